What follows belongs to an exercise in optimizing a design on an open flow for small area; a production flow would make more cautious choices.
Only simulation tests tie the RTL to the original design; equivalence was not proved.
Order is by start time. A run may have started before the one above it ended, and the first run may already hold edits.
The series may have gaps, and a smaller design here may also do less where the tests do not look.
Power is estimated from default activity; no workload was simulated.

### flow/run.sh
#!/bin/bash
# synth_recipe.tcl (not shown) runs the flow's synth.tcl, then flattens the netlist and writes it again
# the make line also repeats each setting of config.mk as NAME=value (left out here)
make -C /OpenROAD-flow-scripts/flow DESIGN_CONFIG=/design/flow/config.mk WORK_HOME=/design/flow/orfs CLKGATE_MAP_FILE= SYNTH_SCRIPT=/design/flow/synth_recipe.tcl finish
### flow/config.mk
export PLATFORM = sky130hd
export DESIGN_NAME = ram_memory
export DESIGN_NICKNAME = ram_memory
export VERILOG_FILES = /design/flow/design.v
export SDC_FILE = /design/flow/constraint.sdc
export NUM_CORES = 8
export LEC_CHECK = 0
export CAP_MARGIN = 20
export CORE_MARGIN = 2
export CORE_UTILIZATION = 40
export PLACE_DENSITY = 0.5
export SLEW_MARGIN = 20
### flow/constraint.sdc
create_clock -name core_clock -period 8.0 [get_ports {clk}]
set_input_delay 1.6000 -clock core_clock [delete_from_list [all_inputs] [get_ports {clk}]]
set_output_delay 1.6000 -clock core_clock [all_outputs]
set_load 0.01 [all_outputs]
### flow/design.v
module ram_memory
#(
    parameter BUS_WIDTH = 32,
    parameter ADDR_BASE = 0,
    parameter MEM_SIZE = 64
)
(
    input clk,
    input nreset,
    input write_en,
    input [BUS_WIDTH - 1 : 0]addr_write,
    input [BUS_WIDTH - 1 : 0]data_write,
    input [BUS_WIDTH - 1 : 0]addr_read,
    output [BUS_WIDTH - 1 : 0]data_read,
    output ready
);
reg [BUS_WIDTH - 1 : 0]ram_memory_reg[MEM_SIZE - 1 : 0];
reg ready_buffer;
wire [BUS_WIDTH - 1 : 0]addr_write_internal;
wire [BUS_WIDTH - 1 : 0]addr_read_internal;
assign ready = ready_buffer;
assign addr_write_internal = addr_write - ADDR_BASE;
assign addr_read_internal = addr_read - ADDR_BASE;
assign data_read = (addr_read_internal < MEM_SIZE)? ram_memory_reg[addr_read_internal] : 'd0;
integer index = 0;
always @(posedge clk or negedge nreset)
begin
    if(!nreset)
    begin
        ready_buffer <= 1'b0;
        for(index = 0; index < MEM_SIZE; index = index + 1)
        begin
            ram_memory_reg[index] <= 'd0;
        end
    end
    else
    begin
        ready_buffer <= 1'b1;
        if((addr_read_internal < MEM_SIZE) && (addr_write_internal < MEM_SIZE))
            ram_memory_reg[addr_write_internal] <= (write_en)? data_write : ram_memory_reg[addr_write_internal];
        else
            for(index = 0; index < MEM_SIZE; index = index + 1)
            begin
                ram_memory_reg[index] <= ram_memory_reg[index];
            end
    end
end
endmodule
==> run notes, run 1 <==
Timing
The maximum clock frequency is 128 MHz. In the finished design, the share of the clock period the worst path needs comes to 0.976. The total count of max-transition violations in the final report came to 0. Setup violations remaining at the end of the flow were counted as 0. The actual transition at the worst max-transition pin is 1.30 ns. Setup repair after global routing left no endpoint under its margin. After routing, the total negative slack on setup checks comes to 0 ns. The relative slew slack is 0.134.

For the final database, setup skew stands at 0.0364 ns. The post-route minimum period is 7.81 ns. The count of final hold-check violations is 0.

Synth
The top cell type's share of synthesized area is 0.505. The synthesized net count is 12000. The synthesized cell area is 102000 µm². Of the total synthesized cell area, the portion taken by AND, OR, NAND and NOR gates is 0.250. The number of warnings printed during yosys synthesis is 2. Of the total synthesized cell area, the portion taken by full adders, half adders and majority gates is 0.

The number of distinct library cells after synthesis is 63. Counting flops with a built-in enable in the synthesized netlist gives 0. The post-synthesis compound-gate area fraction was 0.187. The instance count of the mapped netlist is 11900. The flip-flop and latch count after synthesis is 2049. A synthesized cell averages 8.52 µm². The cell with the most instances after synthesis is sky130_fd_sc_hd__nand2_1. The share of the yosys chip area belonging to registers is 0.505. Of the total synthesized cell area, the portion taken by XOR and XNOR cells is 0. By count the netlist is led by sky130_fd_sc_hd__nand2_1, sky130_fd_sc_hd__dfrtp_1, sky130_fd_sc_hd__nand3_1. After synthesis, the share of flip-flops with an asynchronous set or reset is 1.00. By area the synthesized netlist is led by sky130_fd_sc_hd__dfrtp_1, sky130_fd_sc_hd__nand3_1, sky130_fd_sc_hd__nand2_1, sky130_fd_sc_hd__o21ai_0, sky130_fd_sc_hd__a22oi_1. The cell taking the most area after synthesis is sky130_fd_sc_hd__dfrtp_1. Among all flip-flop cells after synthesis, the most frequent one is sky130_fd_sc_hd__dfrtp_1. The combinational family with the most area after synthesis is simple AND/OR/NAND/NOR gates.

The multiplexer share of the synthesized area is 0.00615.

Drt
In this run, the number of DRC markers left after iteration 0 of detailed routing was 23200. The number of iterations in the first detailed-routing pass is 12. The final antenna-violating net count is 0. For this block, the routed nets add up to 715000 µm of wire. The detailed router placed 114000 vias in this run. The final routed wire length divided by cell count is 47.2 µm. The via density per instance is 7.54. The DRC violation count after routing is 0.

Clocking
CTS placed an instance of sky130_fd_sc_hd__clkbuf_16 at the clock tree root. The clock net in this run drives a total of 2049 sinks. Post-CTS timing repair inserted 0 buffers for setup. The maximum buffer depth of the clock tree is 3. After clock tree synthesis, the flow added hold-fix buffers numbering 0. The clock-pin transition on the worst setup and hold timing paths is 0.07 ns. TritonCTS built the clock tree. Gates resized during post-CTS repair numbered 0. The TritonCTS buffer count is 233.

The clock latency on the worst-skew pair is 0.92 ns. The H-tree level count is 4.

Cells and area
The flip-flop count of the largest register after layout is 2048. The fraction of final layout cells sized beyond drive strength 1 is 0.0930. The number of nets at the end of the flow is 11600.

The area added between synthesis and finish is 14.9%.

Place
After legalization and detailed placement, the total HPWL measured 421000 µm. Port buffering added 131 buffers. The congestion estimate from routability-driven global placement came to 1.02.

Worst hold path
The worst min-delay path category is reg -> reg.

Global routing
The number of antenna violations at the first check in global routing is 70. The number of global-route vias before repair is 103000. The total global routing track utilization is 0.541. After global routing the overflow that remains totals 0. The first global-routing pass estimated 949000 µm of wire. The pin count of the biggest net entering global routing is 168.

Power and ir drop
The power density of the placed cells is 202 nW/µm². The highest ir drop seen on vdd is 0.000239 V. The total power after layout is 23.5 mW.

The static leakage is 49.1 nW.

Worst setup path
The largest fanout of any net on the critical path is 13. For the worst setup path, the data arrival time is 6.21 ns. The worst setup path is captured at a primary output. The nature of the critical path startpoint is a primary input. The type of the worst setup path is in -> out.

At the worst endpoint, the required time is 6.40 ns.

Outcome
The run finished with no timing, DRC or antenna violations.

Floorplan
The floorplan step defined a die boundary enclosing 258000 µm². 132 I/O pins were placed. The initial utilization of the core area, before any placement, comes to 0.403. The floorplan has 184 rows. The die is 508 µm wide. From bottom edge to top edge, the die measures 508 µm. The core outline area is 252000 µm².

Flow run
The number of maximum-capacitance constraint violations is 0.
-- worst paths after layout --
kind	depth (start not counted)	from	slack, ns	end
worst max-delay path	10	addr_read[5]	0.19	data_read[4]
worst min-delay path	2	ram_memory_reg[42][0]	0.51	ram_memory_reg[42][0]
worst max register to register	7	ram_memory_reg[53][4]	4.84	ram_memory_reg[41][4]
worst min register to register	2	ram_memory_reg[42][0]	0.51	ram_memory_reg[42][0]
max in group asynchronous	3	nreset	5.20	ram_memory_reg[24][11]
min in group asynchronous	1	nreset	0.65	ram_memory_reg[19][3]
-- critical path, stage by stage --
cell and delay [ns]:
sky130_fd_sc_hd__clkdlybuf4s50_1 0.81, sky130_fd_sc_hd__nand2b_2 0.53, sky130_fd_sc_hd__nor2_4 0.96, sky130_fd_sc_hd__buf_12 0.31
sky130_fd_sc_hd__a22oi_1 0.15, sky130_fd_sc_hd__nand4_1 0.20, sky130_fd_sc_hd__nor3_1 0.11, sky130_fd_sc_hd__a31oi_1 0.62
sky130_fd_sc_hd__buf_4 0.26, sky130_fd_sc_hd__clkdlybuf4s50_1 0.55
-- power by group --
group          switching (mW)  internal (mW)
clock network            4.93           6.88
registers           0.0000525           10.4
logic                    1.19          0.190
total                    6.11           17.4
-- stage by stage --
step	utilization	instance area (µm²)	hold WS [ns]	instances	worst slack, ns
global placement	0.429	108000	0.480	14600	0.370
finish	0.463	117000	0.507	15100	0.194
CTS	0.462	116000	0.502	15100	0.329
floorplan	-	102000	0.464	11900	2.79
detailed placement	0.430	108000	0.488	14600	0.328
global route	0.462	116000	0.526	15100	0.389
-- logic make-up after synthesis --
kind of cell	count (synthesis)
muxes	58
AOI/OAI and AO/OA	3189
other	1
DFF	2049
and+or+nand+nor	5361
buffers and inverters	1262
-- cells in the final DEF, fill, tap and decap left out, drive strengths merged, types with 39 or more instances in the layout --
cell type	instances
nor4	200
nor2	87
clkbuf	344
nand3	1878
a22oi	946
clkdlybuf4s50	125
diode	85
o21ai	2046
clkinv	39
dfrtp	2049
nand4	613
buf	490
nand2	2346
-- metal layers --
layer / track usage / wire length [µm] / up-vias
met5: 0.00556 / 411 / -
li1: - / - / 42500
met4: 0.412 / 64800 / 50
met2: 0.713 / 278000 / 11800
met3: 0.231 / 110000 / 3524
met1: 0.692 / 262000 / 56200
-- layout make-up --
class,count,area [µm²]
Clock buffer,344,6860
Timing Repair Buffer,615,6400
Clock inverter,86,1350
Sequential cell,2049,51300
Inverter,1,3.75
Multi-Input combinational cell,8609,46400
Tap cell,3348,4190
Fill cell,24500,135000
Antenna cell,85,213
==> run 2, diff against run 1 <==
==> flow/design.v (replaced) <==
module ram_memory
#(
    parameter BUS_WIDTH = 32,
    parameter ADDR_BASE = 0,
    parameter MEM_SIZE = 64
)
(
    input clk,
    input nreset,
    input write_en,
    input [BUS_WIDTH - 1 : 0]addr_write,
    input [BUS_WIDTH - 1 : 0]data_write,
    input [BUS_WIDTH - 1 : 0]addr_read,
    output [BUS_WIDTH - 1 : 0]data_read,
    output ready
);
reg ready_buffer;
reg [MEM_SIZE - 1 : 0]valid;
wire [BUS_WIDTH - 1 : 0]addr_write_internal = addr_write - ADDR_BASE;
wire [BUS_WIDTH - 1 : 0]addr_read_internal = addr_read - ADDR_BASE;
wire read_in_range = addr_read_internal < MEM_SIZE;
wire write_in_range = addr_write_internal < MEM_SIZE;
wire write_ok = write_en & read_in_range & write_in_range;
assign ready = ready_buffer;
always @(posedge clk or negedge nreset)
begin
    if(!nreset)
        ready_buffer <= 1'b0;
    else
        ready_buffer <= 1'b1;
end
wire [MEM_SIZE - 1 : 0]read_select;
wire [BUS_WIDTH - 1 : 0]word_data[MEM_SIZE - 1 : 0];
genvar w;
generate
for(w = 0; w < MEM_SIZE; w = w + 1)
begin : word
    wire write_word = write_ok & (addr_write_internal == w);
    reg [BUS_WIDTH - 1 : 0]data;
    always @(posedge clk or negedge nreset)
    begin
        if(!nreset)
            valid[w] <= 1'b0;
        else if(write_word)
            valid[w] <= 1'b1;
    end
    always @(posedge clk)
    begin
        if(write_word)
            data <= data_write;
    end
    assign read_select[w] = read_in_range & (addr_read_internal == w) & valid[w];
    assign word_data[w] = data & {BUS_WIDTH{read_select[w]}};
end
endgenerate
reg [BUS_WIDTH - 1 : 0]read_value;
integer index;
always @(*)
begin
    read_value = 'd0;
    for(index = 0; index < MEM_SIZE; index = index + 1)
        read_value = read_value | word_data[index];
end
assign data_read = read_value;
endmodule
==> run 2 against run 1 <==
- still clean on timing, DRC and antenna
- combinational power shrank 76%
- synthesized cell count shrank 64%
- clock skew shrank 0.036 ns
- maximum frequency shrank 2.3%
- area after synthesis shrank 24%
- via count shrank 61%
- worst hold slack lost 0.052 ns
- sequential cell count grew 64
- final area shrank 22%
- global-route usage shrank 29 points
- first-iteration DRC count shrank 74%
- die area shrank 24%
- largest power group is now registers
==> run notes, run 2 <==
Outcome
The flow ran to the end and the layout has no timing, DRC or antenna violations.

Synth
The number of warnings printed during yosys synthesis is 1 (-1). The top flip-flop cell by instance count after synthesis is sky130_fd_sc_hd__edfxtp_1. The instance count of the mapped netlist came to 4272 (-64%).

The number of distinct library cells after synthesis was 51 (-19%). Ranked by total cell area, the synthesized netlist is headed by sky130_fd_sc_hd__edfxtp_1, sky130_fd_sc_hd__a22oi_1, sky130_fd_sc_hd__dfrtp_1, sky130_fd_sc_hd__a22o_1, sky130_fd_sc_hd__clkbuf_1. The synthesized area per cell is 18.1 µm² (+110%). The share of the yosys chip area belonging to registers was 0.817 (+0.312). Ranked by instance count, the synthesized netlist is headed by sky130_fd_sc_hd__edfxtp_1, sky130_fd_sc_hd__a22oi_1, sky130_fd_sc_hd__clkbuf_1. The top cell type's share of synthesized area is 0.796 (+0.291). The synthesized cell area is 77200 µm² (-24%). In the post-synthesis netlist, the cell with the most instances is sky130_fd_sc_hd__edfxtp_1. The flip-flop and latch count after synthesis is 2113 (+3.1%). The synthesized net count was 4371 (-64%). The number of flops mapped to enable cells by yosys is 2048 (+2048). The cell taking the most area after synthesis is sky130_fd_sc_hd__edfxtp_1. The share of async-settable or async-resettable flops after synthesis is 0.0308 (-0.969).

Cells and area
The number of fill cells in the layout was 16400 (-33%). The number of nets at the end of the flow is 4741 (-59%). The commonest non-fill, non-tap cell in the layout is sky130_fd_sc_hd__edfxtp_1. Relative to the synthesized area, the layout overhead comes to 17.1%.

The fraction of final layout cells sized beyond drive strength 1 came to 0.166 (+0.0728). The top cell types in the final layout, fill and taps aside, are sky130_fd_sc_hd__edfxtp_1, sky130_fd_sc_hd__a22oi_1, sky130_fd_sc_hd__buf_4, sky130_fd_sc_hd__clkbuf_16, sky130_fd_sc_hd__nand2_1. The non-filler instance count after layout came to 7367 (-51%).

The flip-flop count of the largest register after layout is 2048 (unchanged). The final core area utilization is 0.471 (+0.00757).

Timing
The summed negative setup slack over all endpoints is 0 ns (unchanged). The worst clock skew is 0 ns (-0.0364 ns). The worst slack on hold paths is 0.455 ns (-0.0519 ns). The total count of max-transition violations in the final report is 0 (unchanged). The number of failing setup endpoints in the final timing report is 0 (unchanged). Setup repair after global routing left no endpoint under its margin. The count of final hold-check violations was 0 (unchanged).

The relative slew slack is 0.144 (+0.0101). The final clock period utilization by the worst path came to 0.999 (+0.0234). The maximum clock frequency was 125 MHz (-2.3%). The post-route minimum period came to 7.99 ns (+0.187 ns). The actual transition at the worst max-transition pin is 1.28 ns (-0.0165 ns).

The post-route worst setup slack is 0.00645 ns (-0.187 ns).

Clocking
The post-CTS setup repair buffer count came to 0 (unchanged). The H-tree level count is 4 (unchanged). The maximum buffer depth of the clock tree is 3 (unchanged).

The count of clock tree sinks is 2113 (+3.1%). The clock tree from TritonCTS is built. The clock-pin transition on the worst setup and hold timing paths is 0.06 ns (about the same). The clock latency on the worst-skew pair is 0.85 ns (-0.07 ns). The TritonCTS buffer count came to 218 (-6.4%). The tree is rooted in a sky130_fd_sc_hd__clkbuf_16.

Drt
The wire length after detailed routing is 250000 µm (-65%). The final antenna-violating net count came to 0 (unchanged). The via count was 44000 (-61%). The via density per instance is 5.98 (-21%). The final routed wire length divided by cell count was 33.9 µm (-28%). The number of iterations in the first detailed-routing pass came to 6 (-6).

The iteration-0 DRC count of the detailed router is 5922 (-74%). The DRC violation count after routing is 0 (unchanged).

Global routing
The number of global-route vias before repair came to 41900 (-59%). The number of antenna violations at the first check in global routing is 42 (-40%). The total global routing track utilization is 0.249 (-0.292). The remaining global-route overflow is 0 (unchanged).

The pin count of the biggest net entering global routing is 65 (-61%). The global-route wire length before repair was 344000 µm (-64%).

Floorplan
The vertical extent of the die is 443 µm (-13%). The effective utilization at floorplan was 0.402 (-0.00113). The die area is 197000 µm² (-24%). The boundary pin count was 132 (unchanged). The core outline area came to 192000 µm² (-24%). The die extent in x is 443 µm (-13%). The number of core rows is 161 (-13%).

Place
The number of port buffers came to 131 (unchanged). The worst slack at placement came to -0.176 ns (-0.505 ns). The half-perimeter wire length after placement is 151000 µm (-64%).

The weighted congestion reported at the end of routability-driven placement is 0.871 (-14%). The placed cell count is 6948 (-52%).

Worst hold path
The worst min-delay path category is reg -> reg. The instance count along the most critical hold path is 1 (-1).

Power and ir drop
The power density of the placed cells was 246 nW/µm² (+22%). The highest ir drop seen on vdd is 0.000172 V (-28%). The static leakage was 29.0 nW (-41%).

Worst setup path
The critical path is of the in -> out type. The depth of the worst register-to-register path came to 2 (-5). The worst setup path is captured at a primary output. The largest fanout of any net on the critical path is 22 (+9). The signal arrival time at the worst endpoint is 6.39 ns (+0.18 ns). The worst setup path is launched from a primary input.

The endpoint required time on the critical path is 6.40 ns (about the same).

Flow run
The number of maximum-capacitance constraint violations is 0 (unchanged).
## run 2: worst paths after layout
check                          endpoint          from  slack (ns)
setup / recovery           data_read[0]  addr_read[2]       0.006
hold / removal                 valid[1]      valid[1]        0.45
setup reg to reg              valid[63]     valid[63]        6.89
hold reg to reg                valid[1]      valid[1]        0.45
max in group asynchronous  ready_buffer        nreset        6.07
min in group asynchronous     valid[52]        nreset        0.68
## run 2: worst max-delay path: stages
cell,delay (ns)
sky130_fd_sc_hd__clkdlybuf4s50_1,0.77
sky130_fd_sc_hd__and4b_1,0.42
sky130_fd_sc_hd__and2_1,0.41
sky130_fd_sc_hd__buf_4,0.33
sky130_fd_sc_hd__a22oi_1,0.26
sky130_fd_sc_hd__nand3_1,0.18
sky130_fd_sc_hd__o21ai_0,0.42
sky130_fd_sc_hd__nand3_1,0.45
sky130_fd_sc_hd__or4_1,0.94
sky130_fd_sc_hd__clkdlybuf4s50_1,0.59
## run 2: through the flow
step                total power, mW  cell area (µm²)
CTS                            22.4            90400
finish                         22.3            90500
global route                   22.9            90400
detailed placement             12.7            83500
global placement               12.7            83500
floorplan                      12.4            77200
## run 2: timing repair
| item | in CTS | in global routing |
|---|---|---|
| hold buffers | 0 | 0 |
| resized for setup | 5 | 2 |
| endpoints found under the hold margin | 0 | 0 |
| setup endpoints to repair | 5 | 2 |
## run 2: area by class of cell
type	instances	area, µm²	area share
flip-flops and latches	2113	63100	0.698
multi-input cells	1862	13400	0.148
clock buffers	291	5890	0.0651
repair buffers	447	3860	0.0427
well taps	2526	3160	0.0349
clock inverters	112	992	0.0110
diodes	16	40.0	0.000443
## run 2: where the power goes
group	total [mW]	leakage, nW	internal [mW]	switching [mW]
registers	12.1	19.3	12.1	0.0000537
clock network	9.79	3.35	5.52	4.27
logic	0.328	6.38	0.0520	0.276
total	22.3	29.0	17.7	4.55
## run 2: cell families after synthesis
logic type / count (synthesis) / share of synthesized area
buffers and inverters: 297 / 0.0169
other: 1 / 0.0000485
flip-flops: 2113 / 0.817
AO/OA/AOI/OAI: 1217 / 0.124
AND/OR/NAND/NOR: 644 / 0.0423
## run 2: layer usage
metal,global-route usage,part of all wire,routed length [µm]
met4,0.0827,0.033,8190
met3,0.0405,0.076,18900
met5,0,0.00030,76
met2,0.388,0.47,116000
met1,0.358,0.43,106000
==> run 3, diff against run 2 <==
--- a/flow/design.v
+++ b/flow/design.v
@@ -15,19 +15,27 @@
     output ready
 );
 reg ready_buffer;
+reg phase;
 reg [MEM_SIZE - 1 : 0]valid;
 wire [BUS_WIDTH - 1 : 0]addr_write_internal = addr_write - ADDR_BASE;
 wire [BUS_WIDTH - 1 : 0]addr_read_internal = addr_read - ADDR_BASE;
 wire read_in_range = addr_read_internal < MEM_SIZE;
 wire write_in_range = addr_write_internal < MEM_SIZE;
 wire write_ok = write_en & read_in_range & write_in_range;
+wire [BUS_WIDTH - 1 : 0]data_write_coded = data_write ^ {BUS_WIDTH{~phase}};
 assign ready = ready_buffer;
 always @(posedge clk or negedge nreset)
 begin
     if(!nreset)
+    begin
         ready_buffer <= 1'b0;
+        phase <= 1'b0;
+    end
     else
+    begin
         ready_buffer <= 1'b1;
+        phase <= ~phase;
+    end
 end
 wire [MEM_SIZE - 1 : 0]read_select;
 wire [BUS_WIDTH - 1 : 0]word_data[MEM_SIZE - 1 : 0];
@@ -47,19 +55,22 @@
     always @(posedge clk)
     begin
         if(write_word)
-            data <= data_write;
+            data <= data_write_coded;
+        else
+            data <= ~data;
     end
-    assign read_select[w] = read_in_range & (addr_read_internal == w) & valid[w];
+    assign read_select[w] = (addr_read_internal == w);
     assign word_data[w] = data & {BUS_WIDTH{read_select[w]}};
 end
 endgenerate
-reg [BUS_WIDTH - 1 : 0]read_value;
+reg [BUS_WIDTH - 1 : 0]read_coded;
 integer index;
 always @(*)
 begin
-    read_value = 'd0;
+    read_coded = 'd0;
     for(index = 0; index < MEM_SIZE; index = index + 1)
-        read_value = read_value | word_data[index];
+        read_coded = read_coded | word_data[index];
 end
-assign data_read = read_value;
+wire read_valid = read_in_range & valid[addr_read_internal[5:0]];
+assign data_read = (read_coded ^ {BUS_WIDTH{phase}}) & {BUS_WIDTH{read_valid}};
 endmodule
==> flow/flow/run.sh (new file) <==
#!/bin/bash
# Own layout flow: the standard synthesis, then the logic between its registers
# replaced by a hand-mapped netlist (flow/gen_netlist.py, same registers, same
# names and cell types), then the standard layout steps on that netlist.
set -euo pipefail
cd "$(dirname "$0")/.."
R=orfs/results/${FLOW_PLATFORM}/ram_memory/base

bash standard.sh synth > synth_std.log 2>&1

cp $R/1_2_yosys.v std_synth.v
python3 flow/gen_netlist.py hand_netlist.v std_synth.v > gen_netlist.log 2>&1
cp hand_netlist.v $R/1_2_yosys.v
rm -f $R/1_synth.odb $R/1_synth.sdc

export CTS_ARGS="-sink_clustering_enable -repair_clock_nets -dont_use_dummy_load -buf_list {sky130_fd_sc_hd__clkbuf_8} -sink_clustering_size 16 -sink_clustering_max_diameter 60"
export BUFFER_PORTS_ARGS="-buffer_cell sky130_fd_sc_hd__buf_2"
bash standard.sh > layout.log 2>&1
==> flow/flow/gen_netlist.py (new file) <==
#!/usr/bin/env python3
"""Write the gate-level netlist of ram_memory (rtl/ram_memory.v) in sky130hd cells.

The registers are the ones the standard synthesis makes from the RTL, with the
same instance names and cell types; only the logic between them is mapped here
by hand:

  data flip-flop (word w, bit j):  D = o22ai(Q, we[w], dc[j], hold[w])
                                     = ~(we[w] ? dc[j] : Q)
      with dc[j] = data_write[j] ^ phase, hold[w] = ~we[w]
  read: per bit, a222oi/nand2 over the 64 words (one-hot word select),
        a nand4/nand2, nor3, nand2 tree, then data_read = valid & (raw ^ phase)

usage: gen_netlist.py OUT.v [STANDARD_SYNTH.v]
With the standard synthesis netlist, checks that it holds exactly the same
registers (instance name and cell type) and fails otherwise.
"""
import re
import sys

W = 32        # BUS_WIDTH
N = 64        # MEM_SIZE
AB = 6        # address bits used inside the array
P = "sky130_fd_sc_hd__"


class Net:
    def __init__(self):
        self.lines = []
        self.wires = []
        self.k = 0
        self.regs = {}

    def wire(self, name=None):
        if name is None:
            name = f"n{self.k}"
            self.k += 1
        self.wires.append(name)
        return name

    def cell(self, typ, inst, **pins):
        conn = ", ".join(f".{p}({v})" for p, v in pins.items())
        self.lines.append(f"  {P}{typ} {inst} ({conn});")

    def g(self, typ, out_pin="Y", name=None, **pins):
        o = self.wire(name)
        self.cell(typ, f"g{self.k}_{len(self.lines)}", **pins, **{out_pin: o})
        return o

    def reg(self, typ, inst, **pins):
        self.regs[inst] = typ
        self.cell(typ, esc(inst), **pins)


def esc(name):
    return "\\" + name + " "


def zero_test(net, bits):
    """1 when every bit in bits is 0."""
    z = []
    for i in range(0, len(bits), 4):
        grp = bits[i:i + 4]
        if len(grp) == 4:
            z.append(net.g("nor4_1", A=grp[0], B=grp[1], C=grp[2], D=grp[3]))
        elif len(grp) == 3:
            z.append(net.g("nor3_1", A=grp[0], B=grp[1], C=grp[2]))
        elif len(grp) == 2:
            z.append(net.g("nor2_1", A=grp[0], B=grp[1]))
        else:
            z.append(net.g("inv_1", A=grp[0]))
    return and_all(net, z)


def and_all(net, sig):
    """AND of sig (active high), through alternating nand4 and nor3 levels."""
    while True:
        if len(sig) == 1:
            return sig[0]
        low = []
        for i in range(0, len(sig), 4):
            grp = sig[i:i + 4]
            typ = {4: "nand4_1", 3: "nand3_1", 2: "nand2_1", 1: "inv_1"}[len(grp)]
            pins = dict(zip("ABCD", grp)) if len(grp) > 1 else {"A": grp[0]}
            low.append(net.g(typ, **pins))
        if len(low) == 1:
            return net.g("inv_1", A=low[0])
        sig = []
        for i in range(0, len(low), 3):
            grp = low[i:i + 3]
            typ = {3: "nor3_1", 2: "nor2_1", 1: "inv_1"}[len(grp)]
            pins = dict(zip("ABC", grp)) if len(grp) > 1 else {"A": grp[0]}
            sig.append(net.g(typ, **pins))


def or_tree_low(net, terms):
    """OR of the functions whose complements are terms (active low), active high."""
    sig = terms
    low = True   # sig holds active-low values
    while len(sig) > 1 or low:
        nxt = []
        if low:
            step = 4
            for i in range(0, len(sig), step):
                grp = sig[i:i + step]
                typ = {4: "nand4_1", 3: "nand3_1", 2: "nand2_1", 1: "inv_1"}[len(grp)]
                pins = dict(zip("ABCD", grp)) if len(grp) > 1 else {"A": grp[0]}
                nxt.append(net.g(typ, **pins))
        else:
            step = 3
            for i in range(0, len(sig), step):
                grp = sig[i:i + step]
                typ = {3: "nor3_1", 2: "nor2_1", 1: "inv_1"}[len(grp)]
                pins = dict(zip("ABC", grp)) if len(grp) > 1 else {"A": grp[0]}
                nxt.append(net.g(typ, **pins))
        sig = nxt
        low = not low
    return sig[0]


def mux_terms(net, sel, val):
    """Active-low terms whose AND is ~OR(sel[i] & val[i])."""
    terms = []
    n = len(sel)
    i = 0
    while i < n:
        k = min(3, n - i)
        if k == 3:
            terms.append(net.g("a222oi_1", A1=sel[i], A2=val[i], B1=sel[i + 1], B2=val[i + 1],
                               C1=sel[i + 2], C2=val[i + 2]))
        elif k == 2:
            terms.append(net.g("a22oi_1", A1=sel[i], A2=val[i], B1=sel[i + 1], B2=val[i + 1]))
        else:
            terms.append(net.g("nand2_1", A=sel[i], B=val[i]))
        i += k
    return terms


def predecode(net, bits, extra=None):
    """8 one-hot lines from 3 address bits (and extra, if given)."""
    inv = [net.g("inv_1", A=b) for b in bits]
    out = []
    for v in range(8):
        lits = [bits[t] if (v >> t) & 1 else inv[t] for t in range(3)]
        if extra is None:
            out.append(net.g("and3_1", out_pin="X", A=lits[0], B=lits[1], C=lits[2]))
        else:
            out.append(net.g("and4_1", out_pin="X", A=lits[0], B=lits[1], C=lits[2], D=extra))
    return out


def build():
    net = Net()
    aw = [f"addr_write[{i}]" for i in range(W)]
    ar = [f"addr_read[{i}]" for i in range(W)]
    dw = [f"data_write[{i}]" for i in range(W)]
    dr = [f"data_read[{i}]" for i in range(W)]

    # ready and phase
    one = net.wire()
    net.cell("conb_1", "tie_hi", HI=one)
    net.reg("dfrtp_1", "ready_buffer$_DFF_PN0_", CLK="clk", D=one, Q="ready", RESET_B="nreset")
    phase = net.wire("phase")
    phase_d = net.g("inv_1", A=phase)
    net.reg("dfrtp_1", "phase$_DFF_PN0_", CLK="clk", D=phase_d, Q=phase, RESET_B="nreset")
    phase_w = net.g("buf_4", out_pin="X", A=phase)
    phase_r = net.g("buf_4", out_pin="X", A=phase)

    # address range
    rd_in = zero_test(net, ar[AB:])
    wr_in = zero_test(net, aw[AB:])
    write_ok = net.g("and3_1", out_pin="X", A="write_en", B=rd_in, C=wr_in)

    # write decode: we[w] = write_ok & (addr_write[5:0] == w)
    wlo = predecode(net, aw[0:3], extra=write_ok)
    whi = predecode(net, aw[3:6])
    we, hold = [], []
    for w in range(N):
        e = net.g("and2_2", out_pin="X", A=wlo[w % 8], B=whi[w // 8])
        we.append(e)
        hold.append(net.g("inv_2", A=e))

    # written data in the next cycle's encoding, inverted by the o22ai
    dc = []
    for j in range(W):
        x = net.g("xor2_1", out_pin="X", A=dw[j], B=phase_w)
        dc.append(net.g("buf_4", out_pin="X", A=x))

    # registers
    q = [[None] * W for _ in range(N)]
    valid = []
    for w in range(N):
        v = net.wire(esc(f"valid[{w}]"))
        vd = net.g("or2_1", out_pin="X", A=v, B=we[w])
        net.reg("dfrtp_1", f"valid[{w}]$_DFFE_PN0P_", CLK="clk", D=vd, Q=v, RESET_B="nreset")
        valid.append(v)
        for j in range(W):
            qq = net.wire(esc(f"word[{w}].data[{j}]"))
            d = net.g("o22ai_1", A1=qq, A2=we[w], B1=dc[j], B2=hold[w])
            net.reg("dfxtp_1", f"word[{w}].data[{j}]$_DFF_P_", CLK="clk", D=d, Q=qq)
            q[w][j] = qq

    # read decode: one-hot select of addr_read[5:0]
    rlo = predecode(net, ar[0:3])
    rhi = predecode(net, ar[3:6])
    sel = [net.g("and2_2", out_pin="X", A=rlo[w % 8], B=rhi[w // 8]) for w in range(N)]

    # valid of the addressed word, and in range
    vraw = or_tree_low(net, mux_terms(net, sel, valid))
    rvalid_n = net.g("nand2_2", A=vraw, B=rd_in)

    for j in range(W):
        raw = or_tree_low(net, mux_terms(net, sel, [q[w][j] for w in range(N)]))
        xn = net.g("xnor2_1", A=raw, B=phase_r)          # ~(raw ^ phase)
        net.cell("nor2_1", f"out_{j}", A=xn, B=rvalid_n, Y=dr[j])

    return net


HEADER = """module ram_memory(clk, nreset, write_en, addr_write, data_write, addr_read, data_read, ready);
  input clk;
  input nreset;
  input write_en;
  input [31:0] addr_write;
  input [31:0] data_write;
  input [31:0] addr_read;
  output [31:0] data_read;
  output ready;
"""

REG = re.compile(r"^\s*(sky130_fd_sc_hd__\w+)\s+(\\\S+|\w+)\s*\(", re.M)


def std_regs(path):
    regs = {}
    for typ, inst in REG.findall(open(path).read()):
        short = typ[len(P):]
        if short.startswith(("df", "edf", "sdf", "dl")):
            regs[inst.lstrip("\\")] = short
    return regs


def main():
    net = build()
    if len(sys.argv) > 2:
        ref = std_regs(sys.argv[2])
        if ref != net.regs:
            miss = sorted(set(ref.items()) ^ set(net.regs.items()))[:10]
            sys.exit(f"registers differ from the standard synthesis: {miss}")
    with open(sys.argv[1], "w") as f:
        f.write(HEADER)
        for wname in net.wires:
            f.write(f"  wire {wname};\n")
        f.write("\n".join(net.lines))
        f.write("\nendmodule\n")


if __name__ == "__main__":
    main()
==> flow/standard.sh (new file) <==
#!/bin/bash
# synth_recipe.tcl (not shown) runs the flow's synth.tcl, then flattens the netlist and writes it again
# the make line also repeats each setting of config.mk as NAME=value (left out here)
make -C /OpenROAD-flow-scripts/flow DESIGN_CONFIG=/design/flow/config.mk WORK_HOME=/design/flow/orfs CLKGATE_MAP_FILE= SYNTH_SCRIPT=/design/flow/synth_recipe.tcl "${@:-finish}"
--- a/flow/config.mk
+++ b/flow/config.mk
@@ -7,6 +7,8 @@
 export LEC_CHECK = 0
 export CAP_MARGIN = 20
 export CORE_MARGIN = 2
-export CORE_UTILIZATION = 40
-export PLACE_DENSITY = 0.5
+export CORE_UTILIZATION = 55
+export GPL_TIMING_DRIVEN = 0
+export PLACE_DENSITY = 0.65
+export SETUP_SLACK_MARGIN = 0.2
 export SLEW_MARGIN = 20
removed: flow/run.sh
==> run 3 against run 2 <==
- non-clock buffer count is 278 lower
- clock power is 49% lower
- highest routed layer unchanged
- sequential cell count is 1 higher
- synthesized cell count is 32% higher
- wire length is 5.3% higher
- sequential power is 13% lower
- combinational power is 32% higher
- final cell count is 2.7% higher
==> run notes, run 3 <==
Outcome
The flow ran to the end and the layout has no timing, DRC or antenna violations.

Timing
Setup repair after global routing left no endpoint under its margin. The post-route minimum period is 7.85 ns (-0.145 ns). The relative slew slack is 0.118 (-0.0261). The number of failing setup endpoints in the final timing report was 0 (unchanged). The actual transition at the worst max-transition pin came to 1.32 ns (+0.0405 ns). The count of final hold-check violations is 0 (unchanged).

The total count of max-transition violations in the final report is 0 (unchanged). The post-route worst setup slack came to 0.151 ns (+0.145 ns). The summed negative setup slack over all endpoints came to 0 ns (unchanged). The maximum clock frequency is 127 MHz (+1.8%).

The final clock period utilization by the worst path came to 0.981 (-0.0181). The worst clock skew is 0.0548 ns (+0.0548 ns).

Synth
The instance count of the mapped netlist came to 5639 (+32%). The synthesized cell area was 67100 µm² (-13%). The number of warnings printed during yosys synthesis is 1 (unchanged).

The synthesized area per cell is 11.9 µm² (-34%). The synthesized net count is 5738 (+31%).

Clocking
The clock-pin transition on the worst setup and hold timing paths is 0.10 ns (+0.04 ns). The count of clock tree sinks is 2114 (+0.047%). The TritonCTS buffer count is 153 (-30%).

The count of instances resized after the clock tree is built came to 0 (-5). The post-CTS setup repair buffer count is 0 (unchanged). The clock tree from TritonCTS is built. The tree is rooted in a sky130_fd_sc_hd__clkbuf_8. The clock latency on the worst-skew pair is 0.93 ns (+0.08 ns). The maximum buffer depth of the clock tree came to 3 (unchanged). The H-tree level count is 4 (unchanged). The number of buffers added to fix hold violations after cts is 0 (unchanged).

Worst setup path
The largest fanout of any net on the critical path came to 33 (+50%). The endpoint required time on the critical path was 6.40 ns (about the same). The startpoint of the worst register-to-register path is phase. The nature of the critical path endpoint is a primary output. By startpoint and endpoint, the worst setup path is classified as in -> out. The nature of the critical path startpoint is a primary input. The signal arrival time at the worst endpoint is 6.25 ns (-0.14 ns).

The source of the critical timing path is addr_read[1].

Cells and area
The flip-flop count of the largest register after layout is 2048 (unchanged). Relative to the synthesized area, the layout overhead comes to 7.30%. The non-filler instance count after layout came to 7568 (+2.7%).

The post-route standard cell area excluding fillers came to 72000 µm² (-20%). The register cell area after layout is 42700 µm² (-32%). The number of fill cells in the layout was 10400 (-36%).

The area used by multi-input combinational logic was 23900 µm² (+78%). In the layout the commonest cells are sky130_fd_sc_hd__o22ai_1, sky130_fd_sc_hd__dfxtp_1, sky130_fd_sc_hd__a222oi_1, sky130_fd_sc_hd__nand4_1, sky130_fd_sc_hd__clkbuf_8. The number of nets at the end of the flow is 6028 (+27%). The fraction of final layout cells sized beyond drive strength 1 is 0.0869 (-0.0789).

Flow run
The number of maximum-capacitance constraint violations is 0 (unchanged).

Drt
The final routed wire length divided by cell count is 34.7 µm (+2.5%). The via count is 59800 (+36%). The final antenna-violating net count is 0 (unchanged). The DRC violation count after routing came to 0 (unchanged). The wire length after detailed routing is 263000 µm (+5.3%). The iteration-0 DRC count of the detailed router came to 13000 (+120%).

The number of iterations in the first detailed-routing pass is 14 (+8). The via density per instance was 7.90 (+32%).

Floorplan
The core outline area came to 121000 µm² (-37%). The boundary pin count is 132 (unchanged). The die extent in x is 353 µm (-20%).

The die area is 125000 µm² (-37%). The vertical extent of the die is 353 µm (-20%). The effective utilization at floorplan came to 0.552 (+0.151). The number of core rows is 128 (-20%).

Global routing
The global-route wire length before repair is 371000 µm (+7.9%). The total global routing track utilization is 0.398 (+0.149). The remaining global-route overflow was 0 (unchanged). The number of antenna violations at the first check in global routing is 28 (-33%).

The number of global-route vias before repair is 52900 (+26%). The pin count of the biggest net entering global routing is 65 (unchanged).

Place
The half-perimeter wire length after placement is 142000 µm (-5.9%). The number of port buffers is 131 (unchanged). The worst slack at placement came to 0.315 ns (+0.491 ns). The placed cell count is 7396 (+6.4%). The weighted congestion reported at the end of routability-driven placement is 0.953 (+9.4%).

The cell area after placement is 69800 µm² (-16%).

Power and ir drop
The power density of the placed cells came to 222 nW/µm² (-9.9%). The highest ir drop seen on vdd was 0.000180 V (+4.9%). The static leakage came to 26.1 nW (-10%).

Worst hold path
The startpoint identified for the worst hold timing path is phase. The min-delay analysis places its worst path in the category reg -> reg.
-- run 3: through the flow --
| step | hold WS (ns) | utilization | total power, mW |
|---|---|---|---|
| after floorplan | 0.418 | - | 11.0 |
| after global placement | 0.431 | 0.575 | 11.2 |
| after detailed placement | 0.435 | 0.575 | 11.2 |
| after CTS | 0.447 | 0.592 | 16.0 |
| after global routing | 0.470 | 0.593 | 16.3 |
| final | 0.451 | 0.593 | 16.0 |
-- run 3: worst max-delay path, cell delays in order --
cell	delay, ns
sky130_fd_sc_hd__buf_2	0.11
sky130_fd_sc_hd__inv_1	0.06
sky130_fd_sc_hd__and3_1	0.53
sky130_fd_sc_hd__and2_2	0.65
sky130_fd_sc_hd__a222oi_1	0.94
sky130_fd_sc_hd__nand4_1	0.30
sky130_fd_sc_hd__nor3_1	0.69
sky130_fd_sc_hd__nand2_1	0.33
sky130_fd_sc_hd__nand2_4	0.44
sky130_fd_sc_hd__nor2_1	0.28
sky130_fd_sc_hd__buf_2	0.21
-- run 3: power by group --
group	internal (mW)	total [mW]	leakage (nW)	switching, mW
Sequential	10.5	10.5	19.7	0.0000386
Combinational	0.0856	0.433	5.27	0.347
Clock	1.72	5.00	1.10	3.28
-- run 3: worst paths after layout --
kind | end | slack, ns | depth (start not counted)
worst max-delay path | data_read[15] | 0.15 | 11
worst min-delay path | phase | 0.45 | 1
worst max register to register | word[42].data[4] | 5.37 | 4
worst min register to register | phase | 0.45 | 1
max in group asynchronous | valid[35] | 6.83 | 2
min in group asynchronous | valid[14] | 0.53 | 1
-- run 3: cell type report --
| type | instances | share of cell area |
|---|---|---|
| Antenna cell | 16 | 0.000556 |
| Buffer | 34 | 0.00355 |
| Clock buffer | 153 | 0.0293 |
| Inverter | 77 | 0.00402 |
| Multi-Input combinational cell | 3414 | 0.332 |
| Sequential cell | 2114 | 0.593 |
| Tap cell | 1625 | 0.0283 |
| Timing Repair Buffer | 135 | 0.00989 |
-- run 3: per-layer routing --
metal | up-vias | share of wire | global-route usage | wire length, µm
li1 | 25000 | - | - | -
met1 | 30000 | 0.39 | 0.563 | 104000
met2 | 4277 | 0.41 | 0.542 | 108000
met3 | 492 | 0.15 | 0.157 | 40500
met4 | 26 | 0.039 | 0.153 | 10400
met5 | - | 0.00063 | 0 | 166
==> run 4, diff against run 3 <==
--- a/flow/flow/run.sh
+++ b/flow/flow/run.sh
@@ -14,5 +14,5 @@
 rm -f $R/1_synth.odb $R/1_synth.sdc
 
 export CTS_ARGS="-sink_clustering_enable -repair_clock_nets -dont_use_dummy_load -buf_list {sky130_fd_sc_hd__clkbuf_8} -sink_clustering_size 16 -sink_clustering_max_diameter 60"
-export BUFFER_PORTS_ARGS="-buffer_cell sky130_fd_sc_hd__buf_2"
+export BUFFER_PORTS_ARGS="-buffer_cell sky130_fd_sc_hd__buf_1"
 bash standard.sh > layout.log 2>&1
--- a/flow/flow/gen_netlist.py
+++ b/flow/flow/gen_netlist.py
@@ -8,8 +8,9 @@
   data flip-flop (word w, bit j):  D = o22ai(Q, we[w], dc[j], hold[w])
                                      = ~(we[w] ? dc[j] : Q)
       with dc[j] = data_write[j] ^ phase, hold[w] = ~we[w]
-  read: per bit, a222oi/nand2 over the 64 words (one-hot word select),
-        a nand4/nand2, nor3, nand2 tree, then data_read = valid & (raw ^ phase)
+  read: per bit, a222oi/nand2 over the 64 words (one-hot select of the
+        addressed word, only when in range and valid), a nand4/nand2, nor3,
+        nand2 tree, then data_read = raw ^ (phase & any word selected)
 
 usage: gen_netlist.py OUT.v [STANDARD_SYNTH.v]
 With the standard synthesis netlist, checks that it holds exactly the same
@@ -118,6 +119,27 @@
     return sig[0]
 
 
+def or_tree_high(net, sig):
+    """OR of sig (active high), through alternating nor4 and nand3 levels."""
+    while True:
+        low = []
+        for i in range(0, len(sig), 4):
+            grp = sig[i:i + 4]
+            typ = {4: "nor4_1", 3: "nor3_1", 2: "nor2_1", 1: "inv_1"}[len(grp)]
+            pins = dict(zip("ABCD", grp)) if len(grp) > 1 else {"A": grp[0]}
+            low.append(net.g(typ, **pins))
+        if len(low) == 1:
+            return net.g("inv_1", A=low[0])
+        sig = []
+        for i in range(0, len(low), 4):
+            grp = low[i:i + 4]
+            typ = {4: "nand4_1", 3: "nand3_1", 2: "nand2_1", 1: "inv_1"}[len(grp)]
+            pins = dict(zip("ABCD", grp)) if len(grp) > 1 else {"A": grp[0]}
+            sig.append(net.g(typ, **pins))
+        if len(sig) == 1:
+            return sig[0]
+
+
 def mux_terms(net, sel, val):
     """Active-low terms whose AND is ~OR(sel[i] & val[i])."""
     terms = []
@@ -164,7 +186,6 @@
     phase_d = net.g("inv_1", A=phase)
     net.reg("dfrtp_1", "phase$_DFF_PN0_", CLK="clk", D=phase_d, Q=phase, RESET_B="nreset")
     phase_w = net.g("buf_4", out_pin="X", A=phase)
-    phase_r = net.g("buf_4", out_pin="X", A=phase)
 
     # address range
     rd_in = zero_test(net, ar[AB:])
@@ -200,19 +221,21 @@
             net.reg("dfxtp_1", f"word[{w}].data[{j}]$_DFF_P_", CLK="clk", D=d, Q=qq)
             q[w][j] = qq
 
-    # read decode: one-hot select of addr_read[5:0]
+    # read decode: one-hot select of addr_read[5:0], only in range and only
+    # for a word written since reset
     rlo = predecode(net, ar[0:3])
-    rhi = predecode(net, ar[3:6])
-    sel = [net.g("and2_2", out_pin="X", A=rlo[w % 8], B=rhi[w // 8]) for w in range(N)]
-
-    # valid of the addressed word, and in range
-    vraw = or_tree_low(net, mux_terms(net, sel, valid))
-    rvalid_n = net.g("nand2_2", A=vraw, B=rd_in)
+    rhi = predecode(net, ar[3:6], extra=rd_in)
+    sel = [net.g("and3_2", out_pin="X", A=rlo[w % 8], B=rhi[w // 8], C=valid[w])
+           for w in range(N)]
+
+    # phase, where a word is selected (else the read is 0)
+    any_sel = or_tree_high(net, sel)
+    phase_g = net.g("and2_1", out_pin="X", A=phase, B=any_sel)
+    phase_o = net.g("buf_4", out_pin="X", A=phase_g)
 
     for j in range(W):
         raw = or_tree_low(net, mux_terms(net, sel, [q[w][j] for w in range(N)]))
-        xn = net.g("xnor2_1", A=raw, B=phase_r)          # ~(raw ^ phase)
-        net.cell("nor2_1", f"out_{j}", A=xn, B=rvalid_n, Y=dr[j])
+        net.cell("xor2_1", f"out_{j}", A=raw, B=phase_o, X=dr[j])
 
     return net
 
==> run 4 against run 3 <==
- still clean
- clock power about the same
- worst setup slack got worse by 0.11 ns
- final area decreased by 0.52%
- clock skew decreased by 0.0053 ns
- via count about the same
- final cell count decreased by 0.87%
- register-to-register slack improved by 0.23 ns
- sequential share of layout area increased by 0.31 points
- combinational power decreased by 19%
- worst hold slack got worse by 0.0065 ns
- critical endpoint is now data_read[19]
- largest cell class unchanged
==> run notes, run 4 <==
Outcome
The run finished with no timing, DRC or antenna violations.

Flow run
The number of maximum-capacitance constraint violations is 0 (unchanged).

Synth
The synthesized area per cell is 11.9 µm² (+0.39%). The synthesized net count came to 5697 (-0.71%). The synthesized cell area is 66800 µm² (-0.34%). The number of warnings printed during yosys synthesis is 1 (unchanged). The instance count of the mapped netlist was 5598 (-0.73%).

Drt
The wire length after detailed routing is 257000 µm (-2.4%). The via density per instance is 7.97 (+0.89%). The via count is 59800 (+0.013%). The final antenna-violating net count is 0 (unchanged). The iteration-0 DRC count of the detailed router came to 11600 (-11%).

The number of iterations in the first detailed-routing pass is 13 (-1). The DRC violation count after routing is 0 (unchanged). The final routed wire length divided by cell count came to 34.2 µm (-1.5%).

Clocking
The TritonCTS buffer count came to 153 (unchanged). TritonCTS built the clock tree. The H-tree level count is 4 (unchanged). The post-CTS setup repair buffer count is 0 (unchanged). The number of buffers added to fix hold violations after cts came to 0 (unchanged). The maximum buffer depth of the clock tree is 3 (unchanged).

The count of clock tree sinks is 2114 (unchanged). The clock-pin transition on the worst setup and hold timing paths is 0.08 ns (-0.02 ns). The clock latency on the worst-skew pair is 0.95 ns (+0.02 ns). Clock tree synthesis selected as its root buffer the cell sky130_fd_sc_hd__clkbuf_8.

Floorplan
The vertical extent of the die came to 353 µm (-0.17%). The boundary pin count is 132 (unchanged). The effective utilization at floorplan was 0.556 (+0.00319).

The number of core rows is 127 (-0.78%). The die extent in x is 353 µm (-0.17%). The die area was 124000 µm² (-0.34%).

The core outline area is 120000 µm² (-0.91%).

Cells and area
The flip-flop count of the largest register after layout is 2048 (unchanged). The fraction of final layout cells sized beyond drive strength 1 is 0.0674 (-0.0194). The number of fill cells in the layout is 10200 (-2.0%).

In the layout the commonest cells are sky130_fd_sc_hd__o22ai_1, sky130_fd_sc_hd__dfxtp_1, sky130_fd_sc_hd__a222oi_1, sky130_fd_sc_hd__nand4_1, sky130_fd_sc_hd__clkbuf_8. The number of nets at the end of the flow is 5987 (-0.68%). Compared with the post-synthesis result, the final layout area differs by 7.11%.

Global routing
The number of antenna violations at the first check in global routing is 18 (-36%). The total global routing track utilization is 0.392 (-0.00551). The remaining global-route overflow came to 0 (unchanged).

The global-route wire length before repair is 371000 µm (-0.11%). The number of global-route vias before repair is 55000 (+4.1%). The pin count of the biggest net entering global routing is 65 (unchanged).

Timing
The number of failing setup endpoints in the final timing report came to 0 (unchanged). Setup repair after global routing left no endpoint under its margin. The actual transition at the worst max-transition pin was 1.22 ns (-0.106 ns). The final clock period utilization by the worst path is 0.995 (+0.0134). The relative slew slack is 0.182 (+0.0644).

The post-route worst setup slack was 0.0438 ns (-0.107 ns). The maximum clock frequency is 126 MHz (-1.4%). The post-route minimum period was 7.96 ns (+0.107 ns). The count of final hold-check violations is 0 (unchanged). The total count of max-transition violations in the final report was 0 (unchanged). The worst clock skew is 0.0495 ns (-0.00534 ns).

Worst setup path
The largest fanout of any net on the critical path came to 33 (unchanged). Traced cell by cell, the critical path runs through buf_1 -> nor4_1 -> nand3_1 -> nor2_2 -> and4_1 -> and3_2 -> a222oi_1 -> nand4_1 -> nor3_1 -> nand2_1 -> xor2_1 -> buf_1. The signal arrival time at the worst endpoint was 6.36 ns (+0.11 ns). The highest-delay cell along the critical path is sky130_fd_sc_hd__nor3_1.

The type of the worst setup path is in -> out. The most numerous cell on the critical path is sky130_fd_sc_hd__buf_1. The endpoint required time on the critical path is 6.40 ns (about the same).

The largest stage delay on the critical path is 0.95 ns (about the same). The nature of the critical path startpoint is a primary input. The nature of the critical path endpoint is a primary output.

Power and ir drop
The static leakage came to 25.8 nW (-0.92%). The total power after layout is 15.8 mW (-0.71%). The highest ir drop seen on vdd is 0.000177 V (-1.7%). The power density of the placed cells was 221 nW/µm² (-0.20%).

Worst hold path
The worst min-delay path category is reg -> reg.

Place
The number of port buffers is 131 (unchanged). The worst slack at placement is -0.111 ns (-0.426 ns). The half-perimeter wire length after placement was 142000 µm (about the same). The weighted congestion reported at the end of routability-driven placement is 0.885 (-7.1%).
[run 4: cell count changes in the layout (fill, tap and decap cells not counted), moves of 10 or more]
cell	delta
sky130_fd_sc_hd__a222oi_1	-21
sky130_fd_sc_hd__and2_2	-64
sky130_fd_sc_hd__and3_2	+63
sky130_fd_sc_hd__buf_1	+130
sky130_fd_sc_hd__buf_2	-129
sky130_fd_sc_hd__diode_2	-12
sky130_fd_sc_hd__nor2_1	-34
sky130_fd_sc_hd__nor3_1	-13
sky130_fd_sc_hd__nor3_2	+10
sky130_fd_sc_hd__nor4_1	+17
sky130_fd_sc_hd__xnor2_1	-32
sky130_fd_sc_hd__xor2_1	+32
[run 4: metal layers]
layer	vias up	routed length [µm]	track usage
li1	24900	-	-
met1	30000	102000	0.550
met2	4286	107000	0.554
met3	580	33000	0.0954
met4	20	14900	0.218
met5	-	135	0
[run 4: worst paths after layout]
path	slack [ns]	cells after the start	from	endpoint
max	0.04	12	addr_read[25]	data_read[19]
min	0.44	1	phase	phase
max reg2reg	5.60	4	phase	word[18].data[20]
min reg2reg	0.44	1	phase	phase
max in group asynchronous	6.46	3	nreset	valid[50]
min in group asynchronous	0.70	1	nreset	ready_buffer
[run 4: area by class of cell]
class                   count  area (µm²)  area share
repair buffers            135         548     0.00765
flip-flops and latches   2114       42700       0.596
well taps                1612        2020      0.0282
diodes                      4        10.0    0.000140
multi-input cells        3372       23700       0.331
clock buffers             153        2110      0.0294
plain buffers              34         255     0.00357
inverters                  78         293     0.00409
[run 4: stage by stage]
stage	hold WS [ns]	util	std cells	instance area [µm²]	TNS, ns
floorplan	0.409	-	5598	66800	0
global placement	0.427	0.577	7341	69400	-0.535
detailed placement	0.436	0.577	7345	69400	-0.246
CTS	0.451	0.595	7498	71600	0
global route	0.469	0.595	7499	71600	0
finish	0.445	0.595	7502	71600	0
[run 4: power breakdown]
| group | total (mW) | switching (mW) | internal, mW |
|---|---|---|---|
| Clock | 4.97 | 3.25 | 1.72 |
| Sequential | 10.5 | 0.0000686 | 10.5 |
| Combinational | 0.349 | 0.274 | 0.0743 |
| Total | 15.8 | 3.53 | 12.3 |
[run 4: repair_timing]
action | in CTS | in global routing
endpoints found under the setup margin | 32 | 3
endpoints found under the hold margin | 0 | 0
pin swaps | 1 | 1
gates resized for setup | 6 | 3
gates cloned | 0 | 0
[run 4: critical path, delay by kind of cell]
kind	cells	cell delay, ns
xor gates and xnor gates	1	0.27
buffers and inverters	2	0.70
and+or+nand+nor	8	2.97
AOI/OAI and AO/OA	1	0.76
==> run 5, diff against run 4 <==
--- a/flow/config.mk
+++ b/flow/config.mk
@@ -10,5 +10,5 @@
 export CORE_UTILIZATION = 55
 export GPL_TIMING_DRIVEN = 0
 export PLACE_DENSITY = 0.65
-export SETUP_SLACK_MARGIN = 0.2
+export SETUP_SLACK_MARGIN = 0.5
 export SLEW_MARGIN = 20
==> run 5 against run 4 <==
- synthesized cell count stayed put
- total power hardly changed
- clock power hardly changed
- final area is 0.39% higher
- sequential cell count stayed put
- combinational power hardly changed
- register-to-register slack hardly changed
- critical path type unchanged
==> run notes, run 5 <==
Worst setup path
The startpoint of the worst register-to-register path is phase. The source of the critical timing path is addr_read[25]. The endpoint required time on the critical path is 6.40 ns (about the same). The type of the worst setup path is in -> out. The largest stage delay on the critical path came to 1.12 ns (+0.17 ns). The buffer and inverter count on the worst path is 2 (unchanged). The nature of the critical path endpoint is a primary output. The kind of cell with the highest combined delay along the critical path is simple AND/OR/NAND/NOR gates. The highest-delay cell along the critical path is sky130_fd_sc_hd__a222oi_1.

The nature of the critical path startpoint is a primary input. The largest fanout of any net on the critical path is 33 (unchanged). Traced cell by cell, the critical path runs through clkbuf_2 -> nor4_1 -> nand3_1 -> nor2_4 -> and4_1 -> and3_4 -> a222oi_1 -> nand4_1 -> nor3_4 -> nand2_1 -> xor2_1 -> buf_1. The signal arrival time at the worst endpoint is 5.89 ns (-0.47 ns).

Clocking
The clock latency on the worst-skew pair is 0.95 ns (about the same). The clock tree from TritonCTS is built. The number of buffers added to fix hold violations after cts is 0 (unchanged).

The maximum buffer depth of the clock tree came to 3 (unchanged). The post-CTS setup repair buffer count came to 0 (unchanged). The clock-pin transition on the worst setup and hold timing paths was 0.08 ns (about the same). The count of clock tree sinks is 2114 (unchanged). The TritonCTS buffer count is 153 (unchanged).

The H-tree level count was 4 (unchanged). The root buffer cell is sky130_fd_sc_hd__clkbuf_8.

Timing
The worst clock skew came to 0.0504 ns (+0.000905 ns). The actual transition at the worst max-transition pin is 1.24 ns (+0.0184 ns). The total count of max-transition violations in the final report is 0 (unchanged).

The relative slew slack is 0.176 (-0.00600). The post-route worst setup slack is 0.507 ns (+0.463 ns). The maximum clock frequency came to 133 MHz (+6.2%).

The count of final hold-check violations was 0 (unchanged). The post-route minimum period is 7.49 ns (-0.463 ns). The number of failing setup endpoints in the final timing report is 0 (unchanged). The summed negative setup slack over all endpoints is 0 ns (unchanged). The final clock period utilization by the worst path is 0.937 (-0.0579). Setup repair after global routing left no endpoint under its margin.

Drt
The final antenna-violating net count is 0 (unchanged). The final routed wire length divided by cell count came to 34.1 µm (-0.18%). The iteration-0 DRC count of the detailed router is 11500 (-0.77%). The via density per instance is 7.98 (about the same). The wire length after detailed routing is 256000 µm (-0.14%).

The via count is 59900 (+0.11%). The DRC violation count after routing is 0 (unchanged). The number of iterations in the first detailed-routing pass is 15 (+2).

Place
The weighted congestion reported at the end of routability-driven placement is 0.885 (unchanged). The placed cell count is 7345 (unchanged). The worst slack at placement is -0.111 ns (unchanged). The number of port buffers was 131 (unchanged). The cell area after placement is 69400 µm² (unchanged). The half-perimeter wire length after placement is 142000 µm (unchanged).

Cells and area
The number of nets at the end of the flow came to 5987 (unchanged). The fraction of final layout cells sized beyond drive strength 1 was 0.0690 (+0.00153). The post-route standard cell area excluding fillers is 71900 µm² (+0.39%).

The non-filler instance count after layout is 7505 (+0.040%). The final core area utilization is 0.597 (+0.00231). The top cell types in the final layout, fill and taps aside, are sky130_fd_sc_hd__o22ai_1, sky130_fd_sc_hd__dfxtp_1, sky130_fd_sc_hd__a222oi_1, sky130_fd_sc_hd__nand4_1, sky130_fd_sc_hd__clkbuf_8. The flip-flop count of the largest register after layout came to 2048 (unchanged). The area growth from synthesis to layout is 7.52%.

The number of fill cells in the layout is 10200 (-0.28%).

Synth
The synthesized net count was 5697 (unchanged). The instance count of the mapped netlist is 5598 (unchanged). The number of warnings printed during yosys synthesis is 1 (unchanged). The synthesized area per cell is 11.9 µm² (unchanged).

The synthesized cell area is 66800 µm² (unchanged).

Global routing
The number of global-route vias before repair is 55000 (-0.049%). The number of antenna violations at the first check in global routing is 19 (+1). The global-route wire length before repair is 371000 µm (about the same). The remaining global-route overflow is 0 (unchanged). The total global routing track utilization is 0.393 (+0.000406). The pin count of the biggest net entering global routing is 65 (unchanged).

Floorplan
The effective utilization at floorplan is 0.556 (unchanged). The boundary pin count was 132 (unchanged). The core outline area was 120000 µm² (unchanged). The die extent in x is 353 µm (unchanged). The number of core rows is 127 (unchanged).

The vertical extent of the die was 353 µm (unchanged). The die area came to 124000 µm² (unchanged).

Power and ir drop
The highest ir drop seen on vdd is 0.000177 V (-0.27%). The static leakage is 25.8 nW (-0.27%). The power density of the placed cells is 220 nW/µm² (-0.36%).

Outcome
The flow ran to the end and the layout has no timing, DRC or antenna violations.

Worst hold path
The worst min-delay path category is reg -> reg. The worst hold path begins at phase.

Flow run
The number of maximum-capacitance constraint violations is 0 (unchanged).
==> run 5: worst paths after layout <==
path | to | slack [ns] | cells past startpoint
min | phase | 0.46 | 1
min in group asynchronous | ready_buffer | 0.70 | 1
min reg2reg | phase | 0.46 | 1
max in group asynchronous | valid[17] | 6.46 | 3
max reg2reg | word[4].data[16] | 5.59 | 4
max | data_read[15] | 0.51 | 12
==> run 5: repair_timing <==
item,4_1_cts,5_1_grt
endpoints found under the setup margin,32,32
pin swaps,1,3
resized for setup,20,62
==> run 5: cell type report <==
type	count	area [µm²]	share of cell area
Sequential cell	2114	42700	0.593
Multi-Input combinational cell	3372	24000	0.334
Clock buffer	153	2110	0.0293
Tap cell	1612	2020	0.0281
Timing Repair Buffer	135	552	0.00768
Inverter	78	293	0.00407
Buffer	34	255	0.00355
Antenna cell	7	17.5	0.000244
==> run 5: stage by stage <==
step / hold WS, ns / power [mW]
2_1_floorplan: 0.409 / 10.9
3_3_place_gp: 0.427 / 11.1
3_5_place_dp: 0.436 / 11.1
4_1_cts: 0.451 / 15.9
5_1_grt: 0.469 / 16.3
6_report: 0.456 / 15.8
==> run 5: per-layer routing <==
layer	global-route usage	part of all wire
met1	0.553	0.40
met2	0.556	0.42
met3	0.0925	0.13
met4	0.216	0.059
met5	0	0.00049
==> run 5: power by group <==
part	leakage, nW	internal, mW	switching [mW]
logic	4.96	0.0747	0.276
registers	19.7	10.5	0.0000686
clock network	1.10	1.72	3.26
total	25.8	12.3	3.53
==> run 6, diff against run 5 <==
--- a/flow/flow/gen_netlist.py
+++ b/flow/flow/gen_netlist.py
@@ -94,26 +94,24 @@
             sig.append(net.g(typ, **pins))
 
 
-def or_tree_low(net, terms):
-    """OR of the functions whose complements are terms (active low), active high."""
+def or_tree_low(net, terms, sizes=(4, 2, 4, 2, 4)):
+    """OR of the functions whose complements are terms (active low), active high.
+    Alternating nand and nor levels, sizes[k] inputs per gate at level k."""
     sig = terms
     low = True   # sig holds active-low values
+    k = 0
     while len(sig) > 1 or low:
+        step = sizes[k]
+        k += 1
         nxt = []
-        if low:
-            step = 4
-            for i in range(0, len(sig), step):
-                grp = sig[i:i + step]
+        for i in range(0, len(sig), step):
+            grp = sig[i:i + step]
+            if low:
                 typ = {4: "nand4_1", 3: "nand3_1", 2: "nand2_1", 1: "inv_1"}[len(grp)]
-                pins = dict(zip("ABCD", grp)) if len(grp) > 1 else {"A": grp[0]}
-                nxt.append(net.g(typ, **pins))
-        else:
-            step = 3
-            for i in range(0, len(sig), step):
-                grp = sig[i:i + step]
-                typ = {3: "nor3_1", 2: "nor2_1", 1: "inv_1"}[len(grp)]
-                pins = dict(zip("ABC", grp)) if len(grp) > 1 else {"A": grp[0]}
-                nxt.append(net.g(typ, **pins))
+            else:
+                typ = {4: "nor4_1", 3: "nor3_1", 2: "nor2_1", 1: "inv_1"}[len(grp)]
+            pins = dict(zip("ABCD", grp)) if len(grp) > 1 else {"A": grp[0]}
+            nxt.append(net.g(typ, **pins))
         sig = nxt
         low = not low
     return sig[0]
--- a/flow/config.mk
+++ b/flow/config.mk
@@ -10,5 +10,5 @@
 export CORE_UTILIZATION = 55
 export GPL_TIMING_DRIVEN = 0
 export PLACE_DENSITY = 0.65
-export SETUP_SLACK_MARGIN = 0.5
+export SETUP_SLACK_MARGIN = 0.3
 export SLEW_MARGIN = 20
==> run 6 against run 5 <==
- count of clock-buffer cells in the layout stayed put
- combinational power decreased by 3%
- final area fell by 0.18%
- still clean
- wire length decreased by 3.2%
- critical path type unchanged
- sequential cell count did not move
- via count fell by 1.9%
- die area increased by 0.12%
- final cell count grew 0.49%
- clock power hardly changed
==> run notes, run 6 <==
Power and ir drop
The static leakage is 25.7 nW (-0.13%). The highest ir drop seen on vdd was 0.000199 V (+13%). The power density of the placed cells is 221 nW/µm² (about the same).

Drt
The via count is 58700 (-1.9%). The wire length after detailed routing was 248000 µm (-3.2%). The final antenna-violating net count is 0 (unchanged).

The via density per instance came to 7.79 (-2.4%). The number of iterations in the first detailed-routing pass is 10 (-5). The iteration-0 DRC count of the detailed router is 10300 (-11%). The DRC violation count after routing is 0 (unchanged).

The final routed wire length divided by cell count came to 32.9 µm (-3.7%).

Clocking
The root buffer cell is sky130_fd_sc_hd__clkbuf_8. The H-tree level count is 4 (unchanged). The maximum buffer depth of the clock tree is 3 (unchanged). The clock latency on the worst-skew pair was 0.94 ns (about the same). The number of buffers added to fix hold violations after cts is 0 (unchanged). The post-CTS setup repair buffer count is 0 (unchanged). The clock-pin transition on the worst setup and hold timing paths came to 0.06 ns (-0.02 ns). The TritonCTS buffer count came to 153 (unchanged).

The count of clock tree sinks is 2114 (unchanged). The clock tree from TritonCTS is built.

Synth
The synthesized net count is 5729 (+0.56%). The number of warnings printed during yosys synthesis is 1 (unchanged). The instance count of the mapped netlist is 5630 (+0.57%).

The synthesized cell area is 66900 µm² (+0.12%). The synthesized area per cell is 11.9 µm² (-0.45%).

Floorplan
The effective utilization at floorplan is 0.556 (+0.000666). The boundary pin count is 132 (unchanged). The vertical extent of the die was 353 µm (about the same). The die area was 124000 µm² (+0.12%). The die extent in x came to 353 µm (about the same). The number of core rows is 127 (unchanged).

The core outline area is 120000 µm² (unchanged).

Worst hold path
The worst min-delay path category is reg -> reg.

Worst setup path
Broken down by cell family, the worst path's largest delay share belongs to simple AND/OR/NAND/NOR gates. The buffer and inverter count on the worst path is 4 (+2). Walking the worst path, the cells encountered are buf_1 -> nor4_1 -> nand4_1 -> nor2_2 -> and4_1 -> and3_4 -> nor4_1 -> nand4_1 -> nor4_1 -> inv_1 -> and2_1 -> buf_4 -> xor2_1 -> buf_1. The depth of the worst register-to-register path was 4 (unchanged).

The slowest stage of the critical path belongs to the cell sky130_fd_sc_hd__and3_4. The critical path depth was 14 (+2). The most numerous cell on the critical path is sky130_fd_sc_hd__nor4_1. The endpoint required time on the critical path is 6.40 ns (about the same). The endpoint of the lowest-slack register-to-register path is word[30].data[16]. The nature of the critical path endpoint is a primary output. The source of the critical timing path is addr_read[18].

The largest stage delay on the critical path is 0.67 ns (-0.45 ns). The most critical setup path has its endpoint at data_read[3]. The setup slack on the worst flop-to-flop path came to 5.53 ns (-0.06 ns).

The type of the worst setup path is in -> out. The nature of the critical path startpoint is a primary input. The signal arrival time at the worst endpoint was 5.70 ns (-0.19 ns). The largest fanout of any net on the critical path is 33 (unchanged). The startpoint identified for the worst register-to-register timing path is phase.

Timing
The post-route worst setup slack is 0.695 ns (+0.188 ns). The relative slew slack came to 0.163 (-0.0132). The final clock period utilization by the worst path is 0.913 (-0.0235).

The maximum clock frequency was 137 MHz (+2.6%). The summed negative setup slack over all endpoints is 0 ns (unchanged). Setup repair after global routing left no endpoint under its margin. The number of failing setup endpoints in the final timing report is 0 (unchanged). The worst slack on hold paths is 0.460 ns (+0.00436 ns). The count of final hold-check violations is 0 (unchanged). The total count of max-transition violations in the final report is 0 (unchanged).

The actual transition at the worst max-transition pin is 1.26 ns (+0.0198 ns). The worst clock skew is 0.0747 ns (+0.0242 ns). The post-route minimum period came to 7.30 ns (-0.188 ns).

Cells and area
The fraction of final layout cells sized beyond drive strength 1 is 0.0649 (-0.00407). The flip-flop count of the largest register after layout is 2048 (unchanged). Relative to the synthesized area, the layout overhead comes to 7.20%.

The non-filler instance count after layout is 7542 (+0.49%). The number of nets at the end of the flow was 6017 (+0.50%). The number of fill cells in the layout is 10300 (+1.2%).

The post-route standard cell area excluding fillers is 71700 µm² (-0.18%). In the layout the commonest cells are sky130_fd_sc_hd__o22ai_1, sky130_fd_sc_hd__dfxtp_1, sky130_fd_sc_hd__a222oi_1, sky130_fd_sc_hd__nand4_1, sky130_fd_sc_hd__clkbuf_8.

Place
The cell area after placement is 69500 µm² (about the same). The placed cell count is 7375 (+0.41%). The half-perimeter wire length after placement is 139000 µm (-2.4%). The worst slack at placement came to 0.484 ns (+0.596 ns). The weighted congestion reported at the end of routability-driven placement was 0.865 (-2.2%).

The number of port buffers came to 131 (unchanged).

Global routing
The number of global-route vias before repair is 54200 (-1.4%). The total global routing track utilization came to 0.377 (-0.0160). The number of antenna violations at the first check in global routing is 22 (+3). The global-route wire length before repair is 356000 µm (-4.1%). The remaining global-route overflow is 0 (unchanged). The pin count of the biggest net entering global routing is 65 (unchanged).

Flow run
The number of maximum-capacitance constraint violations came to 0 (unchanged).

Outcome
The flow ran to the end and the layout has no timing, DRC or antenna violations.
[run 6: changes by cell type in the layout (fill, tap and decap cells not counted), moves of 29 or more]
cell	before	now
sky130_fd_sc_hd__nand3_1	2	34
sky130_fd_sc_hd__nor2_1	2	99
sky130_fd_sc_hd__nor3_1	47	0
sky130_fd_sc_hd__nand2_1	96	64
sky130_fd_sc_hd__and3_4	61	32
sky130_fd_sc_hd__and3_2	3	32
[run 6: worst min path at each step]
stage | startpoint | cells after the start | slack [ns] | end
2_1_floorplan | phase | 1 | 0.41 | phase
3_5_place_dp | valid[45] | 1 | 0.44 | valid[45]
6_report | word[9].data[11] | 1 | 0.46 | word[9].data[11]
4_1_cts | word[10].data[12] | 1 | 0.46 | word[10].data[12]
3_3_place_gp | valid[6] | 1 | 0.44 | valid[6]
5_1_grt | word[17].data[6] | 1 | 0.47 | word[17].data[6]
[run 6: timing repair]
action,CTS,global route
endpoints found under the setup margin,0,32
gates resized for setup,0,33
hold endpoints to repair,0,0
[run 6: area by class of cell]
cell class	instances	area (µm²)	share of cell area
timing repair buffer	133	533	0.00743
sequential	2114	42700	0.595
inverter	78	293	0.00408
tap	1612	2020	0.0281
buffer	34	255	0.00356
clock buffer	153	2110	0.0294
antenna	14	35.0	0.000488
multi-input combinational	3404	23900	0.332
[run 6: report_power, final]
part	internal [mW]	switching [mW]	total (mW)	leakage [nW]
Clock	1.72	3.25	4.97	1.10
Sequential	10.5	0.000263	10.5	19.7
Combinational	0.0743	0.266	0.341	4.93
Total	12.3	3.51	15.8	25.7
[run 6: per-stage QoR]
step	power (mW)	util
detailed placement	11.1	0.578
floorplan	10.9	-
finish	15.8	0.596
CTS	15.9	0.595
global placement	11.1	0.577
global route	16.2	0.596
[run 6: worst register-to-register path: cells and delay by family (launching register included)]
kind,cells,cell delay [ns]
XOR/XNOR,1,0.23
buffers and inverters,2,1.21
flip-flops,1,0.45
AO/OA/AOI/OAI,1,0.36
[run 6: per-layer routing]
metal / share of wire / vias up / global-route usage
met5: 0.00038 / - / 0
li1: - / 25000 / -
met4: 0.053 / 14 / 0.205
met2: 0.43 / 3600 / 0.543
met3: 0.12 / 549 / 0.116
met1: 0.40 / 29600 / 0.505
==> run 7, diff against run 6 <==
--- a/flow/config.mk
+++ b/flow/config.mk
@@ -10,5 +10,5 @@
 export CORE_UTILIZATION = 55
 export GPL_TIMING_DRIVEN = 0
 export PLACE_DENSITY = 0.65
-export SETUP_SLACK_MARGIN = 0.3
+export SETUP_SLACK_MARGIN = 0.1
 export SLEW_MARGIN = 20
==> run 7 against run 6 <==
- still clean on timing, DRC and antenna
- sequential share of layout area is 0.080 points higher
- count of clock-buffer cells in the layout stayed put
- clock power hardly changed
- final cell count stayed put
- global-route usage stayed put
- non-clock buffer count stayed put
- sequential power hardly changed
- synthesized cell count stayed put
==> run notes, run 7 <==
Timing
The post-route minimum period is 7.64 ns (+0.335 ns). The summed negative setup slack over all endpoints is 0 ns (unchanged). The relative slew slack is 0.202 (+0.0394). The count of final hold-check violations is 0 (unchanged). The total count of max-transition violations in the final report is 0 (unchanged). The final clock period utilization by the worst path is 0.955 (+0.0419). The actual transition at the worst max-transition pin is 1.20 ns (-0.0592 ns). The number of failing setup endpoints in the final timing report is 0 (unchanged). The worst clock skew is 0.0717 ns (-0.00290 ns).

The maximum clock frequency is 131 MHz (-4.4%). The worst slack on hold paths is 0.460 ns (-0.0000100 ns). Setup repair after global routing left no endpoint under its margin.

Drt
The wire length after detailed routing is 248000 µm (-0.17%). The via density per instance came to 7.79 (about the same). The iteration-0 DRC count of the detailed router is 10400 (+1.6%). The final routed wire length divided by cell count came to 32.8 µm (-0.17%). The DRC violation count after routing was 0 (unchanged). The via count is 58700 (+0.012%).

The final antenna-violating net count is 0 (unchanged). The number of iterations in the first detailed-routing pass came to 15 (+5).

Worst setup path
In this run the critical register-to-register path is captured at word[30].data[16]. The largest stage delay on the critical path is 0.85 ns (+0.18 ns). The startpoint of the worst register-to-register path is phase. The nature of the critical path startpoint is a primary input. The slowest stage of the critical path belongs to the cell sky130_fd_sc_hd__and3_2. The depth of the worst register-to-register path is 4 (unchanged). The source of the critical timing path is addr_read[18]. The setup path with the least slack is of type in -> out.

The signal arrival time at the worst endpoint is 6.04 ns (+0.34 ns). The setup slack on the worst flop-to-flop path came to 5.53 ns (about the same). The largest fanout of any net on the critical path is 33 (unchanged). Traced cell by cell, the critical path runs through buf_1 -> nor4_1 -> nand4_1 -> nor2_1 -> and4_1 -> and3_2 -> nor4_1 -> nand4_1 -> nor4_1 -> inv_1 -> and2_1 -> buf_4 -> xor2_1 -> buf_1. The critical path depth came to 14 (unchanged). The endpoint required time on the critical path is 6.40 ns (about the same). The buffer and inverter count on the worst path is 4 (unchanged). The most numerous cell on the critical path is sky130_fd_sc_hd__nor4_1. Grouping stages by cell kind, the critical path spends the most delay in simple AND/OR/NAND/NOR gates. The worst setup path is captured at a primary output.

Outcome
The run finished with no timing, DRC or antenna violations.

Clocking
The maximum buffer depth of the clock tree is 3 (unchanged). The post-CTS setup repair buffer count is 0 (unchanged). TritonCTS built the clock tree. The H-tree level count came to 4 (unchanged). The clock latency on the worst-skew pair is 0.94 ns (about the same). The clock-pin transition on the worst setup and hold timing paths is 0.06 ns (about the same).

The TritonCTS buffer count is 153 (unchanged). The count of clock tree sinks is 2114 (unchanged). The root buffer cell chosen for the clock tree is sky130_fd_sc_hd__clkbuf_8.

Place
The number of port buffers is 131 (unchanged). The half-perimeter wire length after placement came to 139000 µm (unchanged). The weighted congestion reported at the end of routability-driven placement is 0.865 (unchanged). The cell area after placement came to 69500 µm² (unchanged).

Worst hold path
The instance count along the most critical hold path is 1 (unchanged). In this run the worst hold path is classified as reg -> reg. For hold timing, the worst endpoint is word[9].data[11]. The worst hold path begins at word[9].data[11].

Flow run
The number of maximum-capacitance constraint violations was 0 (unchanged).

Synth
The synthesized net count is 5729 (unchanged). The synthesized cell area is 66900 µm² (unchanged). The number of warnings printed during yosys synthesis is 1 (unchanged). The instance count of the mapped netlist is 5630 (unchanged). The synthesized area per cell is 11.9 µm² (unchanged).

Global routing
The remaining global-route overflow came to 0 (unchanged). The number of antenna violations at the first check in global routing is 23 (+4.5%). The total global routing track utilization was 0.377 (unchanged). The global-route wire length before repair came to 356000 µm (unchanged). The number of global-route vias before repair is 54200 (unchanged).

The pin count of the biggest net entering global routing is 65 (unchanged).

Floorplan
The effective utilization at floorplan is 0.556 (unchanged). The vertical extent of the die is 353 µm (unchanged). The core outline area is 120000 µm² (unchanged). The number of core rows was 127 (unchanged). The die extent in x was 353 µm (unchanged). The boundary pin count is 132 (unchanged). The die area is 124000 µm² (unchanged).

Cells and area
The number of fill cells in the layout was 10300 (-0.039%). The flip-flop count of the largest register after layout is 2048 (unchanged). The fraction of final layout cells sized beyond drive strength 1 came to 0.0647 (-0.000169).

The final core area utilization was 0.596 (-0.000801). Relative to the synthesized area, the layout overhead comes to 7.06%. The library cells used most frequently in the layout, excluding fill and tap cells, are sky130_fd_sc_hd__o22ai_1, sky130_fd_sc_hd__dfxtp_1, sky130_fd_sc_hd__a222oi_1, sky130_fd_sc_hd__nand4_1, sky130_fd_sc_hd__clkbuf_8. The number of nets at the end of the flow is 6017 (unchanged). The post-route standard cell area excluding fillers was 71600 µm² (-0.13%).

Power and ir drop
The static leakage is 25.8 nW (+0.15%). The power density of the placed cells is 221 nW/µm² (+0.18%). The total power after layout was 15.8 mW (about the same).

The highest ir drop seen on vdd is 0.000201 V (+0.83%).
-- run 7: worst max-delay path by stage --
stage | slack [ns] | endpoint
global placement | 0.47 | data_read[3]
floorplan | 2.39 | data_read[0]
finish | 0.36 | data_read[3]
detailed placement | 0.48 | data_read[3]
CTS | 0.46 | data_read[3]
global route | 0.11 | data_read[10]
-- run 7: worst reg2reg max path, cell delays in order (launching register included) --
cell and delay (ns):
sky130_fd_sc_hd__dfrtp_1 0.46, sky130_fd_sc_hd__buf_4 0.48, sky130_fd_sc_hd__xor2_1 0.23, sky130_fd_sc_hd__buf_4 0.72, sky130_fd_sc_hd__o22ai_1 0.37
-- run 7: layer usage --
layer	track usage	part of all wire	up-vias
li1	-	-	25000
met1	0.505	0.39	29500
met2	0.543	0.42	3643
met3	0.116	0.13	579
met4	0.205	0.055	14
met5	0	0.00039	-
-- run 7: what timing repair did --
action / 4_1_cts / 5_1_grt
gates resized for setup: 0 / 7
setup endpoints to repair: 0 / 6
hold buffers: 0 / 0
-- run 7: report_power, final --
part | internal, mW | total [mW] | switching, mW
clock network | 1.72 | 4.97 | 3.25
logic | 0.0742 | 0.340 | 0.266
registers | 10.5 | 10.5 | 0.000266
total | 12.3 | 15.8 | 3.52
-- run 7: metrics by stage --
| stage | worst slack, ns | std cells |
|---|---|---|
| 5_1_grt | 0.110 | 7534 |
| 3_5_place_dp | 0.484 | 7375 |
| 2_1_floorplan | 2.39 | 5630 |
| 4_1_cts | 0.465 | 7528 |
| 6_report | 0.360 | 7542 |
| 3_3_place_gp | 0.471 | 7373 |
-- run 7: area by class of cell --
cell class | instances | area [µm²] | share of cell area
multi-input cells | 3404 | 23800 | 0.332
diodes | 14 | 35.0 | 0.000489
plain buffers | 34 | 255 | 0.00356
clock buffers | 153 | 2110 | 0.0294
flip-flops and latches | 2114 | 42700 | 0.595
repair buffers | 133 | 533 | 0.00744
inverters | 78 | 293 | 0.00409
well taps | 1612 | 2020 | 0.0282
==> run 8, diff against run 7 <==
--- a/flow/flow/run.sh
+++ b/flow/flow/run.sh
@@ -13,6 +13,6 @@
 cp hand_netlist.v $R/1_2_yosys.v
 rm -f $R/1_synth.odb $R/1_synth.sdc
 
-export CTS_ARGS="-sink_clustering_enable -repair_clock_nets -dont_use_dummy_load -buf_list {sky130_fd_sc_hd__clkbuf_8} -sink_clustering_size 16 -sink_clustering_max_diameter 60"
+export CTS_ARGS="-sink_clustering_enable -repair_clock_nets -dont_use_dummy_load -buf_list {sky130_fd_sc_hd__clkbuf_8} -sink_clustering_size 18 -sink_clustering_max_diameter 60"
 export BUFFER_PORTS_ARGS="-buffer_cell sky130_fd_sc_hd__buf_1"
 bash standard.sh > layout.log 2>&1
--- a/flow/config.mk
+++ b/flow/config.mk
@@ -7,8 +7,8 @@
 export LEC_CHECK = 0
 export CAP_MARGIN = 20
 export CORE_MARGIN = 2
-export CORE_UTILIZATION = 55
+export CORE_UTILIZATION = 65
 export GPL_TIMING_DRIVEN = 0
-export PLACE_DENSITY = 0.65
+export PLACE_DENSITY = 0.75
 export SETUP_SLACK_MARGIN = 0.1
 export SLEW_MARGIN = 20
==> run 8 against run 7 <==
- wire length decreased by 3.2%
- sequential cell count did not move
- still clean
- maximum frequency about the same
- clock skew shrank 0.020 ns
==> run notes, run 8 <==
Place
The cell area after placement is 69200 µm² (-0.43%). The number of port buffers is 131 (unchanged). The half-perimeter wire length after placement is 131000 µm (-5.6%).

The weighted congestion reported at the end of routability-driven placement was 0.902 (+4.3%). The placed cell count is 7131 (-3.3%).

Timing
Setup repair after global routing left no endpoint under its margin. The worst slack on hold paths is 0.450 ns (-0.0107 ns). The count of final hold-check violations is 0 (unchanged). The total count of max-transition violations in the final report is 0 (unchanged). The final clock period utilization by the worst path is 0.954 (about the same).

The maximum clock frequency was 131 MHz (about the same). The relative slew slack came to 0.286 (+0.0833). The actual transition at the worst max-transition pin came to 1.07 ns (-0.125 ns). The post-route minimum period is 7.63 ns (-0.00510 ns). The worst clock skew is 0.0515 ns (-0.0203 ns). The number of failing setup endpoints in the final timing report is 0 (unchanged). The summed negative setup slack over all endpoints is 0 ns (unchanged).

Cells and area
The fraction of final layout cells sized beyond drive strength 1 is 0.0625 (-0.00222). The area added between synthesis and finish is 6.27%. The number of nets at the end of the flow is 6003 (-0.23%).

The flip-flop count of the largest register after layout is 2048 (unchanged). The library cells used most frequently in the layout, excluding fill and tap cells, are sky130_fd_sc_hd__o22ai_1, sky130_fd_sc_hd__dfxtp_1, sky130_fd_sc_hd__a222oi_1, sky130_fd_sc_hd__nand4_1, sky130_fd_sc_hd__clkbuf_8. The area used by multi-input combinational logic is 23700 µm² (-0.13%). The register cell area after layout is 42700 µm² (unchanged). The non-filler instance count after layout is 7281 (-3.5%).

The number of fill cells in the layout is 7905 (-23%). The post-route standard cell area excluding fillers was 71100 µm² (-0.74%).

Drt
The number of iterations in the first detailed-routing pass is 13 (-2). The wire length after detailed routing was 240000 µm (-3.2%). The final antenna-violating net count came to 0 (unchanged). The DRC violation count after routing came to 0 (unchanged). The via count was 59600 (+1.4%).

The via density per instance came to 8.18 (+5.1%). The final routed wire length divided by cell count was 32.9 µm (+0.22%). The iteration-0 DRC count of the detailed router came to 12100 (+15%).

Clocking
TritonCTS built the clock tree. The H-tree level count is 4 (unchanged). The clock latency on the worst-skew pair is 0.88 ns (-0.06 ns).

The maximum buffer depth of the clock tree was 3 (unchanged). The TritonCTS buffer count is 139 (-9.2%). The post-CTS setup repair buffer count came to 0 (unchanged).

Clock tree synthesis selected as its root buffer the cell sky130_fd_sc_hd__clkbuf_8. The clock-pin transition on the worst setup and hold timing paths was 0.11 ns (+0.05 ns). The count of clock tree sinks is 2114 (unchanged).

Worst setup path
The signal on the critical path passes through buf_1 -> nor4_1 -> nand4_1 -> nor2_2 -> and4_1 -> and3_2 -> nor4_1 -> nand4_1 -> nor4_1 -> inv_1 -> and2_1 -> buf_4 -> xor2_1 -> buf_1. Tracing the worst setup path back leads to its startpoint at addr_read[14]. Among the stages of the critical path, the cell type that occurs most often is sky130_fd_sc_hd__nor4_1. The endpoint required time on the critical path was 6.40 ns (about the same). The type of the worst setup path is in -> out. On the critical path, the stage with the largest delay is an instance of sky130_fd_sc_hd__and3_2. The worst setup path is launched from a primary input. The buffer and inverter count on the worst path is 4 (unchanged). The signal arrival time at the worst endpoint was 6.03 ns (about the same). The largest stage delay on the critical path is 0.85 ns (about the same).

The largest fanout of any net on the critical path was 33 (unchanged). The startpoint of the worst register-to-register path is phase. STA classifies the critical path endpoint as a primary output. Grouping stages by cell kind, the critical path spends the most delay in simple AND/OR/NAND/NOR gates.

Floorplan
The number of core rows is 117 (-7.9%). The die area is 106000 µm² (-15%). The core outline area was 102000 µm² (-15%).

The boundary pin count is 132 (unchanged). The effective utilization at floorplan is 0.657 (+0.100). The vertical extent of the die was 325 µm (-7.9%). The die extent in x is 325 µm (-7.9%).

Synth
The synthesized area per cell is 11.9 µm² (unchanged). The number of warnings printed during yosys synthesis was 1 (unchanged). The synthesized net count is 5729 (unchanged). The instance count of the mapped netlist came to 5630 (unchanged). The synthesized cell area is 66900 µm² (unchanged).

Power and ir drop
The power density of the placed cells is 219 nW/µm² (-0.95%). The highest ir drop seen on vdd is 0.000216 V (+7.8%). The static leakage is 25.7 nW (-0.34%).

Worst hold path
The launch instance of the worst min-delay path is phase. The worst min-delay path category is reg -> reg.

Global routing
The number of global-route vias before repair is 55400 (+2.1%). The pin count of the biggest net entering global routing is 65 (unchanged). The global-route wire length before repair came to 349000 µm (-1.9%).

The number of antenna violations at the first check in global routing is 21 (-8.7%). The remaining global-route overflow is 0 (unchanged). The total global routing track utilization is 0.432 (+0.0549).

Outcome
The run finished with no timing, DRC or antenna violations.

Flow run
The number of maximum-capacitance constraint violations came to 0 (unchanged).
-- run 8: what timing repair did --
item | in CTS | in global routing
hold buffers | 0 | 0
endpoints found under the setup margin | 0 | 16
resized for setup | 0 | 1
-- run 8: where the power goes --
group          switching, mW  internal (mW)
clock                   3.14           1.57
combinational          0.259         0.0743
sequential         0.0000576           10.5
-- run 8: through the flow --
step	utilization	setup slack, ns	power (mW)
after floorplan	-	2.39	10.9
after global placement	0.678	0.516	11.1
after detailed placement	0.679	0.470	11.1
after CTS	0.698	0.459	15.6
after global routing	0.698	0.275	16.0
final	0.698	0.366	15.6
-- run 8: worst paths after layout --
path / endpoint / slack (ns) / depth (start not counted)
worst max-delay path: data_read[10] / 0.37 / 14
worst min-delay path: phase / 0.45 / 1
worst max register to register: word[37].data[13] / 5.39 / 4
worst min register to register: phase / 0.45 / 1
max in group asynchronous: valid[49] / 6.42 / 3
min in group asynchronous: valid[31] / 0.77 / 1
-- run 8: final cells by class --
| cell class | count | area share |
|---|---|---|
| flip-flops and latches | 2114 | 0.600 |
| multi-input cells | 3404 | 0.334 |
| clock buffers | 139 | 0.0269 |
| inverters | 78 | 0.00412 |
| repair buffers | 133 | 0.00760 |
| well taps | 1368 | 0.0241 |
| plain buffers | 34 | 0.00359 |
| diodes | 11 | 0.000387 |
-- run 8: metal layers --
layer	wire length, µm	vias up	global-route usage
li1	-	25000	-
met1	88800	29600	0.565
met2	102000	4361	0.625
met3	36200	661	0.161
met4	12800	18	0.223
met5	123	-	0
==> run 9, diff against run 8 <==
--- a/flow/config.mk
+++ b/flow/config.mk
@@ -7,8 +7,8 @@
 export LEC_CHECK = 0
 export CAP_MARGIN = 20
 export CORE_MARGIN = 2
-export CORE_UTILIZATION = 65
+export CORE_UTILIZATION = 75
 export GPL_TIMING_DRIVEN = 0
-export PLACE_DENSITY = 0.75
+export PLACE_DENSITY = 0.85
 export SETUP_SLACK_MARGIN = 0.1
 export SLEW_MARGIN = 20
==> run 9 against run 8 <==
- critical path depth unchanged
- sequential power about the same
- maximum frequency increased by 0.24%
- core utilization increased by 10 points
- highest routed layer unchanged
- synthesized cell count unchanged
- count of clock-buffer cells in the layout decreased by 2
- final cell count decreased by 2.8%
- via count increased by 2.0%
- critical path type unchanged
- total power about the same
- wire length decreased by 1.2%
- final area decreased by 0.42%
==> run notes, run 9 <==
Place
The half-perimeter wire length after placement is 133000 µm (+1.2%). The weighted congestion reported at the end of routability-driven placement is 0.962 (+6.7%). The worst slack at placement is 0.655 ns (+0.184 ns). The number of port buffers came to 131 (unchanged).

Cells and area
In the layout the commonest cells are sky130_fd_sc_hd__o22ai_1, sky130_fd_sc_hd__dfxtp_1, sky130_fd_sc_hd__a222oi_1, sky130_fd_sc_hd__nand4_1, sky130_fd_sc_hd__clkbuf_8. The flip-flop count of the largest register after layout is 2048 (unchanged). The number of fill cells in the layout came to 5633 (-29%). The area added between synthesis and finish is 5.83%.

The fraction of final layout cells sized beyond drive strength 1 came to 0.0620 (-0.000487). The number of nets at the end of the flow was 6001 (-0.033%).

Drt
The via count is 60800 (+2.0%). The number of iterations in the first detailed-routing pass is 17 (+4). The DRC violation count after routing is 0 (unchanged).

The via density per instance is 8.59 (+5.0%). The wire length after detailed routing is 237000 µm (-1.2%). The final routed wire length divided by cell count is 33.5 µm (+1.7%). The final antenna-violating net count came to 0 (unchanged). The iteration-0 DRC count of the detailed router was 14800 (+23%).

Floorplan
The boundary pin count is 132 (unchanged). The effective utilization at floorplan is 0.757 (+0.100). The number of core rows is 109 (-6.8%). The die area is 91600 µm² (-13%). The vertical extent of the die is 303 µm (-6.8%). The die extent in x came to 303 µm (-6.8%). The core outline area is 88400 µm² (-13%).

Clocking
CTS placed an instance of sky130_fd_sc_hd__clkbuf_8 at the clock tree root. The TritonCTS buffer count came to 137 (-1.4%). The maximum buffer depth of the clock tree is 3 (unchanged).

The post-CTS setup repair buffer count was 0 (unchanged). The clock-pin transition on the worst setup and hold timing paths is 0.06 ns (-0.05 ns). The H-tree level count is 4 (unchanged). TritonCTS built the clock tree. The clock latency on the worst-skew pair is 0.89 ns (about the same). The count of instances resized after the clock tree is built was 0 (unchanged).

The count of clock tree sinks came to 2114 (unchanged). The number of buffers added to fix hold violations after cts is 0 (unchanged).

Timing
The post-route minimum period is 7.62 ns (-0.0181 ns). The count of final hold-check violations is 0 (unchanged). The number of failing setup endpoints in the final timing report was 0 (unchanged). The post-route worst setup slack is 0.384 ns (+0.0181 ns). The actual transition at the worst max-transition pin is 1.13 ns (+0.0627 ns). The worst clock skew came to 0.0311 ns (-0.0203 ns).

Setup repair after global routing left no endpoint under its margin. The final clock period utilization by the worst path was 0.952 (-0.00227). The total count of max-transition violations in the final report is 0 (unchanged). The relative slew slack is 0.244 (-0.0418).

The maximum clock frequency is 131 MHz (+0.24%). The summed negative setup slack over all endpoints was 0 ns (unchanged).

Synth
The synthesized cell area is 66900 µm² (unchanged). The synthesized area per cell was 11.9 µm² (unchanged). The synthesized net count was 5729 (unchanged). The number of warnings printed during yosys synthesis is 1 (unchanged). The instance count of the mapped netlist is 5630 (unchanged).

Global routing
The number of global-route vias before repair is 55000 (-0.64%). The total global routing track utilization is 0.492 (+0.0605). The number of antenna violations at the first check in global routing came to 19 (-9.5%). The global-route wire length before repair came to 341000 µm (-2.4%). The remaining global-route overflow is 0 (unchanged).

The pin count of the biggest net entering global routing came to 65 (unchanged).

Worst setup path
The endpoint of the lowest-slack register-to-register path is word[29].data[9]. The type of the worst setup path is in -> out. The signal arrival time at the worst endpoint was 6.02 ns (about the same). The nature of the critical path startpoint is a primary input. The depth of the worst register-to-register path is 4 (unchanged).

STA classifies the critical path endpoint as a primary output. The largest fanout of any net on the critical path is 33 (unchanged). The most critical setup path has its startpoint at addr_read[10].

The end point of the critical path is data_read[22]. The setup slack on the worst flop-to-flop path came to 5.42 ns (+0.03 ns). The startpoint of the worst register-to-register path is phase. The endpoint required time on the critical path is 6.40 ns (about the same).

Power and ir drop
The power density of the placed cells is 220 nW/µm² (+0.35%). The highest ir drop seen on vdd is 0.000248 V (+15%). The total power after layout is 15.6 mW (about the same). The static leakage was 25.7 nW (about the same).

Flow run
The number of maximum-capacitance constraint violations was 0 (unchanged).

Outcome
The flow ran to the end and the layout has no timing, DRC or antenna violations.

Worst hold path
The worst min-delay path category is reg -> reg. The instance count along the most critical hold path is 1 (unchanged).
[run 9: per-stage QoR]
step | util | area (µm²) | cells | hold slack, ns
floorplan | - | 66900 | 5630 | 0.409
global placement | 0.779 | 68900 | 6926 | 0.439
detailed placement | 0.780 | 68900 | 6928 | 0.443
CTS | 0.801 | 70800 | 7065 | 0.460
global route | 0.801 | 70800 | 7072 | 0.472
finish | 0.801 | 70800 | 7074 | 0.462
[run 9: area by class of cell]
type,instances,area (µm²),area share
diodes,9,22.5,0.000318
plain buffers,34,255,0.00360
clock buffers,137,1890,0.0266
inverters,78,293,0.00413
multi-input cells,3404,23700,0.335
flip-flops and latches,2114,42700,0.602
well taps,1165,1460,0.0206
repair buffers,133,533,0.00753
[run 9: how the worst min path moves through the flow]
stage                       from                end  slack (ns)
2_1_floorplan              phase              phase        0.41
3_3_place_gp           valid[22]          valid[22]        0.44
3_5_place_dp           valid[22]          valid[22]        0.44
4_1_cts         word[47].data[4]   word[47].data[4]        0.46
5_1_grt        word[47].data[27]  word[47].data[27]        0.47
6_report        word[47].data[3]   word[47].data[3]        0.46
[run 9: where the power goes]
group	internal, mW	switching [mW]
sequential	10.5	0.000381
combinational	0.0740	0.274
clock	1.55	3.14
[run 9: per-layer routing]
metal  vias up  track usage  part of all wire
li1      25000            -                 -
met1     29500        0.641              0.35
met2      5316        0.683              0.41
met3       944        0.201              0.17
met4        20        0.301             0.071
met5         -       0.0119            0.0011
[run 9: critical path, cell delays in order]
cell and delay, ns:
sky130_fd_sc_hd__buf_1 0.08, sky130_fd_sc_hd__nor4_1 0.28, sky130_fd_sc_hd__nand4_1 0.14, sky130_fd_sc_hd__nor2_1 0.70
sky130_fd_sc_hd__and4_1 0.55, sky130_fd_sc_hd__and3_2 0.83, sky130_fd_sc_hd__nor4_1 0.26, sky130_fd_sc_hd__nand4_1 0.30
sky130_fd_sc_hd__nor4_1 0.13, sky130_fd_sc_hd__inv_1 0.06, sky130_fd_sc_hd__and2_1 0.12, sky130_fd_sc_hd__buf_4 0.46
sky130_fd_sc_hd__xor2_1 0.28, sky130_fd_sc_hd__buf_1 0.18
==> run 10, diff against run 9 <==
--- a/flow/flow/run.sh
+++ b/flow/flow/run.sh
@@ -13,6 +13,6 @@
 cp hand_netlist.v $R/1_2_yosys.v
 rm -f $R/1_synth.odb $R/1_synth.sdc
 
-export CTS_ARGS="-sink_clustering_enable -repair_clock_nets -dont_use_dummy_load -buf_list {sky130_fd_sc_hd__clkbuf_8} -sink_clustering_size 18 -sink_clustering_max_diameter 60"
+export CTS_ARGS="-sink_clustering_enable -repair_clock_nets -dont_use_dummy_load -buf_list {sky130_fd_sc_hd__buf_4} -sink_clustering_size 10 -sink_clustering_max_diameter 60"
 export BUFFER_PORTS_ARGS="-buffer_cell sky130_fd_sc_hd__buf_1"
 bash standard.sh > layout.log 2>&1
--- a/flow/config.mk
+++ b/flow/config.mk
@@ -7,8 +7,8 @@
 export LEC_CHECK = 0
 export CAP_MARGIN = 20
 export CORE_MARGIN = 2
-export CORE_UTILIZATION = 75
+export CORE_UTILIZATION = 65
 export GPL_TIMING_DRIVEN = 0
-export PLACE_DENSITY = 0.85
+export PLACE_DENSITY = 0.75
 export SETUP_SLACK_MARGIN = 0.1
 export SLEW_MARGIN = 20
==> run 10 against run 9 <==
- still clean
- area after synthesis stayed put
- count of clock-buffer cells in the layout grew 92
- via count decreased by 1.1%
- core utilization shrank 11 points
- first-iteration DRC count shrank 18%
- sequential share of layout area fell by 0.11 points
- worst setup slack lost 0.10 ns
- combinational power decreased by 4%
- clock skew up 0.021 ns
- critical path type unchanged
- largest cell class unchanged
==> run notes, run 10 <==
Outcome
The run finished with no timing, DRC or antenna violations.

Clocking
The H-tree level count is 4 (unchanged). The root buffer cell is sky130_fd_sc_hd__buf_4. TritonCTS built the clock tree.

The clock-pin transition on the worst setup and hold timing paths is 0.10 ns (+0.04 ns). The count of clock tree sinks came to 2114 (unchanged). The clock latency on the worst-skew pair was 1.10 ns (+0.21 ns).

The maximum buffer depth of the clock tree is 3 (unchanged). The TritonCTS buffer count is 229 (+67%). The post-CTS setup repair buffer count is 0 (unchanged).

Place
The half-perimeter wire length after placement is 131000 µm (-1.2%). The weighted congestion reported at the end of routability-driven placement is 0.902 (-6.3%). The number of port buffers is 131 (unchanged).

The cell area after placement is 69200 µm² (+0.38%).

Timing
The count of final hold-check violations is 0 (unchanged). The actual transition at the worst max-transition pin was 1.05 ns (-0.0850 ns). Setup repair after global routing left no endpoint under its margin. The maximum clock frequency is 130 MHz (-1.3%). The post-route minimum period is 7.72 ns (+0.102 ns).

The final clock period utilization by the worst path is 0.965 (+0.0128). The summed negative setup slack over all endpoints is 0 ns (unchanged). The worst clock skew was 0.0525 ns (+0.0213 ns). The relative slew slack is 0.300 (+0.0567).

The worst slack on hold paths came to 0.444 ns (-0.0173 ns). The number of failing setup endpoints in the final timing report is 0 (unchanged). The total count of max-transition violations in the final report is 0 (unchanged).

Floorplan
The core outline area is 102000 µm² (+15%). The die area came to 106000 µm² (+15%). The vertical extent of the die is 325 µm (+7.3%). The boundary pin count is 132 (unchanged). The number of core rows is 117 (+7.3%). The die extent in x is 325 µm (+7.3%). The effective utilization at floorplan is 0.657 (-0.100).

Worst setup path
The cell class contributing the biggest share of worst-path delay is simple AND/OR/NAND/NOR gates. The endpoint required time on the critical path is 6.40 ns (about the same). The worst setup path is launched from a primary input. The type of the worst setup path is in -> out. The largest stage delay on the critical path is 0.86 ns (+0.03 ns). The largest fanout of any net on the critical path came to 33 (unchanged). The signal arrival time at the worst endpoint is 6.12 ns (+0.10 ns). Among all stages on the critical path, the largest delay is contributed by sky130_fd_sc_hd__and3_2.

The most numerous cell on the critical path is sky130_fd_sc_hd__nor4_1. The buffer and inverter count on the worst path came to 4 (unchanged). The nature of the critical path endpoint is a primary output. Walking the worst path, the cells encountered are buf_1 -> nor4_1 -> nand4_1 -> nor2_2 -> and4_1 -> and3_2 -> nor4_1 -> nand4_1 -> nor4_1 -> inv_1 -> and2_1 -> buf_4 -> xor2_1 -> buf_1.

Drt
The DRC violation count after routing came to 0 (unchanged). The via density per instance is 8.14 (-5.2%). The via count is 60100 (-1.1%).

The final routed wire length divided by cell count is 32.7 µm (-2.3%). The iteration-0 DRC count of the detailed router is 12100 (-18%). The number of iterations in the first detailed-routing pass is 14 (-3). The wire length after detailed routing came to 241000 µm (+2.0%). The final antenna-violating net count came to 0 (unchanged).

Synth
The synthesized cell area is 66900 µm² (unchanged). The number of warnings printed during yosys synthesis is 1 (unchanged). The synthesized area per cell is 11.9 µm² (unchanged). The instance count of the mapped netlist is 5630 (unchanged).

The synthesized net count is 5729 (unchanged).

Power and ir drop
The static leakage is 25.8 nW (+0.46%). The power density of the placed cells is 219 nW/µm² (-0.14%). The highest ir drop seen on vdd came to 0.000171 V (-31%).

The total power after layout is 15.6 mW (about the same).

Global routing
The number of global-route vias before repair came to 56300 (+2.2%). The total global routing track utilization is 0.434 (-0.0579). The pin count of the biggest net entering global routing is 65 (unchanged). The remaining global-route overflow is 0 (unchanged). The number of antenna violations at the first check in global routing came to 21 (+2). The global-route wire length before repair came to 352000 µm (+3.2%).

Cells and area
The number of fill cells in the layout is 7975 (+42%). The number of nets at the end of the flow came to 6093 (+1.5%). The final core area utilization came to 0.696 (-0.105). The area added between synthesis and finish is 6.01%. The flip-flop count of the largest register after layout was 2048 (unchanged).

In the layout the commonest cells are sky130_fd_sc_hd__o22ai_1, sky130_fd_sc_hd__dfxtp_1, sky130_fd_sc_hd__a222oi_1, sky130_fd_sc_hd__buf_4, sky130_fd_sc_hd__nand4_1. The post-route standard cell area excluding fillers is 70900 µm² (+0.18%). The fraction of final layout cells sized beyond drive strength 1 is 0.0766 (+0.0146).

The register cell area after layout came to 42700 µm² (unchanged). The area used by multi-input combinational logic is 23700 µm² (about the same).

Worst hold path
The worst hold path belongs to the class reg -> reg.

Flow run
The number of maximum-capacitance constraint violations is 0 (unchanged).
[run 10: cell type report]
type	instances	area share
Antenna cell	20	0.000705
Multi-Input combinational cell	3404	0.334
Sequential cell	2114	0.601
Buffer	34	0.00360
Timing Repair Buffer	133	0.00762
Clock buffer	229	0.0242
Tap cell	1368	0.0241
Inverter	78	0.00413
[run 10: final timing paths]
kind	start	endpoint	slack (ns)	depth (start not counted)
worst min-delay path	phase	phase	0.44	1
max in group asynchronous	nreset	valid[51]	6.60	3
worst min register to register	phase	phase	0.44	1
worst max-delay path	addr_read[14]	data_read[30]	0.28	14
worst max register to register	phase	word[30].data[13]	5.40	4
min in group asynchronous	nreset	valid[29]	0.56	1
[run 10: metrics by stage]
step | cells | setup slack (ns)
2_1_floorplan | 5630 | 2.39
3_3_place_gp | 7129 | 0.516
3_5_place_dp | 7131 | 0.470
4_1_cts | 7360 | 0.450
5_1_grt | 7374 | 0.278
6_report | 7380 | 0.282
[run 10: routing by layer]
| metal | track usage | part of all wire |
|---|---|---|
| met1 | 0.563 | 0.37 |
| met2 | 0.628 | 0.42 |
| met3 | 0.167 | 0.15 |
| met4 | 0.228 | 0.054 |
| met5 | 0.0136 | 0.0014 |
[run 10: timing repair]
action	CTS	global route
endpoints found under the setup margin	0	17
hold buffers	0	0
resized for setup	0	1
[run 10: report_power, final]
part	total (mW)	internal, mW	switching (mW)
combinational	0.334	0.0743	0.260
clock	4.71	1.44	3.27
sequential	10.5	10.5	0.0000556
==> run 11, diff against run 10 <==
--- a/flow/flow/run.sh
+++ b/flow/flow/run.sh
@@ -13,6 +13,6 @@
 cp hand_netlist.v $R/1_2_yosys.v
 rm -f $R/1_synth.odb $R/1_synth.sdc
 
-export CTS_ARGS="-sink_clustering_enable -repair_clock_nets -dont_use_dummy_load -buf_list {sky130_fd_sc_hd__buf_4} -sink_clustering_size 10 -sink_clustering_max_diameter 60"
+export CTS_ARGS="-sink_clustering_enable -repair_clock_nets -dont_use_dummy_load -buf_list {sky130_fd_sc_hd__buf_4} -sink_clustering_size 11 -sink_clustering_max_diameter 60"
 export BUFFER_PORTS_ARGS="-buffer_cell sky130_fd_sc_hd__buf_1"
 bash standard.sh > layout.log 2>&1
==> run 11 against run 10 <==
- sequential cell count unchanged
- core utilization down 0.15 points
- worst hold slack improved by 0.016 ns
- global-route usage decreased by 0.058 points
- final area down 0.22%
- non-clock buffer count is the same
- combinational power barely moved
- area after synthesis stayed put
- synthesized cell count unchanged
- register-to-register slack improved by 0.03 ns
- count of clock-buffer cells in the layout decreased by 19
- critical path type unchanged
- largest cell class unchanged
==> run notes, run 11 <==
Cells and area
The number of nets at the end of the flow came to 6074 (-0.31%). The flip-flop count of the largest register after layout came to 2048 (unchanged). The final core area utilization is 0.695 (-0.00150). Relative to the synthesized area, the layout overhead comes to 5.78%. The register cell area after layout is 42700 µm² (unchanged).

The fraction of final layout cells sized beyond drive strength 1 came to 0.0737 (-0.00294). The number of fill cells in the layout is 7985 (+0.13%). In the layout the commonest cells are sky130_fd_sc_hd__o22ai_1, sky130_fd_sc_hd__dfxtp_1, sky130_fd_sc_hd__a222oi_1, sky130_fd_sc_hd__buf_4, sky130_fd_sc_hd__nand4_1. The area used by multi-input combinational logic is 23700 µm² (unchanged).

Worst setup path
Among cell families on the critical path, the largest total delay comes from simple AND/OR/NAND/NOR gates. The largest fanout of any net on the critical path is 33 (unchanged). The critical path goes through buf_1 -> nor4_1 -> nand4_1 -> nor2_2 -> and4_1 -> and3_2 -> nor4_1 -> nand4_1 -> nor4_1 -> inv_1 -> and2_1 -> buf_4 -> xor2_1 -> buf_1. The slowest stage of the critical path is the sky130_fd_sc_hd__and3_2 cell.

The startpoint of the worst register-to-register path is phase. In this run the critical register-to-register path is captured at word[39].data[13]. The type of the worst setup path is in -> out. The most critical setup path has its startpoint at addr_read[14]. The buffer and inverter count on the worst path came to 4 (unchanged). The nature of the critical path endpoint is a primary output.

The endpoint required time on the critical path is 6.40 ns (about the same). The critical path depth is 14 (unchanged). The most critical setup path has its endpoint at data_read[13]. The signal arrival time at the worst endpoint is 6.04 ns (-0.08 ns).

Among the stages of the critical path, the cell type that occurs most often is sky130_fd_sc_hd__nor4_1. The depth of the worst register-to-register path was 4 (unchanged). The setup slack on the worst flop-to-flop path is 5.43 ns (+0.03 ns). The largest stage delay on the critical path came to 0.83 ns (-0.03 ns).

The nature of the critical path startpoint is a primary input.

Drt
The wire length after detailed routing came to 241000 µm (-0.15%). The number of iterations in the first detailed-routing pass came to 11 (-3). The iteration-0 DRC count of the detailed router is 12500 (+3.5%).

The via count came to 60000 (-0.14%). The DRC violation count after routing came to 0 (unchanged). The final routed wire length divided by cell count was 32.8 µm (+0.16%). The final antenna-violating net count is 0 (unchanged). The via density per instance came to 8.16 (+0.17%).

Global routing
The remaining global-route overflow is 0 (unchanged). The pin count of the biggest net entering global routing came to 65 (unchanged). The met1 layer usage reported by global route came to 0.568 (+0.00510). The number of antenna violations at the first check in global routing is 22 (+4.8%). The layer flagged by global routing as most heavily used is met2. The number of global-route vias before repair is 56000 (-0.37%).

The total global routing track utilization was 0.434 (-0.000582). The met2 demand-to-capacity share in global routing was 0.629 (+0.00121). The global-route wire length before repair was 351000 µm (-0.11%).

The met3 usage is 0.158 (-0.00927).

Flow run
The number of maximum-capacitance constraint violations is 0 (unchanged).

Power and ir drop
The total net switching power is 3.47 mW (-1.7%). The part of the total power dissipated in sequential elements is 0.684 (+0.008). The highest ir drop seen on vdd is 0.000174 V (+1.9%). The combinational share of power came to 0.022 (about the same). The power density of the placed cells is 217 nW/µm² (-0.91%). The share of total power in the clock network came to 0.295 (-0.008). The total internal power is 11.9 mW (-0.94%). The static leakage was 25.7 nW (-0.35%). The fraction of power spent switching nets came to 0.226 (-0.00139).

Synth
The synthesized area per cell is 11.9 µm² (unchanged). The synthesized cell area is 66900 µm² (unchanged). The synthesized net count is 5729 (unchanged). The instance count of the mapped netlist is 5630 (unchanged). The number of warnings printed during yosys synthesis is 1 (unchanged).

Clocking
The H-tree level count is 4 (unchanged). The count of clock tree sinks came to 2114 (unchanged). The clock-pin transition on the worst setup and hold timing paths came to 0.10 ns (about the same). The number of buffers added to fix hold violations after cts is 0 (unchanged). The clock latency on the worst-skew pair is 1.00 ns (-0.10 ns).

The maximum buffer depth of the clock tree is 3 (unchanged). The TritonCTS buffer count is 210 (-8.3%). Clock tree synthesis selected as its root buffer the cell sky130_fd_sc_hd__buf_4. The clock tree from TritonCTS is built. The count of instances resized after the clock tree is built is 0 (unchanged). The post-CTS setup repair buffer count is 0 (unchanged).

Floorplan
The effective utilization at floorplan is 0.657 (unchanged). The core outline area is 102000 µm² (unchanged). The vertical extent of the die came to 325 µm (unchanged). The boundary pin count is 132 (unchanged).

The number of core rows is 117 (unchanged). The die extent in x is 325 µm (unchanged). The die area came to 106000 µm² (unchanged).

Timing
The total count of max-transition violations in the final report is 0 (unchanged). The final clock period utilization by the worst path came to 0.954 (-0.0104). The worst clock skew is 0.0536 ns (+0.00118 ns). The post-route minimum period is 7.64 ns (-0.0830 ns). The maximum clock frequency came to 131 MHz (+1.1%). The actual transition at the worst max-transition pin is 1.07 ns (+0.0236 ns). The count of final hold-check violations is 0 (unchanged). The relative slew slack is 0.285 (-0.0157). Setup repair after global routing left no endpoint under its margin. The summed negative setup slack over all endpoints is 0 ns (unchanged). The number of failing setup endpoints in the final timing report was 0 (unchanged).

Outcome
The flow ran to the end and the layout has no timing, DRC or antenna violations.

Worst hold path
The worst min-delay path category is reg -> reg.

Place
The half-perimeter wire length after placement is 131000 µm (unchanged). The number of port buffers is 131 (unchanged). The weighted congestion reported at the end of routability-driven placement was 0.902 (unchanged).
[run 11: cell types whose count changed in the layout (fill, tap and decap cells not counted)]
cell / delta
sky130_fd_sc_hd__diode_2: -4
sky130_fd_sc_hd__buf_4: -19
[run 11: metal layers]
metal,routed length (µm),vias to the layer above
met3,36700,738
met5,124,-
met2,102000,4444
met1,89400,29700
met4,12800,20
li1,-,25100
[run 11: power by group through the flow]
| stage | clock network [mW] | logic (mW) | registers, mW |
|---|---|---|---|
| floorplan | 0 | 0.171 | 10.8 |
| global placement | 0 | 0.309 | 10.8 |
| detailed placement | 0 | 0.318 | 10.8 |
| CTS | 4.54 | 0.318 | 10.5 |
| global route | 4.94 | 0.341 | 10.5 |
| finish | 4.54 | 0.334 | 10.5 |
[run 11: how the worst min path moves through the flow]
stage | from | to | cells after the start
floorplan | phase | phase | 1
global placement | phase | phase | 1
detailed placement | phase | phase | 1
CTS | word[57].data[29] | word[57].data[29] | 1
global route | word[32].data[8] | word[32].data[8] | 1
finish | word[1].data[3] | word[1].data[3] | 1
[run 11: area by class of cell]
| cell class | instances | area share |
|---|---|---|
| Inverter | 78 | 0.00414 |
| Tap cell | 1368 | 0.0242 |
| Antenna cell | 16 | 0.000566 |
| Clock buffer | 210 | 0.0223 |
| Buffer | 34 | 0.00361 |
| Sequential cell | 2114 | 0.602 |
| Multi-Input combinational cell | 3404 | 0.335 |
| Timing Repair Buffer | 133 | 0.00764 |
[run 11: through the flow]
stage | instances | instance area, µm² | worst slack [ns] | total power, mW | hold slack (ns)
after floorplan | 5630 | 66900 | 2.39 | 10.9 | 0.409
after global routing | 7348 | 70800 | 0.253 | 15.8 | 0.471
final | 7357 | 70800 | 0.365 | 15.4 | 0.461
after CTS | 7341 | 70800 | 0.451 | 15.4 | 0.462
after global placement | 7129 | 69100 | 0.516 | 11.1 | 0.427
after detailed placement | 7131 | 69200 | 0.470 | 11.1 | 0.437
==> run 12, diff against run 11 <==
--- a/flow/flow/gen_netlist.py
+++ b/flow/flow/gen_netlist.py
@@ -94,7 +94,7 @@
             sig.append(net.g(typ, **pins))
 
 
-def or_tree_low(net, terms, sizes=(4, 2, 4, 2, 4)):
+def or_tree_low(net, terms, sizes=(4, 3, 2, 4, 2)):
     """OR of the functions whose complements are terms (active low), active high.
     Alternating nand and nor levels, sizes[k] inputs per gate at level k."""
     sig = terms
==> run 12 against run 11 <==
- non-clock buffer count did not move
- area after synthesis fell by 0.12%
- worst hold slack got worse by 0.0033 ns
- total power rose by 0.25%
- worst setup slack got worse by 0.27 ns
- global-route usage rose by 0.26 points
- critical endpoint is now data_read[18]
- combinational power barely moved
- final cell count fell by 0.45%
- maximum frequency fell by 3.5%
- critical path type unchanged
- sequential power barely moved
- wire length rose by 0.89%
- sequential cell count did not move
==> run notes, run 12 <==
Cells and area
The non-filler instance count after layout is 7324 (-0.45%). The number of nets at the end of the flow is 6042 (-0.53%). The fraction of final layout cells sized beyond drive strength 1 is 0.0742 (+0.000565). The flip-flop count of the largest register after layout came to 2048 (unchanged). The final core area utilization is 0.696 (+0.000945). Leaving out fill and tap cells, the most frequent cells in the layout are sky130_fd_sc_hd__o22ai_1, sky130_fd_sc_hd__dfxtp_1, sky130_fd_sc_hd__a222oi_1, sky130_fd_sc_hd__buf_4, sky130_fd_sc_hd__nand4_1. The area added between synthesis and finish is 6.06%.

Floorplan
The boundary pin count is 132 (unchanged). The core outline area is 102000 µm² (unchanged). The die extent in x came to 325 µm (about the same).

The die area is 105000 µm² (-0.12%). The effective utilization at floorplan is 0.656 (-0.000786). The vertical extent of the die is 325 µm (about the same). The number of core rows came to 117 (unchanged).

Worst setup path
STA classifies the critical path endpoint as a primary output. The depth of the worst register-to-register path is 4 (unchanged). Walking the worst path, the cells encountered are buf_1 -> nor4_1 -> nand4_1 -> nor2_2 -> and4_1 -> and3_4 -> a222oi_1 -> nand4_1 -> nor3_1 -> nand2_1 -> xor2_1 -> buf_1. The buffer and inverter count on the worst path was 2 (-2). The type of the worst setup path is in -> out.

The signal arrival time at the worst endpoint came to 6.31 ns (+0.27 ns). The endpoint required time on the critical path was 6.40 ns (about the same). The setup slack on the worst flop-to-flop path came to 5.30 ns (-0.13 ns). The worst register-to-register path ends at word[38].data[0]. The largest stage delay on the critical path came to 0.77 ns (-0.06 ns). The worst setup path is launched from a primary input. The slowest stage of the critical path is the sky130_fd_sc_hd__nor3_1 cell.

The startpoint of the worst register-to-register path is phase. The largest fanout of any net on the critical path is 33 (unchanged). The cell class contributing the biggest share of worst-path delay is simple AND/OR/NAND/NOR gates.

Timing
Setup repair after global routing left no endpoint under its margin. The worst slack on hold paths came to 0.457 ns (-0.00334 ns). The total count of max-transition violations in the final report is 0 (unchanged). The relative slew slack was 0.275 (-0.00932). The worst clock skew is 0.0706 ns (+0.0170 ns). The count of final hold-check violations was 0 (unchanged). The number of failing setup endpoints in the final timing report came to 0 (unchanged). The actual transition at the worst max-transition pin is 1.09 ns (+0.0140 ns). The post-route worst setup slack is 0.0897 ns (-0.275 ns). The summed negative setup slack over all endpoints is 0 ns (unchanged). The final clock period utilization by the worst path is 0.989 (+0.0344). The maximum clock frequency was 126 MHz (-3.5%). The post-route minimum period is 7.91 ns (+0.275 ns).

Power and ir drop
The highest ir drop seen on vdd was 0.000179 V (+2.6%). The power density of the placed cells is 218 nW/µm² (+0.11%). The static leakage came to 25.7 nW (-0.15%).

Place
The placed cell count is 7099 (-0.45%). The worst slack at placement came to 0.0842 ns (-0.386 ns). The weighted congestion reported at the end of routability-driven placement is 0.945 (+4.8%).

The half-perimeter wire length after placement is 134000 µm (+2.1%). The number of port buffers is 131 (unchanged).

Drt
The via count was 60400 (+0.69%). The wire length after detailed routing is 243000 µm (+0.89%). The final antenna-violating net count was 0 (unchanged). The iteration-0 DRC count of the detailed router is 13200 (+5.6%).

The via density per instance is 8.25 (+1.1%). The number of iterations in the first detailed-routing pass is 14 (+3). The final routed wire length divided by cell count is 33.2 µm (+1.3%).

The DRC violation count after routing was 0 (unchanged).

Synth
The synthesized area per cell is 11.9 µm² (+0.45%). The instance count of the mapped netlist is 5598 (-0.57%). The synthesized net count is 5697 (-0.56%). The number of warnings printed during yosys synthesis is 1 (unchanged). The synthesized cell area was 66800 µm² (-0.12%).

Clocking
The TritonCTS buffer count was 210 (unchanged). The clock latency on the worst-skew pair was 1.09 ns (+0.09 ns). The clock-pin transition on the worst setup and hold timing paths came to 0.10 ns (about the same). The count of clock tree sinks is 2114 (unchanged).

TritonCTS built the clock tree. The number of buffers added to fix hold violations after cts is 0 (unchanged). The H-tree level count came to 4 (unchanged).

The post-CTS setup repair buffer count was 0 (unchanged). The maximum buffer depth of the clock tree is 3 (unchanged). Clock tree synthesis selected as its root buffer the cell sky130_fd_sc_hd__buf_4.

Global routing
The total global routing track utilization is 0.436 (+0.00259). The number of antenna violations at the first check in global routing is 15 (-32%). The remaining global-route overflow is 0 (unchanged). The number of global-route vias before repair was 55300 (-1.4%). The pin count of the biggest net entering global routing is 65 (unchanged). The global-route wire length before repair is 353000 µm (+0.43%).

Flow run
The number of maximum-capacitance constraint violations is 0 (unchanged).

Outcome
The run finished with no timing, DRC or antenna violations.

Worst hold path
The worst min-delay path category is in -> async.
[run 12: worst reg2reg max path: stages (launching register included)]
cell and delay, ns:
sky130_fd_sc_hd__dfrtp_1 0.48, sky130_fd_sc_hd__buf_4 0.55, sky130_fd_sc_hd__xor2_1 0.42, sky130_fd_sc_hd__buf_4 0.75, sky130_fd_sc_hd__o22ai_1 0.28
[run 12: worst max path at each step]
stage                        from       endpoint  cells after the start
finish              addr_read[20]  data_read[18]                     12
detailed placement  addr_read[20]   data_read[2]                     14
global route        addr_read[21]  data_read[30]                     14
floorplan           addr_read[18]   data_read[0]                     12
CTS                 addr_read[20]   data_read[2]                     14
global placement    addr_read[20]   data_read[2]                     14
[run 12: per-layer routing]
metal | track usage | up-vias | part of all wire
met5 | 0 | - | 0.00033
met4 | 0.186 | 12 | 0.042
met3 | 0.148 | 704 | 0.16
met2 | 0.611 | 4933 | 0.42
met1 | 0.614 | 29700 | 0.38
li1 | - | 25100 | -
[run 12: repair_timing]
action | CTS | global route
endpoints found under the hold margin | 0 | 0
cloned | 0 | 0
gates resized for setup | 1 | 49
pin swaps | 0 | 1
setup endpoints to repair | 3 | 27
[run 12: layout make-up]
cell class | instances | area, µm²
buffer | 34 | 255
fill | 7850 | 31000
inverter | 78 | 293
timing repair buffer | 133 | 533
clock buffer | 210 | 1580
multi-input combinational | 3372 | 23800
sequential | 2114 | 42700
antenna | 15 | 37.5
tap | 1368 | 1710
[run 12: power by group]
part	switching (mW)	internal (mW)	total, mW	leakage (nW)
Clock	3.25	1.32	4.57	1.01
Combinational	0.262	0.0741	0.336	4.94
Sequential	0.000237	10.5	10.5	19.7
Total	3.51	11.9	15.4	25.7
[run 12: per-stage QoR]
stage	total power, mW	cell area, µm²
after floorplan	10.9	66800
after global placement	11.1	69000
after detailed placement	11.1	69100
after CTS	15.4	70700
after global routing	15.8	70900
final	15.4	70900
==> run 13, diff against run 12 <==
--- a/flow/flow/run.sh
+++ b/flow/flow/run.sh
@@ -13,6 +13,6 @@
 cp hand_netlist.v $R/1_2_yosys.v
 rm -f $R/1_synth.odb $R/1_synth.sdc
 
-export CTS_ARGS="-sink_clustering_enable -repair_clock_nets -dont_use_dummy_load -buf_list {sky130_fd_sc_hd__buf_4} -sink_clustering_size 11 -sink_clustering_max_diameter 60"
+export CTS_ARGS="-sink_clustering_enable -repair_clock_nets -dont_use_dummy_load -buf_list {sky130_fd_sc_hd__buf_4} -sink_clustering_size 12 -sink_clustering_max_diameter 40"
 export BUFFER_PORTS_ARGS="-buffer_cell sky130_fd_sc_hd__buf_1"
 bash standard.sh > layout.log 2>&1
--- a/flow/flow/gen_netlist.py
+++ b/flow/flow/gen_netlist.py
@@ -94,7 +94,7 @@
             sig.append(net.g(typ, **pins))
 
 
-def or_tree_low(net, terms, sizes=(4, 3, 2, 4, 2)):
+def or_tree_low(net, terms, sizes=(4, 2, 4, 2, 4)):
     """OR of the functions whose complements are terms (active low), active high.
     Alternating nand and nor levels, sizes[k] inputs per gate at level k."""
     sig = terms
--- a/flow/config.mk
+++ b/flow/config.mk
@@ -7,8 +7,8 @@
 export LEC_CHECK = 0
 export CAP_MARGIN = 20
 export CORE_MARGIN = 2
-export CORE_UTILIZATION = 65
+export CORE_UTILIZATION = 75
 export GPL_TIMING_DRIVEN = 0
-export PLACE_DENSITY = 0.75
+export PLACE_DENSITY = 0.85
 export SETUP_SLACK_MARGIN = 0.1
 export SLEW_MARGIN = 20
==> run 13 against run 12 <==
- critical path type unchanged
- synthesized cell count increased by 0.57%
- critical endpoint is now data_read[10]
- still clean
- final area shrank 0.56%
- final cell count fell by 2.4%
==> run notes, run 13 <==
Outcome
The flow ran to the end and the layout has no timing, DRC or antenna violations.

Floorplan
The boundary pin count is 132 (unchanged). The vertical extent of the die is 303 µm (-6.8%). The core outline area is 88400 µm² (-13%). The die extent in x is 303 µm (-6.8%). The die area is 91600 µm² (-13%). The number of core rows is 109 (-6.8%).

The effective utilization at floorplan is 0.757 (+0.101).

Drt
The wire length after detailed routing came to 237000 µm (-2.6%). The final routed wire length divided by cell count was 33.1 µm (-0.26%). The final antenna-violating net count is 0 (unchanged). The via count came to 61000 (+0.91%). The iteration-0 DRC count of the detailed router came to 14900 (+13%).

The number of iterations in the first detailed-routing pass is 15 (+1). The DRC violation count after routing came to 0 (unchanged). The via density per instance is 8.53 (+3.3%).

Place
The number of port buffers is 131 (unchanged). The half-perimeter wire length after placement is 133000 µm (-0.91%). The worst slack at placement is 0.655 ns (+0.571 ns). The weighted congestion reported at the end of routability-driven placement is 0.962 (+1.8%). The placed cell count is 6928 (-2.4%).

Worst setup path
The worst setup path is launched from a primary input. The endpoint required time on the critical path is 6.40 ns (about the same). The endpoint of the lowest-slack register-to-register path is word[29].data[9]. The startpoint of the worst register-to-register path is phase. The signal arrival time at the worst endpoint was 6.06 ns (-0.25 ns).

The type of the worst setup path is in -> out. The setup slack on the worst flop-to-flop path is 5.37 ns (+0.07 ns). The depth of the worst register-to-register path is 4 (unchanged).

The largest fanout of any net on the critical path is 33 (unchanged). STA classifies the critical path endpoint as a primary output.

Clocking
The root buffer cell chosen for the clock tree is sky130_fd_sc_hd__buf_4. The H-tree level count is 4 (unchanged). The number of buffers added to fix hold violations after cts is 0 (unchanged).

The count of clock tree sinks is 2114 (unchanged). The clock latency on the worst-skew pair is 1.06 ns (-0.03 ns). The clock-pin transition on the worst setup and hold timing paths is 0.11 ns (about the same). The post-CTS setup repair buffer count is 0 (unchanged). The maximum buffer depth of the clock tree is 3 (unchanged). The count of instances resized after the clock tree is built is 0 (-1). TritonCTS built the clock tree. The TritonCTS buffer count is 204 (-2.9%).

Timing
Setup repair after global routing left no endpoint under its margin. The post-route minimum period came to 7.66 ns (-0.251 ns). The post-route worst setup slack came to 0.341 ns (+0.251 ns).

The worst clock skew is 0.0556 ns (-0.0151 ns). The number of failing setup endpoints in the final timing report is 0 (unchanged). The actual transition at the worst max-transition pin is 1.16 ns (+0.0718 ns).

The count of final hold-check violations is 0 (unchanged). The maximum clock frequency came to 131 MHz (+3.3%). The total count of max-transition violations in the final report is 0 (unchanged). The final clock period utilization by the worst path is 0.957 (-0.0314). The relative slew slack is 0.228 (-0.0478). The summed negative setup slack over all endpoints is 0 ns (unchanged).

Power and ir drop
The highest ir drop seen on vdd was 0.000186 V (+4.1%). The static leakage came to 25.7 nW (about the same). The power density of the placed cells is 217 nW/µm² (-0.12%).

Flow run
The number of maximum-capacitance constraint violations is 0 (unchanged).

Synth
The synthesized cell area was 66900 µm² (+0.12%). The synthesized area per cell came to 11.9 µm² (-0.45%). The synthesized net count is 5729 (+0.56%). The instance count of the mapped netlist is 5630 (+0.57%).

The number of warnings printed during yosys synthesis came to 1 (unchanged).

Cells and area
The final core area utilization is 0.798 (+0.102). The area added between synthesis and finish is 5.33%. The flip-flop count of the largest register after layout was 2048 (unchanged). The number of nets at the end of the flow is 6068 (+0.43%). The top cell types in the final layout, fill and taps aside, are sky130_fd_sc_hd__o22ai_1, sky130_fd_sc_hd__dfxtp_1, sky130_fd_sc_hd__a222oi_1, sky130_fd_sc_hd__buf_4, sky130_fd_sc_hd__nand4_1. The fraction of final layout cells sized beyond drive strength 1 is 0.0726 (-0.00166).

The non-filler instance count after layout was 7151 (-2.4%).

Global routing
The total global routing track utilization is 0.493 (+0.0563). The global-route wire length before repair was 341000 µm (-3.3%). The number of antenna violations at the first check in global routing came to 20 (+5). The pin count of the biggest net entering global routing is 65 (unchanged). The remaining global-route overflow is 0 (unchanged). The number of global-route vias before repair is 55600 (+0.61%).

Worst hold path
In this run the worst hold path is classified as in -> async.
==> run 13: where the power goes <==
| group | switching (mW) | internal, mW |
|---|---|---|
| Clock | 3.16 | 1.29 |
| Sequential | 0.000335 | 10.5 |
| Combinational | 0.273 | 0.0740 |
| Total | 3.44 | 11.9 |
==> run 13: cell type report <==
class	count	area [µm²]
Inverter	78	293
Clock buffer	204	1530
Buffer	34	255
Sequential cell	2114	42700
Multi-Input combinational cell	3404	23700
Tap cell	1165	1460
Timing Repair Buffer	133	533
Fill cell	5751	17900
Antenna cell	19	47.5
==> run 13: per-stage QoR <==
step	power, mW	area (µm²)	hold slack [ns]
floorplan	10.9	66900	0.409
detailed placement	11.1	68900	0.443
global route	15.7	70500	0.425
finish	15.3	70500	0.431
global placement	11.1	68900	0.439
CTS	15.3	70400	0.394
==> run 13: routing by layer <==
| metal | track usage | wire length [µm] |
|---|---|---|
| met1 | 0.642 | 81800 |
| met5 | 0 | 128 |
| met3 | 0.201 | 41100 |
| met2 | 0.680 | 97100 |
| met4 | 0.310 | 16700 |
==> run 13: worst max-delay path, stage by stage <==
cell	delay, ns
sky130_fd_sc_hd__buf_1	0.07
sky130_fd_sc_hd__nor4_1	0.29
sky130_fd_sc_hd__nand4_1	0.14
sky130_fd_sc_hd__nor2_1	0.71
sky130_fd_sc_hd__and4_1	0.56
sky130_fd_sc_hd__and3_2	0.83
sky130_fd_sc_hd__nor4_1	0.25
sky130_fd_sc_hd__nand4_1	0.31
sky130_fd_sc_hd__nor4_1	0.13
sky130_fd_sc_hd__inv_1	0.06
sky130_fd_sc_hd__and2_1	0.13
sky130_fd_sc_hd__buf_4	0.47
sky130_fd_sc_hd__xor2_1	0.29
sky130_fd_sc_hd__buf_1	0.19
==> run 13: worst max-delay path by stage <==
| stage | startpoint | endpoint | slack, ns | cells past startpoint |
|---|---|---|---|---|
| finish | addr_read[6] | data_read[10] | 0.34 | 14 |
| global route | addr_read[10] | data_read[10] | 0.30 | 14 |
| CTS | addr_read[6] | data_read[22] | 0.63 | 14 |
| detailed placement | addr_read[10] | data_read[22] | 0.65 | 14 |
| global placement | addr_read[18] | data_read[10] | 0.74 | 14 |
| floorplan | addr_read[18] | data_read[0] | 2.39 | 12 |
==> run 14, diff against run 13 <==
--- a/flow/design.v
+++ b/flow/design.v
@@ -71,6 +71,6 @@
     for(index = 0; index < MEM_SIZE; index = index + 1)
         read_coded = read_coded | word_data[index];
 end
-wire read_valid = read_in_range & valid[addr_read_internal[5:0]];
+wire read_valid = read_in_range & valid[addr_read_internal];
 assign data_read = (read_coded ^ {BUS_WIDTH{phase}}) & {BUS_WIDTH{read_valid}};
 endmodule
--- a/flow/flow/run.sh
+++ b/flow/flow/run.sh
@@ -13,6 +13,6 @@
 cp hand_netlist.v $R/1_2_yosys.v
 rm -f $R/1_synth.odb $R/1_synth.sdc
 
-export CTS_ARGS="-sink_clustering_enable -repair_clock_nets -dont_use_dummy_load -buf_list {sky130_fd_sc_hd__buf_4} -sink_clustering_size 12 -sink_clustering_max_diameter 40"
+export CTS_ARGS="-sink_clustering_enable -repair_clock_nets -dont_use_dummy_load -buf_list {sky130_fd_sc_hd__buf_4} -sink_clustering_size 11 -sink_clustering_max_diameter 60"
 export BUFFER_PORTS_ARGS="-buffer_cell sky130_fd_sc_hd__buf_1"
 bash standard.sh > layout.log 2>&1
--- a/flow/config.mk
+++ b/flow/config.mk
@@ -7,8 +7,8 @@
 export LEC_CHECK = 0
 export CAP_MARGIN = 20
 export CORE_MARGIN = 2
-export CORE_UTILIZATION = 75
+export CORE_UTILIZATION = 65
 export GPL_TIMING_DRIVEN = 0
-export PLACE_DENSITY = 0.85
+export PLACE_DENSITY = 0.75
 export SETUP_SLACK_MARGIN = 0.1
 export SLEW_MARGIN = 20
==> run 14 against run 13 <==
- final cell count increased by 2.9%
- count of clock-buffer cells in the layout up 6
- first-iteration DRC count down 16%
- critical path depth is the same
- sequential share of layout area fell by 0.26 points
- worst hold slack better by 0.030 ns
- final area is 0.43% higher
- worst setup slack gained 0.024 ns
- maximum frequency rose by 0.31%
- largest power group unchanged
==> run notes, run 14 <==
Worst setup path
The worst setup path is captured at a primary output. The setup slack on the worst flop-to-flop path is 5.43 ns (+0.06 ns). The buffer and inverter count on the worst path came to 4 (unchanged).

The largest stage delay on the critical path is 0.83 ns (about the same). The most numerous cell on the critical path is sky130_fd_sc_hd__nor4_1. The largest fanout of any net on the critical path is 33 (unchanged).

The startpoint of the worst register-to-register path is phase. The depth of the worst register-to-register path is 4 (unchanged). The signal arrival time at the worst endpoint is 6.04 ns (-0.02 ns). The kind of cell with the highest combined delay along the critical path is simple AND/OR/NAND/NOR gates.

STA classifies the critical path startpoint as a primary input. The endpoint required time on the critical path was 6.40 ns (about the same). The type of the worst setup path is in -> out. Among all stages on the critical path, the largest delay is contributed by sky130_fd_sc_hd__and3_2. Walking the worst path, the cells encountered are buf_1 -> nor4_1 -> nand4_1 -> nor2_2 -> and4_1 -> and3_2 -> nor4_1 -> nand4_1 -> nor4_1 -> inv_1 -> and2_1 -> buf_4 -> xor2_1 -> buf_1. The endpoint of the lowest-slack register-to-register path is word[39].data[13].

Cells and area
The flip-flop count of the largest register after layout is 2048 (unchanged). The post-route standard cell area excluding fillers came to 70800 µm² (+0.43%). The number of fill cells in the layout is 7985 (+39%). The number of nets at the end of the flow is 6074 (+0.099%).

The fraction of final layout cells sized beyond drive strength 1 was 0.0737 (+0.00110). The top cell types in the final layout, fill and taps aside, are sky130_fd_sc_hd__o22ai_1, sky130_fd_sc_hd__dfxtp_1, sky130_fd_sc_hd__a222oi_1, sky130_fd_sc_hd__buf_4, sky130_fd_sc_hd__nand4_1. From synthesis to final layout, the design area changed by 5.78%.

Synth
The synthesized area per cell is 11.9 µm² (unchanged). The instance count of the mapped netlist is 5630 (unchanged). The number of warnings printed during yosys synthesis is 1 (unchanged). The synthesized cell area is 66900 µm² (unchanged). The synthesized net count is 5729 (unchanged).

Power and ir drop
The fraction of power spent switching nets was 0.226 (+0.00113). The power density of the placed cells came to 217 nW/µm² (about the same). The part of the total power dissipated in sequential elements is 0.684 (-0.003). The share of total power in the clock network is 0.295 (+0.004).

The static leakage is 25.7 nW (+0.12%). The combinational share of power is 0.022 (about the same). The total internal power came to 11.9 mW (+0.29%).

The total net switching power is 3.47 mW (+0.94%). The highest ir drop seen on vdd is 0.000174 V (-6.3%).

Floorplan
The number of core rows is 117 (+7.3%). The boundary pin count came to 132 (unchanged). The vertical extent of the die is 325 µm (+7.3%).

The die area is 106000 µm² (+15%). The effective utilization at floorplan is 0.657 (-0.100). The die extent in x came to 325 µm (+7.3%). The core outline area is 102000 µm² (+15%).

Place
The weighted congestion reported at the end of routability-driven placement is 0.902 (-6.3%). The half-perimeter wire length after placement is 131000 µm (-1.2%). The number of port buffers came to 131 (unchanged). The worst slack at placement is 0.470 ns (-0.184 ns). The cell area after placement is 69200 µm² (+0.38%).

Worst hold path
The instance count along the most critical hold path is 1. For hold timing, the worst endpoint is word[1].data[3]. The startpoint identified for the worst hold timing path is word[1].data[3]. The worst min-delay path category is reg -> reg.

Clocking
The H-tree level count is 4 (unchanged). The count of instances resized after the clock tree is built came to 0 (unchanged). The number of buffers added to fix hold violations after cts was 0 (unchanged).

The clock-pin transition on the worst setup and hold timing paths came to 0.10 ns (about the same). The clock latency on the worst-skew pair is 1.00 ns (-0.06 ns). The root buffer cell is sky130_fd_sc_hd__buf_4.

The count of clock tree sinks is 2114 (unchanged). TritonCTS built the clock tree. The post-CTS setup repair buffer count was 0 (unchanged).

The TritonCTS buffer count is 210 (+2.9%). The maximum buffer depth of the clock tree was 3 (unchanged).

Timing
The total count of max-transition violations in the final report came to 0 (unchanged). Setup repair after global routing left no endpoint under its margin. The worst clock skew is 0.0536 ns (-0.00192 ns). The post-route minimum period is 7.64 ns (-0.0237 ns).

The relative slew slack came to 0.285 (+0.0572). The count of final hold-check violations is 0 (unchanged). The summed negative setup slack over all endpoints is 0 ns (unchanged). The actual transition at the worst max-transition pin is 1.07 ns (-0.0857 ns).

The maximum clock frequency came to 131 MHz (+0.31%). The final clock period utilization by the worst path came to 0.954 (-0.00297). The post-route worst setup slack came to 0.365 ns (+0.0237 ns). The number of failing setup endpoints in the final timing report is 0 (unchanged).

Drt
The number of iterations in the first detailed-routing pass was 11 (-4). The via count is 60000 (-1.6%). The final antenna-violating net count is 0 (unchanged).

The DRC violation count after routing is 0 (unchanged). The iteration-0 DRC count of the detailed router is 12500 (-16%). The final routed wire length divided by cell count was 32.8 µm (-1.1%). The via density per instance is 8.16 (-4.3%).

The wire length after detailed routing is 241000 µm (+1.8%).

Global routing
The total global routing track utilization is 0.434 (-0.0589). The number of antenna violations at the first check in global routing is 22 (+10%). The global-route wire length before repair is 351000 µm (+3.0%). The number of global-route vias before repair is 56000 (+0.81%).

The remaining global-route overflow came to 0 (unchanged). The pin count of the biggest net entering global routing is 65 (unchanged).

Outcome
The run finished with no timing, DRC or antenna violations.

Flow run
The number of maximum-capacitance constraint violations is 0 (unchanged).
run 14: how the worst max path moves through the flow:
stage | end | depth (start not counted) | slack, ns | from
finish | data_read[13] | 14 | 0.36 | addr_read[14]
global route | data_read[22] | 14 | 0.25 | addr_read[14]
CTS | data_read[10] | 14 | 0.45 | addr_read[14]
detailed placement | data_read[10] | 14 | 0.47 | addr_read[14]
floorplan | data_read[0] | 12 | 2.39 | addr_read[18]
global placement | data_read[22] | 14 | 0.52 | addr_read[14]
run 14: worst reg2reg max path: stages (launching register included):
cell	delay (ns)
sky130_fd_sc_hd__dfrtp_1	0.39
sky130_fd_sc_hd__buf_4	0.49
sky130_fd_sc_hd__xor2_1	0.44
sky130_fd_sc_hd__buf_4	0.77
sky130_fd_sc_hd__o22ai_1	0.31
run 14: layer usage:
metal  share of wire  GRT usage  wire length (µm)
met1            0.37      0.568             89400
met2            0.42      0.629            102000
met3            0.15      0.158             36700
met4           0.053      0.227             12800
met5         0.00051   0.000906               124
run 14: final cells by class:
type / count / area, µm² / share of cell area
Antenna cell: 16 / 40.0 / 0.000566
Buffer: 34 / 255 / 0.00361
Timing Repair Buffer: 133 / 541 / 0.00764
Clock buffer: 210 / 1580 / 0.0223
Sequential cell: 2114 / 42700 / 0.602
Inverter: 78 / 293 / 0.00414
Multi-Input combinational cell: 3404 / 23700 / 0.335
Tap cell: 1368 / 1710 / 0.0242
run 14: per-stage QoR:
step	utilization	cells	hold WS [ns]	total power, mW
CTS	0.694	7341	0.462	15.4
floorplan	-	5630	0.409	10.9
detailed placement	0.679	7131	0.437	11.1
global route	0.695	7348	0.471	15.8
global placement	0.678	7129	0.427	11.1
finish	0.695	7357	0.461	15.4
run 14: power groups by stage:
stage	logic (mW)	registers (mW)	clock network, mW
floorplan	0.171	10.8	0
global placement	0.309	10.8	0
finish	0.334	10.5	4.54
detailed placement	0.318	10.8	0
global route	0.341	10.5	4.94
CTS	0.318	10.5	4.54
==> run 15, diff against run 14 <==
--- a/flow/flow/run.sh
+++ b/flow/flow/run.sh
@@ -13,6 +13,6 @@
 cp hand_netlist.v $R/1_2_yosys.v
 rm -f $R/1_synth.odb $R/1_synth.sdc
 
-export CTS_ARGS="-sink_clustering_enable -repair_clock_nets -dont_use_dummy_load -buf_list {sky130_fd_sc_hd__buf_4} -sink_clustering_size 11 -sink_clustering_max_diameter 60"
+export CTS_ARGS="-sink_clustering_enable -repair_clock_nets -dont_use_dummy_load -buf_list {sky130_fd_sc_hd__buf_4} -sink_clustering_size 12 -sink_clustering_max_diameter 40"
 export BUFFER_PORTS_ARGS="-buffer_cell sky130_fd_sc_hd__buf_1"
 bash standard.sh > layout.log 2>&1
--- a/flow/config.mk
+++ b/flow/config.mk
@@ -7,8 +7,8 @@
 export LEC_CHECK = 0
 export CAP_MARGIN = 20
 export CORE_MARGIN = 2
-export CORE_UTILIZATION = 65
+export CORE_UTILIZATION = 75
 export GPL_TIMING_DRIVEN = 0
-export PLACE_DENSITY = 0.75
+export PLACE_DENSITY = 0.85
 export SETUP_SLACK_MARGIN = 0.1
 export SLEW_MARGIN = 20
==> run 15 against run 14 <==
- maximum frequency is 0.31% lower
- final area shrank 0.43%
- worst hold slack worse by 0.030 ns
- critical path depth stayed put
- total power shrank 0.43%
- highest routed layer unchanged
==> run notes, run 15 <==
Outcome
The flow ran to the end and the layout has no timing, DRC or antenna violations.

Worst hold path
In this run the worst hold path is classified as in -> async.

Synth
The instance count of the mapped netlist is 5630 (unchanged). The number of warnings printed during yosys synthesis came to 1 (unchanged). The synthesized cell area is 66900 µm² (unchanged). The synthesized net count was 5729 (unchanged). The synthesized area per cell is 11.9 µm² (unchanged).

Drt
The via count is 61000 (+1.6%). The final routed wire length divided by cell count is 33.1 µm (+1.1%). The via density per instance came to 8.53 (+4.5%). The iteration-0 DRC count of the detailed router is 14900 (+19%). The number of iterations in the first detailed-routing pass is 15 (+4). The wire length after detailed routing was 237000 µm (-1.7%). The final antenna-violating net count was 0 (unchanged).

The DRC violation count after routing came to 0 (unchanged).

Worst setup path
The depth of the worst register-to-register path is 4 (unchanged). The endpoint required time on the critical path is 6.40 ns (about the same). The buffer and inverter count on the worst path is 4 (unchanged). The signal arrival time at the worst endpoint is 6.06 ns (+0.02 ns).

The highest-delay cell along the critical path is sky130_fd_sc_hd__and3_2. The largest fanout of any net on the critical path came to 33 (unchanged). The type of the worst setup path is in -> out. Among the stages of the critical path, the cell type that occurs most often is sky130_fd_sc_hd__nor4_1. The largest stage delay on the critical path is 0.83 ns (about the same). The critical path goes through buf_1 -> nor4_1 -> nand4_1 -> nor2_1 -> and4_1 -> and3_2 -> nor4_1 -> nand4_1 -> nor4_1 -> inv_1 -> and2_1 -> buf_4 -> xor2_1 -> buf_1. The nature of the critical path endpoint is a primary output. The critical path depth is 14 (unchanged). The worst setup path is launched from a primary input. Among cell families on the critical path, the largest total delay comes from simple AND/OR/NAND/NOR gates.

Floorplan
The boundary pin count came to 132 (unchanged). The number of core rows is 109 (-6.8%). The die area was 91600 µm² (-13%). The effective utilization at floorplan was 0.757 (+0.100). The die extent in x is 303 µm (-6.8%). The core outline area came to 88400 µm² (-13%). The vertical extent of the die came to 303 µm (-6.8%).

Global routing
The total global routing track utilization was 0.493 (+0.0589). The number of antenna violations at the first check in global routing came to 20 (-9.1%). The pin count of the biggest net entering global routing is 65 (unchanged). The global-route wire length before repair is 341000 µm (-2.9%). The number of global-route vias before repair is 55600 (-0.80%).

The remaining global-route overflow is 0 (unchanged).

Cells and area
The final core area utilization is 0.798 (+0.103). The fraction of final layout cells sized beyond drive strength 1 is 0.0726 (-0.00110). The area added between synthesis and finish is 5.33%. In the layout the commonest cells are sky130_fd_sc_hd__o22ai_1, sky130_fd_sc_hd__dfxtp_1, sky130_fd_sc_hd__a222oi_1, sky130_fd_sc_hd__buf_4, sky130_fd_sc_hd__nand4_1. The number of nets at the end of the flow was 6068 (-0.099%). The flip-flop count of the largest register after layout is 2048 (unchanged).

Place
The weighted congestion reported at the end of routability-driven placement is 0.962 (+6.7%). The number of port buffers is 131 (unchanged). The half-perimeter wire length after placement is 133000 µm (+1.2%). The worst slack at placement is 0.655 ns (+0.184 ns).

Timing
Setup repair after global routing left no endpoint under its margin. The actual transition at the worst max-transition pin is 1.16 ns (+0.0857 ns). The number of failing setup endpoints in the final timing report came to 0 (unchanged). The post-route minimum period is 7.66 ns (+0.0237 ns).

The maximum clock frequency was 131 MHz (-0.31%). The post-route worst setup slack was 0.341 ns (-0.0237 ns). The relative slew slack is 0.228 (-0.0572). The worst clock skew came to 0.0556 ns (+0.00192 ns). The count of final hold-check violations is 0 (unchanged).

The total count of max-transition violations in the final report is 0 (unchanged). The summed negative setup slack over all endpoints is 0 ns (unchanged). The final clock period utilization by the worst path was 0.957 (+0.00297).

Power and ir drop
The static leakage was 25.7 nW (-0.12%). The power density of the placed cells was 217 nW/µm² (about the same). The highest ir drop seen on vdd was 0.000186 V (+6.8%).

Flow run
The number of maximum-capacitance constraint violations came to 0 (unchanged).

Clocking
The count of clock tree sinks is 2114 (unchanged). The TritonCTS buffer count came to 204 (-2.9%). The post-CTS setup repair buffer count came to 0 (unchanged). The H-tree level count came to 4 (unchanged). The clock latency on the worst-skew pair is 1.06 ns (+0.06 ns). The root buffer cell is sky130_fd_sc_hd__buf_4. The clock-pin transition on the worst setup and hold timing paths came to 0.11 ns (about the same). The number of buffers added to fix hold violations after cts is 0 (unchanged). The clock tree from TritonCTS is built.

The count of instances resized after the clock tree is built is 0 (unchanged). The maximum buffer depth of the clock tree is 3 (unchanged).
-- run 15: per-stage QoR --
step,total power [mW],hold WS [ns],instances,cell area (µm²)
finish,15.3,0.431,7151,70500
global route,15.7,0.425,7147,70500
CTS,15.3,0.394,7132,70400
detailed placement,11.1,0.443,6928,68900
global placement,11.1,0.439,6926,68900
floorplan,10.9,0.409,5630,66900
-- run 15: per-layer routing --
layer  track usage  vias up  routed length, µm
met2         0.680     5393              97100
met1         0.642    29500              81800
met4         0.310       20              16700
li1              -    25100                  -
met5             0        -                128
met3         0.201      917              41100
-- run 15: layout make-up --
type,instances,area (µm²)
flip-flops and latches,2114,42700
multi-input cells,3404,23700
fillers,5751,17900
clock buffers,204,1530
well taps,1165,1460
repair buffers,133,533
inverters,78,293
plain buffers,34,255
diodes,19,47.5
-- run 15: power by group --
part / switching, mW / internal (mW)
logic: 0.273 / 0.0740
clock network: 3.16 / 1.29
registers: 0.000335 / 10.5
total: 3.44 / 11.9
-- run 15: worst paths after layout --
check	from	endpoint	slack [ns]
max in group asynchronous	nreset	valid[37]	6.83
hold reg to reg	word[6].data[12]	word[6].data[12]	0.46
setup reg to reg	phase	word[29].data[9]	5.37
min in group core_clock	word[6].data[12]	word[6].data[12]	0.46
setup / recovery	addr_read[6]	data_read[10]	0.34
hold / removal	nreset	valid[1]	0.43

## separate check: timing with driven ports
In the flow no input, the clock included, has a driving cell. The finished layouts below were timed again as built, in two steps.
Step 1 assumes that a clkbuf_16 drives the clock port and a buf_2 every other input.
Step 2 adds t to the input delays and takes it off the output delays; t is the mean of the earliest and latest rising clock arrival at the registers after step 1. Input paths then give back, and output paths get back, about the clock's delay inside the block.
Three values: ideal, step 1, step 2; two values: the first two.
run | t (ns) | setup WS [ns] | worst setup path at the end | clock arrival spread, ns
run 1 | 1.002 | 0.194 / -0.006 / -0.006 | input to output | 0.043 / 0.043
run 2 | 0.917 | 0.006 / -0.128 / -0.128 | input to output | 0.051 / 0.051
run 3 | 1.000 | 0.151 / 0.077 / 0.077 | input to output | 0.073 / 0.073
run 4 | 0.993 | 0.044 / 0.000 / 0.000 | input to output | 0.080 / 0.080
run 5 | 0.996 | 0.507 / 0.466 / 0.466 | input to output | 0.077 / 0.077
run 6 | 0.990 | 0.695 / 0.501 / 0.501 | input to output | 0.079 / 0.079
run 7 | 0.993 | 0.360 / 0.163 / 0.163 | input to output | 0.077 / 0.078
run 8 | 0.939 | 0.366 / 0.340 / 0.340 | input to output | 0.063 / 0.064
run 9 | 0.941 | 0.384 / 0.350 / 0.350 | input to output | 0.053 / 0.054
run 10 | 1.140 | 0.282 / 0.256 / 0.256 | input to output | 0.075 / 0.076
run 11 | 1.071 | 0.365 / 0.339 / 0.339 | input to output | 0.101 / 0.101
run 12 | 1.131 | 0.090 / 0.050 / 0.050 | input to output | 0.085 / 0.085
run 13 | 1.114 | 0.341 / 0.320 / 0.320 | input to output | 0.062 / 0.062
run 14 | 1.071 | 0.365 / 0.339 / 0.339 | input to output | 0.101 / 0.101
run 15 | 1.114 | 0.341 / 0.320 / 0.320 | input to output | 0.062 / 0.062
With both steps, setup timing fails in run 1 and run 2, where it was met with ideal ports. The setup slack of run 1, which loses most, moves by -0.200 ns with the drivers and by -0.200 ns with both steps.
